Background: an optimization exercise with open tools, aiming at small area. Do not read the settings as production practice. RTL that was checked went through simulation tests only; none was proved equivalent to the original. The runs stand in the order in which they began. Some may have run side by side, so a run need not build on the results above it, and the first need not be the original design. Not every run is shown, and edits may drop behaviour that the tests do not exercise. The RTL of runs 3 to 5, 7, 9 and 10 was laid out without a check of its function.

$ cat design.v
module ultrasonic_sensor (
    input clk,
    input rst,
    input echo,
    output reg trigger,
    output reg [15:0] distance_cm,
    output reg distance_ready
);
    localparam CLK_FREQ = 50000000;       
    localparam TRIG_PULSE_CYCLES = 500;   
    localparam TIMEOUT_CYCLES = 1250000;   
    reg [31:0] timer;
    reg [31:0] pulse_width;
    reg echo_d, echo_dd;
    reg measuring;
    reg [8:0] state;
    always @(posedge clk or posedge rst) begin
        if (rst) begin
            trigger <= 0;
            distance_cm <= 0;
            distance_ready <= 0;
            timer <= 0;
            pulse_width <= 0;
            measuring <= 0;
            echo_d <= 0;
            echo_dd <= 0;
            state <= 0;
        end else begin
            echo_d <= echo;
            echo_dd <= echo_d;
            distance_ready <= 0;
            case (state)
                0: begin
                    trigger <= 1;
                    timer <= 0;
                    state <= 1;
                end
                1: begin
                    if (timer < TRIG_PULSE_CYCLES)
                        timer <= timer + 1;
                    else begin
                        trigger <= 0;
                        timer <= 0;
                        state <= 2;
                    end
                end
                2: begin
                    if (echo_d && !echo_dd) begin    
                        timer <= 0;
                        measuring <= 1;
                        state <= 3;
                    end else if (timer > TIMEOUT_CYCLES) begin
                        state <= 0;
                    end else
                        timer <= timer + 1;
                end
                3: begin
                    if (!echo_d && echo_dd) begin    
                        pulse_width <= timer;
                        measuring <= 0;
                        state <= 4;
                    end else if (timer > TIMEOUT_CYCLES) begin
                        state <= 0;
                    end else
                        timer <= timer + 1;
                end
                4: begin
                    distance_cm <= timer / 2900;
                    distance_ready <= 1;
                    state <= 0;
                end
            endcase
        end
    end
endmodule
module midi_note_sender (
    input clk,
    input rst,
    input [15:0] distance_cm,
    input distance_ready,
    output reg [7:0] midi_byte,
    output reg midi_send,
    input uart_ready,
    output busy,
    output started
);
    localparam [1:0] IDLE = 2'd0, SEND1 = 2'd1, SEND2 = 2'd2, SEND3 = 2'd3;
    reg [1:0] state;
    assign busy = (state != IDLE);
    assign started = (state == SEND2) || (state == SEND3);
    reg [7:0] note;
    always @(posedge clk or posedge rst) begin
        if (rst) begin
            state <= IDLE;
            midi_byte <= 0;
            midi_send <= 0;
        end else begin
            midi_send <= 0;
            case (state)
                IDLE: begin
                    if (distance_ready) begin
                        note <= (distance_cm < 5) ? 80 :
                                (distance_cm > 60) ? 50 :
                                80 - ((distance_cm - 5) * 30 / 55);
                        state <= SEND1;
                    end
                end
                SEND1: if (uart_ready) begin midi_byte <= 8'h90; midi_send <= 1; state <= SEND2; end
                SEND2: if (uart_ready) begin midi_byte <= note; midi_send <= 1; state <= SEND3; end
                SEND3: if (uart_ready) begin midi_byte <= 8'd100; midi_send <= 1; state <= IDLE; end
            endcase
        end
    end
endmodule
module midi_volume_sender (
    input clk,
    input rst,
    input [15:0] distance_cm,
    input distance_ready,
    output reg [7:0] midi_byte,
    output reg midi_send,
    input uart_ready,
    output busy,
    output started
);
    localparam [1:0] IDLE = 2'd0, SEND1 = 2'd1, SEND2 = 2'd2, SEND3 = 2'd3;
    reg [1:0] state;
    assign busy = (state != IDLE);
    assign started = (state == SEND2) || (state == SEND3);
    reg [7:0] volume;
    always @(posedge clk or posedge rst) begin
        if (rst) begin
            state <= IDLE;
            midi_byte <= 0;
            midi_send <= 0;
        end else begin
            midi_send <= 0;
            case (state)
                IDLE: begin
                    if (distance_ready) begin
                        volume <= (distance_cm < 5) ? 127 :
                                  (distance_cm > 60) ? 0 :
                                  127 - ((distance_cm - 5) * 127 / 55);
                        state <= SEND1;
                    end
                end
                SEND1: if (uart_ready) begin midi_byte <= 8'hB0; midi_send <= 1; state <= SEND2; end
                SEND2: if (uart_ready) begin midi_byte <= 8'h07; midi_send <= 1; state <= SEND3; end
                SEND3: if (uart_ready) begin midi_byte <= volume; midi_send <= 1; state <= IDLE; end
            endcase
        end
    end
endmodule
module uart_tx #(parameter CLK_FREQ = 50000000, BAUD_RATE = 31250) (
    input clk,
    input rst,
    input [7:0] data_in,
    input send,
    output reg tx,
    output reg ready
);
    localparam CLK_PER_BIT = CLK_FREQ / BAUD_RATE;
    reg [15:0] clk_count;
    reg [3:0] bit_index;
    reg [9:0] shift_reg;
    reg sending;
    always @(posedge clk or posedge rst) begin
        if (rst) begin
            tx <= 1;
            ready <= 1;
            clk_count <= 0;
            bit_index <= 0;
            shift_reg <= 0;
            sending <= 0;
        end else begin
            if (send && ready) begin
                shift_reg <= {1'b1, data_in, 1'b0};
                sending <= 1;
                ready <= 0;
                clk_count <= 0;
                bit_index <= 0;
            end else if (sending) begin
                if (clk_count == CLK_PER_BIT - 1) begin
                    clk_count <= 0;
                    tx <= shift_reg[0];
                    shift_reg <= {1'b0, shift_reg[9:1]};
                    if (bit_index == 9) begin
                        sending <= 0;
                        ready <= 1;
                    end else begin
                        bit_index <= bit_index + 1;
                    end
                end else begin
                    clk_count <= clk_count + 1;
                end
            end
        end
    end
endmodule
module top_module (
    input clk,
    input rst,
    input echo1, echo2,
    output trigger1, trigger2,
    output tx
);
    wire [15:0] distancia_tono, distancia_volumen;
    wire listo_tono, listo_volumen;
    wire [7:0] midi_byte_note, midi_byte_vol;
    wire midi_send_note, midi_send_vol;
    wire uart_ready;
    reg [7:0] midi_byte_mux;
    reg midi_send_mux;
    wire note_busy, note_started, vol_busy, vol_started;
    wire bus_free = uart_ready && !midi_send_note && !midi_send_vol;
    wire note_go = bus_free && !vol_started;
    wire vol_go = bus_free && (vol_started || !note_busy);
    ultrasonic_sensor sensor_tono (
        .clk(clk), .rst(rst),
        .echo(echo1), .trigger(trigger1),
        .distance_cm(distancia_tono),
        .distance_ready(listo_tono)
    );
    ultrasonic_sensor sensor_volumen (
        .clk(clk), .rst(rst),
        .echo(echo2), .trigger(trigger2),
        .distance_cm(distancia_volumen),
        .distance_ready(listo_volumen)
    );
    midi_note_sender note_midi (
        .clk(clk), .rst(rst),
        .distance_cm(distancia_tono),
        .distance_ready(listo_tono),
        .midi_byte(midi_byte_note),
        .midi_send(midi_send_note),
        .uart_ready(note_go),
        .busy(note_busy),
        .started(note_started)
    );
    midi_volume_sender volume_midi (
        .clk(clk), .rst(rst),
        .distance_cm(distancia_volumen),
        .distance_ready(listo_volumen),
        .midi_byte(midi_byte_vol),
        .midi_send(midi_send_vol),
        .uart_ready(vol_go),
        .busy(vol_busy),
        .started(vol_started)
    );
    uart_tx uart (
        .clk(clk), .rst(rst),
        .data_in(midi_byte_mux),
        .send(midi_send_mux),
        .tx(tx),
        .ready(uart_ready)
    );
    always @(*) begin
        if (midi_send_note) begin
            midi_byte_mux = midi_byte_note;
            midi_send_mux = 1;
        end else if (midi_send_vol) begin
            midi_byte_mux = midi_byte_vol;
            midi_send_mux = 1;
        end else begin
            midi_byte_mux = 8'd0;
            midi_send_mux = 0;
        end
    end
endmodule
$ cat run.sh
#!/bin/bash
# synth_recipe.tcl (not shown) runs the flow's synth.tcl, then flattens the netlist and writes it again
# the make line also repeats each setting of config.mk as NAME=value (left out here)
make -C /OpenROAD-flow-scripts/flow DESIGN_CONFIG=/design/flow/config.mk WORK_HOME=/design/flow/orfs CLKGATE_MAP_FILE= SYNTH_SCRIPT=/design/flow/synth_recipe.tcl finish
$ cat config.mk
export PLATFORM = sky130hd
export DESIGN_NAME = top_module
export DESIGN_NICKNAME = top_module
export VERILOG_FILES = /design/flow/design.v
export SDC_FILE = /design/flow/constraint.sdc
export NUM_CORES = 4
export LEC_CHECK = 0
export CAP_MARGIN = 20
export CORE_MARGIN = 2
export CORE_UTILIZATION = 40
export SLEW_MARGIN = 20
$ cat constraint.sdc
create_clock -name core_clock -period 30.0 [get_ports {clk}]
set_input_delay 6.0000 -clock core_clock [delete_from_list [all_inputs] [get_ports {clk}]]
set_output_delay 6.0000 -clock core_clock [all_outputs]
set_load 0.01 [all_outputs]
==> results of run 1 <==
[synthesized netlist by cell type (56+ instances only)]
library cell | count | area, µm²
a21o_1 | 100 | 751
nand3_1 | 257 | 1290
a211oi_1 | 89 | 668
o21ai_1 | 97 | 485
or2_2 | 56 | 350
nand2_1 | 672 | 2520
or3_1 | 73 | 457
o31ai_1 | 67 | 503
xnor2_1 | 335 | 2930
nand2b_1 | 64 | 400
a21oi_1 | 459 | 2300
ha_1 | 79 | 988
o21a_1 | 91 | 683
buf_2 | 80 | 400
mux2i_1 | 120 | 1200
o21ai_0 | 417 | 2090
a31oi_1 | 113 | 707
o211ai_1 | 123 | 923
and3_1 | 107 | 669
nor4_1 | 60 | 375
nor2_1 | 595 | 2230
dfrtp_1 | 175 | 4380
fa_1 | 86 | 1720
clkbuf_1 | 188 | 706
inv_1 | 240 | 901
nor3_1 | 242 | 1210
nand4_1 | 86 | 538
and2_1 | 131 | 820
xor2_1 | 130 | 1140
[path summary, 6_finish.rpt]
path	startpoint	to	slack, ns	cells past startpoint
max	sensor_tono.distance_cm[0]$_DFFE_PP0P_	note_midi.note[6]$_SDFFCE_PP1P_	3.67	80
min	sensor_volumen.state[6]$_DFFE_PP0P_	sensor_volumen.state[6]$_DFFE_PP0P_	0.38	0
max reg2reg	sensor_tono.distance_cm[0]$_DFFE_PP0P_	note_midi.note[6]$_SDFFCE_PP1P_	3.67	80
min reg2reg	sensor_volumen.state[6]$_DFFE_PP0P_	sensor_volumen.state[6]$_DFFE_PP0P_	0.38	0
max in group asynchronous	rst	sensor_volumen.state[3]$_DFFE_PP0P_	22.22	3
min in group asynchronous	rst	sensor_volumen.distance_cm[3]$_DFFE_PP0P_	6.35	2
[kinds of logic after synthesis]
family,after synthesis,share of synthesized area
buf+inv,592,0.0528
flops,193,0.101
xor+xnor,484,0.0910
fa+ha+maj,202,0.0636
mux,188,0.0416
compound gates,2476,0.375
simple gates,2642,0.275
[area by class of cell]
type                    instances  area share
clock buffers                  19     0.00868
clock inverters                13     0.00206
inverters                     252      0.0191
multi-input cells            5992       0.823
flip-flops and latches        193      0.0985
well taps                    1612      0.0404
repair buffers                 50     0.00783
[per-stage QoR]
step	setup WS, ns	instances	util	cell area [µm²]
after global routing	1.53	8131	0.415	49900
final	3.67	8131	0.415	49900
after CTS	4.18	8130	0.415	49900
after floorplan	8.67	6777	-	48500
after detailed placement	4.30	8098	0.411	49300
after global placement	5.09	8098	0.411	49300
[critical path, delay by kind of cell, from the launching register on]
kind            cells  cell delay (ns)
compound gates     38            12.10
xor+xnor            5             2.03
fa+ha+maj           5             2.00
buf+inv             3             0.48
flops               1             0.58
mux                 2             1.04
simple gates       27             7.79
[routing by layer]
metal	routed length, µm	vias to the layer above
met5	0	-
met4	1930	0
met3	5450	134
met2	64100	1317
met1	67900	24300
li1	-	25200
==> out/metrics.yaml, run 1 <==
sta:
  fin_crit_sh: 0.878
  finalSetupViolCount: 0
  period_minus_slack_ns: 26.33
  hold_viol_final: 0
  fin_tns_setup_ns: 0
  fmax_mhz: 38.0
  rsz0062_at_grt: "false"
  whs_ns: 0.377
  report.final.slew_viol_count: 0
  relSlewSlack: 0.227
  fin_worst_skew_ns: 0.0155
  worst_pin_slew_ns: 1.16
yosys:
  syn_nets: 6946
  yosys_warnings: 5
  ys_types: 181
  ys_ff_latch: 193
  avgSynthCellArea_um2: 7.16
  yosys_most_used_dff: "dfrtp_1"
  ys_seq_area_frac: 0.101
  synth_area_um2: 48500
  async_reset_ff_frac: 0.917
  syn_inst: 6777
  synth_edf_count: 16
drt:
  vias: 51000
  vias_per_cell: 6.27
  wl_per_cell_um: 17.1
  first_pass_iters: 7
  first_iter_violations: 4492
  routed_wl_um: 139000
  ant_nets: 0
  remaining_drc_errors: 0
floorplan:
  fp.dieW_um: 352
  io_pins: 7
  die_height_um: 352
  rows: 127
  core_area_um2: 120000
  start_util: 0.404
  dieArea_um2: 124000
finish:
  multi_input_area_um2: 41100
  layout-drive-gt1-share: 0.0816
  seq_area_um2: 4910
  diodes: 0
  layout_common_cells: "nand2_1 (672), nor2_1 (595), a21oi_1 (458)"
  nFillCells: 12400
  syn_to_final_growth_pct: 2.77
  final_common_cell: "nand2_1"
  nets: 6675
  top_regs: "sensor_tono.timer x32, sensor_volumen.timer x32"
grt:
  grt_usage: 0.212
  grt_use_met1: 0.304
  met3_usage: 0.0115
  grt_first_pass_wirelength_um: 233000
  overflow: 0
  grt_use_met2: 0.350
  grt_max_degree: 111
  grt_pass1_vias: 46200
  top_usage_layer: "met2"
  antenna_found_initial: 0
worst_setup_path:
  critPathMaxStageDelay_ns: 0.86
  arrival_ns: 26.52
  worst_ep_required_time_ns: 30.19
  path_max_fanout: 18
  slowest_stage: "a31oi_1"
  cp-start-kind: "flip-flop"
  crit_top_cell: "a21oi_1"
  path_class: "reg2reg"
  crit_path_end_kind: "flip-flop"
job:
  drv_cap: 0
clocking:
  h-tree-depth: 4
  cts_inserted_buffers: 17
  clk_path_buf_depth: 2
  cts_tree: "done"
  postCtsHoldBufs: 0
  clkSlewWorstSetupHoldPaths_ns: 0.07
  post_cts_buffers: 0
  cts_resized: 0
  clk_latency_ns: 0.46
  cts.sinks: 193
  root_buffer: "clkbuf_16"
outcome:
  status: "complete, no violations"
worst_hold_path:
  hold_path.class: "reg2reg"
placed_design:
  hpwl_um: 108000
  place_congestion: 0.923
  io_buffers: 6
Power of run 1 is not shown: the default activity estimate is doubtful for this run.
==> run 2: changes to the inputs <==
==> design.v (replaced) <==
module ultrasonic_sensor (
    input clk,
    input rst,
    input echo,
    output trigger,
    output [8:0] distance_cm,
    output distance_ready
);
    localparam [11:0] R500  = 12'd3630;
    localparam [11:0] R2899 = 12'd3674;
    localparam [11:0] R101  = 12'd29;
    localparam [8:0]  Q_TMO = 9'd431;    
    localparam [2:0] S0 = 3'd0, S1 = 3'd6, S2 = 3'd1, S3 = 3'd3, S4 = 3'd2, S0R = 3'd4;
    reg [2:0] state;
    reg echo_d, echo_dd;
    reg [11:0] r;
    reg [8:0] q;
    assign trigger = (state == S1);
    assign distance_ready = (state == S0R);
    assign distance_cm = q;
    wire rise = echo_d & ~echo_dd;
    wire fall = ~echo_d & echo_dd;
    wire wrap = (r == R2899);
    wire tmo = (q == Q_TMO) && (r == R101);
    wire p500 = (r == R500);
    wire [11:0] rstep = {r[10:0], ~(r[11] ^ r[10])};
    reg clr;
    always @(*) begin
        case (state)
            S1: clr = p500;
            S2: clr = rise;
            S3: clr = 1'b0;
            S4: clr = 1'b0;
            default: clr = 1'b1;
        endcase
    end
    wire qen = wrap & ((state == S2) | ((state == S3) & ~fall));
    always @(posedge clk) begin
        echo_d <= echo;
        echo_dd <= echo_d;
        r <= (clr | wrap) ? 12'd0 : rstep;
        q <= clr ? 9'd0 : q + qen;
    end
    always @(posedge clk or posedge rst) begin
        if (rst)
            state <= S0;
        else
            case (state)
                S0, S0R: state <= S1;
                S1: if (p500) state <= S2;
                S2: if (rise) state <= S3; else if (tmo) state <= S0;
                S3: if (fall) state <= S4; else if (tmo) state <= S0;
                S4: state <= S0R;
                default: state <= S0;
            endcase
    end
endmodule
module top_module (
    input clk,
    input rst,
    input echo1, echo2,
    output trigger1, trigger2,
    output tx
);
    wire [8:0] d1, d2;
    wire rdy1, rdy2;
    ultrasonic_sensor sensor_tono (
        .clk(clk), .rst(rst), .echo(echo1), .trigger(trigger1),
        .distance_cm(d1), .distance_ready(rdy1)
    );
    ultrasonic_sensor sensor_volumen (
        .clk(clk), .rst(rst), .echo(echo2), .trigger(trigger2),
        .distance_cm(d2), .distance_ready(rdy2)
    );
    function [5:0] kmap(input [8:0] d);
        kmap = (d < 5) ? 6'd0 : (d > 60) ? 6'd55 : d - 5;
    endfunction
    localparam [1:0] IDLE = 2'd0, SEND1 = 2'd1, SEND2 = 2'd2, SEND3 = 2'd3;
    reg [1:0] ns, vs;           
    reg [4:0] note_off;         
    reg [5:0] vol_k;            
    reg [5:0] vol_fly;          
    reg owner;                  
    reg [3:0] bi;
    reg [10:0] cnt;             
    localparam [10:0] C_T = 11'd1353;
    wire free = (bi == 4'd10);
    wire note_busy = (ns != IDLE);
    wire vol_busy = (vs != IDLE);
    wire vol_started = vs[1];
    wire note_go = free & ~vol_started;
    wire vol_go = free & (vol_started | ~note_busy);
    wire go = free & (note_busy | vol_busy);
    wire tick = (cnt == C_T);
    wire [10:0] cstep = {cnt[9:0], ~(cnt[10] ^ cnt[8])};
    always @(posedge clk) begin
        if (ns == IDLE && rdy1)
            note_off <= ({4'd0, kmap(d1)} * 10'd6) / 10'd11;
        if (vs == IDLE && rdy2)
            vol_k <= kmap(d2);
        if (free) begin
            vol_fly <= vol_k;
            owner <= note_busy & ~vol_started;
        end
        cnt <= go ? C_T : tick ? 11'd0 : cstep;
    end
    always @(posedge clk or posedge rst) begin
        if (rst) begin
            ns <= IDLE;
            vs <= IDLE;
            bi <= 4'd10;
        end else begin
            if (ns == IDLE) begin
                if (rdy1) ns <= SEND1;
            end else if (note_go)
                ns <= ns + 2'd1;
            if (vs == IDLE) begin
                if (rdy2) vs <= SEND1;
            end else if (vol_go)
                vs <= vs + 2'd1;
            if (free) begin
                if (go) bi <= 4'd15;
            end else if (tick)
                bi <= bi + 4'd1;
        end
    end
    wire [7:0] note_byte = 8'd80 - {3'd0, note_off};
    wire [12:0] vol_div = ({7'd0, vol_fly} * 13'd127) / 13'd55;
    wire [7:0] vol_byte = 8'd127 - vol_div[7:0];
    reg [7:0] cur;
    always @(*) begin
        if (owner)
            cur = (ns == SEND2) ? 8'h90 : (ns == SEND3) ? note_byte : 8'd100;
        else
            cur = (vs == SEND2) ? 8'hB0 : (vs == SEND3) ? 8'h07 : vol_byte;
    end
    reg txr;
    always @(*) begin
        case (bi)
            4'd1: txr = 1'b0;
            4'd2: txr = cur[0];
            4'd3: txr = cur[1];
            4'd4: txr = cur[2];
            4'd5: txr = cur[3];
            4'd6: txr = cur[4];
            4'd7: txr = cur[5];
            4'd8: txr = cur[6];
            4'd9: txr = cur[7];
            default: txr = 1'b1;
        endcase
    end
    assign tx = txr;
endmodule
==> run 2 against run 1 <==
Against the previous run: count of clock-buffer cells in the layout is 9 lower; wire length is 87% lower; critical path depth is 50 lower.
==> out/metrics.yaml, run 2 <==
drt:
  first_iter_violations: 451  # -90%
  remaining_drc_errors: 0  # unchanged
  vias_per_cell: 5.58  # -11%
  routed_wl_um: 17400  # -87%
  ant_nets: 0  # unchanged
  first_pass_iters: 7  # unchanged
  vias: 6869  # -87%
  wl_per_cell_um: 14.2  # -17%
grt:
  overflow: 0  # unchanged
  grt_first_pass_wirelength_um: 30100  # -87%
  grt_max_degree: 19  # -83%
  grt_pass1_vias: 6380  # -86%
  antenna_found_initial: 1  # +1
  grt_usage: 0.164  # -0.0479
sta:
  relSlewSlack: 0.269  # +0.0416
  finalSetupViolCount: 0  # unchanged
  fmax_mhz: 61.6  # +62%
  hold_viol_final: 0  # unchanged
  worst_pin_slew_ns: 1.09  # -0.0661 ns
  fin_crit_sh: 0.541  # -0.336
  report.final.slew_viol_count: 0  # unchanged
  rsz0062_at_grt: "false"
  fin_worst_skew_ns: 0.0112  # -0.00429 ns
  fin_tns_setup_ns: 0  # unchanged
  period_minus_slack_ns: 16.24  # -10.09 ns
outcome:
  status: "complete, no violations"
worst_hold_path:
  min_to: "sensor_tono.echo_dd$_DFF_P_"
  hold_path_depth: 0  # unchanged
  hp-start: "sensor_tono.echo_d$_DFF_P_"
  hold_path.class: "reg2reg"
clocking:
  cts.sinks: 89  # -54%
  clkSlewWorstSetupHoldPaths_ns: 0.07  # about the same
  clk_path_buf_depth: 2  # unchanged
  cts_resized: 0  # unchanged
  postCtsHoldBufs: 0  # unchanged
  root_buffer: "clkbuf_16"
  clk_latency_ns: 0.34  # -0.12 ns
  post_cts_buffers: 0  # unchanged
  h-tree-depth: 3  # -1
  cts_inserted_buffers: 9  # -8
  cts_tree: "done"
worst_setup_path:
  critPathMaxStageDelay_ns: 0.67  # -0.19 ns
  r2r-start: "sensor_tono.q[1]$_SDFF_PP0_"
  cp-start-kind: "flip-flop"
  crit_buf_inv: 4  # +1
  r2r_setup_slack_ns: 23.12  # +19.45 ns
  crit_path_end_kind: "output port"
  slowest_stage: "fa_1"
  cp_top_family: "compound AO/OA/AOI/OAI gates"
  reg2reg_depth: 26  # -68%
  path_max_fanout: 12  # -6
  reg2reg_to: "note_off[0]$_DFFE_PP_"
  path_class: "reg2out"
  cp_num_cells: 30  # -63%
  arrival_ns: 10.24  # -16.28 ns
  worst_ep_required_time_ns: 24.00  # -6.19 ns
floorplan:
  io_pins: 7  # unchanged
  die_height_um: 146  # -59%
  fp.dieW_um: 146  # -59%
  dieArea_um2: 21200  # -83%
  start_util: 0.410  # +0.00637
  core_area_um2: 19600  # -84%
  rows: 51  # -60%
yosys:
  syn_nets: 1047  # -85%
  synth_largest_area_cell: "dfxtp_1"
  synth_compound_area_frac: 0.249  # -0.126
  yosys_most_used_dff: "dfxtp_1"
  synth-adder-area-share: 0.130  # +0.0669
  ys_top_cells_by_count: "nor2_1 (76), inv_1 (70), a21oi_1 (69)"
  synth_edf_count: 18  # +2
  async_reset_ff_frac: 0.157  # -0.760
  yosys.area_share.simple: 0.241  # -0.0338
  synth_mux_area_frac: 0.0177  # -0.0238
  ys_ff_latch: 89  # -54%
  yosys_warnings: 2  # -3
  synth_top_family_by_area: "compound AO/OA/AOI/OAI gates"
  synth_area_um2: 8040  # -83%
  syn_inst: 969  # -86%
  ys_seq_area_frac: 0.253  # +0.152
  synth_top_area_share: 0.142  # +0.0517
  synth_xor_area_frac: 0.0609  # -0.0302
  avgSynthCellArea_um2: 8.29  # +16%
  ys_types: 108  # -40%
  synth_area_leaders: "dfxtp_1 (14%), ha_1 (9.2%), edfxtp_1 (6.7%), a21oi_1 (4.3%), dfrtp_1 (3.7%)"
  synthMostInstantiatedCell: "nor2_1"
placed_design:
  hpwl_um: 13400  # -88%
  io_buffers: 6  # unchanged
  place_congestion: 0.859  # -7.0%
finish:
  nets: 1038  # -84%
  syn_to_final_growth_pct: 7.55
  layout-drive-gt1-share: 0.0767  # -0.00492
  nFillCells: 1990  # -84%
  final_common_cell: "nor2_1"
  diodes: 0  # unchanged
  layout_common_cells: "nor2_1 (76), inv_1 (70), a21oi_1 (69)"
  top_regs: "sensor_tono.r x12, sensor_volumen.r x12, cnt x11"
job:
  drv_cap: 0  # unchanged
## run 2: cell types whose count changed after synthesis, sizes merged, moves of 170 or more
cell | before | now
nand2 | 678 | 67
nor2 | 608 | 78
o21ai | 544 | 52
a21oi | 490 | 75
xnor2 | 348 | 29
nand3 | 263 | 32
nor3 | 253 | 35
inv | 245 | 70
clkbuf | 189 | 19
## run 2: how the worst max path moves through the flow
stage,start,endpoint,slack [ns]
floorplan,vol_fly[3]$_DFFE_PP_,tx,15.60
global placement,vol_fly[3]$_DFFE_PP_,tx,14.33
detailed placement,vol_fly[4]$_DFFE_PP_,tx,14.18
CTS,vol_fly[4]$_DFFE_PP_,tx,13.77
global route,vol_fly[4]$_DFFE_PP_,tx,13.23
finish,vol_fly[4]$_DFFE_PP_,tx,13.76
## run 2: cell families (layout without fill, tap and decap cells)
kind of cell,Yosys count,count (layout)
flops,89,89
mux,12,12
buf+inv,98,94
xor+xnor,55,55
simple gates,361,361
compound gates,279,279
fa+ha+maj,75,75
## run 2: cell type report
cell class / count / area [µm²] / area share
timing repair buffer: 8 / 72.6 / 0.00839
clock inverter: 6 / 67.6 / 0.00782
multi-input combinational: 782 / 5630 / 0.651
tap: 265 / 332 / 0.0384
sequential: 89 / 2030 / 0.235
clock buffer: 10 / 250 / 0.0289
inverter: 70 / 263 / 0.0304
## run 2: metal layers
metal,track usage,wire (µm),up-vias
li1,-,-,3536
met1,0.234,8800,3215
met2,0.262,7810,97
met3,0.0210,584,21
met4,0.0431,229,0
met5,0,0,-
## run 2: through the flow
step	cells	setup WS, ns	hold WS [ns]	area, µm²	util
global placement	1213	14.33	0.366	8320	0.424
detailed placement	1214	14.18	0.372	8320	0.425
floorplan	969	15.60	0.351	8040	-
finish	1230	13.76	0.379	8640	0.441
global route	1230	13.23	0.399	8640	0.441
CTS	1230	13.77	0.382	8640	0.441
## run 2: worst register-to-register path, stage by stage (launching register included)
cell and delay [ns]:
dfxtp_1 0.46, inv_1 0.07, ha_1 0.20, inv_1 0.08
nand3_1 0.08, and2_1 0.20, a21oi_1 0.48, ha_1 0.26
inv_1 0.05, fa_1 0.42, inv_1 0.08, a21oi_1 0.06
o21bai_1 0.24, xor2_1 0.89, a21oi_1 0.08, o31ai_1 0.42
xnor2_1 0.27, inv_1 0.12, o21ai_0 0.17, a21oi_1 0.08
or2_2 0.43, mux2i_1 0.23, xnor2_1 0.23, or4_1 0.56
a31o_2 0.25, o22ai_1 0.14, nand2_1 0.09
Power of run 2 is not shown: the default activity estimate is doubtful for this run.
==> run 3: changes to the inputs <==
--- a/design.v
+++ b/design.v
@@ -75,6 +75,128 @@
     function [5:0] kmap(input [8:0] d);
         kmap = (d < 5) ? 6'd0 : (d > 60) ? 6'd55 : d - 5;
     endfunction
+    function [4:0] noff(input [5:0] k);
+        case (k)
+            6'd0: noff = 5'd0;
+            6'd1: noff = 5'd0;
+            6'd2: noff = 5'd1;
+            6'd3: noff = 5'd1;
+            6'd4: noff = 5'd2;
+            6'd5: noff = 5'd2;
+            6'd6: noff = 5'd3;
+            6'd7: noff = 5'd3;
+            6'd8: noff = 5'd4;
+            6'd9: noff = 5'd4;
+            6'd10: noff = 5'd5;
+            6'd11: noff = 5'd6;
+            6'd12: noff = 5'd6;
+            6'd13: noff = 5'd7;
+            6'd14: noff = 5'd7;
+            6'd15: noff = 5'd8;
+            6'd16: noff = 5'd8;
+            6'd17: noff = 5'd9;
+            6'd18: noff = 5'd9;
+            6'd19: noff = 5'd10;
+            6'd20: noff = 5'd10;
+            6'd21: noff = 5'd11;
+            6'd22: noff = 5'd12;
+            6'd23: noff = 5'd12;
+            6'd24: noff = 5'd13;
+            6'd25: noff = 5'd13;
+            6'd26: noff = 5'd14;
+            6'd27: noff = 5'd14;
+            6'd28: noff = 5'd15;
+            6'd29: noff = 5'd15;
+            6'd30: noff = 5'd16;
+            6'd31: noff = 5'd16;
+            6'd32: noff = 5'd17;
+            6'd33: noff = 5'd18;
+            6'd34: noff = 5'd18;
+            6'd35: noff = 5'd19;
+            6'd36: noff = 5'd19;
+            6'd37: noff = 5'd20;
+            6'd38: noff = 5'd20;
+            6'd39: noff = 5'd21;
+            6'd40: noff = 5'd21;
+            6'd41: noff = 5'd22;
+            6'd42: noff = 5'd22;
+            6'd43: noff = 5'd23;
+            6'd44: noff = 5'd24;
+            6'd45: noff = 5'd24;
+            6'd46: noff = 5'd25;
+            6'd47: noff = 5'd25;
+            6'd48: noff = 5'd26;
+            6'd49: noff = 5'd26;
+            6'd50: noff = 5'd27;
+            6'd51: noff = 5'd27;
+            6'd52: noff = 5'd28;
+            6'd53: noff = 5'd28;
+            6'd54: noff = 5'd29;
+            6'd55: noff = 5'd30;
+            default: noff = 5'bx;
+        endcase
+    endfunction
+    function [6:0] vtab(input [5:0] k);
+        case (k)
+            6'd0: vtab = 7'd127;
+            6'd1: vtab = 7'd125;
+            6'd2: vtab = 7'd123;
+            6'd3: vtab = 7'd121;
+            6'd4: vtab = 7'd118;
+            6'd5: vtab = 7'd116;
+            6'd6: vtab = 7'd114;
+            6'd7: vtab = 7'd111;
+            6'd8: vtab = 7'd109;
+            6'd9: vtab = 7'd107;
+            6'd10: vtab = 7'd104;
+            6'd11: vtab = 7'd102;
+            6'd12: vtab = 7'd100;
+            6'd13: vtab = 7'd97;
+            6'd14: vtab = 7'd95;
+            6'd15: vtab = 7'd93;
+            6'd16: vtab = 7'd91;
+            6'd17: vtab = 7'd88;
+            6'd18: vtab = 7'd86;
+            6'd19: vtab = 7'd84;
+            6'd20: vtab = 7'd81;
+            6'd21: vtab = 7'd79;
+            6'd22: vtab = 7'd77;
+            6'd23: vtab = 7'd74;
+            6'd24: vtab = 7'd72;
+            6'd25: vtab = 7'd70;
+            6'd26: vtab = 7'd67;
+            6'd27: vtab = 7'd65;
+            6'd28: vtab = 7'd63;
+            6'd29: vtab = 7'd61;
+            6'd30: vtab = 7'd58;
+            6'd31: vtab = 7'd56;
+            6'd32: vtab = 7'd54;
+            6'd33: vtab = 7'd51;
+            6'd34: vtab = 7'd49;
+            6'd35: vtab = 7'd47;
+            6'd36: vtab = 7'd44;
+            6'd37: vtab = 7'd42;
+            6'd38: vtab = 7'd40;
+            6'd39: vtab = 7'd37;
+            6'd40: vtab = 7'd35;
+            6'd41: vtab = 7'd33;
+            6'd42: vtab = 7'd31;
+            6'd43: vtab = 7'd28;
+            6'd44: vtab = 7'd26;
+            6'd45: vtab = 7'd24;
+            6'd46: vtab = 7'd21;
+            6'd47: vtab = 7'd19;
+            6'd48: vtab = 7'd17;
+            6'd49: vtab = 7'd14;
+            6'd50: vtab = 7'd12;
+            6'd51: vtab = 7'd10;
+            6'd52: vtab = 7'd7;
+            6'd53: vtab = 7'd5;
+            6'd54: vtab = 7'd3;
+            6'd55: vtab = 7'd0;
+            default: vtab = 7'bx;
+        endcase
+    endfunction
     localparam [1:0] IDLE = 2'd0, SEND1 = 2'd1, SEND2 = 2'd2, SEND3 = 2'd3;
     reg [1:0] ns, vs;           
     reg [4:0] note_off;         
@@ -95,7 +217,7 @@
     wire [10:0] cstep = {cnt[9:0], ~(cnt[10] ^ cnt[8])};
     always @(posedge clk) begin
         if (ns == IDLE && rdy1)
-            note_off <= ({4'd0, kmap(d1)} * 10'd6) / 10'd11;
+            note_off <= noff(kmap(d1));
         if (vs == IDLE && rdy2)
             vol_k <= kmap(d2);
         if (free) begin
@@ -125,8 +247,7 @@
         end
     end
     wire [7:0] note_byte = 8'd80 - {3'd0, note_off};
-    wire [12:0] vol_div = ({7'd0, vol_fly} * 13'd127) / 13'd55;
-    wire [7:0] vol_byte = 8'd127 - vol_div[7:0];
+    wire [7:0] vol_byte = {1'b0, vtab(vol_fly)};
     reg [7:0] cur;
     always @(*) begin
         if (owner)
--- a/config.mk
+++ b/config.mk
@@ -5,6 +5,7 @@
 export SDC_FILE = /design/flow/constraint.sdc
 export NUM_CORES = 4
 export LEC_CHECK = 0
+export ABC_AREA = 1
 export CAP_MARGIN = 20
 export CORE_MARGIN = 2
 export CORE_UTILIZATION = 40
==> run 3 against run 2 <==
Against the previous run: worst hold slack lost 0.0078 ns; first-iteration DRC count shrank 43%; still clean; synthesized cell count shrank 17%; global-route usage shrank 2.1 points; clock skew shrank 0.0058 ns; count of clock-buffer cells in the layout grew 2; core utilization shrank 0.083 points; flip-flop and latch count grew 7; register-to-register slack gained 4.3 ns.
==> out/metrics.yaml, run 3 <==
outcome:
  status: "complete, no violations"
yosys:
  synth_area_leaders: "dfxtp_1 (22%), nand2_1 (12%), ha_1 (9.4%), edfxtp_1 (9.3%), inv_1 (8.2%)"
  synth_top_area_share: 0.220  # +0.0776
  synth_area_um2: 5830  # -27%
  yosys.area_share.simple: 0.321  # +0.0798
  ys_top_cells_by_count: "nand2_1 (192), inv_1 (128), nor2_1 (90)"
  syn_nets: 855  # -18%
  synth-adder-area-share: 0.0944  # -0.0361
  synthMostInstantiatedCell: "nand2_1"
  synth_compound_area_frac: 0.0907  # -0.158
  synth_edf_count: 18  # unchanged
  synth_largest_area_cell: "dfxtp_1"
  synth_xor_area_frac: 0.0165  # -0.0444
  synth_mux_area_frac: 0  # -0.0177
  ys_types: 43  # -60%
  synth_top_family_by_area: "simple AND/OR/NAND/NOR gates"
  avgSynthCellArea_um2: 7.23  # -13%
  async_reset_ff_frac: 0.146  # -0.0115
  ys_seq_area_frac: 0.373  # +0.120
  yosys_warnings: 2  # unchanged
  syn_inst: 807  # -17%
  yosys_most_used_dff: "dfxtp_1"
  ys_ff_latch: 96  # +7.9%
clocking:
  postCtsHoldBufs: 0  # unchanged
  cts_inserted_buffers: 9  # unchanged
  cts.sinks: 96  # +7.9%
  clk_path_buf_depth: 2  # unchanged
  cts_tree: "done"
  root_buffer: "clkbuf_16"
  cts_resized: 0  # unchanged
  clk_latency_ns: 0.34  # about the same
  h-tree-depth: 3  # unchanged
  clkSlewWorstSetupHoldPaths_ns: 0.07  # about the same
  post_cts_buffers: 0  # unchanged
worst_setup_path:
  path_class: "reg2out"
  r2r-start: "sensor_tono.q[1]$_SDFF_PP0_"
  crit_path_end_kind: "output port"
  worst_ep_required_time_ns: 24.00  # about the same
  startpoint: "bi[0]$_DFFE_PP0P_"
  path_max_fanout: 6  # -6
  cp-start-kind: "flip-flop"
  arrival_ns: 2.35  # -7.89 ns
floorplan:
  start_util: 0.406  # -0.00425
  die_height_um: 125  # -14%
  core_area_um2: 14400  # -27%
  fp.dieW_um: 125  # -14%
  rows: 44  # -14%
  dieArea_um2: 15600  # -27%
  io_pins: 7  # unchanged
sta:
  finalSetupViolCount: 0  # unchanged
  fin_worst_skew_ns: 0.00540  # -0.00580 ns
  hold_viol_final: 0  # unchanged
  worst_pin_slew_ns: 0.602  # -0.491 ns
  relSlewSlack: 0.599  # +0.330
  fin_tns_setup_ns: 0  # unchanged
  period_minus_slack_ns: 8.35  # -7.90 ns
  fmax_mhz: 120  # +95%
  rsz0062_at_grt: "false"
  setup_ws_ns: 21.65  # +7.90 ns
  report.final.slew_viol_count: 0  # unchanged
  fin_crit_sh: 0.278  # -0.263
grt:
  antenna_found_initial: 0  # -1
  grt_usage: 0.143  # -0.0212
  overflow: 0  # unchanged
  grt_pass1_vias: 4331  # -32%
  grt_max_degree: 21  # +2
  grt_first_pass_wirelength_um: 18900  # -37%
drt:
  remaining_drc_errors: 0  # unchanged
  first_pass_iters: 5  # -2
  vias_per_cell: 4.72  # -15%
  first_iter_violations: 256  # -43%
  vias: 4722  # -31%
  wl_per_cell_um: 10.7  # -24%
  ant_nets: 0  # unchanged
  routed_wl_um: 10700  # -39%
finish:
  final_cells: 1000  # -19%
  diodes: 0  # unchanged
  top_regs: "sensor_tono.r x12, sensor_volumen.r x12, cnt x11"
  nets: 859  # -17%
  layout-drive-gt1-share: 0.0735  # -0.00315
  syn_to_final_growth_pct: 8.47
  stdcell_area_um2: 6330  # -27%
  nFillCells: 1483  # -25%
  final_common_cell: "nand2_1"
  layout_common_cells: "nand2_1 (192), inv_1 (128), nor2_1 (90)"
placed_design:
  placed_cell_area_um2: 6030  # -28%
  place_congestion: 0.902  # +5.0%
  placedCellCount: 984  # -19%
  place_ws_ns: 22.03  # +7.85 ns
  io_buffers: 6  # unchanged
  hpwl_um: 8160  # -39%
worst_hold_path:
  hold_path.class: "reg2reg"
  hp-start: "sensor_tono.echo_d$_DFF_P_"
job:
  drv_cap: 0  # unchanged
==> run 3: cell count changes after synthesis, sizes merged, moves of 17 or more <==
cell,previous run,this run
inv,70,137
nor3,35,13
nand3,32,73
and2,34,0
xor2,26,8
nor2,78,95
nand2,67,204
a21oi,75,21
and3,24,0
xnor2,29,3
==> run 3: logic make-up after synthesis <==
logic type / after synthesis
AND/OR/NAND/NOR: 421
buffers and inverters: 150
flip-flops: 96
AO/OA/AOI/OAI: 85
adder cells (fa/ha/maj): 44
XOR/XNOR: 11
==> run 3: final cells by class <==
cell class              instances  area, µm²  share of cell area
well taps                     184        230              0.0364
flip-flops and latches         96       2170               0.344
clock buffers                  12        268              0.0423
inverters                     137        514              0.0813
clock inverters                 4       32.5             0.00514
multi-input cells             561       3050               0.482
repair buffers                  6       60.1             0.00949
==> run 3: final timing paths <==
path	endpoint	slack, ns	depth (start not counted)
setup reg to reg	note_off[0]$_DFFE_PP_	27.45	16
hold / removal	sensor_tono.echo_dd$_DFF_P_	0.37	0
max in group asynchronous	sensor_volumen.state[0]$_DFFE_PP0P_	23.58	2
setup / recovery	tx	21.65	8
hold reg to reg	sensor_tono.echo_dd$_DFF_P_	0.37	0
min in group asynchronous	sensor_tono.state[2]$_DFFE_PP0P_	6.04	2
==> run 3: worst max-delay path, cell delays in order, from the launching register on <==
cell             delay (ns)
dfrtp_1                0.43
inv_1                  0.09
ha_1                   0.28
inv_2                  0.13
nor2_1                 0.08
nor4_1                 0.27
nand3_1                0.11
nand3_1                0.09
clkdlybuf4s50_1        0.53
==> run 3: routing by layer <==
metal  track usage  share of wire  vias to the layer above
li1              -              -                     2588
met1         0.198           0.53                     2068
met2         0.224           0.43                       51
met3        0.0198          0.024                       15
met4        0.0582          0.019                        0
met5             0              0                        -
==> run 3: stage by stage <==
stage,utilization,hold slack (ns)
6_report,0.440,0.372
3_5_place_dp,0.420,0.363
5_1_grt,0.440,0.385
3_3_place_gp,0.420,0.362
2_1_floorplan,-,0.331
4_1_cts,0.440,0.373
Power of run 3 is not shown: the default activity estimate is doubtful for this run.
==> run 4: changes to the inputs <==
==> design.v (replaced) <==
module ultrasonic_sensor (
    input clk,
    input rst,
    input echo,
    output trigger,
    output [8:0] distance_cm,
    output distance_ready
);
    localparam [11:0] R500  = 12'd3630;
    localparam [11:0] R2899 = 12'd3674;
    localparam [11:0] R101  = 12'd29;
    localparam [8:0]  Q_TMO = 9'd431;    
    localparam [2:0] S0 = 3'd0, S1 = 3'd6, S2 = 3'd1, S3 = 3'd3, S4 = 3'd2, S0R = 3'd4;
    reg [2:0] state;
    reg echo_d, echo_dd;
    reg [11:0] r;
    reg [8:0] q;
    assign trigger = (state == S1);
    assign distance_ready = (state == S0R);
    assign distance_cm = q;
    wire rise = echo_d & ~echo_dd;
    wire fall = ~echo_d & echo_dd;
    wire wrap = (r == R2899);
    wire tmo = (q == Q_TMO) && (r == R101);
    wire p500 = (r == R500);
    wire [11:0] rstep = {r[10:0], ~(r[11] ^ r[10])};
    reg clr;
    always @(*) begin
        case (state)
            S1: clr = p500;
            S2: clr = rise;
            S3: clr = 1'b0;
            S4: clr = 1'b0;
            default: clr = 1'b1;
        endcase
    end
    wire qen = wrap & ((state == S2) | ((state == S3) & ~fall));
    always @(posedge clk) begin
        echo_d <= echo;
        echo_dd <= echo_d;
        r <= (clr | wrap) ? 12'd0 : rstep;
        q <= clr ? 9'd0 : q + qen;
    end
    always @(posedge clk or posedge rst) begin
        if (rst)
            state <= S0;
        else
            case (state)
                S0, S0R: state <= S1;
                S1: if (p500) state <= S2;
                S2: if (rise) state <= S3; else if (tmo) state <= S0;
                S3: if (fall) state <= S4; else if (tmo) state <= S0;
                S4: state <= S0R;
                default: state <= S0;
            endcase
    end
endmodule
module top_module (
    input clk,
    input rst,
    input echo1, echo2,
    output trigger1, trigger2,
    output tx
);
    wire [8:0] d1, d2;
    wire rdy1, rdy2;
    ultrasonic_sensor sensor_tono (
        .clk(clk), .rst(rst), .echo(echo1), .trigger(trigger1),
        .distance_cm(d1), .distance_ready(rdy1)
    );
    ultrasonic_sensor sensor_volumen (
        .clk(clk), .rst(rst), .echo(echo2), .trigger(trigger2),
        .distance_cm(d2), .distance_ready(rdy2)
    );
    function [5:0] kmap(input [8:0] d);
        kmap = (d < 5) ? 6'd0 : (d > 60) ? 6'd55 : d - 5;
    endfunction
    function [4:0] noff(input [5:0] k);
        begin
            noff[0] = (k == 6'd2) |
                (k == 6'd3) |
                (k == 6'd6) |
                (k == 6'd7) |
                (k == 6'd10) |
                (k == 6'd13) |
                (k == 6'd14) |
                (k == 6'd17) |
                (k == 6'd18) |
                (k == 6'd21) |
                (k == 6'd24) |
                (k == 6'd25) |
                (k == 6'd28) |
                (k == 6'd29) |
                (k == 6'd32) |
                (k == 6'd35) |
                (k == 6'd36) |
                (k == 6'd39) |
                (k == 6'd40) |
                (k == 6'd43) |
                (k == 6'd46) |
                (k == 6'd47) |
                (k == 6'd50) |
                (k == 6'd51) |
                (k == 6'd54);
            noff[1] = (k == 6'd4) |
                (k == 6'd5) |
                (k == 6'd6) |
                (k == 6'd7) |
                (k == 6'd11) |
                (k == 6'd12) |
                (k == 6'd13) |
                (k == 6'd14) |
                (k == 6'd19) |
                (k == 6'd20) |
                (k == 6'd21) |
                (k == 6'd26) |
                (k == 6'd27) |
                (k == 6'd28) |
                (k == 6'd29) |
                (k == 6'd33) |
                (k == 6'd34) |
                (k == 6'd35) |
                (k == 6'd36) |
                (k == 6'd41) |
                (k == 6'd42) |
                (k == 6'd43) |
                (k == 6'd48) |
                (k == 6'd49) |
                (k == 6'd50) |
                (k == 6'd51) |
                (k == 6'd55);
            noff[2] = (k == 6'd8) |
                (k == 6'd9) |
                (k == 6'd10) |
                (k == 6'd11) |
                (k == 6'd12) |
                (k == 6'd13) |
                (k == 6'd14) |
                (k == 6'd22) |
                (k == 6'd23) |
                (k == 6'd24) |
                (k == 6'd25) |
                (k == 6'd26) |
                (k == 6'd27) |
                (k == 6'd28) |
                (k == 6'd29) |
                (k == 6'd37) |
                (k == 6'd38) |
                (k == 6'd39) |
                (k == 6'd40) |
                (k == 6'd41) |
                (k == 6'd42) |
                (k == 6'd43) |
                (k == 6'd52) |
                (k == 6'd53) |
                (k == 6'd54) |
                (k == 6'd55);
            noff[3] = (k == 6'd15) |
                (k == 6'd16) |
                (k == 6'd17) |
                (k == 6'd18) |
                (k == 6'd19) |
                (k == 6'd20) |
                (k == 6'd21) |
                (k == 6'd22) |
                (k == 6'd23) |
                (k == 6'd24) |
                (k == 6'd25) |
                (k == 6'd26) |
                (k == 6'd27) |
                (k == 6'd28) |
                (k == 6'd29) |
                (k == 6'd44) |
                (k == 6'd45) |
                (k == 6'd46) |
                (k == 6'd47) |
                (k == 6'd48) |
                (k == 6'd49) |
                (k == 6'd50) |
                (k == 6'd51) |
                (k == 6'd52) |
                (k == 6'd53) |
                (k == 6'd54) |
                (k == 6'd55);
            noff[4] = (k == 6'd30) |
                (k == 6'd31) |
                (k == 6'd32) |
                (k == 6'd33) |
                (k == 6'd34) |
                (k == 6'd35) |
                (k == 6'd36) |
                (k == 6'd37) |
                (k == 6'd38) |
                (k == 6'd39) |
                (k == 6'd40) |
                (k == 6'd41) |
                (k == 6'd42) |
                (k == 6'd43) |
                (k == 6'd44) |
                (k == 6'd45) |
                (k == 6'd46) |
                (k == 6'd47) |
                (k == 6'd48) |
                (k == 6'd49) |
                (k == 6'd50) |
                (k == 6'd51) |
                (k == 6'd52) |
                (k == 6'd53) |
                (k == 6'd54) |
                (k == 6'd55);
        end
    endfunction
    function [6:0] vtab(input [5:0] k);
        begin
            vtab[0] = (k == 6'd0) |
                (k == 6'd1) |
                (k == 6'd2) |
                (k == 6'd3) |
                (k == 6'd7) |
                (k == 6'd8) |
                (k == 6'd9) |
                (k == 6'd13) |
                (k == 6'd14) |
                (k == 6'd15) |
                (k == 6'd16) |
                (k == 6'd20) |
                (k == 6'd21) |
                (k == 6'd22) |
                (k == 6'd26) |
                (k == 6'd27) |
                (k == 6'd28) |
                (k == 6'd29) |
                (k == 6'd33) |
                (k == 6'd34) |
                (k == 6'd35) |
                (k == 6'd39) |
                (k == 6'd40) |
                (k == 6'd41) |
                (k == 6'd42) |
                (k == 6'd46) |
                (k == 6'd47) |
                (k == 6'd48) |
                (k == 6'd52) |
                (k == 6'd53) |
                (k == 6'd54);
            vtab[1] = (k == 6'd0) |
                (k == 6'd2) |
                (k == 6'd4) |
                (k == 6'd6) |
                (k == 6'd7) |
                (k == 6'd9) |
                (k == 6'd11) |
                (k == 6'd14) |
                (k == 6'd16) |
                (k == 6'd18) |
                (k == 6'd21) |
                (k == 6'd23) |
                (k == 6'd25) |
                (k == 6'd26) |
                (k == 6'd28) |
                (k == 6'd30) |
                (k == 6'd32) |
                (k == 6'd33) |
                (k == 6'd35) |
                (k == 6'd37) |
                (k == 6'd40) |
                (k == 6'd42) |
                (k == 6'd44) |
                (k == 6'd47) |
                (k == 6'd49) |
                (k == 6'd51) |
                (k == 6'd52) |
                (k == 6'd54);
            vtab[2] = (k == 6'd0) |
                (k == 6'd1) |
                (k == 6'd4) |
                (k == 6'd5) |
                (k == 6'd7) |
                (k == 6'd8) |
                (k == 6'd11) |
                (k == 6'd12) |
                (k == 6'd14) |
                (k == 6'd15) |
                (k == 6'd18) |
                (k == 6'd19) |
                (k == 6'd21) |
                (k == 6'd22) |
                (k == 6'd25) |
                (k == 6'd28) |
                (k == 6'd29) |
                (k == 6'd32) |
                (k == 6'd35) |
                (k == 6'd36) |
                (k == 6'd39) |
                (k == 6'd42) |
                (k == 6'd43) |
                (k == 6'd46) |
                (k == 6'd49) |
                (k == 6'd50) |
                (k == 6'd52) |
                (k == 6'd53);
            vtab[3] = (k == 6'd0) |
                (k == 6'd1) |
                (k == 6'd2) |
                (k == 6'd3) |
                (k == 6'd7) |
                (k == 6'd8) |
                (k == 6'd9) |
                (k == 6'd10) |
                (k == 6'd14) |
                (k == 6'd15) |
                (k == 6'd16) |
                (k == 6'd17) |
                (k == 6'd21) |
                (k == 6'd22) |
                (k == 6'd23) |
                (k == 6'd24) |
                (k == 6'd28) |
                (k == 6'd29) |
                (k == 6'd30) |
                (k == 6'd31) |
                (k == 6'd35) |
                (k == 6'd36) |
                (k == 6'd37) |
                (k == 6'd38) |
                (k == 6'd42) |
                (k == 6'd43) |
                (k == 6'd44) |
                (k == 6'd45) |
                (k == 6'd49) |
                (k == 6'd50) |
                (k == 6'd51);
            vtab[4] = (k == 6'd0) |
                (k == 6'd1) |
                (k == 6'd2) |
                (k == 6'd3) |
                (k == 6'd4) |
                (k == 6'd5) |
                (k == 6'd6) |
                (k == 6'd14) |
                (k == 6'd15) |
                (k == 6'd16) |
                (k == 6'd17) |
                (k == 6'd18) |
                (k == 6'd19) |
                (k == 6'd20) |
                (k == 6'd28) |
                (k == 6'd29) |
                (k == 6'd30) |
                (k == 6'd31) |
                (k == 6'd32) |
                (k == 6'd33) |
                (k == 6'd34) |
                (k == 6'd42) |
                (k == 6'd43) |
                (k == 6'd44) |
                (k == 6'd45) |
                (k == 6'd46) |
                (k == 6'd47) |
                (k == 6'd48);
            vtab[5] = (k == 6'd0) |
                (k == 6'd1) |
                (k == 6'd2) |
                (k == 6'd3) |
                (k == 6'd4) |
                (k == 6'd5) |
                (k == 6'd6) |
                (k == 6'd7) |
                (k == 6'd8) |
                (k == 6'd9) |
                (k == 6'd10) |
                (k == 6'd11) |
                (k == 6'd12) |
                (k == 6'd13) |
                (k == 6'd28) |
                (k == 6'd29) |
                (k == 6'd30) |
                (k == 6'd31) |
                (k == 6'd32) |
                (k == 6'd33) |
                (k == 6'd34) |
                (k == 6'd35) |
                (k == 6'd36) |
                (k == 6'd37) |
                (k == 6'd38) |
                (k == 6'd39) |
                (k == 6'd40) |
                (k == 6'd41);
            vtab[6] = (k == 6'd0) |
                (k == 6'd1) |
                (k == 6'd2) |
                (k == 6'd3) |
                (k == 6'd4) |
                (k == 6'd5) |
                (k == 6'd6) |
                (k == 6'd7) |
                (k == 6'd8) |
                (k == 6'd9) |
                (k == 6'd10) |
                (k == 6'd11) |
                (k == 6'd12) |
                (k == 6'd13) |
                (k == 6'd14) |
                (k == 6'd15) |
                (k == 6'd16) |
                (k == 6'd17) |
                (k == 6'd18) |
                (k == 6'd19) |
                (k == 6'd20) |
                (k == 6'd21) |
                (k == 6'd22) |
                (k == 6'd23) |
                (k == 6'd24) |
                (k == 6'd25) |
                (k == 6'd26) |
                (k == 6'd27);
        end
    endfunction
    localparam [1:0] IDLE = 2'd0, SEND1 = 2'd1, SEND2 = 2'd2, SEND3 = 2'd3;
    reg [1:0] ns, vs;           
    reg [4:0] note_off;         
    reg [5:0] vol_k;            
    reg [5:0] vol_fly;          
    reg owner;                  
    reg [3:0] bi;
    reg [10:0] cnt;             
    localparam [10:0] C_T = 11'd1353;
    wire free = (bi == 4'd0);
    wire note_busy = (ns != IDLE);
    wire vol_busy = (vs != IDLE);
    wire vol_started = vs[1];
    wire note_go = free & ~vol_started;
    wire vol_go = free & (vol_started | ~note_busy);
    wire go = free & (note_busy | vol_busy);
    wire tick = (cnt == C_T);
    wire [10:0] cstep = {cnt[9:0], ~(cnt[10] ^ cnt[8])};
    always @(posedge clk) begin
        if (ns == IDLE && rdy1)
            note_off <= noff(kmap(d1));
        if (vs == IDLE && rdy2)
            vol_k <= kmap(d2);
        if (free) begin
            vol_fly <= vol_k;
            owner <= note_busy & ~vol_started;
        end
        cnt <= go ? C_T : tick ? 11'd0 : cstep;
    end
    always @(posedge clk or posedge rst) begin
        if (rst) begin
            ns <= IDLE;
            vs <= IDLE;
            bi <= 4'd0;
        end else begin
            if (ns == IDLE) begin
                if (rdy1) ns <= SEND1;
            end else if (note_go)
                ns <= ns + 2'd1;
            if (vs == IDLE) begin
                if (rdy2) vs <= SEND1;
            end else if (vol_go)
                vs <= vs + 2'd1;
            if (free) begin
                if (go) bi <= 4'd5;
            end else if (tick)
                bi <= bi + 4'd1;
        end
    end
    wire [7:0] note_byte = 8'd80 - {3'd0, note_off};
    wire [7:0] vol_byte = {1'b0, vtab(vol_fly)};
    reg [7:0] cur;
    always @(*) begin
        if (owner)
            cur = (ns == SEND2) ? 8'h90 : (ns == SEND3) ? note_byte : 8'd100;
        else
            cur = (vs == SEND2) ? 8'hB0 : (vs == SEND3) ? 8'h07 : vol_byte;
    end
    assign tx = bi[3] ? cur[bi[2:0]] : ~(bi[2] & bi[1] & bi[0]);
endmodule
--- a/config.mk
+++ b/config.mk
@@ -9,4 +9,7 @@
 export CAP_MARGIN = 20
 export CORE_MARGIN = 2
 export CORE_UTILIZATION = 40
+export CTS_BUF_LIST = sky130_fd_sc_hd__clkbuf_8
+export CTS_CLUSTER_DIAMETER = 100
+export CTS_CLUSTER_SIZE = 50
 export SLEW_MARGIN = 20
==> run 4 against run 3 <==
Against the previous run: final cell count increased by 5.2%; flip-flop and latch count shrank 7; critical endpoint unchanged; maximum frequency fell by 9.1%; wire length is 13% higher; design area shrank 3.1%; clock skew is 0.0045 ns higher; global-route usage is 2.5 points higher; critical path depth is 8 higher.
==> out/metrics.yaml, run 4 <==
outcome:
  status: "complete, no violations"
finish:
  top_regs: "sensor_tono.r x12, sensor_volumen.r x12, cnt x11"
  stdcell_area_um2: 6130  # -3.1%
  nets: 893  # +4.0%
  final_common_cell: "nand2_1"
  seq_area_um2: 2030  # -6.6%
  layout-drive-gt1-share: 0.0711  # -0.00243
  multi_input_area_um2: 3090  # +1.4%
  layout_common_cells: "nand2_1 (232), nor2_1 (145), inv_1 (118)"
  diodes: 0  # unchanged
  syn_to_final_growth_pct: 8.10
  nFillCells: 1468  # -1.0%
clocking:
  h-tree-depth: 3  # unchanged
  cts_resized: 0  # unchanged
  post_cts_buffers: 0  # unchanged
  cts_tree: "done"
  cts_inserted_buffers: 9  # unchanged
  root_buffer: "clkbuf_8"
  postCtsHoldBufs: 0  # unchanged
  clkSlewWorstSetupHoldPaths_ns: 0.09  # +0.02 ns
  clk_latency_ns: 0.35  # about the same
  cts.sinks: 89  # -7.3%
  clk_path_buf_depth: 2  # unchanged
yosys:
  yosys_most_used_dff: "dfxtp_1"
  ys_top_cells_by_count: "nand2_1 (232), nor2_1 (145), inv_1 (118)"
  synth_area_leaders: "dfxtp_1 (20%), nand2_1 (15%), nor2_1 (9.6%), edfxtp_1 (9.5%), inv_1 (7.8%)"
  async_reset_ff_frac: 0.157  # +0.0115
  yosys_warnings: 2  # unchanged
  synth_largest_area_cell: "dfxtp_1"
  syn_nets: 885  # +3.5%
  synthMostInstantiatedCell: "nand2_1"
  syn_inst: 859  # +6.4%
  synth_top_area_share: 0.201  # -0.0184
  ys_ff_latch: 89  # -7.3%
  synth_edf_count: 18  # unchanged
  avgSynthCellArea_um2: 6.60  # -8.7%
  synth_area_um2: 5670  # -2.8%
  ys_seq_area_frac: 0.358  # -0.0145
  ys_types: 48  # +12%
drt:
  vias: 5230  # +11%
  routed_wl_um: 12100  # +13%
  wl_per_cell_um: 11.5  # +7.5%
  remaining_drc_errors: 0  # unchanged
  first_iter_violations: 455  # +78%
  first_pass_iters: 6  # +1
  ant_nets: 0  # unchanged
  vias_per_cell: 4.97  # +5.3%
worst_setup_path:
  reg2reg_depth: 8  # -8
  worst_ep_required_time_ns: 24.00  # about the same
  crit_path_end_kind: "output port"
  reg2reg_to: "bi[2]$_DFFE_PP0P_"
  r2r_setup_slack_ns: 27.45  # about the same
  path_class: "reg2out"
  cp-start-kind: "flip-flop"
  r2r-start: "bi[0]$_DFFE_PP0P_"
  arrival_ns: 3.18  # +0.83 ns
  path_max_fanout: 14  # +8
sta:
  relSlewSlack: 0.412  # -0.186
  setup_ws_ns: 20.82  # -0.832 ns
  worst_pin_slew_ns: 0.878  # +0.276 ns
  report.final.slew_viol_count: 0  # unchanged
  finalSetupViolCount: 0  # unchanged
  fmax_mhz: 109  # -9.1%
  fin_crit_sh: 0.306  # +0.0277
  fin_worst_skew_ns: 0.00985  # +0.00445 ns
  fin_tns_setup_ns: 0  # unchanged
  period_minus_slack_ns: 9.18  # +0.832 ns
  rsz0062_at_grt: "false"
  hold_viol_final: 0  # unchanged
placed_design:
  hpwl_um: 9380  # +15%
  io_buffers: 6  # unchanged
  place_ws_ns: 21.25  # -0.776 ns
  place_congestion: 0.952  # +5.5%
  placed_cell_area_um2: 5900  # -2.1%
floorplan:
  io_pins: 7  # unchanged
  die_height_um: 123  # -1.4%
  core_area_um2: 13900  # -3.4%
  start_util: 0.409  # +0.00256
  dieArea_um2: 15100  # -2.7%
  fp.dieW_um: 123  # -1.4%
  rows: 43  # -2.3%
worst_hold_path:
  hold_path.class: "reg2reg"
  hp-start: "sensor_volumen.echo_d$_DFF_P_"
  min_to: "sensor_volumen.echo_dd$_DFF_P_"
  hold_path_depth: 0  # unchanged
grt:
  overflow: 0  # unchanged
  grt_usage: 0.168  # +0.0250
  grt_pass1_vias: 4669  # +7.8%
  grt_max_degree: 18  # -14%
  grt_first_pass_wirelength_um: 20700  # +9.3%
  antenna_found_initial: 0  # unchanged
job:
  drv_cap: 0  # unchanged
run 4: changes by cell type after synthesis, sizes merged, moves of 4 or more:
cell	change
buf	-4
dfxtp	-7
ha	-22
inv	-8
nand2	+37
nand3	-4
nor2	+62
o21ai	-15
run 4: critical path: stages (launching register included):
cell and delay, ns:
edfxtp_1 0.45, nor2_1 0.71, nand3_1 0.27, nand2_1 0.17, nor2_1 0.07, nand2_1 0.06, nor2_1 0.04, nand2_1 0.05
nand2_1 0.04, nand2_1 0.06, nand2_1 0.05, nand3_1 0.07, nand2_1 0.05, nand2_1 0.06, nand3_1 0.07, nand2_1 0.08
clkdlybuf4s50_1 0.53
run 4: per-stage QoR:
stage	hold slack [ns]	std cells	utilization
after CTS	0.374	1052	0.442
after detailed placement	0.363	1036	0.425
after global placement	0.360	1036	0.425
final	0.371	1052	0.442
after floorplan	0.351	859	-
after global routing	0.380	1052	0.442
run 4: worst max path at each step:
stage	from	endpoint	slack, ns
2_1_floorplan	vol_fly[0]$_DFFE_PP_	tx	22.32
3_3_place_gp	vol_fly[4]$_DFFE_PP_	tx	21.21
3_5_place_dp	vol_fly[4]$_DFFE_PP_	tx	21.25
4_1_cts	vol_fly[4]$_DFFE_PP_	tx	20.84
5_1_grt	vol_fly[4]$_DFFE_PP_	tx	20.39
6_report	vol_fly[4]$_DFFE_PP_	tx	20.82
run 4: layout make-up:
class / instances / area share
Clock inverter: 6 / 0.0145
Timing Repair Buffer: 6 / 0.00980
Clock buffer: 10 / 0.0224
Tap cell: 180 / 0.0367
Inverter: 132 / 0.0808
Sequential cell: 89 / 0.331
Multi-Input combinational cell: 629 / 0.504
run 4: logic make-up after synthesis:
| group | Yosys count | share of synthesized area |
|---|---|---|
| buf+inv | 141 | 0.0966 |
| fa+ha+maj | 22 | 0.0485 |
| xor+xnor | 8 | 0.0124 |
| compound gates | 74 | 0.0790 |
| simple gates | 525 | 0.405 |
| flops | 89 | 0.358 |
run 4: per-layer routing:
metal  routed length [µm]  up-vias  global-route usage
li1                     -     2755                   -
met1                 5980     2287               0.238
met2                 5150      161               0.258
met3                  696       27              0.0268
met4                  276        0              0.0611
met5                    0        -                   0
Power of run 4 is not shown: the default activity estimate is doubtful for this run.
==> run 5: changes to the inputs <==
--- a/config.mk
+++ b/config.mk
@@ -9,7 +9,7 @@
 export CAP_MARGIN = 20
 export CORE_MARGIN = 2
 export CORE_UTILIZATION = 40
-export CTS_BUF_LIST = sky130_fd_sc_hd__clkbuf_8
-export CTS_CLUSTER_DIAMETER = 100
-export CTS_CLUSTER_SIZE = 50
+export CTS_BUF_LIST = sky130_fd_sc_hd__clkbuf_16
+export CTS_CLUSTER_DIAMETER = 500
+export CTS_CLUSTER_SIZE = 100
 export SLEW_MARGIN = 20
==> run 5 against run 4 <==
Against the previous run: flip-flop and latch count unchanged; area after synthesis unchanged; sequential share of layout area decreased by 0.46 points; die area unchanged; non-clock buffer count unchanged; global-route usage about the same; worst hold slack got worse by 0.0023 ns; maximum frequency about the same; largest cell class unchanged.
==> out/metrics.yaml, run 5 <==
outcome:
  status: "complete, no violations"
worst_setup_path:
  crit_buf_inv: 1  # unchanged
  r2r_setup_slack_ns: 27.47  # +0.02 ns
  crit_top_cell: "nand2_1"
  crit_path_end_kind: "output port"
  worst_ep_required_time_ns: 24.00  # about the same
  arrival_ns: 3.17  # about the same
  cp-start-kind: "flip-flop"
  cp_cell_sequence: "nor2_1 > nand3_1 > nand2_1 > a21oi_1 > nand2_1 > nor2_1 > nand2_1 > a21oi_1 > nor2_1 > nor2_1 > nand2_1 > nand3_1 > nand2_1 > clkdlybuf4s50_1"
  path_class: "reg2out"
  critPathMaxStageDelay_ns: 0.72  # about the same
  slowest_stage: "nor2_1"
  cp_top_family: "simple AND/OR/NAND/NOR gates"
  path_max_fanout: 14  # unchanged
placed_design:
  placedCellCount: 1036  # unchanged
  hpwl_um: 9380  # unchanged
  place_congestion: 0.952  # unchanged
  io_buffers: 6  # unchanged
  place_ws_ns: 21.25  # unchanged
yosys:
  ys_top_cells_by_count: "nand2_1 (232), nor2_1 (145), inv_1 (118)"
  ys_ff_latch: 89  # unchanged
  synth_area_um2: 5670  # unchanged
  syn_nets: 885  # unchanged
  ys_types: 48  # unchanged
  syn_inst: 859  # unchanged
  synth_top_area_share: 0.201  # unchanged
  yosys_warnings: 2  # unchanged
  synth_largest_area_cell: "dfxtp_1"
  synth_area_leaders: "dfxtp_1 (20%), nand2_1 (15%), nor2_1 (9.6%), edfxtp_1 (9.5%), inv_1 (7.8%)"
  avgSynthCellArea_um2: 6.60  # unchanged
  synthMostInstantiatedCell: "nand2_1"
  ys_seq_area_frac: 0.358  # unchanged
  async_reset_ff_frac: 0.157  # unchanged
  synth_edf_count: 18  # unchanged
  yosys_most_used_dff: "dfxtp_1"
floorplan:
  core_area_um2: 13900  # unchanged
  start_util: 0.409  # unchanged
  fp.dieW_um: 123  # unchanged
  dieArea_um2: 15100  # unchanged
  rows: 43  # unchanged
  die_height_um: 123  # unchanged
  io_pins: 7  # unchanged
drt:
  vias_per_cell: 4.97  # -0.11%
  ant_nets: 0  # unchanged
  remaining_drc_errors: 0  # unchanged
  vias: 5224  # -0.11%
  routed_wl_um: 12000  # -0.60%
  first_iter_violations: 388  # -15%
  wl_per_cell_um: 11.4  # -0.60%
  first_pass_iters: 5  # -1
finish:
  diodes: 0  # unchanged
  syn_to_final_growth_pct: 9.62
  layout-drive-gt1-share: 0.0700  # -0.00115
  final_cells: 1052  # unchanged
  layout_common_cells: "nand2_1 (232), nor2_1 (145), inv_1 (118)"
  nets: 893  # unchanged
  top_regs: "sensor_tono.r x12, sensor_volumen.r x12, cnt x11"
  final_common_cell: "nand2_1"
  nFillCells: 1449  # -1.3%
clocking:
  post_cts_buffers: 0  # unchanged
  cts_inserted_buffers: 9  # unchanged
  cts.sinks: 89  # unchanged
  cts_tree: "done"
  postCtsHoldBufs: 0  # unchanged
  clk_path_buf_depth: 2  # unchanged
  clkSlewWorstSetupHoldPaths_ns: 0.06  # -0.03 ns
  cts_resized: 0  # unchanged
  h-tree-depth: 3  # unchanged
  root_buffer: "clkbuf_16"
  clk_latency_ns: 0.33  # -0.02 ns
sta:
  fin_worst_skew_ns: 0.00606  # -0.00379 ns
  fmax_mhz: 109  # about the same
  setup_ws_ns: 20.83  # +0.00880 ns
  relSlewSlack: 0.407  # -0.00567
  finalSetupViolCount: 0  # unchanged
  report.final.slew_viol_count: 0  # unchanged
  period_minus_slack_ns: 9.17  # -0.00880 ns
  fin_tns_setup_ns: 0  # unchanged
  fin_crit_sh: 0.306  # about the same
  hold_viol_final: 0  # unchanged
  rsz0062_at_grt: "false"
  worst_pin_slew_ns: 0.887  # +0.00847 ns
grt:
  grt_usage: 0.167  # -0.000408
  grt_max_degree: 18  # unchanged
  overflow: 0  # unchanged
  grt_pass1_vias: 4641  # -0.60%
  antenna_found_initial: 0  # unchanged
  grt_first_pass_wirelength_um: 20600  # -0.46%
job:
  drv_cap: 0  # unchanged
worst_hold_path:
  hold_path.class: "reg2reg"
-- run 5: cell counts after synthesis --
No cell type changed its count.
-- run 5: kinds of logic after synthesis --
kind of cell	count (synthesis)	share of synthesized area
adders and majority gates	22	0.0485
buffers and inverters	141	0.0966
DFF	89	0.358
AOI/OAI and AO/OA	74	0.0790
and+or+nand+nor	525	0.405
xor gates and xnor gates	8	0.0124
-- run 5: cell type report --
class | instances | area, µm² | share of cell area
Inverter | 132 | 495 | 0.0797
Sequential cell | 89 | 2030 | 0.327
Clock buffer | 10 | 250 | 0.0402
Timing Repair Buffer | 6 | 60.1 | 0.00966
Multi-Input combinational cell | 629 | 3090 | 0.497
Clock inverter | 6 | 62.6 | 0.0101
Tap cell | 180 | 225 | 0.0362
-- run 5: final timing paths --
path                                               start                               end  cells past startpoint
max                                 vol_fly[4]$_DFFE_PP_                                tx                     14
min                        sensor_volumen.echo_d$_DFF_P_    sensor_volumen.echo_dd$_DFF_P_                      0
max reg2reg                            bi[0]$_DFFE_PP0P_                 bi[2]$_DFFE_PP0P_                      8
min reg2reg                sensor_volumen.echo_d$_DFF_P_    sensor_volumen.echo_dd$_DFF_P_                      0
max in group asynchronous                            rst                 ns[1]$_DFFE_PP0P_                      2
min in group asynchronous                            rst  sensor_tono.state[0]$_DFFE_PP0P_                      2
-- run 5: layer usage --
layer	up-vias	global-route usage	share of wire
met4	0	0.0632	0.023
li1	2753	-	-
met3	27	0.0268	0.062
met5	-	0	0
met2	173	0.256	0.42
met1	2271	0.238	0.49
-- run 5: metrics by stage --
step	utilization	cell area (µm²)	hold slack (ns)
floorplan	-	5670	0.351
global placement	0.425	5900	0.360
detailed placement	0.425	5900	0.363
CTS	0.448	6220	0.371
global route	0.448	6220	0.376
finish	0.448	6220	0.368
Power of run 5 is not shown: the default activity estimate is doubtful for this run.
==> run 6: changes to the inputs <==
==> design.v (replaced) <==
module top_module(clk, rst, echo1, echo2, trigger1, trigger2, tx);
  input clk;
  wire clk;
  input rst;
  wire rst;
  input echo1;
  wire echo1;
  input echo2;
  wire echo2;
  output trigger1;
  wire trigger1;
  output trigger2;
  wire trigger2;
  output tx;
  wire tx;
  reg [3:0] bi;
  reg [10:0] cnt;
  reg [8:0] d1;
  reg [8:0] d2;
  wire go;
  wire n0;
  wire n1;
  wire n10;
  wire n100;
  wire n1000;
  wire n1001;
  wire n1002;
  wire n1003;
  wire n1004;
  wire n1005;
  wire n1006;
  wire n1007;
  wire n1008;
  wire n1009;
  wire n101;
  wire n1010;
  wire n1011;
  wire n1012;
  wire n1013;
  wire n1014;
  wire n1015;
  wire n1016;
  wire n1017;
  wire n1018;
  wire n1019;
  wire n102;
  wire [3:0] n1020;
  wire [1:0] n1021;
  wire [1:0] n1022;
  wire n1023;
  wire n1024;
  wire n1025;
  wire n1026;
  wire n1027;
  wire n1028;
  wire n1029;
  wire n103;
  wire n1030;
  wire n1031;
  wire n1032;
  wire n1033;
  wire n1034;
  wire n1035;
  wire n1036;
  wire n1037;
  wire n1038;
  wire n1039;
  wire n104;
  wire n1040;
  wire n1041;
  wire n1042;
  wire n1043;
  wire n1044;
  wire n1045;
  wire n1046;
  wire n1047;
  wire n1048;
  wire n1049;
  wire n105;
  wire n1050;
  wire n1051;
  wire n1052;
  wire n1053;
  wire n1054;
  wire n1055;
  wire n1056;
  wire n1057;
  wire n1058;
  wire n1059;
  wire n106;
  wire n1060;
  wire n1061;
  wire n1062;
  wire n1063;
  wire n1064;
  wire n1065;
  wire n1066;
  wire n1067;
  wire n1068;
  wire n1069;
  wire n107;
  wire n1070;
  wire n1071;
  wire n1072;
  wire n1073;
  wire n1074;
  wire n1075;
  wire n1076;
  wire n1077;
  wire n1078;
  wire n1079;
  wire n108;
  wire n1080;
  wire n1081;
  wire n1082;
  wire n1083;
  wire n1084;
  wire n1085;
  wire n1086;
  wire n1087;
  wire n1088;
  wire n1089;
  wire n109;
  wire n1090;
  wire n1091;
  wire n1092;
  wire n1093;
  wire n1094;
  wire n1095;
  wire n1096;
  wire n1097;
  wire n1098;
  wire n1099;
  wire n11;
  wire n110;
  wire n1100;
  wire n1101;
  wire n1102;
  wire n1103;
  wire n1104;
  wire n1105;
  wire n1106;
  wire n1107;
  wire n1108;
  wire n1109;
  wire n111;
  wire n1110;
  wire n1111;
  wire n1112;
  wire n1113;
  wire n1114;
  wire n1115;
  wire n1116;
  wire n1117;
  wire n1118;
  wire n1119;
  wire n112;
  wire n1120;
  wire n1121;
  wire n1122;
  wire n1123;
  wire n1124;
  wire n1125;
  wire n1126;
  wire n1127;
  wire n1128;
  wire n1129;
  wire n113;
  wire n1130;
  wire n1131;
  wire n1132;
  wire n1133;
  wire n1134;
  wire n1135;
  wire n1136;
  wire n1137;
  wire n1138;
  wire n1139;
  wire n114;
  wire n1140;
  wire n1141;
  wire n1142;
  wire n1143;
  wire n1144;
  wire n1145;
  wire n1146;
  wire n1147;
  wire n1148;
  wire n1149;
  wire n115;
  wire n1150;
  wire n1151;
  wire n1152;
  wire n1153;
  wire n1154;
  wire n1155;
  wire n1156;
  wire n1157;
  wire n1158;
  wire n1159;
  wire n116;
  wire [8:0] n1160;
  wire [8:0] n1161;
  wire [8:0] n1162;
  wire [8:0] n1163;
  wire [2:0] n1164;
  wire [8:0] n1165;
  wire [2:0] n1166;
  wire n1167;
  wire n1168;
  wire n1169;
  wire n117;
  wire n1170;
  wire n1171;
  wire n1172;
  wire n1173;
  wire n1174;
  wire n1175;
  wire n1176;
  wire n1177;
  wire n1178;
  wire n1179;
  wire n118;
  wire n1180;
  wire n1181;
  wire n1182;
  wire n1183;
  wire n1184;
  wire n1185;
  wire n1186;
  wire n1187;
  wire n1188;
  wire n1189;
  wire n119;
  wire n1190;
  wire n1191;
  wire n1192;
  wire n1193;
  wire n1194;
  wire n1195;
  wire n1196;
  wire n1197;
  wire n1198;
  wire n1199;
  wire n12;
  wire n120;
  wire n1200;
  wire n1201;
  wire n1202;
  wire n1203;
  wire n1204;
  wire n1205;
  wire n1206;
  wire n1207;
  wire n1208;
  wire n1209;
  wire n121;
  wire n1210;
  wire n1211;
  wire n1212;
  wire n1213;
  wire n1214;
  wire n1215;
  wire n1216;
  wire n1217;
  wire n1218;
  wire n1219;
  wire n122;
  wire n1220;
  wire n1221;
  wire n1222;
  wire n1223;
  wire n1224;
  wire n1225;
  wire n1226;
  wire n1227;
  wire n1228;
  wire n1229;
  wire n123;
  wire n1230;
  wire n1231;
  wire n1232;
  wire n1233;
  wire n1234;
  wire n1235;
  wire n1236;
  wire n1237;
  wire n1238;
  wire n1239;
  wire n124;
  wire n1240;
  wire n1241;
  wire n1242;
  wire n1243;
  wire n1244;
  wire n1245;
  wire n1246;
  wire n1247;
  wire n1248;
  wire n1249;
  wire n125;
  wire n1250;
  wire n1251;
  wire n1252;
  wire n1253;
  wire n1254;
  wire n1255;
  wire n1256;
  wire n1257;
  wire n1258;
  wire n1259;
  wire n126;
  wire n1260;
  wire n1261;
  wire n1262;
  wire n1263;
  wire n1264;
  wire n1265;
  wire n1266;
  wire n1267;
  wire n1268;
  wire n1269;
  wire n127;
  wire n1270;
  wire n1271;
  wire n1272;
  wire n1273;
  wire n1274;
  wire n1275;
  wire n1276;
  wire n1277;
  wire n1278;
  wire n1279;
  wire n128;
  wire n1280;
  wire n1281;
  wire n1282;
  wire n1283;
  wire n1284;
  wire n1285;
  wire n1286;
  wire n1287;
  wire n1288;
  wire n1289;
  wire n129;
  wire n1290;
  wire n1291;
  wire n1292;
  wire n1293;
  wire n1294;
  wire n1295;
  wire n1296;
  wire n1297;
  wire n1298;
  wire n1299;
  wire n13;
  wire n130;
  wire n1300;
  wire n1301;
  wire n1302;
  wire n1303;
  wire n1304;
  wire n1305;
  wire n1306;
  wire n1307;
  wire n1308;
  wire n1309;
  wire n131;
  wire n1310;
  wire n1311;
  wire n1312;
  wire n1313;
  wire n1314;
  wire n1315;
  wire n1316;
  wire n1317;
  wire n1318;
  wire n1319;
  wire n132;
  wire n1320;
  wire n1321;
  wire n1322;
  wire n1323;
  wire n1324;
  wire n1325;
  wire n1326;
  wire n1327;
  wire n1328;
  wire n1329;
  wire n133;
  wire n1330;
  wire n1331;
  wire n1332;
  wire n1333;
  wire n1334;
  wire n1335;
  wire n1336;
  wire n1337;
  wire n1338;
  wire n1339;
  wire n134;
  wire n135;
  wire n136;
  wire n137;
  wire n138;
  wire n139;
  wire n14;
  wire n140;
  wire n141;
  wire n142;
  wire n143;
  wire n144;
  wire n145;
  wire n146;
  wire n147;
  wire n148;
  wire n149;
  wire n15;
  wire n150;
  wire n151;
  wire n152;
  wire n153;
  wire n154;
  wire n155;
  wire n156;
  wire n157;
  wire n158;
  wire n159;
  wire n16;
  wire n160;
  wire n161;
  wire n162;
  wire n163;
  wire n164;
  wire n165;
  wire n166;
  wire n167;
  wire n168;
  wire n169;
  wire n17;
  wire n170;
  wire n171;
  wire n172;
  wire n173;
  wire n174;
  wire n175;
  wire n176;
  wire n177;
  wire n178;
  wire n179;
  wire n18;
  wire n180;
  wire n181;
  wire n182;
  wire n183;
  wire n184;
  wire n185;
  wire n186;
  wire n187;
  wire n188;
  wire n189;
  wire n19;
  wire n190;
  wire n191;
  wire n192;
  wire n193;
  wire n194;
  wire n195;
  wire n196;
  wire n197;
  wire n198;
  wire n199;
  wire n2;
  wire n20;
  wire n200;
  wire n201;
  wire n202;
  wire n203;
  wire n204;
  wire n205;
  wire n206;
  wire n207;
  wire n208;
  wire n209;
  wire n21;
  wire n210;
  wire n211;
  wire n212;
  wire n213;
  wire n214;
  wire n215;
  wire n216;
  wire n217;
  wire n218;
  wire n219;
  wire n22;
  wire n220;
  wire n221;
  wire n222;
  wire n223;
  wire n224;
  wire n225;
  wire n226;
  wire n227;
  wire n228;
  wire n229;
  wire n23;
  wire n230;
  wire n231;
  wire n232;
  wire n233;
  wire n234;
  wire n235;
  wire n236;
  wire n237;
  wire n238;
  wire n239;
  wire n24;
  wire n240;
  wire n241;
  wire n242;
  wire n243;
  wire n244;
  wire n245;
  wire n246;
  wire n247;
  wire n248;
  wire n249;
  wire n25;
  wire n250;
  wire n251;
  wire n252;
  wire n253;
  wire n254;
  wire n255;
  wire n256;
  wire n257;
  wire n258;
  wire n259;
  wire n26;
  wire n260;
  wire n261;
  wire n262;
  wire n263;
  wire n264;
  wire n265;
  wire n266;
  wire n267;
  wire n268;
  wire n269;
  wire n27;
  wire n270;
  wire n271;
  wire n272;
  wire n273;
  wire n274;
  wire n275;
  wire n276;
  wire n277;
  wire n278;
  wire n279;
  wire n28;
  wire n280;
  wire n281;
  wire n282;
  wire n283;
  wire n284;
  wire n285;
  wire n286;
  wire n287;
  wire n288;
  wire n289;
  wire n29;
  wire n290;
  wire n291;
  wire n292;
  wire n293;
  wire n294;
  wire n295;
  wire n296;
  wire n297;
  wire n298;
  wire n299;
  wire n3;
  wire n30;
  wire n300;
  wire n301;
  wire n302;
  wire n303;
  wire n304;
  wire n305;
  wire n306;
  wire n307;
  wire n308;
  wire n309;
  wire n31;
  wire n310;
  wire n311;
  wire n312;
  wire n313;
  wire n314;
  wire n315;
  wire n316;
  wire n317;
  wire n318;
  wire n319;
  wire n32;
  wire n320;
  wire n321;
  wire n322;
  wire n323;
  wire n324;
  wire n325;
  wire n326;
  wire n327;
  wire n328;
  wire n329;
  wire n33;
  wire n330;
  wire n331;
  wire n332;
  wire n333;
  wire n334;
  wire n335;
  wire n336;
  wire n337;
  wire n338;
  wire n339;
  wire n34;
  wire n340;
  wire n341;
  wire n342;
  wire n343;
  wire n344;
  wire n345;
  wire n346;
  wire n347;
  wire n348;
  wire n349;
  wire n35;
  wire n350;
  wire n351;
  wire n352;
  wire n353;
  wire n354;
  wire n355;
  wire n356;
  wire n357;
  wire n358;
  wire n359;
  wire n36;
  wire n360;
  wire n361;
  wire n362;
  wire n363;
  wire n364;
  wire n365;
  wire n366;
  wire n367;
  wire n368;
  wire n369;
  wire n37;
  wire n370;
  wire n371;
  wire n372;
  wire n373;
  wire n374;
  wire n375;
  wire n376;
  wire n377;
  wire n378;
  wire n379;
  wire n38;
  wire n380;
  wire n381;
  wire n382;
  wire n383;
  wire n384;
  wire n385;
  wire n386;
  wire n387;
  wire n388;
  wire n389;
  wire n39;
  wire n390;
  wire n391;
  wire n392;
  wire n393;
  wire n394;
  wire n395;
  wire n396;
  wire n397;
  wire n398;
  wire n399;
  wire n4;
  wire n40;
  wire n400;
  wire n401;
  wire n402;
  wire n403;
  wire n404;
  wire n405;
  wire n406;
  wire n407;
  wire n408;
  wire n409;
  wire n41;
  wire n410;
  wire n411;
  wire n412;
  wire n413;
  wire n414;
  wire n415;
  wire n416;
  wire n417;
  wire n418;
  wire n419;
  wire n42;
  wire n420;
  wire n421;
  wire n422;
  wire n423;
  wire n424;
  wire n425;
  wire n426;
  wire n427;
  wire n428;
  wire n429;
  wire n43;
  wire n430;
  wire n431;
  wire n432;
  wire n433;
  wire n434;
  wire n435;
  wire n436;
  wire n437;
  wire n438;
  wire n439;
  wire n44;
  wire n440;
  wire n441;
  wire n442;
  wire n443;
  wire n444;
  wire n445;
  wire n446;
  wire n447;
  wire n448;
  wire n449;
  wire n45;
  wire n450;
  wire n451;
  wire n452;
  wire n453;
  wire n454;
  wire n455;
  wire n456;
  wire n457;
  wire n458;
  wire n459;
  wire n46;
  wire n460;
  wire n461;
  wire n462;
  wire n463;
  wire n464;
  wire n465;
  wire n466;
  wire n467;
  wire n468;
  wire n469;
  wire n47;
  wire n470;
  wire n471;
  wire n472;
  wire n473;
  wire n474;
  wire n475;
  wire n476;
  wire n477;
  wire n478;
  wire n479;
  wire n48;
  wire n480;
  wire n481;
  wire n482;
  wire n483;
  wire n484;
  wire n485;
  wire n486;
  wire n487;
  wire n488;
  wire n489;
  wire n49;
  wire n490;
  wire n491;
  wire n492;
  wire n493;
  wire n494;
  wire n495;
  wire n496;
  wire n497;
  wire n498;
  wire n499;
  wire n5;
  wire n50;
  wire n500;
  wire n501;
  wire n502;
  wire n503;
  wire n504;
  wire n505;
  wire n506;
  wire n507;
  wire n508;
  wire n509;
  wire n51;
  wire n510;
  wire n511;
  wire n512;
  wire n513;
  wire n514;
  wire n515;
  wire n516;
  wire n517;
  wire n518;
  wire n519;
  wire n52;
  wire n520;
  wire n521;
  wire n522;
  wire n523;
  wire n524;
  wire n525;
  wire n526;
  wire n527;
  wire n528;
  wire n529;
  wire n53;
  wire n530;
  wire n531;
  wire n532;
  wire n533;
  wire n534;
  wire n535;
  wire n536;
  wire n537;
  wire n538;
  wire n539;
  wire n54;
  wire n540;
  wire n541;
  wire n542;
  wire n543;
  wire n544;
  wire n545;
  wire n546;
  wire n547;
  wire n548;
  wire n549;
  wire n55;
  wire n550;
  wire n551;
  wire n552;
  wire n553;
  wire n554;
  wire n555;
  wire n556;
  wire n557;
  wire n558;
  wire n559;
  wire n56;
  wire n560;
  wire n561;
  wire n562;
  wire n563;
  wire n564;
  wire n565;
  wire n566;
  wire n567;
  wire n568;
  wire n569;
  wire n57;
  wire n570;
  wire n571;
  wire n572;
  wire n573;
  wire n574;
  wire n575;
  wire n576;
  wire n577;
  wire n578;
  wire n579;
  wire n58;
  wire n580;
  wire n581;
  wire n582;
  wire n583;
  wire n584;
  wire n585;
  wire n586;
  wire n587;
  wire n588;
  wire n589;
  wire n59;
  wire n590;
  wire n591;
  wire n592;
  wire n593;
  wire n594;
  wire n595;
  wire n596;
  wire n597;
  wire n598;
  wire n599;
  wire n6;
  wire n60;
  wire n600;
  wire n601;
  wire n602;
  wire n603;
  wire n604;
  wire n605;
  wire n606;
  wire n607;
  wire n608;
  wire n609;
  wire n61;
  wire n610;
  wire n611;
  wire n612;
  wire n613;
  wire n614;
  wire n615;
  wire n616;
  wire n617;
  wire n618;
  wire n619;
  wire n62;
  wire n620;
  wire n621;
  wire n622;
  wire n623;
  wire n624;
  wire n625;
  wire n626;
  wire n627;
  wire n628;
  wire n629;
  wire n63;
  wire n630;
  wire n631;
  wire n632;
  wire n633;
  wire n634;
  wire n635;
  wire n636;
  wire n637;
  wire n638;
  wire n639;
  wire n64;
  wire n640;
  wire n641;
  wire n642;
  wire n643;
  wire n644;
  wire n645;
  wire n646;
  wire n647;
  wire n648;
  wire n649;
  wire n65;
  wire n650;
  wire n651;
  wire n652;
  wire n653;
  wire n654;
  wire n655;
  wire n656;
  wire n657;
  wire n658;
  wire n659;
  wire n66;
  wire n660;
  wire n661;
  wire n662;
  wire n663;
  wire n664;
  wire n665;
  wire n666;
  wire n667;
  wire n668;
  wire n669;
  wire n67;
  wire n670;
  wire n671;
  wire n672;
  wire n673;
  wire n674;
  wire n675;
  wire n676;
  wire n677;
  wire n678;
  wire n679;
  wire n68;
  wire n680;
  wire n681;
  wire n682;
  wire n683;
  wire n684;
  wire n685;
  wire n686;
  wire n687;
  wire n688;
  wire n689;
  wire n69;
  wire n690;
  wire n691;
  wire n692;
  wire n693;
  wire n694;
  wire n695;
  wire n696;
  wire n697;
  wire n698;
  wire n699;
  wire n7;
  wire n70;
  wire n700;
  wire n701;
  wire n702;
  wire n703;
  wire n704;
  wire n705;
  wire n706;
  wire n707;
  wire n708;
  wire n709;
  wire n71;
  wire n710;
  wire n711;
  wire n712;
  wire n713;
  wire n714;
  wire n715;
  wire n716;
  wire n717;
  wire n718;
  wire n719;
  wire n72;
  wire n720;
  wire n721;
  wire n722;
  wire n723;
  wire n724;
  wire n725;
  wire n726;
  wire n727;
  wire n728;
  wire n729;
  wire n73;
  wire n730;
  wire n731;
  wire n732;
  wire n733;
  wire n734;
  wire n735;
  wire n736;
  wire n737;
  wire n738;
  wire n739;
  wire n74;
  wire n740;
  wire n741;
  wire n742;
  wire n743;
  wire n744;
  wire n745;
  wire n746;
  wire n747;
  wire n748;
  wire n749;
  wire n75;
  wire n750;
  wire n751;
  wire n752;
  wire n753;
  wire n754;
  wire n755;
  wire n756;
  wire n757;
  wire n758;
  wire n759;
  wire n76;
  wire n760;
  wire n761;
  wire n762;
  wire n763;
  wire n764;
  wire n765;
  wire n766;
  wire n767;
  wire n768;
  wire n769;
  wire n77;
  wire n770;
  wire n771;
  wire n772;
  wire n773;
  wire n774;
  wire n775;
  wire n776;
  wire n777;
  wire n778;
  wire n779;
  wire n78;
  wire n780;
  wire n781;
  wire n782;
  wire n783;
  wire n784;
  wire n785;
  wire n786;
  wire n787;
  wire n788;
  wire n789;
  wire n79;
  wire n790;
  wire n791;
  wire n792;
  wire n793;
  wire n794;
  wire n795;
  wire n796;
  wire n797;
  wire n798;
  wire n799;
  wire n8;
  wire n80;
  wire n800;
  wire n801;
  wire n802;
  wire n803;
  wire n804;
  wire n805;
  wire n806;
  wire n807;
  wire n808;
  wire n809;
  wire n81;
  wire n810;
  wire n811;
  wire n812;
  wire n813;
  wire n814;
  wire n815;
  wire n816;
  wire n817;
  wire n818;
  wire n819;
  wire n82;
  wire n820;
  wire n821;
  wire n822;
  wire n823;
  wire n824;
  wire n825;
  wire n826;
  wire n827;
  wire n828;
  wire n829;
  wire n83;
  wire n830;
  wire n831;
  wire n832;
  wire n833;
  wire n834;
  wire n835;
  wire n836;
  wire n837;
  wire n838;
  wire n839;
  wire n84;
  wire n840;
  wire n841;
  wire n842;
  wire n843;
  wire n844;
  wire n845;
  wire n846;
  wire n847;
  wire n848;
  wire n849;
  wire n85;
  wire n850;
  wire n851;
  wire n852;
  wire n853;
  wire n854;
  wire n855;
  wire n856;
  wire n857;
  wire n858;
  wire n859;
  wire n86;
  wire n860;
  wire n861;
  wire n862;
  wire n863;
  wire n864;
  wire n865;
  wire n866;
  wire n867;
  wire n868;
  wire n869;
  wire n87;
  wire n870;
  wire n871;
  wire n872;
  wire n873;
  wire n874;
  wire n875;
  wire n876;
  wire n877;
  wire n878;
  wire n879;
  wire n88;
  wire n880;
  wire n881;
  wire n882;
  wire n883;
  wire n884;
  wire n885;
  wire n886;
  wire n887;
  wire n888;
  wire n889;
  wire n89;
  wire n890;
  wire n891;
  wire n892;
  wire n893;
  wire n894;
  wire n895;
  wire n896;
  wire n897;
  wire n898;
  wire n899;
  wire n9;
  wire n90;
  wire n900;
  wire n901;
  wire n902;
  wire n903;
  wire n904;
  wire n905;
  wire n906;
  wire n907;
  wire n908;
  wire n909;
  wire n91;
  wire n910;
  wire n911;
  wire n912;
  wire n913;
  wire n914;
  wire n915;
  wire n916;
  wire n917;
  wire n918;
  wire n919;
  wire n92;
  wire n920;
  wire n921;
  wire n922;
  wire n923;
  wire n924;
  wire n925;
  wire n926;
  wire n927;
  wire n928;
  wire n929;
  wire n93;
  wire n930;
  wire n931;
  wire n932;
  wire n933;
  wire n934;
  wire n935;
  wire n936;
  wire n937;
  wire n938;
  wire n939;
  wire n94;
  wire n940;
  wire n941;
  wire n942;
  wire n943;
  wire n944;
  wire n945;
  wire n946;
  wire n947;
  wire n948;
  wire n949;
  wire n95;
  wire n950;
  wire n951;
  wire n952;
  wire n953;
  wire n954;
  wire n955;
  wire n956;
  wire n957;
  wire n958;
  wire n959;
  wire n96;
  wire n960;
  wire n961;
  wire n962;
  wire n963;
  wire n964;
  wire n965;
  wire n966;
  wire n967;
  wire n968;
  wire n969;
  wire n97;
  wire n970;
  wire n971;
  wire n972;
  wire n973;
  wire n974;
  wire n975;
  wire n976;
  wire n977;
  wire n978;
  wire n979;
  wire n98;
  wire n980;
  wire n981;
  wire n982;
  wire n983;
  wire n984;
  wire n985;
  wire n986;
  wire n987;
  wire n988;
  wire n989;
  wire n99;
  wire n990;
  wire n991;
  wire n992;
  wire n993;
  wire n994;
  wire n995;
  wire n996;
  wire n997;
  wire n998;
  wire n999;
  wire [7:0] note_byte;
  wire [4:0] note_off;
  reg [1:0] ns;
  reg owner;
  wire \sensor_tono.clr ;
  reg \sensor_tono.echo_d ;
  reg \sensor_tono.echo_dd ;
  reg [11:0] \sensor_tono.r ;
  wire [11:0] \sensor_tono.rstep ;
  reg [2:0] \sensor_tono.state ;
  wire \sensor_volumen.clr ;
  reg \sensor_volumen.echo_d ;
  reg \sensor_volumen.echo_dd ;
  reg [11:0] \sensor_volumen.r ;
  wire [11:0] \sensor_volumen.rstep ;
  reg [2:0] \sensor_volumen.state ;
  reg [5:0] vol_fly;
  reg [5:0] vol_k;
  reg vol_started;
  wire [1:0] vs;
  assign n1329 = ~\sensor_tono.state [2];
  assign n1326 = n1330 | n1329;
  assign n1323 = ~n1326;
  assign trigger1 = n1324 & n1323;
  assign n1317 = ~trigger1;
  assign n1166[2] = n1318 & n1317;
  assign n1308 = ~d2[1];
  assign n1305 = n1309 & n1308;
  assign n1302 = ~n1305;
  assign n1299 = n1303 & n1302;
  assign n1296 = ~n1299;
  assign n1294 = n1297 & n1296;
  assign n1287 = ~d2[3];
  assign n1284 = n1288 | n1287;
  assign n1281 = ~n1284;
  assign n1163[3] = n1282 | n1281;
  assign n1275 = ~cnt[8];
  assign n1244 = n1276 | n1275;
  assign n1264 = ~cnt[9];
  assign n1263 = n1265 & n1264;
  assign n1230 = n1263 & cnt[6];
  assign n1257 = ~cnt[3];
  assign n1253 = n1258 | n1257;
  assign n1250 = ~cnt[7];
  assign n1249 = n1251 & n1250;
  assign n1248 = ~n1253;
  assign n1232 = n1249 & n1248;
  assign n1236 = ~cnt[2];
  assign n1235 = n1237 & n1236;
  assign n1234 = ~n1244;
  assign n1231 = n1235 & n1234;
  assign n1227 = ~n1231;
  assign n1226 = n1228 | n1227;
  assign n1225 = ~n1230;
  assign n1221 = n1226 | n1225;
  assign n1218 = n1219 & n1221;
  assign n1217 = ~n1222;
  assign n1216 = n1217 & n1221;
  assign n1242 = n1218 | n1216;
  assign n1207 = ~n1284;
  assign n1205 = n1208 & n1207;
  assign n1198 = ~d2[7];
  assign n1196 = n1199 & n1198;
  assign n1195 = ~d2[6];
  assign n1194 = n1196 & n1195;
  assign n1188 = ~d2[8];
  assign n1187 = n1194 & n1188;
  assign n1186 = ~d2[4];
  assign n1185 = ~d2[7];
  assign n1184 = n1186 & n1185;
  assign n1183 = ~d2[6];
  assign n1182 = n1184 & n1183;
  assign n1173 = ~d2[8];
  assign n1172 = n1182 & n1173;
  assign n1150 = n1187 | n1172;
  assign n1159 = ~n1285;
  assign n1151 = n1167 & n1159;
  assign n1153 = ~d2[4];
  assign n1149 = n1154 | n1153;
  assign n1146 = n1151 | n1147;
  assign n1145 = ~n1149;
  assign n1241 = n1146 | n1145;
  assign n1136 = ~n1139;
  assign n1133 = n1137 & n1136;
  assign n1129 = ~n1133;
  assign n1128 = n1130 & n1129;
  assign n1127 = ~n1150;
  assign n1240 = n1128 | n1127;
  assign n1115 = ~n1118;
  assign n1113 = n1116 & n1115;
  assign n1105 = ~n1139;
  assign n1104 = n1106 | n1105;
  assign n1103 = ~n1108;
  assign n1239 = n1104 | n1103;
  assign n1097 = ~d2[0];
  assign n1238 = n1098 | n1097;
  assign n1091 = ~n1211;
  assign n1085 = n1092 | n1091;
  assign n1082 = ~d2[6];
  assign n1081 = n1083 & n1082;
  assign n1080 = ~d2[8];
  assign n1079 = n1081 & n1080;
  assign n1078 = ~n1085;
  assign n1086 = n1079 & n1078;
  assign n1063 = ~n1066;
  assign n1058 = n1064 & n1063;
  assign n1055 = ~n1060;
  assign n1054 = n1056 & n1055;
  assign n1053 = ~n1059;
  assign n1052 = n1054 & n1053;
  assign n1051 = ~n1058;
  assign n962 = n1052 | n1051;
  assign n1042 = ~\sensor_volumen.r [8];
  assign n1040 = n1043 & n1042;
  assign n1031 = ~\sensor_volumen.r [9];
  assign n1030 = n1032 | n1031;
  assign n1029 = ~\sensor_volumen.r [11];
  assign n1028 = n1030 | n1029;
  assign n1027 = ~\sensor_volumen.r [10];
  assign n1023 = n1028 | n1027;
  assign n1016 = ~n1024;
  assign n1015 = n1017 & n1016;
  assign n1014 = ~n1023;
  assign n1013 = n1015 & n1014;
  assign n1012 = ~n1019;
  assign n979 = n1013 & n1012;
  assign n997 = ~\sensor_volumen.r [4];
  assign n991 = n998 | n997;
  assign n985 = ~n992;
  assign n982 = n986 & n985;
  assign n981 = ~n991;
  assign n972 = n982 & n981;
  assign n968 = ~n972;
  assign n960 = n969 | n968;
  assign n951 = ~n960;
  assign n949 = n952 & n951;
  assign n927 = ~n1108;
  assign n926 = n928 & n927;
  assign n925 = ~n936;
  assign n920 = n926 & n925;
  assign n915 = ~n920;
  assign n892 = n916 & n915;
  assign n899 = ~d2[3];
  assign n895 = n901 | n899;
  assign n879 = ~n889;
  assign n1161[3] = n886 & n879;
  assign n869 = ~d2[4];
  assign n860 = n874 | n869;
  assign n855 = ~n860;
  assign n853 = n856 & n855;
  assign n844 = n853 & d2[6];
  assign n838 = ~d2[7];
  assign n831 = n839 | n838;
  assign n827 = ~n831;
  assign n820 = n828 & n827;
  assign n819 = d2[8] & n831;
  assign n1161[8] = n820 | n819;
  assign n805 = ~n936;
  assign n802 = n806 & n805;
  assign n799 = ~n802;
  assign n793 = n800 & n799;
  assign n789 = ~n793;
  assign n1161[2] = n790 & n789;
  assign n738 = ~d1[4];
  assign n732 = n739 | n738;
  assign n721 = ~n731;
  assign n720 = n728 & n721;
  assign n719 = ~n730;
  assign n421 = n720 & n719;
  assign n694 = ~n1333;
  assign n687 = n697 & n694;
  assign n681 = ~n1327;
  assign n680 = n682 & n681;
  assign n679 = ~n688;
  assign n676 = n680 & n679;
  assign n675 = ~n687;
  assign n673 = n676 | n675;
  assign n615 = ~\sensor_tono.r [1];
  assign n614 = n616 | n615;
  assign n613 = ~\sensor_tono.r [9];
  assign n604 = n614 | n613;
  assign n597 = ~\sensor_tono.r [8];
  assign n596 = n602 & n597;
  assign n595 = ~n604;
  assign n593 = n596 & n595;
  assign n568 = ~\sensor_tono.r [4];
  assign n497 = n571 | n568;
  assign n525 = ~n553;
  assign n521 = n532 & n525;
  assign n505 = ~n520;
  assign n504 = n506 | n505;
  assign n499 = ~\sensor_tono.r [6];
  assign n496 = n504 | n499;
  assign n492 = ~n496;
  assign n487 = n493 & n492;
  assign n485 = ~n495;
  assign n483 = n487 & n485;
  assign n472 = ~n476;
  assign n432 = n474 | n472;
  assign n448 = ~n451;
  assign n446 = n449 & n448;
  assign n429 = ~n432;
  assign n426 = n430 & n429;
  assign n414 = ~n421;
  assign n406 = n417 | n414;
  assign n403 = ~n407;
  assign n402 = n404 & n403;
  assign n399 = ~n406;
  assign n395 = n402 & n399;
  assign n384 = d1[8] & n393;
  assign n378 = ~d1[8];
  assign n375 = n378 & n395;
  assign n1160[8] = n384 | n375;
  assign n364 = ~n406;
  assign n357 = n365 & n364;
  assign n351 = ~n357;
  assign n343 = n354 & n351;
  assign n340 = ~n343;
  assign n1160[7] = n341 & n340;
  assign n309 = ~\sensor_tono.r [2];
  assign n308 = n310 | n309;
  assign n307 = ~n318;
  assign n301 = n308 | n307;
  assign n292 = ~\sensor_tono.r [4];
  assign n283 = n293 & n292;
  assign n279 = ~n301;
  assign n278 = n283 & n279;
  assign n277 = ~n495;
  assign n274 = n278 & n277;
  assign n271 = ~trigger1;
  assign n219 = n274 | n271;
  assign n254 = ~\sensor_tono.echo_dd ;
  assign n253 = n255 & n254;
  assign n244 = n253 & \sensor_tono.echo_d ;
  assign n236 = ~n244;
  assign n235 = n237 & n236;
  assign n234 = ~n1327;
  assign n226 = n235 | n234;
  assign n202 = n220 & n219;
  assign \sensor_tono.clr  = n203 | n202;
  assign n178 = ~n183;
  assign n175 = n179 & n178;
  assign n172 = ~n175;
  assign n1160[6] = n173 & n172;
  assign n137 = ~bi[1];
  assign n133 = n138 & n137;
  assign n123 = ~n131;
  assign n118 = n124 | n123;
  assign n109 = ~n118;
  assign n706 = n116 & n109;
  assign n87 = ~n94;
  assign n78 = n92 & n87;
  assign n71 = ~bi[2];
  assign n52 = n74 | n71;
  assign n60 = ~n78;
  assign n56 = n65 & n60;
  assign n48 = n49 & n52;
  assign n47 = ~n118;
  assign n46 = n47 & n52;
  assign n1020[2] = n48 | n46;
  assign n23 = ~n731;
  assign n19 = n26 & n23;
  assign n7 = ~n432;
  assign n2 = n9 & n7;
  assign n1319 = ~d1[1];
  assign n1311 = n1321 | n1319;
  assign n1304 = ~n1312;
  assign n1298 = n1307 & n1304;
  assign n1295 = ~n1311;
  assign n1277 = n1298 & n1295;
  assign n1270 = ~n1277;
  assign n1233 = n1271 & n1270;
  assign n1220 = ~n1233;
  assign n1160[5] = n1223 & n1220;
  assign n1200 = ~n78;
  assign n1020[1] = n1202 & n1200;
  assign n1143 = ~\sensor_volumen.state [0];
  assign n1142 = n1144 & n1143;
  assign n1141 = ~\sensor_volumen.state [1];
  assign n1140 = ~\sensor_volumen.state [0];
  assign n1131 = n1141 & n1140;
  assign n1041 = n1142 | n1131;
  assign n1114 = ~n1311;
  assign n1101 = n1117 & n1114;
  assign n1094 = ~n1101;
  assign n1084 = n1099 & n1094;
  assign n1073 = ~n1084;
  assign n1160[4] = n1074 & n1073;
  assign n1044 = ~d1[2];
  assign n1039 = n1045 & n1044;
  assign n1037 = ~d1[4];
  assign n1034 = n1039 & n1037;
  assign n1033 = ~n446;
  assign n797 = n1034 & n1033;
  assign n988 = ~d1[5];
  assign n980 = n993 & n988;
  assign n970 = ~n1313;
  assign n963 = ~d1[5];
  assign n948 = n970 & n963;
  assign n801 = n980 | n948;
  assign n905 = ~n1313;
  assign n894 = n908 & n905;
  assign n878 = ~n894;
  assign n866 = n887 & n878;
  assign n843 = ~n866;
  assign n842 = n846 & n843;
  assign n817 = ~n451;
  assign n815 = ~n866;
  assign n804 = n817 & n815;
  assign n772 = n842 | n804;
  assign n745 = ~n894;
  assign n743 = n747 & n745;
  assign n740 = ~n797;
  assign n718 = n743 & n740;
  assign n717 = ~n772;
  assign n538 = n718 | n717;
  assign n685 = ~d1[4];
  assign n590 = n691 & n685;
  assign n566 = n575 | n801;
  assign n561 = n566 | n587;
  assign n498 = ~n538;
  assign n57 = n509 | n498;
  assign n447 = ~n433;
  assign n367 = n460 & n447;
  assign n396 = ~\sensor_tono.r [10];
  assign n349 = n397 & n396;
  assign n322 = ~n19;
  assign n320 = n339 | n322;
  assign n319 = ~n349;
  assign n68 = n320 | n319;
  assign n241 = ~\sensor_tono.r [8];
  assign n240 = n251 & n241;
  assign n144 = n240 & \sensor_tono.r [0];
  assign n165 = ~n177;
  assign n145 = n174 & n165;
  assign n107 = ~n144;
  assign n105 = n122 | n107;
  assign n104 = ~n408;
  assign n96 = n105 | n104;
  assign n93 = ~d1[7];
  assign n67 = n96 | n93;
  assign n39 = ~n68;
  assign n33 = n40 & n39;
  assign n27 = ~n67;
  assign n20 = n33 & n27;
  assign n16 = ~n57;
  assign n5 = n20 & n16;
  assign n1206 = ~n673;
  assign n1158 = n1210 & n1206;
  assign n1157 = ~n226;
  assign n1152 = ~n673;
  assign n1126 = n1157 & n1152;
  assign n1110 = n1158 | n1126;
  assign n803 = ~n889;
  assign n758 = n875 & n803;
  assign n701 = ~n716;
  assign n1161[4] = n710 & n701;
  assign n229 = ~n373;
  assign n221 = n311 & n229;
  assign n204 = ~n1060;
  assign trigger2 = n221 & n204;
  assign n76 = ~\sensor_volumen.r [2];
  assign n1102 = n83 | n76;
  assign n939 = ~\sensor_volumen.r [4];
  assign n466 = n994 & n939;
  assign n405 = ~n1102;
  assign n15 = n466 & n405;
  assign n181 = n363 & trigger2;
  assign n1018 = ~n15;
  assign n1224 = n1018 & trigger2;
  assign n1125 = n181 | n1224;
  assign n126 = ~n1059;
  assign n134 = n44 | n126;
  assign n139 = ~\sensor_volumen.echo_d ;
  assign n342 = n134 | n139;
  assign n468 = ~\sensor_volumen.state [1];
  assign n576 = n467 & n468;
  assign n715 = ~\sensor_volumen.state [0];
  assign n798 = ~\sensor_volumen.state [1];
  assign n876 = n715 & n798;
  assign n1010 = n576 | n876;
  assign n1062 = ~n1010;
  assign n1124 = n1061 & n1062;
  assign n1272 = ~n1125;
  assign \sensor_volumen.clr  = n1243 & n1272;
  assign n176 = ~\sensor_volumen.r [9];
  assign n200 = n149 & n176;
  assign n266 = ~\sensor_volumen.r [0];
  assign n294 = n265 | n266;
  assign n295 = ~\sensor_volumen.r [3];
  assign n523 = n294 | n295;
  assign n431 = ~d2[7];
  assign n445 = n411 | n431;
  assign n461 = ~d2[8];
  assign n565 = n445 | n461;
  assign n611 = ~d2[4];
  assign n628 = n589 & n611;
  assign n631 = ~n523;
  assign n656 = n628 & n631;
  assign n662 = ~n565;
  assign n941 = n656 & n662;
  assign n893 = ~n1102;
  assign n898 = n877 & n893;
  assign n904 = ~n857;
  assign n913 = n898 & n904;
  assign n937 = ~n1019;
  assign n1009 = n913 & n937;
  assign n1046 = n1011 & n1009;
  assign n1072 = ~n962;
  assign n1075 = n1067 & n1072;
  assign n1089 = ~n1057;
  assign n1090 = ~n962;
  assign n1100 = n1089 & n1090;
  assign n1121 = n1075 | n1100;
  assign n1169 = ~n520;
  assign n1203 = n1168 | n1169;
  assign n1204 = ~n521;
  assign n1269 = n1203 | n1204;
  assign n1293 = ~n673;
  assign n1310 = n1292 & n1293;
  assign n1314 = ~n497;
  assign n1339 = n1310 & n1314;
  assign n1 = ~n1269;
  assign n14 = n1339 & n1;
  assign n18 = ~n446;
  assign n29 = n17 | n18;
  assign n38 = ~n29;
  assign n41 = n35 & n38;
  assign n53 = ~n41;
  assign n66 = n50 & n53;
  assign n75 = ~n1101;
  assign n1160[3] = n70 & n75;
  assign n99 = ~n426;
  assign n106 = n97 & n99;
  assign n119 = ~n106;
  assign n1160[2] = n117 & n119;
  assign n143 = ~n2;
  assign n146 = n140 & n143;
  assign n161 = ~n146;
  assign n1160[1] = n154 & n161;
  assign n191 = ~d2[1];
  assign n192 = n190 & n191;
  assign n193 = ~d2[0];
  assign n194 = ~d2[1];
  assign n199 = n193 & n194;
  assign n201 = n192 | n199;
  assign n225 = ~n802;
  assign n1161[1] = n222 & n225;
  assign n262 = d2[7] & n252;
  assign n263 = ~d2[7];
  assign n264 = n263 & n844;
  assign n1161[7] = n262 | n264;
  assign n302 = d2[0] & n296;
  assign n303 = ~d2[0];
  assign n304 = n303 & n949;
  assign n1165[0] = n302 | n304;
  assign n332 = ~n860;
  assign n348 = n327 & n332;
  assign n358 = ~n348;
  assign n372 = n355 & n358;
  assign n394 = ~n372;
  assign n1161[6] = n374 & n394;
  assign n428 = ~n14;
  assign n434 = n418 & n428;
  assign n457 = ~n2;
  assign n1162[0] = n450 & n457;
  assign n475 = ~\sensor_volumen.echo_d ;
  assign n484 = n469 & n475;
  assign n494 = ~n1046;
  assign n507 = n484 | n494;
  assign n555 = ~\sensor_volumen.state [1];
  assign n556 = n554 | n555;
  assign n559 = ~n1058;
  assign n562 = n556 | n559;
  assign n573 = ~n1057;
  assign n1164[1] = n572 | n573;
  assign n603 = ~\sensor_tono.echo_d ;
  assign n605 = n594 & n603;
  assign n606 = ~n5;
  assign n627 = n605 | n606;
  assign n658 = ~\sensor_tono.state [1];
  assign n659 = n657 | n658;
  assign n660 = ~n687;
  assign n674 = n659 | n660;
  assign n693 = ~n226;
  assign n1166[1] = n692 | n693;
  assign n737 = ~ns[0];
  assign n759 = n729 & n737;
  assign n755 = ~vol_started;
  assign n760 = n754 & n755;
  assign n779 = ~n769;
  assign n786 = n775 & n779;
  assign n787 = ~n760;
  assign n788 = ~n769;
  assign n791 = n787 & n788;
  assign go = n786 | n791;
  assign n829 = ~n1221;
  assign n836 = n818 & n829;
  assign n837 = ~n816;
  assign n1197 = n836 | n837;
  assign n865 = ~n1085;
  assign n792 = n858 | n865;
  assign n921 = ~n1125;
  assign n922 = n919 & n921;
  assign n929 = ~n960;
  assign n1192 = n922 | n929;
  assign n959 = ~n1221;
  assign n1191 = n950 | n959;
  assign n1003 = ~ns[1];
  assign n1005 = n1000 & n1003;
  assign n1006 = ~ns[0];
  assign n1007 = n1005 & n1006;
  assign n1008 = ~n1326;
  assign n1036 = n1007 & n1008;
  assign n1026 = ~n759;
  assign n1035 = n1025 & n1026;
  assign n1190 = n1038 | n1036;
  assign n1048 = ~\sensor_volumen.state [2];
  assign n1049 = n1047 | n1048;
  assign n1050 = ~n760;
  assign n1065 = n1049 | n1050;
  assign n1069 = ~n816;
  assign n1070 = n1068 & n1069;
  assign n1071 = ~n1065;
  assign n1189 = n1070 | n1071;
  assign n1088 = ~n1077;
  assign n1093 = n1087 & n1088;
  assign n1096 = ~n1093;
  assign n1022[1] = n1095 & n1096;
  assign n1112 = ~n1109;
  assign n1120 = n1111 & n1112;
  assign n1123 = ~n1120;
  assign n1021[1] = n1122 & n1123;
  assign n1134 = n131 & n1132;
  assign n1135 = ~n131;
  assign n1138 = n1135 & n52;
  assign n1020[3] = n1134 | n1138;
  assign n1156 = ~n1148;
  assign n1209 = n1155 & n1156;
  assign n1171 = ~vol_fly[3];
  assign n1201 = n1170 & n1171;
  assign n1213 = ~vol_fly[4];
  assign n1214 = n1212 & n1213;
  assign n1215 = ~n1209;
  assign n1273 = n1214 | n1215;
  assign n1246 = ~n1229;
  assign n1247 = n1245 & n1246;
  assign n1252 = ~n1148;
  assign n1254 = ~vol_fly[4];
  assign n1255 = n1252 & n1254;
  assign n1256 = n1247 | n1255;
  assign n1259 = ~vol_fly[2];
  assign n1260 = ~n1229;
  assign n1261 = n1259 & n1260;
  assign n1262 = n1256 | n1261;
  assign n1266 = ~vol_fly[2];
  assign n1267 = ~vol_fly[4];
  assign n1268 = n1266 & n1267;
  assign n1274 = n1262 | n1268;
  assign n1279 = ~n1209;
  assign n1280 = n1278 & n1279;
  assign n1283 = ~n1229;
  assign n1286 = n1280 & n1283;
  assign n1289 = ~n1273;
  assign n1290 = n1286 | n1289;
  assign n1291 = ~n1274;
  assign n6 = n1290 | n1291;
  assign n1301 = ~vol_fly[5];
  assign n1315 = n1300 & n1301;
  assign n1325 = ~n1148;
  assign n1328 = n1322 & n1325;
  assign n1331 = ~n1320;
  assign n1332 = n1328 & n1331;
  assign n1334 = ~n1316;
  assign n1335 = ~n1148;
  assign n1336 = n1334 & n1335;
  assign n1337 = ~n1320;
  assign n1338 = n1336 & n1337;
  assign n0 = n1332 | n1338;
  assign n4 = ~n1315;
  assign n8 = n3 | n4;
  assign n11 = ~n133;
  assign n12 = n10 | n11;
  assign n13 = ~n8;
  assign n163 = n12 | n13;
  assign n25 = ~n22;
  assign n28 = n24 & n25;
  assign n31 = ~n28;
  assign n34 = n30 & n31;
  assign n37 = ~n34;
  assign n85 = n36 & n37;
  assign n43 = ~vol_fly[4];
  assign n45 = n42 & n43;
  assign n55 = ~n1316;
  assign n59 = n54 & n55;
  assign n62 = ~n58;
  assign n63 = n61 & n62;
  assign n64 = ~n59;
  assign n84 = n63 & n64;
  assign n73 = ~n59;
  assign n77 = n72 & n73;
  assign n80 = ~n45;
  assign n81 = n79 & n80;
  assign n82 = ~n77;
  assign n86 = n81 & n82;
  assign n89 = ~n85;
  assign n90 = n88 & n89;
  assign n91 = ~n86;
  assign n162 = n90 & n91;
  assign n101 = ~n1201;
  assign n102 = n100 & n101;
  assign n103 = ~n98;
  assign n108 = n102 | n103;
  assign n111 = ~n108;
  assign n112 = n110 & n111;
  assign n113 = ~bi[0];
  assign n114 = ~n0;
  assign n115 = n113 & n114;
  assign n153 = n112 | n115;
  assign n121 = ~vol_fly[2];
  assign n125 = n120 | n121;
  assign n128 = ~n58;
  assign n129 = n127 & n128;
  assign n130 = ~n125;
  assign n132 = n129 | n130;
  assign n136 = ~vol_fly[5];
  assign n152 = n135 | n136;
  assign n142 = ~vol_fly[5];
  assign n150 = n141 | n142;
  assign n148 = ~n1148;
  assign n151 = n147 & n148;
  assign n156 = ~n151;
  assign n157 = n155 & n156;
  assign n158 = ~n152;
  assign n159 = n157 | n158;
  assign n160 = ~n153;
  assign n164 = n159 | n160;
  assign n167 = ~n164;
  assign n168 = n166 & n167;
  assign n169 = ~n163;
  assign n170 = ~n164;
  assign n171 = n169 & n170;
  assign n379 = n168 | n171;
  assign n185 = ~n182;
  assign n186 = n184 & n185;
  assign n187 = ~bi[1];
  assign n188 = ~n180;
  assign n189 = n187 & n188;
  assign n380 = n186 | n189;
  assign n196 = ~n1320;
  assign n197 = n195 & n196;
  assign n198 = ~n77;
  assign n280 = n197 | n198;
  assign n206 = ~vol_fly[2];
  assign n207 = n205 & n206;
  assign n208 = ~n51;
  assign n209 = ~n22;
  assign n210 = n208 & n209;
  assign n211 = n207 | n210;
  assign n212 = ~vol_fly[4];
  assign n213 = ~vol_fly[2];
  assign n214 = n212 & n213;
  assign n215 = n211 | n214;
  assign n216 = ~vol_fly[4];
  assign n217 = ~n22;
  assign n218 = n216 & n217;
  assign n228 = n215 | n218;
  assign n224 = ~n1320;
  assign n227 = n223 & n224;
  assign n231 = ~n227;
  assign n232 = n230 & n231;
  assign n233 = ~n228;
  assign n243 = n232 & n233;
  assign n239 = ~n45;
  assign n242 = n238 | n239;
  assign n246 = ~n243;
  assign n247 = n245 & n246;
  assign n248 = ~n242;
  assign n249 = ~n243;
  assign n250 = n248 & n249;
  assign n282 = n247 | n250;
  assign n257 = ~n150;
  assign n258 = n256 & n257;
  assign n259 = ~n1320;
  assign n260 = ~n150;
  assign n261 = n259 & n260;
  assign n272 = n258 | n261;
  assign n268 = ~n45;
  assign n269 = n267 & n268;
  assign n270 = ~n125;
  assign n273 = n269 | n270;
  assign n276 = ~n273;
  assign n281 = n275 & n276;
  assign n285 = ~n8;
  assign n286 = n284 & n285;
  assign n287 = ~n280;
  assign n288 = n286 | n287;
  assign n289 = ~n281;
  assign n290 = n288 | n289;
  assign n291 = ~n282;
  assign n328 = n290 | n291;
  assign n298 = ~vol_fly[5];
  assign n299 = n297 | n298;
  assign n300 = ~n151;
  assign n329 = n299 | n300;
  assign n306 = ~n95;
  assign n330 = n305 & n306;
  assign n313 = ~n1229;
  assign n314 = n312 & n313;
  assign n315 = ~n22;
  assign n316 = ~n1229;
  assign n317 = n315 & n316;
  assign n321 = n314 | n317;
  assign n324 = ~n227;
  assign n325 = n323 & n324;
  assign n326 = ~n321;
  assign n331 = n325 | n326;
  assign n334 = ~n329;
  assign n335 = n333 | n334;
  assign n336 = ~n330;
  assign n337 = n335 | n336;
  assign n338 = ~n331;
  assign n381 = n337 | n338;
  assign n345 = ~n1316;
  assign n346 = n344 | n345;
  assign n347 = ~n1320;
  assign n350 = n346 | n347;
  assign n353 = ~n350;
  assign n356 = n352 | n353;
  assign n360 = ~n356;
  assign n361 = n359 & n360;
  assign n362 = ~n163;
  assign n366 = n361 & n362;
  assign n369 = ~n150;
  assign n370 = n368 & n369;
  assign n371 = ~n366;
  assign n382 = n370 | n371;
  assign n377 = ~owner;
  assign n383 = n376 & n377;
  assign n386 = ~n380;
  assign n387 = n385 & n386;
  assign n388 = ~n381;
  assign n389 = n387 | n388;
  assign n390 = ~n382;
  assign n391 = n389 | n390;
  assign n392 = ~n383;
  assign n776 = n391 | n392;
  assign n401 = ~n398;
  assign n420 = n400 & n401;
  assign n410 = ~note_off[1];
  assign n412 = n409 & n410;
  assign n416 = ~n413;
  assign n419 = n415 | n416;
  assign n423 = ~n419;
  assign n424 = n422 & n423;
  assign n425 = ~n420;
  assign n427 = n424 | n425;
  assign n436 = ~n1076;
  assign n437 = n435 & n436;
  assign n438 = ~n419;
  assign n439 = ~n1076;
  assign n440 = n438 & n439;
  assign n441 = n437 | n440;
  assign n442 = ~note_off[3];
  assign n443 = ~n1076;
  assign n444 = n442 & n443;
  assign n534 = n441 | n444;
  assign n454 = ~n413;
  assign n455 = n453 & n454;
  assign n456 = ~n412;
  assign n458 = n455 & n456;
  assign n463 = ~n459;
  assign n464 = n462 & n463;
  assign n465 = ~n95;
  assign n535 = n464 | n465;
  assign n471 = ~note_off[1];
  assign n473 = n470 | n471;
  assign n478 = ~bi[1];
  assign n479 = n477 & n478;
  assign n480 = ~note_byte[0];
  assign n481 = ~bi[1];
  assign n482 = n480 & n481;
  assign n486 = n479 | n482;
  assign n489 = ~n473;
  assign n490 = n488 & n489;
  assign n491 = ~n486;
  assign n536 = n490 | n491;
  assign n501 = ~n1107;
  assign n502 = n500 & n501;
  assign n503 = ~n1109;
  assign n508 = n502 & n503;
  assign n511 = ~n508;
  assign n512 = n510 & n511;
  assign n513 = ~bi[1];
  assign n514 = ~n508;
  assign n515 = n513 & n514;
  assign n516 = n512 | n515;
  assign n517 = ~owner;
  assign n518 = ~n508;
  assign n519 = n517 & n518;
  assign n522 = n516 | n519;
  assign n527 = ~n522;
  assign n528 = n526 & n527;
  assign n529 = ~bi[3];
  assign n530 = n528 | n529;
  assign n531 = ~n524;
  assign n537 = n530 | n531;
  assign n540 = ~n537;
  assign n541 = n539 & n540;
  assign n542 = ~n534;
  assign n543 = ~n537;
  assign n544 = n542 & n543;
  assign n545 = n541 | n544;
  assign n546 = ~n535;
  assign n547 = ~n537;
  assign n548 = n546 & n547;
  assign n549 = n545 | n548;
  assign n550 = ~n536;
  assign n551 = ~n537;
  assign n552 = n550 & n551;
  assign n777 = n549 | n552;
  assign n558 = ~n524;
  assign n560 = n557 & n558;
  assign n564 = ~n133;
  assign n567 = n563 | n564;
  assign n570 = ~n567;
  assign n709 = n569 | n570;
  assign n578 = ~vol_started;
  assign n579 = n577 & n578;
  assign n580 = ~vol_fly[3];
  assign n581 = ~vol_started;
  assign n582 = n580 & n581;
  assign n583 = n579 | n582;
  assign n584 = ~n22;
  assign n585 = ~vol_started;
  assign n586 = n584 & n585;
  assign n588 = n583 | n586;
  assign n592 = ~n398;
  assign n632 = n591 | n592;
  assign n599 = ~n1315;
  assign n600 = n598 & n599;
  assign n601 = ~n34;
  assign n630 = n600 & n601;
  assign n608 = ~n1320;
  assign n609 = n607 & n608;
  assign n610 = ~n51;
  assign n612 = n609 | n610;
  assign n618 = ~n28;
  assign n619 = n617 & n618;
  assign n620 = ~n69;
  assign n621 = ~n28;
  assign n622 = n620 & n621;
  assign n623 = n619 | n622;
  assign n624 = ~n58;
  assign n625 = ~n28;
  assign n626 = n624 & n625;
  assign n629 = n623 | n626;
  assign n635 = ~n630;
  assign n636 = n634 & n635;
  assign n637 = ~n632;
  assign n638 = n636 & n637;
  assign n639 = ~n1316;
  assign n640 = ~n1320;
  assign n641 = n639 & n640;
  assign n642 = ~n632;
  assign n643 = n641 & n642;
  assign n644 = n638 | n643;
  assign n645 = ~n629;
  assign n646 = ~n630;
  assign n647 = n645 & n646;
  assign n648 = ~n632;
  assign n649 = n647 & n648;
  assign n650 = n644 | n649;
  assign n651 = ~n629;
  assign n652 = ~n1320;
  assign n653 = n651 & n652;
  assign n654 = ~n632;
  assign n655 = n653 & n654;
  assign n661 = n650 | n655;
  assign n664 = n131 & n661;
  assign n665 = n663 | n664;
  assign n666 = n383 & bi[0];
  assign n667 = n665 | n666;
  assign n668 = n420 & bi[0];
  assign n669 = n667 | n668;
  assign n670 = n383 & n661;
  assign n671 = n669 | n670;
  assign n672 = n420 & n661;
  assign n708 = n671 | n672;
  assign n678 = ~owner;
  assign n700 = n677 | n678;
  assign n684 = ~note_off[4];
  assign n686 = n683 | n684;
  assign n690 = ~n420;
  assign n699 = n689 | n690;
  assign n696 = ~n533;
  assign n698 = n695 & n696;
  assign n703 = ~n699;
  assign n704 = n702 & n703;
  assign n705 = ~n700;
  assign n707 = n704 | n705;
  assign n712 = ~n708;
  assign n713 = n711 & n712;
  assign n714 = ~n709;
  assign n771 = n713 | n714;
  assign n723 = n722 & bi[1];
  assign n724 = n723 & n699;
  assign n725 = n632 & n95;
  assign n726 = n725 & bi[1];
  assign n727 = n726 & n699;
  assign n757 = n724 | n727;
  assign n734 = ~n630;
  assign n735 = n733 & n734;
  assign n736 = ~n588;
  assign n744 = n735 | n736;
  assign n742 = ~n330;
  assign n746 = n741 | n742;
  assign n749 = ~n746;
  assign n750 = n748 & n749;
  assign n751 = ~n398;
  assign n752 = ~n746;
  assign n753 = n751 & n752;
  assign n756 = n750 | n753;
  assign n762 = ~n756;
  assign n763 = n761 & n762;
  assign n764 = ~n757;
  assign n765 = n763 & n764;
  assign n766 = ~n700;
  assign n767 = n765 | n766;
  assign n768 = ~n560;
  assign n770 = n767 | n768;
  assign n774 = ~n771;
  assign n778 = n773 | n774;
  assign n781 = ~n778;
  assign n782 = n780 & n781;
  assign n783 = ~n777;
  assign n784 = ~n778;
  assign n785 = n783 & n784;
  assign tx = n782 | n785;
  assign n795 = ~n1151;
  assign n796 = n794 & n795;
  assign n1180 = n796 | n792;
  assign n808 = ~n797;
  assign n809 = n807 & n808;
  assign n810 = ~n408;
  assign n811 = n809 | n810;
  assign n812 = ~n407;
  assign n813 = n811 | n812;
  assign n814 = ~n177;
  assign n1178 = n813 | n814;
  assign n822 = ~d1[7];
  assign n823 = n821 & n822;
  assign n824 = ~d1[8];
  assign n825 = n823 & n824;
  assign n826 = ~n421;
  assign n830 = n825 & n826;
  assign n833 = n832 & n830;
  assign n834 = ~n797;
  assign n835 = n834 & n830;
  assign n868 = n833 | n835;
  assign n841 = ~n433;
  assign n845 = n840 & n841;
  assign n848 = ~n845;
  assign n849 = n847 & n848;
  assign n850 = ~d1[5];
  assign n851 = ~n845;
  assign n852 = n850 & n851;
  assign n854 = n849 | n852;
  assign n862 = ~d1[2];
  assign n863 = n861 & n862;
  assign n864 = ~n859;
  assign n867 = n863 & n864;
  assign n871 = ~n867;
  assign n872 = n870 & n871;
  assign n873 = ~n868;
  assign n1177 = n872 | n873;
  assign n881 = ~d1[1];
  assign n882 = n880 & n881;
  assign n883 = ~d1[4];
  assign n884 = n882 & n883;
  assign n885 = ~d1[5];
  assign n888 = n884 & n885;
  assign n891 = ~n888;
  assign n907 = n890 & n891;
  assign n897 = ~n859;
  assign n900 = n896 & n897;
  assign n903 = ~n900;
  assign n906 = n902 & n903;
  assign n910 = ~n906;
  assign n911 = n909 & n910;
  assign n912 = ~n907;
  assign n914 = n911 | n912;
  assign n918 = ~n868;
  assign n1176 = n917 | n918;
  assign n924 = ~n907;
  assign n940 = n923 | n924;
  assign n931 = ~n859;
  assign n932 = n930 & n931;
  assign n933 = ~d1[3];
  assign n934 = ~n859;
  assign n935 = n933 & n934;
  assign n938 = n932 | n935;
  assign n943 = ~n938;
  assign n944 = n942 & n943;
  assign n945 = ~n868;
  assign n946 = n944 | n945;
  assign n947 = ~n940;
  assign n1175 = n946 | n947;
  assign n954 = ~n845;
  assign n955 = n953 & n954;
  assign n956 = ~n590;
  assign n957 = ~n845;
  assign n958 = n956 & n957;
  assign n961 = n955 | n958;
  assign n965 = ~n961;
  assign n966 = n964 & n965;
  assign n967 = ~n830;
  assign n971 = n966 | n967;
  assign n974 = ~n971;
  assign n975 = n973 & n974;
  assign n976 = ~n561;
  assign n977 = ~n971;
  assign n978 = n976 & n977;
  assign n1174 = n975 | n978;
  assign n984 = ~\sensor_volumen.r [10];
  assign n987 = n983 | n984;
  assign n990 = ~n987;
  assign \sensor_volumen.rstep [0] = n989 | n990;
  assign n996 = ~n716;
  assign n999 = n995 & n996;
  assign n1002 = ~n999;
  assign n1161[5] = n1001 & n1002;
  assign n1318 = ~\sensor_tono.state [0];
  assign n1306 = ~d2[2];
  assign n1309 = ~d2[0];
  assign n1303 = ~n1306;
  assign n1297 = ~d2[3];
  assign n1285 = ~n1294;
  assign n1288 = ~n1299;
  assign n1282 = ~n1285;
  assign n1276 = ~cnt[10];
  assign n1222 = cnt[10] | cnt[8];
  assign n1265 = ~cnt[4];
  assign n1258 = ~cnt[0];
  assign n1251 = ~cnt[1];
  assign n1237 = ~cnt[5];
  assign n1228 = ~n1232;
  assign n1219 = ~n1244;
  assign n1211 = ~d2[5];
  assign n1208 = ~n1211;
  assign n1199 = ~n1205;
  assign n1167 = ~d2[4];
  assign n1154 = ~n1285;
  assign n1147 = ~n1150;
  assign n1139 = ~n1305;
  assign n1137 = ~d2[2];
  assign n1130 = ~n1299;
  assign n1119 = ~d2[0];
  assign n1118 = ~d2[1];
  assign n1116 = ~n1119;
  assign n1108 = ~n1113;
  assign n1106 = ~n1150;
  assign n1098 = ~n1150;
  assign n1092 = ~n1151;
  assign n1083 = ~d2[7];
  assign n1060 = ~\sensor_volumen.state [1];
  assign n1059 = ~\sensor_volumen.echo_dd ;
  assign n1066 = ~\sensor_volumen.state [0];
  assign n1064 = ~\sensor_volumen.state [2];
  assign n1056 = ~\sensor_volumen.echo_d ;
  assign n1024 = ~\sensor_volumen.r [3];
  assign n1043 = ~\sensor_volumen.r [7];
  assign n1019 = ~n1040;
  assign n1032 = ~\sensor_volumen.r [1];
  assign n1017 = ~\sensor_volumen.r [0];
  assign n992 = ~\sensor_volumen.r [6];
  assign n1004 = ~\sensor_volumen.r [5];
  assign n998 = ~n1004;
  assign n986 = ~\sensor_volumen.r [2];
  assign n969 = ~n979;
  assign n952 = ~n962;
  assign n936 = ~n949;
  assign n928 = ~n1306;
  assign n916 = ~d2[3];
  assign n901 = ~n920;
  assign n889 = ~n895;
  assign n886 = ~n892;
  assign n874 = ~n889;
  assign n856 = ~n1211;
  assign n839 = ~n844;
  assign n828 = ~d2[8];
  assign n806 = ~n1108;
  assign n800 = ~d2[2];
  assign n790 = ~n920;
  assign n408 = ~d1[6];
  assign n407 = ~d1[7];
  assign n731 = ~d1[2];
  assign n730 = ~d1[5];
  assign n739 = ~d1[3];
  assign n728 = ~n732;
  assign n688 = ~\sensor_tono.echo_dd ;
  assign n697 = ~\sensor_tono.state [2];
  assign n682 = ~\sensor_tono.echo_d ;
  assign n476 = ~n673;
  assign n633 = \sensor_tono.r [11] & \sensor_tono.r [10];
  assign n616 = ~n633;
  assign n602 = ~\sensor_tono.r [0];
  assign n495 = ~n593;
  assign n574 = ~\sensor_tono.r [5];
  assign n571 = ~n574;
  assign n520 = ~\sensor_tono.r [2];
  assign n553 = ~\sensor_tono.r [3];
  assign n532 = ~\sensor_tono.r [7];
  assign n506 = ~n521;
  assign n493 = ~n497;
  assign n474 = ~n483;
  assign n452 = ~d1[0];
  assign n451 = ~d1[1];
  assign n449 = ~n452;
  assign n433 = ~n446;
  assign n430 = ~n433;
  assign n417 = ~n426;
  assign n404 = ~n408;
  assign n393 = ~n395;
  assign n365 = ~n408;
  assign n354 = ~d1[7];
  assign n341 = ~n395;
  assign n318 = ~\sensor_tono.r [6];
  assign n310 = ~n521;
  assign n293 = ~n574;
  assign n255 = ~\sensor_tono.state [2];
  assign n237 = ~n1333;
  assign n220 = ~n226;
  assign n203 = \sensor_tono.state [2] & n219;
  assign n1077 = ~ns[0];
  assign n183 = ~n406;
  assign n179 = ~d1[6];
  assign n173 = ~n357;
  assign n1107 = ~vs[0];
  assign n131 = ~bi[3];
  assign n138 = ~bi[0];
  assign n124 = ~n133;
  assign n116 = ~bi[2];
  assign n95 = ~bi[0];
  assign n94 = ~bi[1];
  assign n92 = ~n95;
  assign n74 = ~n78;
  assign n65 = ~bi[2];
  assign n49 = ~n56;
  assign n1313 = ~d1[4];
  assign n32 = ~d1[3];
  assign n26 = ~n32;
  assign n1312 = ~n19;
  assign n9 = ~n452;
  assign n1321 = ~n2;
  assign n1307 = ~n1313;
  assign n1271 = ~d1[5];
  assign n1223 = ~n183;
  assign n1202 = ~n133;
  assign n1144 = ~\sensor_volumen.state [2];
  assign n1117 = ~n1312;
  assign n1099 = ~d1[4];
  assign n1074 = ~n1277;
  assign n1045 = ~d1[3];
  assign n993 = ~n452;
  assign n908 = ~n452;
  assign n887 = ~d1[1];
  assign n846 = ~n1312;
  assign n747 = ~n801;
  assign n691 = ~d1[3];
  assign n587 = ~n866;
  assign n575 = n452 & n590;
  assign n509 = ~n561;
  assign n460 = ~n497;
  assign n397 = ~\sensor_tono.r [11];
  assign n339 = ~n367;
  assign n251 = ~\sensor_tono.r [9];
  assign n177 = ~d1[8];
  assign n174 = ~\sensor_tono.r [1];
  assign n122 = ~n145;
  assign n40 = ~n301;
  assign n1210 = ~n5;
  assign n1166[0] = trigger1 | n1110;
  assign n716 = ~n860;
  assign n875 = ~d2[4];
  assign n710 = ~n758;
  assign n373 = ~\sensor_volumen.state [2];
  assign n311 = ~\sensor_volumen.state [0];
  assign n83 = ~n992;
  assign n994 = ~n1004;
  assign n363 = ~n979;
  assign n44 = ~n373;
  assign n467 = ~n342;
  assign n1061 = ~\sensor_volumen.state [2];
  assign n1243 = ~n1124;
  assign n1057 = ~n1010;
  assign n149 = ~\sensor_volumen.r [1];
  assign n265 = ~n200;
  assign n411 = ~n1113;
  assign n589 = ~d2[6];
  assign n857 = \sensor_volumen.r [11] | \sensor_volumen.r [10];
  assign n877 = ~n991;
  assign n1011 = n941 & n1205;
  assign n1067 = ~n1046;
  assign n1164[0] = trigger2 | n1121;
  assign n1168 = ~n593;
  assign n1292 = ~n318;
  assign n17 = ~n14;
  assign n35 = ~n731;
  assign n50 = ~d1[3];
  assign n70 = ~n66;
  assign n97 = ~d1[2];
  assign n117 = ~n41;
  assign n140 = ~d1[1];
  assign n154 = ~n426;
  assign n190 = ~n949;
  assign n222 = ~n201;
  assign n252 = ~n844;
  assign n296 = ~n949;
  assign n327 = ~n1211;
  assign n355 = ~d2[6];
  assign n374 = ~n844;
  assign n418 = ~d1[0];
  assign n450 = ~n434;
  assign n469 = ~n1059;
  assign n554 = ~n507;
  assign n572 = ~n562;
  assign n594 = ~n688;
  assign n657 = ~n627;
  assign n692 = ~n674;
  assign n769 = ~n706;
  assign n729 = ~ns[1];
  assign n754 = ~vs[0];
  assign n775 = ~n759;
  assign n816 = ~go;
  assign n818 = ~n706;
  assign n858 = ~n1150;
  assign \sensor_tono.rstep [0] = n349 | n633;
  assign n1193 = n483 | \sensor_tono.clr ;
  assign n919 = ~n1124;
  assign n950 = ~n816;
  assign n1000 = ~\sensor_tono.state [1];
  assign n1025 = ~vol_started;
  assign n1038 = n706 & n1035;
  assign n1047 = ~n1041;
  assign n1068 = ~n1035;
  assign n1076 = ~ns[1];
  assign n1087 = ~n1076;
  assign n1095 = ~n759;
  assign n1109 = ~vol_started;
  assign n1111 = ~n1107;
  assign n1122 = ~n760;
  assign n1132 = ~n52;
  assign n1148 = ~vol_fly[1];
  assign n1155 = ~vol_fly[2];
  assign n1170 = ~vol_fly[0];
  assign n1229 = ~n1201;
  assign n1212 = ~vol_fly[3];
  assign n1245 = ~n1148;
  assign n1278 = ~vol_fly[4];
  assign n1300 = ~vol_fly[2];
  assign n1316 = ~vol_fly[3];
  assign n1320 = ~vol_fly[4];
  assign n1322 = ~n1315;
  assign n3 = ~n0;
  assign n10 = ~n6;
  assign n21 = ~vol_fly[2];
  assign n22 = ~vol_fly[5];
  assign n24 = ~n21;
  assign n30 = ~vol_fly[1];
  assign n36 = ~n1320;
  assign n42 = ~vol_fly[1];
  assign n58 = ~n45;
  assign n51 = ~vol_fly[0];
  assign n54 = ~n51;
  assign n61 = ~bi[0];
  assign n69 = ~n1315;
  assign n72 = ~n69;
  assign n79 = ~n1201;
  assign n88 = ~n84;
  assign n98 = ~n28;
  assign n100 = ~bi[0];
  assign n110 = ~n1315;
  assign n120 = ~n59;
  assign n127 = ~n51;
  assign n135 = ~n132;
  assign n141 = ~vol_fly[3];
  assign n147 = ~vol_fly[4];
  assign n155 = ~n150;
  assign n166 = ~n162;
  assign n180 = ~n163;
  assign n182 = ~n162;
  assign n184 = ~n153;
  assign n195 = ~n1316;
  assign n205 = ~n51;
  assign n223 = ~n21;
  assign n230 = ~vol_fly[1];
  assign n238 = ~n1229;
  assign n245 = ~n28;
  assign n256 = ~n51;
  assign n267 = ~n1229;
  assign n275 = ~n272;
  assign n284 = ~n51;
  assign n297 = ~n132;
  assign n305 = ~bi[1];
  assign n312 = ~n227;
  assign n323 = ~n22;
  assign n333 = ~n328;
  assign n344 = ~n1315;
  assign n352 = ~n125;
  assign n359 = ~n227;
  assign n368 = ~vol_fly[0];
  assign n376 = ~vol_started;
  assign n385 = ~n379;
  assign n398 = ~owner;
  assign n400 = ~n1077;
  assign n413 = ~note_off[2];
  assign n409 = ~note_byte[0];
  assign n415 = ~n412;
  assign n422 = ~note_off[3];
  assign n533 = ~n427;
  assign n435 = ~n78;
  assign n459 = ~n419;
  assign n453 = ~n94;
  assign n462 = ~n458;
  assign n470 = ~bi[0];
  assign n477 = ~n473;
  assign n488 = ~note_byte[0];
  assign n524 = ~bi[2];
  assign n500 = ~owner;
  assign n510 = ~n1076;
  assign n526 = ~n78;
  assign n539 = ~n533;
  assign n557 = ~n131;
  assign n563 = ~n560;
  assign n569 = ~n52;
  assign n577 = ~n227;
  assign n591 = ~n588;
  assign n598 = ~n1316;
  assign n607 = ~n1148;
  assign n617 = ~n612;
  assign n634 = ~n1316;
  assign n663 = n131 & bi[0];
  assign n677 = ~n1076;
  assign n683 = ~n533;
  assign n689 = ~n686;
  assign n695 = ~note_off[4];
  assign n702 = ~n698;
  assign n711 = ~n707;
  assign n722 = vol_fly[5] & n95;
  assign n733 = ~vol_fly[4];
  assign n741 = ~n686;
  assign n748 = ~n744;
  assign n761 = ~n508;
  assign n773 = ~n770;
  assign n780 = ~n776;
  assign n1181 = ~n1125;
  assign n794 = ~n1211;
  assign n1179 = ~n1065;
  assign n807 = ~n730;
  assign n821 = ~d1[6];
  assign n832 = ~d1[5];
  assign n840 = ~n732;
  assign n847 = ~n587;
  assign n859 = ~n854;
  assign n861 = ~d1[3];
  assign n870 = ~n1313;
  assign n880 = ~d1[0];
  assign n890 = ~n590;
  assign n896 = ~d1[2];
  assign n902 = ~n32;
  assign n909 = ~n867;
  assign n917 = ~n914;
  assign n923 = ~n900;
  assign n930 = ~n888;
  assign n942 = ~n731;
  assign n953 = ~n731;
  assign n964 = ~d1[5];
  assign n973 = ~n538;
  assign n983 = ~\sensor_volumen.r [11];
  assign n989 = ~n857;
  assign n995 = ~d2[5];
  assign n1001 = ~n348;
  assign n1324 = ~n1327;
  assign n1330 = ~n1333;
  assign n1333 = ~\sensor_tono.state [0];
  assign n1327 = ~\sensor_tono.state [1];
  always @(posedge clk)
    if (\sensor_tono.clr ) d1[2] <= 1'h0;
    else d1[2] <= n1160[2];
  always @(posedge clk)
    if (\sensor_tono.clr ) d1[1] <= 1'h0;
    else d1[1] <= n1160[1];
  always @(posedge clk)
    if (\sensor_tono.clr ) d1[0] <= 1'h0;
    else d1[0] <= n1162[0];
  always @(posedge clk, posedge rst)
    if (rst) \sensor_volumen.state [1] <= 1'h0;
    else if (n1181) \sensor_volumen.state [1] <= n1164[1];
  always @(posedge clk, posedge rst)
    if (rst) \sensor_volumen.state [0] <= 1'h0;
    else if (n1181) \sensor_volumen.state [0] <= n1164[0];
  always @(posedge clk)
    if (n1179)
      if (n1086) vol_k[4] <= 1'h0;
      else vol_k[4] <= n1241;
  always @(posedge clk)
    if (n1179)
      if (n1086) vol_k[2] <= 1'h0;
      else vol_k[2] <= n1240;
  always @(posedge clk)
    if (n1179)
      if (n1086) vol_k[1] <= 1'h0;
      else vol_k[1] <= n1239;
  always @(posedge clk)
    if (\sensor_tono.clr ) d1[4] <= 1'h0;
    else d1[4] <= n1160[4];
  always @(posedge clk)
    if (n1179)
      if (n1086) vol_k[0] <= 1'h0;
      else vol_k[0] <= n1238;
  reg n2717;
  always @(posedge clk)
    if (n1036) n2717 <= n1177;
  assign note_off[3] = n2717;
  reg n2718;
  always @(posedge clk)
    if (n1036) n2718 <= n1176;
  assign note_off[2] = n2718;
  reg n2719;
  always @(posedge clk)
    if (n1036) n2719 <= n1175;
  assign note_off[1] = n2719;
  reg n2720;
  always @(posedge clk)
    if (n1036) n2720 <= n1174;
  assign note_byte[0] = n2720;
  always @(posedge clk, posedge rst)
    if (rst) bi[2] <= 1'h0;
    else if (n1197) bi[2] <= n1020[2];
  always @(posedge clk, posedge rst)
    if (rst) bi[1] <= 1'h0;
    else if (n1197) bi[1] <= n1020[1];
  always @(posedge clk, posedge rst)
    if (rst) bi[0] <= 1'h0;
    else if (n1197) bi[0] <= n95;
  always @(posedge clk)
    if (\sensor_volumen.clr ) d2[7] <= 1'h0;
    else d2[7] <= n1161[7];
  always @(posedge clk)
    if (\sensor_volumen.clr ) d2[6] <= 1'h0;
    else d2[6] <= n1161[6];
  always @(posedge clk)
    \sensor_volumen.echo_dd  <= \sensor_volumen.echo_d ;
  always @(posedge clk)
    if (go) cnt[8] <= 1'h1;
    else cnt[8] <= cnt[7];
  always @(posedge clk)
    if (go) cnt[6] <= 1'h1;
    else cnt[6] <= cnt[5];
  always @(posedge clk)
    if (go) cnt[3] <= 1'h1;
    else cnt[3] <= cnt[2];
  always @(posedge clk)
    if (go) cnt[0] <= 1'h1;
    else cnt[0] <= n1242;
  always @(posedge clk)
    if (n1191) cnt[7] <= 1'h0;
    else cnt[7] <= cnt[6];
  always @(posedge clk)
    if (go) cnt[10] <= 1'h1;
    else cnt[10] <= cnt[9];
  always @(posedge clk, posedge rst)
    if (rst) \sensor_volumen.state [2] <= 1'h0;
    else if (n1181) \sensor_volumen.state [2] <= n1041;
  always @(posedge clk)
    if (n1191) cnt[5] <= 1'h0;
    else cnt[5] <= cnt[4];
  always @(posedge clk)
    if (n1191) cnt[4] <= 1'h0;
    else cnt[4] <= cnt[3];
  always @(posedge clk)
    if (n1191) cnt[2] <= 1'h0;
    else cnt[2] <= cnt[1];
  always @(posedge clk)
    if (n1191) cnt[1] <= 1'h0;
    else cnt[1] <= cnt[0];
  always @(posedge clk)
    if (n1192) \sensor_volumen.r [11] <= 1'h0;
    else \sensor_volumen.r [11] <= \sensor_volumen.r [10];
  always @(posedge clk)
    if (n1192) \sensor_volumen.r [10] <= 1'h0;
    else \sensor_volumen.r [10] <= \sensor_volumen.r [9];
  always @(posedge clk)
    \sensor_volumen.echo_d  <= echo2;
  always @(posedge clk)
    if (n1192) \sensor_volumen.r [9] <= 1'h0;
    else \sensor_volumen.r [9] <= \sensor_volumen.r [8];
  always @(posedge clk)
    if (n1192) \sensor_volumen.r [8] <= 1'h0;
    else \sensor_volumen.r [8] <= \sensor_volumen.r [7];
  always @(posedge clk)
    if (\sensor_tono.clr ) d1[8] <= 1'h0;
    else d1[8] <= n1160[8];
  always @(posedge clk)
    if (n1192) \sensor_volumen.r [7] <= 1'h0;
    else \sensor_volumen.r [7] <= \sensor_volumen.r [6];
  always @(posedge clk, posedge rst)
    if (rst) \sensor_tono.state [2] <= 1'h0;
    else if (n219) \sensor_tono.state [2] <= n1166[2];
  always @(posedge clk)
    if (n1192) \sensor_volumen.r [6] <= 1'h0;
    else \sensor_volumen.r [6] <= \sensor_volumen.r [5];
  always @(posedge clk)
    \sensor_tono.echo_d  <= echo1;
  always @(posedge clk)
    if (n1179)
      if (n1086) vol_k[5] <= 1'h0;
      else vol_k[5] <= n1180;
  always @(posedge clk)
    \sensor_tono.echo_dd  <= \sensor_tono.echo_d ;
  always @(posedge clk)
    if (n1192) \sensor_volumen.r [5] <= 1'h0;
    else \sensor_volumen.r [5] <= \sensor_volumen.r [4];
  always @(posedge clk)
    if (n1193) \sensor_tono.r [11] <= 1'h0;
    else \sensor_tono.r [11] <= \sensor_tono.r [10];
  always @(posedge clk)
    if (n1192) \sensor_volumen.r [4] <= 1'h0;
    else \sensor_volumen.r [4] <= \sensor_volumen.r [3];
  always @(posedge clk, posedge rst)
    if (rst) vol_started <= 1'h0;
    else if (n1189) vol_started <= n1021[1];
  always @(posedge clk)
    if (n1192) \sensor_volumen.r [3] <= 1'h0;
    else \sensor_volumen.r [3] <= \sensor_volumen.r [2];
  always @(posedge clk)
    if (n706) owner <= n1035;
  always @(posedge clk)
    if (n1192) \sensor_volumen.r [2] <= 1'h0;
    else \sensor_volumen.r [2] <= \sensor_volumen.r [1];
  always @(posedge clk, posedge rst)
    if (rst) ns[1] <= 1'h0;
    else if (n1190) ns[1] <= n1022[1];
  always @(posedge clk)
    if (n1192) \sensor_volumen.r [1] <= 1'h0;
    else \sensor_volumen.r [1] <= \sensor_volumen.r [0];
  always @(posedge clk)
    if (n706) vol_fly[5] <= vol_k[5];
  always @(posedge clk)
    if (n1192) \sensor_volumen.r [0] <= 1'h0;
    else \sensor_volumen.r [0] <= \sensor_volumen.rstep [0];
  always @(posedge clk)
    if (n706) vol_fly[4] <= vol_k[4];
  always @(posedge clk)
    if (n706) vol_fly[3] <= vol_k[3];
  always @(posedge clk)
    if (n706) vol_fly[2] <= vol_k[2];
  always @(posedge clk)
    if (n706) vol_fly[1] <= vol_k[1];
  always @(posedge clk)
    if (n706) vol_fly[0] <= vol_k[0];
  always @(posedge clk, posedge rst)
    if (rst) ns[0] <= 1'h0;
    else if (n1190) ns[0] <= n1077;
  always @(posedge clk)
    if (n1191) cnt[9] <= 1'h0;
    else cnt[9] <= cnt[8];
  always @(posedge clk)
    if (\sensor_volumen.clr ) d2[5] <= 1'h0;
    else d2[5] <= n1161[5];
  always @(posedge clk, posedge rst)
    if (rst) bi[3] <= 1'h0;
    else if (n1197) bi[3] <= n1020[3];
  always @(posedge clk)
    if (\sensor_volumen.clr ) d2[4] <= 1'h0;
    else d2[4] <= n1161[4];
  reg n2771;
  always @(posedge clk, posedge rst)
    if (rst) n2771 <= 1'h0;
    else if (n1189) n2771 <= n1107;
  assign vs[0] = n2771;
  always @(posedge clk)
    if (\sensor_volumen.clr ) d2[3] <= 1'h0;
    else d2[3] <= n1161[3];
  reg n2773;
  always @(posedge clk)
    if (n1036) n2773 <= n1178;
  assign note_off[4] = n2773;
  always @(posedge clk)
    if (\sensor_volumen.clr ) d2[2] <= 1'h0;
    else d2[2] <= n1161[2];
  always @(posedge clk)
    if (n1179)
      if (n792) vol_k[3] <= 1'h0;
      else vol_k[3] <= n1163[3];
  always @(posedge clk)
    if (n1193) \sensor_tono.r [10] <= 1'h0;
    else \sensor_tono.r [10] <= \sensor_tono.r [9];
  always @(posedge clk)
    if (n1193) \sensor_tono.r [9] <= 1'h0;
    else \sensor_tono.r [9] <= \sensor_tono.r [8];
  always @(posedge clk)
    if (n1193) \sensor_tono.r [8] <= 1'h0;
    else \sensor_tono.r [8] <= \sensor_tono.r [7];
  always @(posedge clk)
    if (n1193) \sensor_tono.r [7] <= 1'h0;
    else \sensor_tono.r [7] <= \sensor_tono.r [6];
  always @(posedge clk)
    if (n1193) \sensor_tono.r [6] <= 1'h0;
    else \sensor_tono.r [6] <= \sensor_tono.r [5];
  always @(posedge clk)
    if (n1193) \sensor_tono.r [5] <= 1'h0;
    else \sensor_tono.r [5] <= \sensor_tono.r [4];
  always @(posedge clk)
    if (n1193) \sensor_tono.r [4] <= 1'h0;
    else \sensor_tono.r [4] <= \sensor_tono.r [3];
  always @(posedge clk)
    if (n1193) \sensor_tono.r [3] <= 1'h0;
    else \sensor_tono.r [3] <= \sensor_tono.r [2];
  always @(posedge clk)
    if (n1193) \sensor_tono.r [2] <= 1'h0;
    else \sensor_tono.r [2] <= \sensor_tono.r [1];
  always @(posedge clk)
    if (n1193) \sensor_tono.r [1] <= 1'h0;
    else \sensor_tono.r [1] <= \sensor_tono.r [0];
  always @(posedge clk)
    if (n1193) \sensor_tono.r [0] <= 1'h0;
    else \sensor_tono.r [0] <= \sensor_tono.rstep [0];
  always @(posedge clk, posedge rst)
    if (rst) \sensor_tono.state [1] <= 1'h0;
    else if (n219) \sensor_tono.state [1] <= n1166[1];
  always @(posedge clk, posedge rst)
    if (rst) \sensor_tono.state [0] <= 1'h0;
    else if (n219) \sensor_tono.state [0] <= n1166[0];
  always @(posedge clk)
    if (\sensor_volumen.clr ) d2[1] <= 1'h0;
    else d2[1] <= n1161[1];
  always @(posedge clk)
    if (\sensor_volumen.clr ) d2[0] <= 1'h0;
    else d2[0] <= n1165[0];
  always @(posedge clk)
    if (\sensor_tono.clr ) d1[3] <= 1'h0;
    else d1[3] <= n1160[3];
  always @(posedge clk)
    if (\sensor_tono.clr ) d1[7] <= 1'h0;
    else d1[7] <= n1160[7];
  always @(posedge clk)
    if (\sensor_tono.clr ) d1[6] <= 1'h0;
    else d1[6] <= n1160[6];
  always @(posedge clk)
    if (\sensor_volumen.clr ) d2[8] <= 1'h0;
    else d2[8] <= n1161[8];
  always @(posedge clk)
    if (\sensor_tono.clr ) d1[5] <= 1'h0;
    else d1[5] <= n1160[5];
  assign n1020[0] = n95;
  assign n1021[0] = n1107;
  assign n1022[0] = n1077;
  assign n1160[0] = n1162[0];
  assign n1161[0] = n1165[0];
  assign n1162[8:1] = d1[8:1];
  assign n1164[2] = n1041;
  assign n1165[8:1] = d2[8:1];
  assign \sensor_tono.rstep [11:1] = \sensor_tono.r [10:0];
  assign \sensor_volumen.rstep [11:1] = \sensor_volumen.r [10:0];
  assign note_byte[7] = 1'h0;
  assign note_off[0] = note_byte[0];
  assign vs[1] = vol_started;
endmodule
--- a/config.mk
+++ b/config.mk
@@ -9,7 +9,7 @@
 export CAP_MARGIN = 20
 export CORE_MARGIN = 2
 export CORE_UTILIZATION = 40
-export CTS_BUF_LIST = sky130_fd_sc_hd__clkbuf_16
-export CTS_CLUSTER_DIAMETER = 500
-export CTS_CLUSTER_SIZE = 100
+export CTS_BUF_LIST = sky130_fd_sc_hd__clkbuf_8
+export CTS_CLUSTER_DIAMETER = 100
+export CTS_CLUSTER_SIZE = 50
 export SLEW_MARGIN = 20
==> run 6 against run 5 <==
Against the previous run: global-route usage fell by 1.2 points; critical path depth fell by 4; highest routed layer unchanged; wire length fell by 31%; die area fell by 21%; non-clock buffer count did not move; area after synthesis fell by 21%; critical endpoint unchanged; count of clock-buffer cells in the layout did not move; still clean on timing, DRC and antenna; clock skew rose by 0.0044 ns; synthesized cell count fell by 30%.
==> out/metrics.yaml, run 6 <==
yosys:
  synthMostInstantiatedCell: "nand2_1"
  ys_ff_latch: 89  # unchanged
  ys_types: 36  # -25%
  async_reset_ff_frac: 0.157  # unchanged
  syn_inst: 605  # -30%
  synth_area_leaders: "dfxtp_1 (26%), edfxtp_1 (12%), nand2_1 (11%), inv_1 (9.8%), nor2_1 (7.9%)"
  synth_edf_count: 18  # unchanged
  yosys_warnings: 1  # -1
  synth_top_area_share: 0.256  # +0.0546
  ys_seq_area_frac: 0.456  # +0.0973
  synth_area_um2: 4460  # -21%
  ys_top_cells_by_count: "nand2_1 (132), inv_1 (117), nor2_1 (94)"
  syn_nets: 627  # -29%
  yosys_most_used_dff: "dfxtp_1"
  avgSynthCellArea_um2: 7.37  # +12%
  synth_largest_area_cell: "dfxtp_1"
clocking:
  clkSlewWorstSetupHoldPaths_ns: 0.08  # +0.02 ns
  clk_latency_ns: 0.36  # +0.03 ns
  cts.sinks: 89  # unchanged
  postCtsHoldBufs: 0  # unchanged
  post_cts_buffers: 0  # unchanged
  cts_inserted_buffers: 9  # unchanged
  clk_path_buf_depth: 2  # unchanged
  cts_tree: "done"
  cts_resized: 0  # unchanged
  root_buffer: "clkbuf_8"
  h-tree-depth: 3  # unchanged
drt:
  wl_per_cell_um: 10.8  # -5.3%
  highest_layer: "met4"
  met1_length_um: 4130  # -30%
  remaining_drc_errors: 0  # unchanged
  wl_met2_um: 3750  # -26%
  routed_wl_um: 8250  # -31%
  first_pass_iters: 5  # unchanged
  ant_nets: 0  # unchanged
  vias_per_cell: 4.70  # -5.3%
  met3_length_um: 221  # -70%
  vias: 3582  # -31%
  first_iter_violations: 226  # -42%
sta:
  fin_worst_skew_ns: 0.0105  # +0.00443 ns
  finalSetupViolCount: 0  # unchanged
  fmax_mhz: 118  # +8.4%
  fin_crit_sh: 0.282  # -0.0238
  rsz0062_at_grt: "false"
  relSlewSlack: 0.629  # +0.223
  worst_pin_slew_ns: 0.555  # -0.331 ns
  report.final.slew_viol_count: 0  # unchanged
  period_minus_slack_ns: 8.46  # -0.713 ns
  fin_tns_setup_ns: 0  # unchanged
  hold_viol_final: 0  # unchanged
grt:
  antenna_found_initial: 0  # unchanged
  overflow: 0  # unchanged
  grt_max_degree: 15  # -3
  grt_first_pass_wirelength_um: 15000  # -27%
  grt_pass1_vias: 3494  # -25%
  grt_usage: 0.155  # -0.0122
floorplan:
  fp.dieW_um: 110  # -11%
  dieArea_um2: 12000  # -21%
  rows: 38  # -12%
  die_height_um: 110  # -11%
  start_util: 0.411  # +0.00287
  io_pins: 7  # unchanged
  core_area_um2: 10800  # -22%
finish:
  nFillCells: 1110  # -23%
  diodes: 0  # unchanged
  top_regs: "sensor_tono.r x12, sensor_volumen.r x12, cnt x11"
  layout-drive-gt1-share: 0.0547  # -0.0153
  syn_to_final_growth_pct: 8.36
  final_util: 0.446  # -0.00203
  seq_area_um2: 2030  # unchanged
  layout_common_cells: "nand2_1 (132), inv_1 (117), nor2_1 (94)"
  nets: 639  # -28%
  final_common_cell: "nand2_1"
  multi_input_area_um2: 1950  # -37%
worst_setup_path:
  worst_ep_required_time_ns: 24.00  # about the same
  arrival_ns: 2.46  # -0.71 ns
  crit_path_end_kind: "output port"
  path_max_fanout: 10  # -4
  cp-start-kind: "flip-flop"
  path_class: "reg2out"
placed_design:
  io_buffers: 6  # unchanged
  hpwl_um: 6350  # -32%
  place_congestion: 0.912  # -4.1%
outcome:
  status: "complete, no violations"
worst_hold_path:
  hold_path.class: "reg2reg"
job:
  drv_cap: 0  # unchanged
## run 6: logic make-up after synthesis
group                      share of synthesized area
AOI/OAI and AO/OA                             0.0698
buffers and inverters                          0.108
adders and majority gates                     0.0505
xor gates and xnor gates                      0.0118
DFF                                            0.456
and+or+nand+nor                                0.305
## run 6: critical path: stages, from the launching register on
cell,delay [ns]
edfxtp_1,0.52
inv_1,0.20
nand2_1,0.13
o21ai_0,0.22
nand3_1,0.10
nand2_1,0.08
nor2_1,0.05
nor2_1,0.08
nand2_1,0.06
a21oi_1,0.11
clkdlybuf4s50_1,0.55
## run 6: layout make-up
type	count	share of cell area
clock inverters	6	0.00699
clock buffers	10	0.0285
repair buffers	6	0.0124
flip-flops and latches	89	0.420
inverters	119	0.0924
well taps	140	0.0362
multi-input cells	392	0.403
## run 6: path summary, 6_finish.rpt
| path | cells past startpoint | slack, ns | startpoint | end |
|---|---|---|---|---|
| setup / recovery | 10 | 21.54 | vol_fly[4]$_DFFE_PP_ | tx |
| hold / removal | 0 | 0.38 | sensor_volumen.echo_d$_DFF_P_ | sensor_volumen.echo_dd$_DFF_P_ |
| setup reg to reg | 14 | 27.61 | sensor_volumen.r[3]$_SDFF_PP0_ | d2[8]$_SDFF_PP0_ |
| hold reg to reg | 0 | 0.38 | sensor_volumen.echo_d$_DFF_P_ | sensor_volumen.echo_dd$_DFF_P_ |
| max in group asynchronous | 2 | 23.64 | rst | bi[0]$_DFFE_PP0P_ |
| min in group asynchronous | 2 | 5.98 | rst | ns[1]$_DFFE_PP0P_ |
## run 6: stage by stage
step | hold slack, ns | cells | instance area (µm²) | setup slack (ns)
after global routing | 0.396 | 762 | 4830 | 21.30
after floorplan | 0.351 | 605 | 4460 | 22.57
after detailed placement | 0.372 | 746 | 4660 | 21.94
after CTS | 0.383 | 762 | 4830 | 21.52
final | 0.381 | 762 | 4830 | 21.54
after global placement | 0.367 | 746 | 4660 | 21.95
## run 6: metal layers
layer  track usage  up-vias
li1              -     1921
met1         0.201     1604
met2         0.250       47
met3        0.0391       10
met4        0.0579        0
met5             0        -
Power of run 6 is not shown: the default activity estimate is doubtful for this run.
==> run 7: changes to the inputs <==
==> design.v: back to that of run 4 <==
==> flow/run.sh (new file) <==
#!/bin/bash
# Own layout flow: the standard synthesis, then its combinational logic re-mapped
# for area (registers untouched), then the standard ORFS steps with a smaller
# clock tree (no dummy loads).
set -euo pipefail
HERE=$(pwd)
LIB=$FLOW_HOME/platforms/sky130hd/lib/sky130_fd_sc_hd__tt_025C_1v80.lib
R=$HERE/orfs/results/sky130hd/top_module/base

bash standard.sh synth > 1_standard_synth.log 2>&1
cp $R/1_2_yosys.v $HERE/1_2_yosys.standard.v

python3 flow/comblib.py $LIB $HERE/comb.lib > comblib.log 2>&1
bash flow/resynth.sh $HERE/1_2_yosys.standard.v $HERE/1_2_yosys.resynth.v $LIB $HERE/comb.lib flow/dontuse.txt flow/deepsyn.abc > resynth.log 2>&1
rm -f $HERE/comb.lib

cp $HERE/1_2_yosys.resynth.v $R/1_2_yosys.v
rm -f $R/1_synth.odb $R/1_synth.sdc
bash standard.sh synth > 1_synth_odb.log 2>&1

CTS="-sink_clustering_enable -repair_clock_nets -dont_use_dummy_load"
if [[ -f flow/cts_args ]]; then CTS=$(cat flow/cts_args); fi
bash standard.sh "CTS_ARGS=$CTS" finish > finish.log 2>&1
==> flow/comblib.py (new file) <==
# writes a liberty holding only the combinational cells of the input liberty
import re, sys
src = open(sys.argv[1]).read()
out = []
i = 0
pat = re.compile(r'\n\s*cell\s*\(\s*"?([\w]+)"?\s*\)\s*\{')
pos = 0
m = pat.search(src, pos)
head = src[:m.start()] if m else src
out.append(head)
while m:
    start = m.start()
    j = m.end(); depth = 1
    while depth:
        c = src[j]
        if c == '{': depth += 1
        elif c == '}': depth -= 1
        j += 1
    body = src[start:j]
    if not re.search(r'\b(ff|latch|statetable|ff_bank|latch_bank)\s*\(', body):
        out.append(body)
    pos = j
    m = pat.search(src, pos)
    if not m:
        out.append(src[pos:])
open(sys.argv[2], 'w').write(''.join(out))
==> flow/cts_args (new file) <==
-sink_clustering_enable -repair_clock_nets -dont_use_dummy_load -buf_list sky130_fd_sc_hd__clkbuf_8 -sink_clustering_size 50 -sink_clustering_max_diameter 100
==> flow/deepsyn.abc (new file) <==
strash
&get -n
&deepsyn -T 60
&put
dch -f
map -a
==> flow/dontuse.txt (new file) <==
sky130_fd_sc_hd__fill_1
sky130_fd_sc_hd__fill_2
sky130_fd_sc_hd__fill_4
sky130_fd_sc_hd__fill_8
sky130_fd_sc_hd__lpflow_bleeder_1
sky130_fd_sc_hd__lpflow_clkbufkapwr_1
sky130_fd_sc_hd__lpflow_clkbufkapwr_16
sky130_fd_sc_hd__lpflow_clkbufkapwr_2
sky130_fd_sc_hd__lpflow_clkbufkapwr_4
sky130_fd_sc_hd__lpflow_clkbufkapwr_8
sky130_fd_sc_hd__lpflow_clkinvkapwr_1
sky130_fd_sc_hd__lpflow_clkinvkapwr_16
sky130_fd_sc_hd__lpflow_clkinvkapwr_2
sky130_fd_sc_hd__lpflow_clkinvkapwr_4
sky130_fd_sc_hd__lpflow_clkinvkapwr_8
sky130_fd_sc_hd__lpflow_decapkapwr_12
sky130_fd_sc_hd__lpflow_decapkapwr_3
sky130_fd_sc_hd__lpflow_decapkapwr_4
sky130_fd_sc_hd__lpflow_decapkapwr_6
sky130_fd_sc_hd__lpflow_decapkapwr_8
sky130_fd_sc_hd__lpflow_inputiso0n_1
sky130_fd_sc_hd__lpflow_inputiso0p_1
sky130_fd_sc_hd__lpflow_inputiso1n_1
sky130_fd_sc_hd__lpflow_inputiso1p_1
sky130_fd_sc_hd__lpflow_inputisolatch_1
sky130_fd_sc_hd__lpflow_isobufsrc_1
sky130_fd_sc_hd__lpflow_isobufsrc_16
sky130_fd_sc_hd__lpflow_isobufsrc_2
sky130_fd_sc_hd__lpflow_isobufsrc_4
sky130_fd_sc_hd__lpflow_isobufsrc_8
sky130_fd_sc_hd__lpflow_isobufsrckapwr_16
sky130_fd_sc_hd__lpflow_lsbuf_lh_hl_isowell_tap_1
sky130_fd_sc_hd__lpflow_lsbuf_lh_hl_isowell_tap_2
sky130_fd_sc_hd__lpflow_lsbuf_lh_hl_isowell_tap_4
sky130_fd_sc_hd__lpflow_lsbuf_lh_isowell_4
sky130_fd_sc_hd__lpflow_lsbuf_lh_isowell_tap_1
sky130_fd_sc_hd__lpflow_lsbuf_lh_isowell_tap_2
sky130_fd_sc_hd__lpflow_lsbuf_lh_isowell_tap_4
sky130_fd_sc_hd__probe_p_8
sky130_fd_sc_hd__probec_p_8
==> flow/resynth.sh (new file) <==
#!/bin/bash
# resynth.sh IN.v OUT.v LIB COMBLIB DONTUSE ABCSCRIPT
# Re-maps the combinational logic of a mapped netlist; register cells are kept
# as they are (same instances, names and cell types).
set -euo pipefail
IN=$1; OUT=$2; LIB=$3; CLIB=$4; ABC=$6
DU=$(sed 's/^/-dont_use /' $5 | tr '\n' ' ')
yosys -p "
read_liberty -lib $LIB
read_liberty -overwrite -ignore_miss_func $CLIB
read_verilog $IN
hierarchy -check -top top_module
flatten
opt_clean -purge
stat -liberty $LIB
abc -liberty $LIB $DU -script $ABC
opt_clean -purge
hilomap -singleton -hicell sky130_fd_sc_hd__conb_1 HI -locell sky130_fd_sc_hd__conb_1 LO
splitnets
opt_clean -purge
insbuf -buf sky130_fd_sc_hd__buf_4 A X
rename -enumerate
stat -liberty $LIB
write_verilog -noattr -nohex -nodec $OUT
"
# the written netlist must consist of library cells only
yosys -p "read_liberty -lib $LIB; read_verilog $OUT; hierarchy -check -top top_module; check -assert -mapped"
==> standard.sh (new file) <==
#!/bin/bash
# synth_recipe.tcl (not shown) runs the flow's synth.tcl, then flattens the netlist and writes it again
# the make line also repeats each setting of config.mk as NAME=value (left out here)
make -C /OpenROAD-flow-scripts/flow DESIGN_CONFIG=/design/flow/config.mk WORK_HOME=/design/flow/orfs CLKGATE_MAP_FILE= SYNTH_SCRIPT=/design/flow/synth_recipe.tcl "${@:-finish}"
--- a/config.mk
+++ b/config.mk
@@ -9,7 +9,4 @@
 export CAP_MARGIN = 20
 export CORE_MARGIN = 2
 export CORE_UTILIZATION = 40
-export CTS_BUF_LIST = sky130_fd_sc_hd__clkbuf_8
-export CTS_CLUSTER_DIAMETER = 100
-export CTS_CLUSTER_SIZE = 50
 export SLEW_MARGIN = 20
removed: run.sh
==> run 7 against run 6 <==
Against the previous run: flip-flop and latch count unchanged; area after synthesis fell by 11%; clock skew shrank 0.0012 ns; die area fell by 11%; final cell count fell by 13%; global-route usage fell by 0.59 points; sequential share of layout area rose by 4.7 points; critical endpoint unchanged.
==> out/metrics.yaml, run 7 <==
yosys:
  syn_inst: 513  # -15%
  synth_area_um2: 3970  # -11%
  yosys_warnings: 2  # +1
  syn_nets: 517  # -18%
  avgSynthCellArea_um2: 7.75  # +5.1%
worst_setup_path:
  cp_top_family: "simple AND/OR/NAND/NOR gates"
  path_class: "reg2out"
  arrival_ns: 3.29  # +0.83 ns
  path_max_fanout: 7  # -3
  critPathMaxStageDelay_ns: 0.56  # about the same
  crit_top_cell: "nor2_1"
  worst_ep_required_time_ns: 24.00  # about the same
  crit_buf_inv: 2  # unchanged
  cp-start-kind: "flip-flop"
  cp_cell_sequence: "clkinv_1 > nor2_1 > nand2_1 > nand2_1 > nor2_1 > nand2_1 > a21oi_1 > nor2_1 > nor2_1 > nor3_1 > o311ai_0 > o221ai_1 > a22oi_1 > clkdlybuf4s50_1"
  slowest_stage: "clkdlybuf4s50_1"
  crit_path_end_kind: "output port"
drt:
  vias_per_cell: 4.99  # +6.2%
  routed_wl_um: 7590  # -8.0%
  first_pass_iters: 4  # -1
  ant_nets: 0  # unchanged
  remaining_drc_errors: 0  # unchanged
  first_iter_violations: 125  # -45%
  vias: 3310  # -7.6%
  wl_per_cell_um: 11.4  # +5.7%
grt:
  grt_max_degree: 15  # unchanged
  grt_first_pass_wirelength_um: 13500  # -11%
  antenna_found_initial: 0  # unchanged
  grt_usage: 0.149  # -0.00591
  grt_pass1_vias: 3095  # -11%
  overflow: 0  # unchanged
clocking:
  root_buffer: "clkbuf_8"
  clk_latency_ns: 0.34  # -0.02 ns
  cts_tree: "done"
  cts.sinks: 89  # unchanged
  cts_resized: 0  # unchanged
  post_cts_buffers: 0  # unchanged
  postCtsHoldBufs: 0  # unchanged
  cts_inserted_buffers: 9  # unchanged
  clkSlewWorstSetupHoldPaths_ns: 0.08  # about the same
  clk_path_buf_depth: 2  # unchanged
  h-tree-depth: 3  # unchanged
finish:
  syn_to_final_growth_pct: 9.29
  final_common_cell: "nor2_1"
  nets: 536  # -16%
  layout_common_cells: "nor2_1 (111), clkinv_1 (96), dfxtp_1 (57)"
  layout-drive-gt1-share: 0.0396  # -0.0150
  top_regs: "sensor_tono.r x12, sensor_volumen.r x12, cnt x11"
  diodes: 0  # unchanged
sta:
  fin_worst_skew_ns: 0.00928  # -0.00121 ns
  fin_tns_setup_ns: 0  # unchanged
  whs_ns: 0.374  # -0.00649 ns
  fin_crit_sh: 0.310  # +0.0279
  fmax_mhz: 108  # -9.0%
  rsz0062_at_grt: "false"
  report.final.slew_viol_count: 0  # unchanged
  period_minus_slack_ns: 9.29  # +0.837 ns
  worst_pin_slew_ns: 0.654  # +0.0980 ns
  relSlewSlack: 0.553  # -0.0762
  finalSetupViolCount: 0  # unchanged
  hold_viol_final: 0  # unchanged
floorplan:
  fp.dieW_um: 104  # -5.4%
  io_pins: 7  # unchanged
  rows: 36  # -5.3%
  dieArea_um2: 10700  # -11%
  start_util: 0.408  # -0.00304
  die_height_um: 104  # -5.4%
  core_area_um2: 9730  # -10%
outcome:
  status: "complete, no violations"
placed_design:
  hpwl_um: 5890  # -7.3%
  place_congestion: 0.894  # -2.0%
  io_buffers: 6  # unchanged
worst_hold_path:
  hold_path.class: "reg2reg"
job:
  drv_cap: 0  # unchanged
==> run 7: final timing paths <==
kind / slack [ns] / end / cells past startpoint / from
worst max register to register: 27.40 / sensor_volumen.q[8]$_SDFF_PP0_ / 16 / sensor_volumen.r[10]$_SDFF_PP0_
worst max-delay path: 20.71 / tx / 14 / vol_fly[4]$_DFFE_PP_
min in group asynchronous: 5.97 / bi[2]$_DFFE_PP0P_ / 2 / rst
max in group asynchronous: 23.75 / sensor_tono.state[0]$_DFFE_PP0P_ / 2 / rst
worst min register to register: 0.37 / sensor_volumen.echo_dd$_DFF_P_ / 0 / sensor_volumen.echo_d$_DFF_P_
worst min-delay path: 0.37 / sensor_volumen.echo_dd$_DFF_P_ / 0 / sensor_volumen.echo_d$_DFF_P_
==> run 7: routing by layer <==
metal	track usage	vias to the layer above	part of all wire
met5	0	-	0
met4	0.0676	0	0.021
met3	0.0302	13	0.032
met2	0.246	55	0.45
met1	0.189	1492	0.50
li1	-	1750	-
==> run 7: final cells by class <==
type | count | area [µm²]
fill | 1042 | 5390
sequential | 89 | 2030
multi-input combinational | 328 | 1590
inverter | 96 | 360
tap | 133 | 166
clock buffer | 9 | 124
timing repair buffer | 8 | 72.6
==> run 7: metrics by stage <==
| stage | instance area, µm² | cells | setup slack [ns] | util |
|---|---|---|---|---|
| after global placement | 4210 | 653 | 21.20 | 0.432 |
| after detailed placement | 4210 | 654 | 21.09 | 0.433 |
| after CTS | 4340 | 663 | 20.69 | 0.446 |
| final | 4340 | 663 | 20.71 | 0.446 |
| after global routing | 4340 | 663 | 20.39 | 0.446 |
| after floorplan | 3970 | 513 | 21.92 | - |
==> run 7: worst register-to-register path, stage by stage, from the launching register on <==
cell and delay (ns):
dfxtp_1 0.31, clkinv_1 0.09, nor2_1 0.16, nand3_1 0.08, nor3_1 0.24, nand3_1 0.14, nor3_1 0.20, nand2_1 0.13
nor2_1 0.15, clkinv_1 0.09, nor2_1 0.17, nand2_1 0.09, nor2_1 0.18, nand2_1 0.10, nor2_1 0.17, o21ai_0 0.10
a21oi_1 0.13
Power of run 7 is not shown: the default activity estimate is doubtful for this run.
==> run 8: changes to the inputs <==
--- a/design.v
+++ b/design.v
@@ -6,53 +6,51 @@
     output [8:0] distance_cm,
     output distance_ready
 );
-    localparam [11:0] R500  = 12'd3630;
-    localparam [11:0] R2899 = 12'd3674;
-    localparam [11:0] R101  = 12'd29;
-    localparam [8:0]  Q_TMO = 9'd431;    
-    localparam [2:0] S0 = 3'd0, S1 = 3'd6, S2 = 3'd1, S3 = 3'd3, S4 = 3'd2, S0R = 3'd4;
-    reg [2:0] state;
-    reg echo_d, echo_dd;
-    reg [11:0] r;
-    reg [8:0] q;
-    assign trigger = (state == S1);
-    assign distance_ready = (state == S0R);
+    localparam [2:0] PM_ST = 3'd0;
+    localparam [11:0] PM_R = 12'd2730;
+    localparam [8:0] PM_Q = 9'd0;
+    localparam [1:0] PM_E = 2'd0;
+    localparam [11:0] R0 = 12'd3118;
+    reg [2:0] state_s;
+    reg [1:0] e_s;
+    reg [11:0] r_s;
+    reg [8:0] q_s;
+    wire [2:0] st = state_s ^ PM_ST;
+    wire [1:0] e = e_s ^ PM_E;          
+    wire [11:0] r = r_s ^ PM_R;
+    wire [8:0] q = q_s ^ PM_Q;
+    wire s_1 = st[2] & st[1];
+    wire s_0r = st[2] & ~st[1];
+    wire s_0 = ~st[2] & ~st[1] & ~st[0];
+    wire s_2 = ~st[2] & ~st[1] & st[0];
+    wire s_3 = ~st[2] & st[1] & st[0];
+    wire s_4 = ~st[2] & st[1] & ~st[0];
+    assign trigger = s_1;
+    assign distance_ready = s_0r;
     assign distance_cm = q;
-    wire rise = echo_d & ~echo_dd;
-    wire fall = ~echo_d & echo_dd;
-    wire wrap = (r == R2899);
-    wire tmo = (q == Q_TMO) && (r == R101);
-    wire p500 = (r == R500);
-    wire [11:0] rstep = {r[10:0], ~(r[11] ^ r[10])};
-    reg clr;
-    always @(*) begin
-        case (state)
-            S1: clr = p500;
-            S2: clr = rise;
-            S3: clr = 1'b0;
-            S4: clr = 1'b0;
-            default: clr = 1'b1;
-        endcase
-    end
-    wire qen = wrap & ((state == S2) | ((state == S3) & ~fall));
+    wire rise = e[0] & ~e[1];
+    wire fall = ~e[0] & e[1];
+    wire wrap = (r[0] & r[1] & r[2] & ~r[3] & ~r[5] & ~r[6] & ~r[7] & ~r[8] & r[9] & r[10]);    
+    wire p500 = (r[0] & r[1] & r[2] & r[3] & r[5] & ~r[7] & ~r[8]);    
+    wire tmo = q[0] & q[1] & q[2] & q[3] & q[5] & q[7] & q[8] & (r[4] & ~r[6] & r[8] & r[11]);    
+    wire clr = s_0 | s_0r | (s_1 & p500) | (s_2 & rise);
+    wire qen = wrap & (s_2 | (s_3 & ~fall));
+    wire [11:0] r_n = clr ? R0 : {r[10:0], ~(r[11] ^ r[10]) ^ wrap};
+    wire [8:0] q_n = clr ? 9'd0 : q + {8'd0, qen};
+    wire [2:0] st_n;
+    assign st_n[2] = s_0 | s_0r | (s_1 & ~p500) | s_4;
+    assign st_n[1] = s_0 | s_0r | (s_1 & ~p500) | (s_2 & rise) | (s_3 & (fall | ~tmo));
+    assign st_n[0] = (s_1 & p500) | (s_2 & (rise | ~tmo)) | (s_3 & ~fall & ~tmo);
     always @(posedge clk) begin
-        echo_d <= echo;
-        echo_dd <= echo_d;
-        r <= (clr | wrap) ? 12'd0 : rstep;
-        q <= clr ? 9'd0 : q + qen;
+        e_s <= {e[0], echo} ^ PM_E;
+        r_s <= r_n ^ PM_R;
+        q_s <= q_n ^ PM_Q;
     end
     always @(posedge clk or posedge rst) begin
         if (rst)
-            state <= S0;
+            state_s <= PM_ST;
         else
-            case (state)
-                S0, S0R: state <= S1;
-                S1: if (p500) state <= S2;
-                S2: if (rise) state <= S3; else if (tmo) state <= S0;
-                S3: if (fall) state <= S4; else if (tmo) state <= S0;
-                S4: state <= S0R;
-                default: state <= S0;
-            endcase
+            state_s <= st_n ^ PM_ST;
     end
 endmodule
 module top_module (
@@ -416,53 +414,57 @@
                 (k == 6'd27);
         end
     endfunction
-    localparam [1:0] IDLE = 2'd0, SEND1 = 2'd1, SEND2 = 2'd2, SEND3 = 2'd3;
-    reg [1:0] ns, vs;           
-    reg [4:0] note_off;         
-    reg [5:0] vol_k;            
-    reg [5:0] vol_fly;          
-    reg owner;                  
-    reg [3:0] bi;
-    reg [10:0] cnt;             
-    localparam [10:0] C_T = 11'd1353;
-    wire free = (bi == 4'd0);
-    wire note_busy = (ns != IDLE);
-    wire vol_busy = (vs != IDLE);
+    localparam [1:0] PM_NS = 2'd0, PM_VS = 2'd0;
+    localparam [4:0] PM_NO = 5'd0;
+    localparam [5:0] PM_VK = 6'd0, PM_VF = 6'd0;
+    localparam PM_OW = 1'd0;
+    localparam [3:0] PM_BI = 4'd0;
+    localparam [10:0] PM_C = 11'd1365;
+    reg [1:0] ns_s, vs_s;
+    reg [4:0] note_off_s;       
+    reg [5:0] vol_k_s;          
+    reg [5:0] vol_fly_s;        
+    reg owner_s;                
+    reg [3:0] bi_s;
+    reg [10:0] cnt_s;
+    wire [1:0] ns = ns_s ^ PM_NS, vs = vs_s ^ PM_VS;
+    wire [4:0] note_off = note_off_s ^ PM_NO;
+    wire [5:0] vol_k = vol_k_s ^ PM_VK, vol_fly = vol_fly_s ^ PM_VF;
+    wire owner = owner_s ^ PM_OW;
+    wire [3:0] bi = bi_s ^ PM_BI;
+    wire [10:0] cnt = cnt_s ^ PM_C;
+    wire free = ~bi[3] & ~bi[2];
+    wire note_busy = ns[1] | ns[0];
+    wire vol_busy = vs[1] | vs[0];
     wire vol_started = vs[1];
     wire note_go = free & ~vol_started;
     wire vol_go = free & (vol_started | ~note_busy);
     wire go = free & (note_busy | vol_busy);
-    wire tick = (cnt == C_T);
-    wire [10:0] cstep = {cnt[9:0], ~(cnt[10] ^ cnt[8])};
+    wire tick = (cnt[0] & cnt[3] & cnt[4] & ~cnt[5] & cnt[6] & cnt[7] & ~cnt[8] & ~cnt[9] & cnt[10]);
+    wire [1:0] ns_n = ~note_busy ? {1'b0, rdy1} : note_go ? ns + 2'd1 : ns;
+    wire [1:0] vs_n = ~vol_busy ? {1'b0, rdy2} : vol_go ? vs + 2'd1 : vs;
+    wire [3:0] bi_n = free ? (go ? 4'd5 : 4'd0) : tick ? bi + 4'd1 : bi;
+    wire [10:0] cnt_n = go ? 11'd1241 : {cnt[9:0], ~(cnt[10] ^ cnt[8]) ^ tick};
     always @(posedge clk) begin
-        if (ns == IDLE && rdy1)
-            note_off <= noff(kmap(d1));
-        if (vs == IDLE && rdy2)
-            vol_k <= kmap(d2);
+        if (~note_busy & rdy1)
+            note_off_s <= noff(kmap(d1)) ^ PM_NO;
+        if (~vol_busy & rdy2)
+            vol_k_s <= kmap(d2) ^ PM_VK;
         if (free) begin
-            vol_fly <= vol_k;
-            owner <= note_busy & ~vol_started;
+            vol_fly_s <= vol_k ^ PM_VF;
+            owner_s <= (note_busy & ~vol_started) ^ PM_OW;
         end
-        cnt <= go ? C_T : tick ? 11'd0 : cstep;
+        cnt_s <= cnt_n ^ PM_C;
     end
     always @(posedge clk or posedge rst) begin
         if (rst) begin
-            ns <= IDLE;
-            vs <= IDLE;
-            bi <= 4'd0;
+            ns_s <= PM_NS;
+            vs_s <= PM_VS;
+            bi_s <= PM_BI;
         end else begin
-            if (ns == IDLE) begin
-                if (rdy1) ns <= SEND1;
-            end else if (note_go)
-                ns <= ns + 2'd1;
-            if (vs == IDLE) begin
-                if (rdy2) vs <= SEND1;
-            end else if (vol_go)
-                vs <= vs + 2'd1;
-            if (free) begin
-                if (go) bi <= 4'd5;
-            end else if (tick)
-                bi <= bi + 4'd1;
+            ns_s <= ns_n ^ PM_NS;
+            vs_s <= vs_n ^ PM_VS;
+            bi_s <= bi_n ^ PM_BI;
         end
     end
     wire [7:0] note_byte = 8'd80 - {3'd0, note_off};
@@ -470,9 +472,9 @@
     reg [7:0] cur;
     always @(*) begin
         if (owner)
-            cur = (ns == SEND2) ? 8'h90 : (ns == SEND3) ? note_byte : 8'd100;
+            cur = (ns == 2'd2) ? 8'h90 : (ns == 2'd3) ? note_byte : 8'd100;
         else
-            cur = (vs == SEND2) ? 8'hB0 : (vs == SEND3) ? 8'h07 : vol_byte;
+            cur = (vs == 2'd2) ? 8'hB0 : (vs == 2'd3) ? 8'h07 : vol_byte;
     end
     assign tx = bi[3] ? cur[bi[2:0]] : ~(bi[2] & bi[1] & bi[0]);
 endmodule
==> run 8 against run 7 <==
Against the previous run: die area decreased by 4.0%; critical path type unchanged; highest routed layer unchanged; flip-flop and latch count stayed put; clock skew rose by 0.0089 ns; register-to-register slack got worse by 0.08 ns; maximum frequency decreased by 1.1%; via count shrank 6.4%; count of clock-buffer cells in the layout unchanged; non-clock buffer count down 2; sequential share of layout area up 2.0 points; worst hold slack got worse by 0.0082 ns; core utilization up 0.47 points.
==> out/metrics.yaml, run 8 <==
outcome:
  status: "complete, no violations"
drt:
  remaining_drc_errors: 0  # unchanged
  vias_per_cell: 5.00  # +0.12%
  routed_wl_um: 7370  # -2.9%
  first_iter_violations: 205  # +64%
  ant_nets: 0  # unchanged
  vias: 3099  # -6.4%
  wl_per_cell_um: 11.9  # +3.8%
  first_pass_iters: 4  # unchanged
sta:
  fin_tns_setup_ns: 0  # unchanged
  rsz0062_at_grt: "false"
  period_minus_slack_ns: 9.40  # +0.106 ns
  fin_crit_sh: 0.313  # +0.00353
  fmax_mhz: 106  # -1.1%
  fin_worst_skew_ns: 0.0181  # +0.00886 ns
  worst_pin_slew_ns: 0.858  # +0.204 ns
  finalSetupViolCount: 0  # unchanged
  relSlewSlack: 0.426  # -0.127
  report.final.slew_viol_count: 0  # unchanged
  hold_viol_final: 0  # unchanged
  whs_ns: 0.366  # -0.00816 ns
finish:
  top_regs: "sensor_tono.r_s x12, sensor_volumen.r_s x12, cnt_s x11"
  nets: 497  # -7.3%
  stdcell_area_um2: 4170  # -4.0%
  syn_to_final_growth_pct: 9.39  # about the same
  final_common_cell: "nor2_1"
  diodes: 0  # unchanged
  layout_common_cells: "nor2_1 (100), clkinv_1 (73), nand2_1 (59)"
  layout-drive-gt1-share: 0.0244  # -0.0152
  final_util: 0.451  # +0.00468
yosys:
  avgSynthCellArea_um2: 8.00  # +3.3%
  synth_area_um2: 3810  # -4.1%
  syn_nets: 480  # -7.2%
  yosys_warnings: 2  # unchanged
  syn_inst: 476  # -7.2%
worst_setup_path:
  crit_buf_inv: 3  # +1
  crit_path_end_kind: "output port"
  cp-start-kind: "flip-flop"
  arrival_ns: 3.40  # +0.11 ns
  cp_cell_sequence: "nor2_1 > clkinv_1 > a211oi_1 > clkinv_1 > a21oi_1 > nor2_1 > nand2_1 > a21oi_1 > a211oi_1 > o2111a_1 > o211ai_1 > o31ai_1 > clkdlybuf4s50_1"
  critPathMaxStageDelay_ns: 0.57  # about the same
  path_class: "reg2out"
  cp_top_family: "compound AO/OA/AOI/OAI gates"
  slowest_stage: "clkdlybuf4s50_1"
  path_max_fanout: 6  # -1
  worst_ep_required_time_ns: 24.00  # about the same
clocking:
  cts_inserted_buffers: 9  # unchanged
  clk_latency_ns: 0.34  # about the same
  cts_resized: 0  # unchanged
  cts.sinks: 89  # unchanged
  cts_tree: "done"
  clk_path_buf_depth: 2  # unchanged
  root_buffer: "clkbuf_8"
  clkSlewWorstSetupHoldPaths_ns: 0.07  # about the same
  h-tree-depth: 3  # unchanged
  postCtsHoldBufs: 0  # unchanged
  post_cts_buffers: 0  # unchanged
floorplan:
  start_util: 0.412  # +0.00389
  die_height_um: 102  # -2.0%
  fp.dieW_um: 102  # -2.0%
  dieArea_um2: 10300  # -4.0%
  rows: 35  # -2.8%
  core_area_um2: 9240  # -5.0%
  io_pins: 7  # unchanged
placed_design:
  hpwl_um: 5550  # -5.8%
  placed_cell_area_um2: 4030  # -4.3%
  place_congestion: 0.874  # -2.3%
  io_buffers: 6  # unchanged
job:
  drv_cap: 0  # unchanged
worst_hold_path:
  hold_path.class: "reg2reg"
grt:
  grt_usage: 0.155  # +0.00611
  overflow: 0  # unchanged
  grt_pass1_vias: 2892  # -6.6%
  grt_max_degree: 17  # +2
  grt_first_pass_wirelength_um: 12700  # -5.4%
  antenna_found_initial: 0  # unchanged
-- run 8: final cells by class --
class	instances	area [µm²]
clock buffer	9	124
sequential	89	2030
tap	129	161
inverter	73	274
fill	942	5070
timing repair buffer	6	60.1
multi-input combinational	314	1520
-- run 8: worst register-to-register path, stage by stage, from the launching register on --
cell and delay (ns):
dfrtp_1 0.42, nor2_1 0.66, clkinv_1 0.26, a31oi_1 0.62, clkinv_1 0.42, o211ai_1 0.21
-- run 8: metrics by stage --
step / instances / worst slack, ns
after floorplan: 476 / 21.76
after global routing: 620 / 20.33
after global placement: 611 / 21.06
after CTS: 620 / 20.64
final: 620 / 20.60
after detailed placement: 611 / 21.01
-- run 8: path summary, 6_finish.rpt --
path / start / end / slack (ns) / cells after the start
max: vol_fly_s[4]$_DFFE_PP_ / tx / 20.60 / 13
min: sensor_tono.e_s[0]$_DFF_P_ / sensor_tono.e_s[1]$_DFF_P_ / 0.37 / 0
max reg2reg: bi_s[2]$_DFFE_PP0P_ / bi_s[2]$_DFFE_PP0P_ / 27.32 / 5
min reg2reg: sensor_tono.e_s[0]$_DFF_P_ / sensor_tono.e_s[1]$_DFF_P_ / 0.37 / 0
max in group asynchronous: rst / sensor_volumen.state_s[2]$_DFF_PP0_ / 23.76 / 2
min in group asynchronous: rst / sensor_tono.state_s[0]$_DFF_PP0_ / 5.95 / 2
-- run 8: metal layers --
layer | part of all wire | track usage | vias to the layer above
li1 | - | - | 1637
met1 | 0.50 | 0.212 | 1386
met2 | 0.44 | 0.239 | 60
met3 | 0.034 | 0.0255 | 16
met4 | 0.025 | 0.0780 | 0
met5 | 0 | 0 | -
Power of run 8 is not shown: the default activity estimate is doubtful for this run.
==> run 9: changes to the inputs <==
--- a/design.v
+++ b/design.v
@@ -73,9 +73,9 @@
     function [5:0] kmap(input [8:0] d);
         kmap = (d < 5) ? 6'd0 : (d > 60) ? 6'd55 : d - 5;
     endfunction
-    function [4:0] noff(input [5:0] k);
+    function [4:0] ncap(input [5:0] k);
         begin
-            noff[0] = (k == 6'd2) |
+            ncap[0] = (k == 6'd2) |
                 (k == 6'd3) |
                 (k == 6'd6) |
                 (k == 6'd7) |
@@ -100,61 +100,42 @@
                 (k == 6'd50) |
                 (k == 6'd51) |
                 (k == 6'd54);
-            noff[1] = (k == 6'd4) |
+            ncap[1] = (k == 6'd2) |
+                (k == 6'd3) |
+                (k == 6'd4) |
                 (k == 6'd5) |
-                (k == 6'd6) |
-                (k == 6'd7) |
+                (k == 6'd10) |
                 (k == 6'd11) |
                 (k == 6'd12) |
-                (k == 6'd13) |
-                (k == 6'd14) |
+                (k == 6'd17) |
+                (k == 6'd18) |
                 (k == 6'd19) |
                 (k == 6'd20) |
-                (k == 6'd21) |
-                (k == 6'd26) |
-                (k == 6'd27) |
-                (k == 6'd28) |
-                (k == 6'd29) |
-                (k == 6'd33) |
-                (k == 6'd34) |
-                (k == 6'd35) |
-                (k == 6'd36) |
-                (k == 6'd41) |
-                (k == 6'd42) |
-                (k == 6'd43) |
-                (k == 6'd48) |
-                (k == 6'd49) |
-                (k == 6'd50) |
-                (k == 6'd51) |
-                (k == 6'd55);
-            noff[2] = (k == 6'd8) |
-                (k == 6'd9) |
-                (k == 6'd10) |
-                (k == 6'd11) |
-                (k == 6'd12) |
-                (k == 6'd13) |
-                (k == 6'd14) |
-                (k == 6'd22) |
-                (k == 6'd23) |
                 (k == 6'd24) |
                 (k == 6'd25) |
                 (k == 6'd26) |
                 (k == 6'd27) |
-                (k == 6'd28) |
-                (k == 6'd29) |
-                (k == 6'd37) |
-                (k == 6'd38) |
+                (k == 6'd32) |
+                (k == 6'd33) |
+                (k == 6'd34) |
                 (k == 6'd39) |
                 (k == 6'd40) |
                 (k == 6'd41) |
                 (k == 6'd42) |
-                (k == 6'd43) |
-                (k == 6'd52) |
-                (k == 6'd53) |
+                (k == 6'd46) |
+                (k == 6'd47) |
+                (k == 6'd48) |
+                (k == 6'd49) |
                 (k == 6'd54) |
                 (k == 6'd55);
-            noff[3] = (k == 6'd15) |
-                (k == 6'd16) |
+            ncap[2] = (k == 6'd2) |
+                (k == 6'd3) |
+                (k == 6'd4) |
+                (k == 6'd5) |
+                (k == 6'd6) |
+                (k == 6'd7) |
+                (k == 6'd8) |
+                (k == 6'd9) |
                 (k == 6'd17) |
                 (k == 6'd18) |
                 (k == 6'd19) |
@@ -162,26 +143,6 @@
                 (k == 6'd21) |
                 (k == 6'd22) |
                 (k == 6'd23) |
-                (k == 6'd24) |
-                (k == 6'd25) |
-                (k == 6'd26) |
-                (k == 6'd27) |
-                (k == 6'd28) |
-                (k == 6'd29) |
-                (k == 6'd44) |
-                (k == 6'd45) |
-                (k == 6'd46) |
-                (k == 6'd47) |
-                (k == 6'd48) |
-                (k == 6'd49) |
-                (k == 6'd50) |
-                (k == 6'd51) |
-                (k == 6'd52) |
-                (k == 6'd53) |
-                (k == 6'd54) |
-                (k == 6'd55);
-            noff[4] = (k == 6'd30) |
-                (k == 6'd31) |
                 (k == 6'd32) |
                 (k == 6'd33) |
                 (k == 6'd34) |
@@ -189,13 +150,6 @@
                 (k == 6'd36) |
                 (k == 6'd37) |
                 (k == 6'd38) |
-                (k == 6'd39) |
-                (k == 6'd40) |
-                (k == 6'd41) |
-                (k == 6'd42) |
-                (k == 6'd43) |
-                (k == 6'd44) |
-                (k == 6'd45) |
                 (k == 6'd46) |
                 (k == 6'd47) |
                 (k == 6'd48) |
@@ -203,45 +157,67 @@
                 (k == 6'd50) |
                 (k == 6'd51) |
                 (k == 6'd52) |
-                (k == 6'd53) |
-                (k == 6'd54) |
-                (k == 6'd55);
-        end
-    endfunction
-    function [6:0] vtab(input [5:0] k);
-        begin
-            vtab[0] = (k == 6'd0) |
-                (k == 6'd1) |
-                (k == 6'd2) |
+                (k == 6'd53);
+            ncap[3] = (k == 6'd2) |
                 (k == 6'd3) |
+                (k == 6'd4) |
+                (k == 6'd5) |
+                (k == 6'd6) |
                 (k == 6'd7) |
                 (k == 6'd8) |
                 (k == 6'd9) |
+                (k == 6'd10) |
+                (k == 6'd11) |
+                (k == 6'd12) |
                 (k == 6'd13) |
                 (k == 6'd14) |
                 (k == 6'd15) |
                 (k == 6'd16) |
-                (k == 6'd20) |
-                (k == 6'd21) |
-                (k == 6'd22) |
-                (k == 6'd26) |
-                (k == 6'd27) |
-                (k == 6'd28) |
-                (k == 6'd29) |
+                (k == 6'd32) |
                 (k == 6'd33) |
                 (k == 6'd34) |
                 (k == 6'd35) |
+                (k == 6'd36) |
+                (k == 6'd37) |
+                (k == 6'd38) |
                 (k == 6'd39) |
                 (k == 6'd40) |
                 (k == 6'd41) |
                 (k == 6'd42) |
+                (k == 6'd43) |
+                (k == 6'd44) |
+                (k == 6'd45);
+            ncap[4] = (k == 6'd0) |
+                (k == 6'd1) |
+                (k == 6'd32) |
+                (k == 6'd33) |
+                (k == 6'd34) |
+                (k == 6'd35) |
+                (k == 6'd36) |
+                (k == 6'd37) |
+                (k == 6'd38) |
+                (k == 6'd39) |
+                (k == 6'd40) |
+                (k == 6'd41) |
+                (k == 6'd42) |
+                (k == 6'd43) |
+                (k == 6'd44) |
+                (k == 6'd45) |
                 (k == 6'd46) |
                 (k == 6'd47) |
                 (k == 6'd48) |
+                (k == 6'd49) |
+                (k == 6'd50) |
+                (k == 6'd51) |
                 (k == 6'd52) |
                 (k == 6'd53) |
-                (k == 6'd54);
-            vtab[1] = (k == 6'd0) |
+                (k == 6'd54) |
+                (k == 6'd55);
+        end
+    endfunction
+    function [5:0] vcap(input [5:0] k);
+        begin
+            vcap[0] = (k == 6'd0) |
                 (k == 6'd2) |
                 (k == 6'd4) |
                 (k == 6'd6) |
@@ -269,7 +245,7 @@
                 (k == 6'd51) |
                 (k == 6'd52) |
                 (k == 6'd54);
-            vtab[2] = (k == 6'd0) |
+            vcap[1] = (k == 6'd0) |
                 (k == 6'd1) |
                 (k == 6'd4) |
                 (k == 6'd5) |
@@ -297,7 +273,7 @@
                 (k == 6'd50) |
                 (k == 6'd52) |
                 (k == 6'd53);
-            vtab[3] = (k == 6'd0) |
+            vcap[2] = (k == 6'd0) |
                 (k == 6'd1) |
                 (k == 6'd2) |
                 (k == 6'd3) |
@@ -328,7 +304,7 @@
                 (k == 6'd49) |
                 (k == 6'd50) |
                 (k == 6'd51);
-            vtab[4] = (k == 6'd0) |
+            vcap[3] = (k == 6'd0) |
                 (k == 6'd1) |
                 (k == 6'd2) |
                 (k == 6'd3) |
@@ -356,7 +332,7 @@
                 (k == 6'd46) |
                 (k == 6'd47) |
                 (k == 6'd48);
-            vtab[5] = (k == 6'd0) |
+            vcap[4] = (k == 6'd0) |
                 (k == 6'd1) |
                 (k == 6'd2) |
                 (k == 6'd3) |
@@ -384,7 +360,7 @@
                 (k == 6'd39) |
                 (k == 6'd40) |
                 (k == 6'd41);
-            vtab[6] = (k == 6'd0) |
+            vcap[5] = (k == 6'd0) |
                 (k == 6'd1) |
                 (k == 6'd2) |
                 (k == 6'd3) |
@@ -414,6 +390,39 @@
                 (k == 6'd27);
         end
     endfunction
+    function vlsb(input [5:0] e);
+        vlsb = (e == 6'd1) |
+            (e == 6'd2) |
+            (e == 6'd3) |
+            (e == 6'd8) |
+            (e == 6'd9) |
+            (e == 6'd10) |
+            (e == 6'd15) |
+            (e == 6'd16) |
+            (e == 6'd17) |
+            (e == 6'd18) |
+            (e == 6'd23) |
+            (e == 6'd24) |
+            (e == 6'd25) |
+            (e == 6'd30) |
+            (e == 6'd31) |
+            (e == 6'd32) |
+            (e == 6'd33) |
+            (e == 6'd38) |
+            (e == 6'd39) |
+            (e == 6'd40) |
+            (e == 6'd45) |
+            (e == 6'd46) |
+            (e == 6'd47) |
+            (e == 6'd48) |
+            (e == 6'd53) |
+            (e == 6'd54) |
+            (e == 6'd55) |
+            (e == 6'd60) |
+            (e == 6'd61) |
+            (e == 6'd62) |
+            (e == 6'd63);
+    endfunction
     localparam [1:0] PM_NS = 2'd0, PM_VS = 2'd0;
     localparam [4:0] PM_NO = 5'd0;
     localparam [5:0] PM_VK = 6'd0, PM_VF = 6'd0;
@@ -447,9 +456,9 @@
     wire [10:0] cnt_n = go ? 11'd1241 : {cnt[9:0], ~(cnt[10] ^ cnt[8]) ^ tick};
     always @(posedge clk) begin
         if (~note_busy & rdy1)
-            note_off_s <= noff(kmap(d1)) ^ PM_NO;
+            note_off_s <= ncap(kmap(d1)) ^ PM_NO;
         if (~vol_busy & rdy2)
-            vol_k_s <= kmap(d2) ^ PM_VK;
+            vol_k_s <= vcap(kmap(d2)) ^ PM_VK;
         if (free) begin
             vol_fly_s <= vol_k ^ PM_VF;
             owner_s <= (note_busy & ~vol_started) ^ PM_OW;
@@ -467,8 +476,9 @@
             bi_s <= bi_n ^ PM_BI;
         end
     end
-    wire [7:0] note_byte = 8'd80 - {3'd0, note_off};
-    wire [7:0] vol_byte = {1'b0, vtab(vol_fly)};
+    wire note_hi = note_off[4] & (note_off[3] | note_off[2] | note_off[1]);
+    wire [7:0] note_byte = {1'b0, ~note_hi, note_hi, note_off};
+    wire [7:0] vol_byte = {1'b0, vol_fly, vlsb(vol_fly)};
     reg [7:0] cur;
     always @(*) begin
         if (owner)
--- a/flow/run.sh
+++ b/flow/run.sh
@@ -20,4 +20,6 @@
 
 CTS="-sink_clustering_enable -repair_clock_nets -dont_use_dummy_load"
 if [[ -f flow/cts_args ]]; then CTS=$(cat flow/cts_args); fi
-bash standard.sh "CTS_ARGS=$CTS" finish > finish.log 2>&1
+EXTRA=()
+if [[ -f flow/make_args ]]; then mapfile -t EXTRA < flow/make_args; fi
+bash standard.sh "CTS_ARGS=$CTS" "${EXTRA[@]}" finish > finish.log 2>&1
==> flow/cts_args (replaced) <==
-sink_clustering_enable -repair_clock_nets -dont_use_dummy_load -buf_list sky130_fd_sc_hd__clkbuf_4 -sink_clustering_size 50 -sink_clustering_max_diameter 100
==> flow/make_args (new file) <==
BUFFER_PORTS_ARGS=-buffer_cell sky130_fd_sc_hd__buf_1
--- a/config.mk
+++ b/config.mk
@@ -8,5 +8,6 @@
 export ABC_AREA = 1
 export CAP_MARGIN = 20
 export CORE_MARGIN = 2
-export CORE_UTILIZATION = 40
+export CORE_UTILIZATION = 65
+export PLACE_DENSITY = 0.8
 export SLEW_MARGIN = 20
==> run 9 against run 8 <==
Against the previous run: non-clock buffer count rose by 2; synthesized cell count down 0.42%; highest routed layer unchanged; worst hold slack improved by 0.0011 ns; core utilization is 26 points higher; critical path depth fell by 7; count of clock-buffer cells in the layout did not move; register-to-register slack hardly changed; still clean on timing, DRC and antenna; global-route usage is 8.9 points higher; first-iteration DRC count up 7.8%; sequential share of layout area increased by 2.7 points.
==> out/metrics.yaml, run 9 <==
worst_setup_path:
  critPathMaxStageDelay_ns: 0.57  # about the same
  r2r-start: "sensor_volumen.q_s[4]$_SDFF_PP0_"
  slowest_stage: "nor2_1"
  path_class: "reg2out"
  reg2reg_depth: 15  # +10
  cp_cell_sequence: "nor2_1 > nor2_1 > a32oi_1 > o21ai_0 > o32ai_1 > buf_1"
  r2r_setup_slack_ns: 27.32  # about the same
  worst_ep_required_time_ns: 24.00  # about the same
  path_max_fanout: 10  # +4
  crit_buf_inv: 1  # -2
  crit_path_end_kind: "output port"
  cp_top_family: "simple AND/OR/NAND/NOR gates"
  arrival_ns: 2.12  # -1.28 ns
  cp_num_cells: 6  # -7
  cp-start-kind: "flip-flop"
  crit_top_cell: "nor2_1"
  reg2reg_to: "vol_k_s[1]$_DFFE_PP_"
yosys:
  syn_inst: 474  # -0.42%
  syn_nets: 478  # -0.42%
  yosys_warnings: 2  # unchanged
  synth_area_um2: 3750  # -1.6%
  avgSynthCellArea_um2: 7.91  # -1.2%
grt:
  grt_pass1_vias: 2918  # +0.90%
  grt_max_degree: 16  # -1
  grt_usage: 0.244  # +0.0890
  antenna_found_initial: 0  # unchanged
  overflow: 0  # unchanged
  grt_first_pass_wirelength_um: 12400  # -2.9%
clocking:
  clk_path_buf_depth: 2  # unchanged
  cts_tree: "done"
  postCtsHoldBufs: 0  # unchanged
  root_buffer: "clkbuf_4"
  h-tree-depth: 3  # unchanged
  post_cts_buffers: 0  # unchanged
  clkSlewWorstSetupHoldPaths_ns: 0.12  # +0.05 ns
  cts.sinks: 89  # unchanged
  cts_resized: 0  # unchanged
  clk_latency_ns: 0.40  # +0.06 ns
  cts_inserted_buffers: 9  # unchanged
drt:
  wl_per_cell_um: 12.4  # +4.6%
  first_pass_iters: 5  # +1
  routed_wl_um: 7000  # -5.0%
  vias_per_cell: 5.61  # +12%
  remaining_drc_errors: 0  # unchanged
  ant_nets: 0  # unchanged
  first_iter_violations: 221  # +7.8%
  vias: 3159  # +1.9%
job:
  drv_cap: 0  # unchanged
sta:
  report.final.slew_viol_count: 0  # unchanged
  fin_tns_setup_ns: 0  # unchanged
  rsz0062_at_grt: "false"
  relSlewSlack: 0.519  # +0.0930
  whs_ns: 0.367  # +0.00111 ns
  worst_pin_slew_ns: 0.719  # -0.139 ns
  fin_crit_sh: 0.271  # -0.0427
  period_minus_slack_ns: 8.12  # -1.28 ns
  fmax_mhz: 123  # +16%
  hold_viol_final: 0  # unchanged
  fin_worst_skew_ns: 0.0247  # +0.00658 ns
  finalSetupViolCount: 0  # unchanged
worst_hold_path:
  min_to: "sensor_volumen.e_s[1]$_DFF_P_"
  hold_path.class: "reg2reg"
  hp-start: "sensor_volumen.e_s[0]$_DFF_P_"
  hold_path_depth: 0  # unchanged
floorplan:
  start_util: 0.677  # +0.265
  die_height_um: 80.0  # -21%
  dieArea_um2: 6390  # -38%
  core_area_um2: 5540  # -40%
  io_pins: 7  # unchanged
  rows: 27  # -23%
  fp.dieW_um: 80.0  # -21%
finish:
  top_regs: "sensor_tono.r_s x12, sensor_volumen.r_s x12, cnt_s x11"
  diodes: 0  # unchanged
  syn_to_final_growth_pct: 5.37
  multi_input_area_um2: 1470  # -3.1%
  seq_area_um2: 2030  # unchanged
  nets: 497  # unchanged
  final_common_cell: "nor2_1"
  layout-drive-gt1-share: 0.0285  # +0.00407
  layout_common_cells: "nor2_1 (108), clkinv_1 (68), nand2_1 (59)"
  nFillCells: 467  # -50%
placed_design:
  place_congestion: 0.892  # +2.1%
  hpwl_um: 5360  # -3.5%
  io_buffers: 6  # unchanged
outcome:
  status: "complete, no violations"
run 9: metal layers:
metal,routed length (µm),global-route usage,share of wire
met5,0,0,0
met4,92,0.0864,0.013
met3,308,0.0486,0.044
met2,3320,0.403,0.47
met1,3280,0.321,0.47
run 9: cell type report:
| cell class | count | area share |
|---|---|---|
| Inverter | 68 | 0.0646 |
| Sequential cell | 89 | 0.514 |
| Clock buffer | 9 | 0.0171 |
| Timing Repair Buffer | 8 | 0.00950 |
| Multi-Input combinational cell | 317 | 0.372 |
| Tap cell | 72 | 0.0228 |
run 9: worst max path at each step:
| stage | startpoint | end |
|---|---|---|
| 2_1_floorplan | bi_s[2]$_DFFE_PP0P_ | tx |
| 3_3_place_gp | bi_s[2]$_DFFE_PP0P_ | tx |
| 3_5_place_dp | bi_s[2]$_DFFE_PP0P_ | tx |
| 4_1_cts | bi_s[2]$_DFFE_PP0P_ | tx |
| 5_1_grt | bi_s[2]$_DFFE_PP0P_ | tx |
| 6_report | bi_s[2]$_DFFE_PP0P_ | tx |
run 9: metrics by stage:
step                setup slack (ns)  instance area, µm²  std cells  utilization
floorplan                      22.59                3750        474            -
global placement               22.35                3880        554        0.700
detailed placement             22.32                3880        554        0.700
CTS                            21.88                3950        563        0.712
global route                   21.72                3950        563        0.713
finish                         21.88                3950        563        0.713
Power of run 9 is not shown: the default activity estimate is doubtful for this run.
==> run 10: changes to the inputs <==
==> flow/cts_args (replaced) <==
-sink_clustering_enable -repair_clock_nets -dont_use_dummy_load -buf_list sky130_fd_sc_hd__clkbuf_8 -sink_clustering_size 50 -sink_clustering_max_diameter 100
--- a/config.mk
+++ b/config.mk
@@ -8,6 +8,5 @@
 export ABC_AREA = 1
 export CAP_MARGIN = 20
 export CORE_MARGIN = 2
-export CORE_UTILIZATION = 65
-export PLACE_DENSITY = 0.8
+export CORE_UTILIZATION = 40
 export SLEW_MARGIN = 20
==> run 10 against run 9 <==
Against the previous run: register-to-register slack got worse by 0.07 ns; largest cell class unchanged; non-clock buffer count decreased by 1; sequential share of layout area decreased by 1.2 points; design area increased by 2.5%; maximum frequency increased by 0.64%; area after synthesis unchanged; synthesized cell count unchanged; count of clock-buffer cells in the layout unchanged; wire length increased by 3.5%; critical path depth unchanged; core utilization decreased by 27 points.
==> out/metrics.yaml, run 10 <==
clocking:
  h-tree-depth: 3  # unchanged
  cts_resized: 0  # unchanged
  post_cts_buffers: 0  # unchanged
  cts_inserted_buffers: 9  # unchanged
  clkSlewWorstSetupHoldPaths_ns: 0.09  # -0.03 ns
  postCtsHoldBufs: 0  # unchanged
  clk_path_buf_depth: 2  # unchanged
  clk_latency_ns: 0.34  # -0.06 ns
  root_buffer: "clkbuf_8"
  cts.sinks: 89  # unchanged
  cts_tree: "done"
worst_setup_path:
  path_class: "reg2out"
  crit_path_end_kind: "output port"
  crit_path_end: "tx"
  path_max_fanout: 10  # unchanged
  r2r-start: "sensor_volumen.q_s[3]$_SDFF_PP0_"
  cp-start-kind: "flip-flop"
  r2r_setup_slack_ns: 27.25  # -0.07 ns
  reg2reg_depth: 11  # -4
  worst_ep_required_time_ns: 24.00  # about the same
  startpoint: "bi_s[2]$_DFFE_PP0P_"
  arrival_ns: 2.07  # -0.05 ns
  reg2reg_to: "vol_k_s[2]$_DFFE_PP_"
drt:
  first_iter_violations: 137  # -38%
  vias: 3057  # -3.2%
  wl_per_cell_um: 12.0  # -3.1%
  first_pass_iters: 4  # -1
  vias_per_cell: 5.09  # -9.3%
  ant_nets: 0  # unchanged
  remaining_drc_errors: 0  # unchanged
  routed_wl_um: 7240  # +3.5%
outcome:
  status: "complete, no violations"
sta:
  worst_pin_slew_ns: 0.907  # +0.188 ns
  period_minus_slack_ns: 8.07  # -0.0517 ns
  relSlewSlack: 0.395  # -0.123
  fmax_mhz: 124  # +0.64%
  fin_crit_sh: 0.269  # -0.00172
  finalSetupViolCount: 0  # unchanged
  fin_worst_skew_ns: 0.0208  # -0.00388 ns
  hold_viol_final: 0  # unchanged
  setup_ws_ns: 21.93  # +0.0517 ns
  rsz0062_at_grt: "false"
  fin_tns_setup_ns: 0  # unchanged
  report.final.slew_viol_count: 0  # unchanged
finish:
  nFillCells: 912  # +95%
  nets: 496  # -0.20%
  diodes: 0  # unchanged
  layout-drive-gt1-share: 0.0265  # -0.00198
  layout_common_cells: "nor2_1 (108), clkinv_1 (68), nand2_1 (59)"
  top_regs: "sensor_tono.r_s x12, sensor_volumen.r_s x12, cnt_s x11"
  syn_to_final_growth_pct: 7.97
  final_common_cell: "nor2_1"
floorplan:
  rows: 35  # +30%
  core_area_um2: 9150  # +65%
  die_height_um: 101  # +26%
  fp.dieW_um: 101  # +26%
  start_util: 0.410  # -0.267
  dieArea_um2: 10200  # +59%
  io_pins: 7  # unchanged
yosys:
  yosys_warnings: 2  # unchanged
  avgSynthCellArea_um2: 7.91  # unchanged
  syn_inst: 474  # unchanged
  syn_nets: 478  # unchanged
  synth_area_um2: 3750  # unchanged
grt:
  grt_max_degree: 16  # unchanged
  grt_pass1_vias: 2821  # -3.3%
  antenna_found_initial: 0  # unchanged
  grt_first_pass_wirelength_um: 12500  # +1.1%
  overflow: 0  # unchanged
  grt_usage: 0.156  # -0.0888
placed_design:
  place_ws_ns: 22.27  # -0.0427 ns
  place_congestion: 0.862  # -3.4%
  hpwl_um: 5580  # +4.1%
  io_buffers: 6  # unchanged
worst_hold_path:
  hold_path.class: "reg2reg"
  hp-start: "cnt_s[2]$_DFF_P_"
job:
  drv_cap: 0  # unchanged
-- run 10: critical path, stage by stage (launching register included) --
cell and delay, ns:
dfrtp_1 0.40, nor2_1 0.57, nor2_1 0.15, a32oi_1 0.20
o21ai_0 0.10, o32ai_1 0.13, buf_1 0.18
-- run 10: worst min path at each step --
| stage | to | slack [ns] | cells past startpoint |
|---|---|---|---|
| 6_report | cnt_s[3]$_SDFF_PP1_ | 0.35 | 1 |
| 5_1_grt | sensor_volumen.e_s[1]$_DFF_P_ | 0.36 | 0 |
| 3_3_place_gp | cnt_s[3]$_SDFF_PP1_ | 0.35 | 1 |
| 3_5_place_dp | sensor_volumen.e_s[1]$_DFF_P_ | 0.36 | 0 |
| 2_1_floorplan | sensor_volumen.e_s[1]$_DFF_P_ | 0.34 | 0 |
| 4_1_cts | sensor_volumen.e_s[1]$_DFF_P_ | 0.35 | 0 |
-- run 10: metrics by stage --
step | area [µm²] | instances | hold slack [ns] | utilization
2_1_floorplan | 3750 | 474 | 0.338 | -
3_3_place_gp | 3920 | 592 | 0.354 | 0.428
3_5_place_dp | 3920 | 592 | 0.360 | 0.428
4_1_cts | 4040 | 601 | 0.352 | 0.442
5_1_grt | 4050 | 601 | 0.360 | 0.442
6_report | 4050 | 601 | 0.353 | 0.442
-- run 10: layout make-up --
class                           count  area (µm²)  share of cell area
Multi-Input combinational cell    317        1470               0.363
Inverter                           68         255              0.0630
Clock buffer                        9         124              0.0306
Timing Repair Buffer                7        30.0             0.00742
Tap cell                          111         139              0.0343
Sequential cell                    89        2030               0.502
-- run 10: per-layer routing --
layer  up-vias  track usage  wire [µm]
met3         4       0.0368        240
met1      1389        0.217       3760
met4         0       0.0643         57
li1       1618            -          -
met2        46        0.232       3190
met5         -            0          0
Power of run 10 is not shown: the default activity estimate is doubtful for this run.
==> run 11: changes to the inputs <==
--- a/design.v
+++ b/design.v
@@ -423,56 +423,73 @@
             (e == 6'd62) |
             (e == 6'd63);
     endfunction
-    localparam [1:0] PM_NS = 2'd0, PM_VS = 2'd0;
+    localparam [2:0] PM_SS = 3'd0;
     localparam [4:0] PM_NO = 5'd0;
     localparam [5:0] PM_VK = 6'd0, PM_VF = 6'd0;
     localparam PM_OW = 1'd0;
     localparam [3:0] PM_BI = 4'd0;
     localparam [10:0] PM_C = 11'd1365;
-    reg [1:0] ns_s, vs_s;
+    reg [2:0] ss_s;
+    reg owner_s;
     reg [4:0] note_off_s;       
     reg [5:0] vol_k_s;          
     reg [5:0] vol_fly_s;        
-    reg owner_s;                
     reg [3:0] bi_s;
     reg [10:0] cnt_s;
-    wire [1:0] ns = ns_s ^ PM_NS, vs = vs_s ^ PM_VS;
+    wire [2:0] ss = ss_s ^ PM_SS;
+    wire st = ss[2], pn = ss[1], pv = ss[0];
     wire [4:0] note_off = note_off_s ^ PM_NO;
     wire [5:0] vol_k = vol_k_s ^ PM_VK, vol_fly = vol_fly_s ^ PM_VF;
     wire owner = owner_s ^ PM_OW;
     wire [3:0] bi = bi_s ^ PM_BI;
     wire [10:0] cnt = cnt_s ^ PM_C;
     wire free = ~bi[3] & ~bi[2];
-    wire note_busy = ns[1] | ns[0];
-    wire vol_busy = vs[1] | vs[0];
-    wire vol_started = vs[1];
-    wire note_go = free & ~vol_started;
-    wire vol_go = free & (vol_started | ~note_busy);
-    wire go = free & (note_busy | vol_busy);
+    wire note_idle = ~pn & ~(st & owner);
+    wire vol_idle = ~pv & ~(st & ~owner);
+    wire cap1 = note_idle & rdy1;
+    wire cap2 = vol_idle & rdy2;
+    wire go = free & (st | pn | pv);
+    wire go_note = st ? owner : pn;
     wire tick = (cnt[0] & cnt[3] & cnt[4] & ~cnt[5] & cnt[6] & cnt[7] & ~cnt[8] & ~cnt[9] & cnt[10]);
-    wire [1:0] ns_n = ~note_busy ? {1'b0, rdy1} : note_go ? ns + 2'd1 : ns;
-    wire [1:0] vs_n = ~vol_busy ? {1'b0, rdy2} : vol_go ? vs + 2'd1 : vs;
+    reg [2:0] ss_n;
+    always @(*) begin
+        ss_n = ss;
+        if (go) begin
+            if (st) begin
+                if (owner) begin
+                    if (pn) ss_n = {1'b0, 1'b0, pv};      
+                    else ss_n = {1'b1, 1'b1, pv};         
+                end else begin
+                    if (pv) ss_n = {1'b0, pn, 1'b0};      
+                    else ss_n = {1'b1, pn, 1'b1};         
+                end
+            end else if (pn)
+                ss_n = {1'b1, 1'b0, pv};                  
+            else
+                ss_n = {1'b1, 1'b0, 1'b0};                
+        end
+        if (cap1) ss_n[1] = 1'b1;
+        if (cap2) ss_n[0] = 1'b1;
+    end
     wire [3:0] bi_n = free ? (go ? 4'd5 : 4'd0) : tick ? bi + 4'd1 : bi;
     wire [10:0] cnt_n = go ? 11'd1241 : {cnt[9:0], ~(cnt[10] ^ cnt[8]) ^ tick};
     always @(posedge clk) begin
-        if (~note_busy & rdy1)
+        if (cap1)
             note_off_s <= ncap(kmap(d1)) ^ PM_NO;
-        if (~vol_busy & rdy2)
+        if (cap2)
             vol_k_s <= vcap(kmap(d2)) ^ PM_VK;
-        if (free) begin
+        if (free)
             vol_fly_s <= vol_k ^ PM_VF;
-            owner_s <= (note_busy & ~vol_started) ^ PM_OW;
-        end
+        if (go)
+            owner_s <= go_note ^ PM_OW;
         cnt_s <= cnt_n ^ PM_C;
     end
     always @(posedge clk or posedge rst) begin
         if (rst) begin
-            ns_s <= PM_NS;
-            vs_s <= PM_VS;
+            ss_s <= PM_SS;
             bi_s <= PM_BI;
         end else begin
-            ns_s <= ns_n ^ PM_NS;
-            vs_s <= vs_n ^ PM_VS;
+            ss_s <= ss_n ^ PM_SS;
             bi_s <= bi_n ^ PM_BI;
         end
     end
@@ -482,9 +499,9 @@
     reg [7:0] cur;
     always @(*) begin
         if (owner)
-            cur = (ns == 2'd2) ? 8'h90 : (ns == 2'd3) ? note_byte : 8'd100;
+            cur = ~st ? 8'd100 : pn ? note_byte : 8'h90;
         else
-            cur = (vs == 2'd2) ? 8'hB0 : (vs == 2'd3) ? 8'h07 : vol_byte;
+            cur = ~st ? vol_byte : pv ? 8'h07 : 8'hB0;
     end
     assign tx = bi[3] ? cur[bi[2:0]] : ~(bi[2] & bi[1] & bi[0]);
 endmodule
==> run 11 against run 10 <==
Against the previous run: design area shrank 1.2%; worst setup slack lost 0.047 ns; core utilization shrank 0.32 points; wire length shrank 2.8%; final cell count shrank 2.3%; flip-flop and latch count shrank 1; maximum frequency shrank 0.58%; count of clock-buffer cells in the layout is the same.
==> out/metrics.yaml, run 11 <==
outcome:
  status: "complete, no violations"
floorplan:
  rows: 35  # unchanged
  fp.dieW_um: 100  # -0.53%
  core_area_um2: 9110  # -0.48%
  die_height_um: 100  # -0.53%
  dieArea_um2: 10100  # -1.0%
  io_pins: 7  # unchanged
  start_util: 0.407  # -0.00256
finish:
  final_util: 0.439  # -0.00323
  final_common_cell: "nor2_1"
  top_regs: "sensor_tono.r_s x12, sensor_volumen.r_s x12, cnt_s x11"
  stdcell_area_um2: 4000  # -1.2%
  diodes: 0  # unchanged
  nets: 482  # -2.8%
  layout_common_cells: "nor2_1 (100), clkinv_1 (76), dfxtp_1 (57)"
  syn_to_final_growth_pct: 7.86
  layout-drive-gt1-share: 0.0378  # +0.0113
grt:
  grt_pass1_vias: 2842  # +0.74%
  overflow: 0  # unchanged
  grt_first_pass_wirelength_um: 12400  # -0.50%
  antenna_found_initial: 0  # unchanged
  grt_usage: 0.153  # -0.00278
  grt_max_degree: 15  # -1
worst_setup_path:
  path_class: "reg2out"
  startpoint: "ss_s[2]$_DFFE_PP0P_"
  r2r_setup_slack_ns: 27.31  # +0.06 ns
  crit_path_end_kind: "output port"
  path_max_fanout: 8  # -2
  reg2reg_depth: 12  # +1
  worst_ep_required_time_ns: 24.00  # about the same
  reg2reg_to: "vol_k_s[2]$_DFFE_PP_"
  arrival_ns: 2.11  # +0.04 ns
  crit_path_end: "tx"
  r2r-start: "sensor_volumen.q_s[4]$_SDFF_PP0_"
  cp-start-kind: "flip-flop"
placed_design:
  placed_cell_area_um2: 3870  # -1.2%
  io_buffers: 6  # unchanged
  place_congestion: 0.873  # +1.2%
  hpwl_um: 5240  # -6.1%
yosys:
  yosys_warnings: 2  # unchanged
  syn_inst: 461  # -2.7%
  avgSynthCellArea_um2: 8.04  # +1.7%
  syn_nets: 465  # -2.7%
  synth_area_um2: 3710  # -1.1%
sta:
  worst_pin_slew_ns: 0.911  # +0.00419 ns
  finalSetupViolCount: 0  # unchanged
  relSlewSlack: 0.390  # -0.00504
  period_minus_slack_ns: 8.11  # +0.0469 ns
  fin_crit_sh: 0.270  # +0.00156
  hold_viol_final: 0  # unchanged
  report.final.slew_viol_count: 0  # unchanged
  whs_ns: 0.359  # +0.00580 ns
  fmax_mhz: 123  # -0.58%
  fin_tns_setup_ns: 0  # unchanged
  fin_worst_skew_ns: 0.0244  # +0.00358 ns
  rsz0062_at_grt: "false"
worst_hold_path:
  hold_path.class: "reg2reg"
clocking:
  postCtsHoldBufs: 0  # unchanged
  clk_latency_ns: 0.34  # about the same
  clk_path_buf_depth: 2  # unchanged
  cts_tree: "done"
  clkSlewWorstSetupHoldPaths_ns: 0.07  # -0.02 ns
  post_cts_buffers: 0  # unchanged
  h-tree-depth: 3  # unchanged
  cts.sinks: 88  # -1.1%
  cts_resized: 0  # unchanged
  root_buffer: "clkbuf_8"
  cts_inserted_buffers: 9  # unchanged
drt:
  first_pass_iters: 4  # unchanged
  vias: 2993  # -2.1%
  wl_per_cell_um: 12.0  # -0.51%
  ant_nets: 0  # unchanged
  first_iter_violations: 180  # +31%
  remaining_drc_errors: 0  # unchanged
  routed_wl_um: 7040  # -2.8%
  vias_per_cell: 5.10  # +0.24%
job:
  drv_cap: 0  # unchanged
run 11: worst min path at each step:
stage | cells past startpoint | to | start
6_report | 0 | sensor_tono.e_s[1]$_DFF_P_ | sensor_tono.e_s[0]$_DFF_P_
5_1_grt | 0 | sensor_tono.e_s[1]$_DFF_P_ | sensor_tono.e_s[0]$_DFF_P_
4_1_cts | 0 | sensor_tono.e_s[1]$_DFF_P_ | sensor_tono.e_s[0]$_DFF_P_
3_5_place_dp | 0 | sensor_tono.e_s[1]$_DFF_P_ | sensor_tono.e_s[0]$_DFF_P_
3_3_place_gp | 0 | sensor_volumen.e_s[1]$_DFF_P_ | sensor_volumen.e_s[0]$_DFF_P_
2_1_floorplan | 0 | sensor_tono.e_s[1]$_DFF_P_ | sensor_tono.e_s[0]$_DFF_P_
run 11: area by class of cell:
type                            instances  area (µm²)
Fill cell                             912        5110
Sequential cell                        88        2010
Multi-Input combinational cell        297        1420
Inverter                               76         285
Tap cell                              111         139
Clock buffer                            9         124
Timing Repair Buffer                    6        22.5
run 11: metal layers:
| metal | vias to the layer above | global-route usage | routed length (µm) |
|---|---|---|---|
| met1 | 1362 | 0.201 | 3520 |
| li1 | 1582 | - | - |
| met4 | 0 | 0.0537 | 53 |
| met3 | 6 | 0.0411 | 255 |
| met5 | - | 0 | 0 |
| met2 | 43 | 0.243 | 3200 |
run 11: stage by stage:
stage	cells	worst slack (ns)
floorplan	461	22.57
global placement	578	22.30
detailed placement	578	22.28
CTS	587	21.91
global route	587	21.58
finish	587	21.89
run 11: critical path, cell delays in order, from the launching register on:
cell      delay, ns
dfrtp_1        0.49
clkinv_1       0.24
nor2_1         0.28
nand2_1        0.13
nand2_1        0.08
a21oi_1        0.04
a21oi_1        0.11
or2_2          0.11
a32o_1         0.15
buf_1          0.15
Power of run 11 is not shown: the default activity estimate is doubtful for this run.
==> run 12: changes to the inputs <==
--- a/design.v
+++ b/design.v
@@ -3,7 +3,7 @@
     input rst,
     input echo,
     output trigger,
-    output [8:0] distance_cm,
+    output [8:0] distance_cm,      
     output distance_ready
 );
     localparam [2:0] PM_ST = 3'd0;
@@ -19,12 +19,12 @@
     wire [1:0] e = e_s ^ PM_E;          
     wire [11:0] r = r_s ^ PM_R;
     wire [8:0] q = q_s ^ PM_Q;
-    wire s_1 = st[2] & st[1];
-    wire s_0r = st[2] & ~st[1];
-    wire s_0 = ~st[2] & ~st[1] & ~st[0];
-    wire s_2 = ~st[2] & ~st[1] & st[0];
-    wire s_3 = ~st[2] & st[1] & st[0];
-    wire s_4 = ~st[2] & st[1] & ~st[0];
+    wire s_0 = (~st[0] & ~st[1] & ~st[2]);
+    wire s_1 = (st[1] & st[2]);
+    wire s_2 = (st[0] & ~st[1]);
+    wire s_3 = (st[0] & st[1]);
+    wire s_4 = (~st[0] & st[1] & ~st[2]);
+    wire s_0r = (~st[1] & st[2]);
     assign trigger = s_1;
     assign distance_ready = s_0r;
     assign distance_cm = q;
@@ -32,15 +32,15 @@
     wire fall = ~e[0] & e[1];
     wire wrap = (r[0] & r[1] & r[2] & ~r[3] & ~r[5] & ~r[6] & ~r[7] & ~r[8] & r[9] & r[10]);    
     wire p500 = (r[0] & r[1] & r[2] & r[3] & r[5] & ~r[7] & ~r[8]);    
-    wire tmo = q[0] & q[1] & q[2] & q[3] & q[5] & q[7] & q[8] & (r[4] & ~r[6] & r[8] & r[11]);    
+    wire tmo = (q[1] & q[3] & ~q[4] & q[5] & q[7] & q[8]) & (r[4] & ~r[6] & r[8] & r[11]);    
     wire clr = s_0 | s_0r | (s_1 & p500) | (s_2 & rise);
     wire qen = wrap & (s_2 | (s_3 & ~fall));
     wire [11:0] r_n = clr ? R0 : {r[10:0], ~(r[11] ^ r[10]) ^ wrap};
-    wire [8:0] q_n = clr ? 9'd0 : q + {8'd0, qen};
+    wire [8:0] q_n = clr ? 9'd507 : q + {8'd0, qen};
     wire [2:0] st_n;
-    assign st_n[2] = s_0 | s_0r | (s_1 & ~p500) | s_4;
-    assign st_n[1] = s_0 | s_0r | (s_1 & ~p500) | (s_2 & rise) | (s_3 & (fall | ~tmo));
-    assign st_n[0] = (s_1 & p500) | (s_2 & (rise | ~tmo)) | (s_3 & ~fall & ~tmo);
+    assign st_n[0] = (s_1 & p500) | (s_2 & rise) | (s_2 & ~rise & ~tmo) | (s_3 & ~fall & ~tmo);
+    assign st_n[1] = (s_0) | (s_0r) | (s_1 & ~p500) | (s_2 & rise) | (s_3 & fall) | (s_3 & ~fall & ~tmo);
+    assign st_n[2] = (s_0) | (s_0r) | (s_1 & ~p500) | (s_4);
     always @(posedge clk) begin
         e_s <= {e[0], echo} ^ PM_E;
         r_s <= r_n ^ PM_R;
@@ -48,7 +48,7 @@
     end
     always @(posedge clk or posedge rst) begin
         if (rst)
-            state_s <= PM_ST;
+            state_s <= 3'd0 ^ PM_ST;
         else
             state_s <= st_n ^ PM_ST;
     end
@@ -70,8 +70,8 @@
         .clk(clk), .rst(rst), .echo(echo2), .trigger(trigger2),
         .distance_cm(d2), .distance_ready(rdy2)
     );
-    function [5:0] kmap(input [8:0] d);
-        kmap = (d < 5) ? 6'd0 : (d > 60) ? 6'd55 : d - 5;
+    function [5:0] kmap(input [8:0] q);
+        kmap = (q[8:3] == 6'b111111) ? 6'd0 : (q > 9'd55) ? 6'd55 : q[5:0];
     endfunction
     function [4:0] ncap(input [5:0] k);
         begin
--- a/flow/run.sh
+++ b/flow/run.sh
@@ -11,7 +11,7 @@
 cp $R/1_2_yosys.v $HERE/1_2_yosys.standard.v
 
 python3 flow/comblib.py $LIB $HERE/comb.lib > comblib.log 2>&1
-bash flow/resynth.sh $HERE/1_2_yosys.standard.v $HERE/1_2_yosys.resynth.v $LIB $HERE/comb.lib flow/dontuse.txt flow/deepsyn.abc > resynth.log 2>&1
+bash flow/resynth.sh $HERE/1_2_yosys.standard.v $HERE/1_2_yosys.resynth.v $LIB $HERE/comb.lib flow/dontuse.txt > resynth.log 2>&1
 rm -f $HERE/comb.lib
 
 cp $HERE/1_2_yosys.resynth.v $R/1_2_yosys.v
==> flow/resynth.sh (replaced) <==
#!/bin/bash
# resynth.sh IN.v OUT.v LIB COMBLIB DONTUSE
# Re-maps the combinational logic of a mapped netlist for area; register cells
# are kept as they are (same instances, names and cell types). ABC's &deepsyn
# is run with several seeds in parallel and the smallest result is kept.
set -euo pipefail
IN=$1; OUT=$2; LIB=$3; CLIB=$4
DU=$(sed 's/^/-dont_use /' $5 | tr '\n' ' ')
SEEDS=${RESYNTH_SEEDS:-"0 1 2 3"}
T=${RESYNTH_TIME:-90}
for S in $SEEDS; do
  printf 'strash\n&get -n\n&deepsyn -T %s -S %s\n&put\ndch -f\nmap -a\n' $T $S > resynth_s$S.abc
  yosys -p "
read_liberty -lib $LIB
read_liberty -overwrite -ignore_miss_func $CLIB
read_verilog $IN
hierarchy -check -top top_module
flatten
opt_clean -purge
abc -liberty $LIB $DU -script resynth_s$S.abc
opt_clean -purge
hilomap -singleton -hicell sky130_fd_sc_hd__conb_1 HI -locell sky130_fd_sc_hd__conb_1 LO
splitnets
opt_clean -purge
insbuf -buf sky130_fd_sc_hd__buf_4 A X
rename -enumerate
write_verilog -noattr -nohex -nodec resynth_s$S.v
" > resynth_s$S.log 2>&1 &
done
wait
BEST=""; BA=""
for S in $SEEDS; do
  [[ -s resynth_s$S.v ]] || continue
  A=$(yosys -p "read_liberty -lib $LIB; read_verilog resynth_s$S.v; hierarchy -check -top top_module; check -assert -mapped; stat -liberty $LIB" 2>&1 | tee resynth_s$S.check.log | grep "Chip area" | awk '{print $NF}')
  grep -q "Found and reported 0 problems" resynth_s$S.check.log || continue
  echo "seed $S area $A"
  if [[ -z "$BA" ]] || awk "BEGIN{exit !($A < $BA)}"; then BA=$A; BEST=$S; fi
done
echo "best seed $BEST area $BA"
cp resynth_s$BEST.v $OUT
removed: flow/deepsyn.abc
==> run 12 against run 11 <==
Against the previous run: clock skew is essentially flat; critical path depth is the same; area after synthesis shrank 1.8%; critical path type unchanged; largest cell class unchanged; still clean; non-clock buffer count grew 2; die area shrank 1.7%.
==> out/metrics.yaml, run 12 <==
drt:
  first_iter_violations: 144  # -20%
  vias: 2962  # -1.0%
  vias_per_cell: 5.15  # +1.0%
  wl_per_cell_um: 12.5  # +4.1%
  remaining_drc_errors: 0  # unchanged
  first_pass_iters: 4  # unchanged
  routed_wl_um: 7180  # +2.0%
  ant_nets: 0  # unchanged
worst_setup_path:
  r2r-start: "bi_s[3]$_DFFE_PP0P_"
  crit_path_end_kind: "output port"
  worst_ep_required_time_ns: 24.00  # about the same
  cp-start-kind: "flip-flop"
  r2r_setup_slack_ns: 26.91  # -0.40 ns
  arrival_ns: 2.21  # +0.10 ns
  reg2reg_depth: 5  # -7
  reg2reg_to: "owner_s$_DFFE_PP_"
  path_max_fanout: 8  # unchanged
  path_class: "reg2out"
  startpoint: "ss_s[2]$_DFFE_PP0P_"
placed_design:
  placed_cell_area_um2: 3810  # -1.6%
  place_ws_ns: 22.18  # -0.103 ns
  hpwl_um: 5360  # +2.3%
  place_congestion: 0.935  # +7.2%
  io_buffers: 6  # unchanged
yosys:
  yosys_warnings: 2  # unchanged
  syn_inst: 450  # -2.4%
  synth_area_um2: 3640  # -1.8%
  syn_nets: 454  # -2.4%
  avgSynthCellArea_um2: 8.09  # +0.61%
floorplan:
  dieArea_um2: 9890  # -1.7%
  io_pins: 7  # unchanged
  start_util: 0.416  # +0.00848
  core_area_um2: 8760  # -3.8%
  rows: 34  # -2.9%
  fp.dieW_um: 99.4  # -0.86%
  die_height_um: 99.4  # -0.86%
worst_hold_path:
  hp-start: "cnt_s[2]$_DFF_P_"
  hold_path_depth: 1  # +1
  hold_path.class: "reg2reg"
  min_to: "cnt_s[3]$_SDFF_PP1_"
finish:
  stdcell_area_um2: 3940  # -1.6%
  diodes: 0  # unchanged
  top_regs: "sensor_tono.r_s x12, sensor_volumen.r_s x12, cnt_s x11"
  nets: 473  # -1.9%
  syn_to_final_growth_pct: 8.07
  layout-drive-gt1-share: 0.0278  # -0.00998
  final_common_cell: "nor2_1"
  final_util: 0.449  # +0.0100
  layout_common_cells: "nor2_1 (94), clkinv_1 (72), dfxtp_1 (57)"
sta:
  finalSetupViolCount: 0  # unchanged
  rsz0062_at_grt: "false"
  report.final.slew_viol_count: 0  # unchanged
  worst_pin_slew_ns: 0.839  # -0.0720 ns
  hold_viol_final: 0  # unchanged
  fin_crit_sh: 0.274  # +0.00326
  setup_ws_ns: 21.79  # -0.0978 ns
  fin_worst_skew_ns: 0.0242  # -0.000226 ns
  fin_tns_setup_ns: 0  # unchanged
  fmax_mhz: 122  # -1.2%
  period_minus_slack_ns: 8.21  # +0.0978 ns
  relSlewSlack: 0.439  # +0.0482
grt:
  grt_pass1_vias: 2854  # +0.42%
  grt_max_degree: 16  # +1
  grt_first_pass_wirelength_um: 12400  # -0.16%
  antenna_found_initial: 0  # unchanged
  overflow: 0  # unchanged
  grt_usage: 0.155  # +0.00188
clocking:
  cts.sinks: 88  # unchanged
  h-tree-depth: 3  # unchanged
  cts_inserted_buffers: 9  # unchanged
  post_cts_buffers: 0  # unchanged
  cts_resized: 0  # unchanged
  postCtsHoldBufs: 0  # unchanged
  clkSlewWorstSetupHoldPaths_ns: 0.07  # about the same
  root_buffer: "clkbuf_8"
  clk_path_buf_depth: 2  # unchanged
  cts_tree: "done"
  clk_latency_ns: 0.35  # about the same
job:
  drv_cap: 0  # unchanged
outcome:
  status: "complete, no violations"
## run 12: per-layer routing
layer  vias to the layer above  share of wire  GRT usage
met5                         -              0          0
met1                      1354           0.50      0.202
met2                        53           0.45      0.244
met4                         0          0.012     0.0601
li1                       1547              -          -
met3                         8          0.037     0.0443
## run 12: metrics by stage
stage | std cells | hold slack (ns)
after floorplan | 450 | 0.338
after global placement | 565 | 0.347
after detailed placement | 565 | 0.359
after CTS | 574 | 0.367
after global routing | 575 | 0.368
final | 575 | 0.365
## run 12: layout make-up
cell class                 count  area (µm²)
tap                          108         135
multi-input combinational    290        1370
inverter                      72         270
fill                         871        4830
sequential                    88        2010
clock buffer                   9         124
timing repair buffer           8        35.0
## run 12: worst max-delay path, stage by stage (launching register included)
cell	delay (ns)
dfrtp_1	0.37
clkinv_1	0.18
nor2_1	0.26
clkinv_1	0.12
nor2_1	0.26
nand2_1	0.10
nand3_1	0.10
a21oi_1	0.06
o32ai_1	0.25
buf_1	0.18
## run 12: worst max path at each step
stage	to	depth (start not counted)
detailed placement	tx	9
floorplan	tx	8
global route	tx	9
global placement	tx	9
finish	tx	9
CTS	tx	9
Power of run 12 is not shown: the default activity estimate is doubtful for this run.
==> run 13: changes to the inputs <==
--- a/flow/resynth.sh
+++ b/flow/resynth.sh
@@ -6,10 +6,14 @@
 set -euo pipefail
 IN=$1; OUT=$2; LIB=$3; CLIB=$4
 DU=$(sed 's/^/-dont_use /' $5 | tr '\n' ' ')
-SEEDS=${RESYNTH_SEEDS:-"0 1 2 3"}
+SEEDS=${RESYNTH_SEEDS:-"0 1 2 3 4 5 6 7"}
+JOBS=${RESYNTH_JOBS:-${NUM_CORES:-4}}
 T=${RESYNTH_TIME:-90}
 for S in $SEEDS; do
-  printf 'strash\n&get -n\n&deepsyn -T %s -S %s\n&put\ndch -f\nmap -a\n' $T $S > resynth_s$S.abc
+  # seeds alternate between two mappers, and between plain and two-input-LUT deepsyn
+  if (( S % 2 )); then MAP="amap"; else MAP="map -a"; fi
+  if (( (S / 2) % 2 )); then OPT="-t"; else OPT=""; fi
+  printf 'strash\n&get -n\n&deepsyn -T %s -S %s %s\n&put\ndch -f\n%s\n' $T $S "$OPT" "$MAP" > resynth_s$S.abc
   yosys -p "
 read_liberty -lib $LIB
 read_liberty -overwrite -ignore_miss_func $CLIB
@@ -26,6 +30,7 @@
 rename -enumerate
 write_verilog -noattr -nohex -nodec resynth_s$S.v
 " > resynth_s$S.log 2>&1 &
+  while (( $(jobs -r | wc -l) >= JOBS )); do sleep 1; done
 done
 wait
 BEST=""; BA=""
@@ -36,5 +41,10 @@
   echo "seed $S area $A"
   if [[ -z "$BA" ]] || awk "BEGIN{exit !($A < $BA)}"; then BA=$A; BEST=$S; fi
 done
-echo "best seed $BEST area $BA"
-cp resynth_s$BEST.v $OUT
+if [[ -z "$BEST" ]]; then
+  echo "no re-mapped netlist passed its check; keeping the standard one"
+  cp $IN $OUT
+else
+  echo "best seed $BEST area $BA"
+  cp resynth_s$BEST.v $OUT
+fi
==> run 13 against run 12 <==
Against the previous run: flip-flop and latch count unchanged; register-to-register slack improved by 0.24 ns; global-route usage increased by 0.52 points; still clean; design area decreased by 0.22%; final cell count decreased by 5.4%; wire length decreased by 1.9%; sequential share of layout area increased by 0.11 points; via count decreased by 1.7%.
==> out/metrics.yaml, run 13 <==
sta:
  report.final.slew_viol_count: 0  # unchanged
  rsz0062_at_grt: "false"
  hold_viol_final: 0  # unchanged
  fin_crit_sh: 0.280  # +0.00616
  fin_tns_setup_ns: 0  # unchanged
  relSlewSlack: 0.481  # +0.0420
  worst_pin_slew_ns: 0.776  # -0.0628 ns
  fin_worst_skew_ns: 0.0188  # -0.00543 ns
  period_minus_slack_ns: 8.39  # +0.185 ns
  fmax_mhz: 119  # -2.2%
  finalSetupViolCount: 0  # unchanged
floorplan:
  start_util: 0.413  # -0.00286
  fp.dieW_um: 99.1  # -0.33%
  rows: 34  # unchanged
  io_pins: 7  # unchanged
  die_height_um: 99.1  # -0.33%
  dieArea_um2: 9820  # -0.66%
  core_area_um2: 8760  # unchanged
clocking:
  postCtsHoldBufs: 0  # unchanged
  cts_resized: 0  # unchanged
  cts_tree: "done"
  post_cts_buffers: 0  # unchanged
  clk_path_buf_depth: 2  # unchanged
  clk_latency_ns: 0.35  # about the same
  h-tree-depth: 3  # unchanged
  clkSlewWorstSetupHoldPaths_ns: 0.07  # about the same
  root_buffer: "clkbuf_8"
  cts.sinks: 88  # unchanged
  cts_inserted_buffers: 9  # unchanged
yosys:
  syn_nets: 422  # -7.0%
  synth_area_um2: 3620  # -0.69%
  avgSynthCellArea_um2: 8.65  # +6.9%
  yosys_warnings: 2  # unchanged
  syn_inst: 418  # -7.1%
worst_setup_path:
  cp_cell_sequence: "clkinv_1 > nor2_1 > clkinv_1 > o22ai_1 > clkinv_1 > o21ai_0 > a31oi_1 > a31oi_1 > buf_1"
  r2r_setup_slack_ns: 27.15  # +0.24 ns
  path_max_fanout: 9  # +1
  cp-start-kind: "flip-flop"
  arrival_ns: 2.39  # +0.18 ns
  crit_top_cell: "clkinv_1"
  slowest_stage: "nor2_1"
  crit_path_end_kind: "output port"
  path_class: "reg2out"
  critPathMaxStageDelay_ns: 0.40  # +0.03 ns
  worst_ep_required_time_ns: 24.00  # about the same
finish:
  layout_common_cells: "nor2_1 (88), dfxtp_1 (57), clkinv_1 (56)"
  final_util: 0.448  # -0.00100
  top_regs: "sensor_tono.r_s x12, sensor_volumen.r_s x12, cnt_s x11"
  layout-drive-gt1-share: 0.0298  # +0.00198
  syn_to_final_growth_pct: 8.58
  final_common_cell: "nor2_1"
  diodes: 0  # unchanged
  nets: 442  # -6.6%
outcome:
  status: "complete, no violations"
placed_design:
  hpwl_um: 5290  # -1.4%
  place_congestion: 0.845  # -9.6%
  io_buffers: 6  # unchanged
grt:
  overflow: 0  # unchanged
  grt_max_degree: 15  # -1
  grt_pass1_vias: 2826  # -0.98%
  antenna_found_initial: 0  # unchanged
  top_usage_layer: "met2"
  grt_first_pass_wirelength_um: 12800  # +3.2%
  grt_use_met2: 0.247  # +0.00312
  met3_usage: 0.0457  # +0.00141
  grt_usage: 0.160  # +0.00523
  grt_use_met1: 0.216  # +0.0140
drt:
  remaining_drc_errors: 0  # unchanged
  first_iter_violations: 140  # -2.8%
  routed_wl_um: 7040  # -1.9%
  first_pass_iters: 4  # unchanged
  wl_per_cell_um: 12.9  # +3.7%
  ant_nets: 0  # unchanged
  vias_per_cell: 5.35  # +3.9%
  vias: 2911  # -1.7%
job:
  drv_cap: 0  # unchanged
worst_hold_path:
  hold_path.class: "reg2reg"
-- run 13: critical path, delay by kind of cell (launching register included) --
| family | cells | cell delay [ns] |
|---|---|---|
| and+or+nand+nor | 1 | 0.40 |
| buffers and inverters | 4 | 0.62 |
| DFF | 1 | 0.39 |
| AOI/OAI and AO/OA | 4 | 0.64 |
-- run 13: worst paths after layout --
kind	from	endpoint	cells past startpoint
setup / recovery	ss_s[2]$_DFFE_PP0P_	tx	9
hold / removal	sensor_volumen.e_s[0]$_DFF_P_	sensor_volumen.e_s[1]$_DFF_P_	0
setup reg to reg	sensor_volumen.q_s[4]$_SDFF_PP1_	vol_k_s[4]$_DFFE_PP_	12
hold reg to reg	sensor_volumen.e_s[0]$_DFF_P_	sensor_volumen.e_s[1]$_DFF_P_	0
max in group asynchronous	rst	sensor_volumen.state_s[0]$_DFF_PP0_	2
min in group asynchronous	rst	bi_s[3]$_DFFE_PP0P_	2
-- run 13: cell type report --
cell class	count	area, µm²
fill	850	4840
sequential	88	2010
multi-input combinational	274	1410
inverter	56	210
tap	108	135
clock buffer	9	124
timing repair buffer	9	45.0
-- run 13: metrics by stage --
stage	setup WS (ns)	hold slack, ns	area (µm²)	instances
finish	21.61	0.359	3930	544
global route	21.21	0.371	3930	544
CTS	21.65	0.357	3920	544
detailed placement	22.03	0.345	3800	535
global placement	22.10	0.347	3800	535
floorplan	22.33	0.338	3620	418
-- run 13: metal layers --
layer  part of all wire  up-vias
met2               0.44       52
li1                   -     1502
met5                  0        -
met4              0.019        0
met1               0.50     1344
met3              0.038       13
Power of run 13 is not shown: the default activity estimate is doubtful for this run.
==> run 14: changes to the inputs <==
--- a/design.v
+++ b/design.v
@@ -215,6 +215,347 @@
                 (k == 6'd55);
         end
     endfunction
+    function [4:0] noff(input [5:0] k);
+        begin
+            noff[0] = (k == 6'd2) |
+                (k == 6'd3) |
+                (k == 6'd6) |
+                (k == 6'd7) |
+                (k == 6'd10) |
+                (k == 6'd13) |
+                (k == 6'd14) |
+                (k == 6'd17) |
+                (k == 6'd18) |
+                (k == 6'd21) |
+                (k == 6'd24) |
+                (k == 6'd25) |
+                (k == 6'd28) |
+                (k == 6'd29) |
+                (k == 6'd32) |
+                (k == 6'd35) |
+                (k == 6'd36) |
+                (k == 6'd39) |
+                (k == 6'd40) |
+                (k == 6'd43) |
+                (k == 6'd46) |
+                (k == 6'd47) |
+                (k == 6'd50) |
+                (k == 6'd51) |
+                (k == 6'd54);
+            noff[1] = (k == 6'd4) |
+                (k == 6'd5) |
+                (k == 6'd6) |
+                (k == 6'd7) |
+                (k == 6'd11) |
+                (k == 6'd12) |
+                (k == 6'd13) |
+                (k == 6'd14) |
+                (k == 6'd19) |
+                (k == 6'd20) |
+                (k == 6'd21) |
+                (k == 6'd26) |
+                (k == 6'd27) |
+                (k == 6'd28) |
+                (k == 6'd29) |
+                (k == 6'd33) |
+                (k == 6'd34) |
+                (k == 6'd35) |
+                (k == 6'd36) |
+                (k == 6'd41) |
+                (k == 6'd42) |
+                (k == 6'd43) |
+                (k == 6'd48) |
+                (k == 6'd49) |
+                (k == 6'd50) |
+                (k == 6'd51) |
+                (k == 6'd55);
+            noff[2] = (k == 6'd8) |
+                (k == 6'd9) |
+                (k == 6'd10) |
+                (k == 6'd11) |
+                (k == 6'd12) |
+                (k == 6'd13) |
+                (k == 6'd14) |
+                (k == 6'd22) |
+                (k == 6'd23) |
+                (k == 6'd24) |
+                (k == 6'd25) |
+                (k == 6'd26) |
+                (k == 6'd27) |
+                (k == 6'd28) |
+                (k == 6'd29) |
+                (k == 6'd37) |
+                (k == 6'd38) |
+                (k == 6'd39) |
+                (k == 6'd40) |
+                (k == 6'd41) |
+                (k == 6'd42) |
+                (k == 6'd43) |
+                (k == 6'd52) |
+                (k == 6'd53) |
+                (k == 6'd54) |
+                (k == 6'd55);
+            noff[3] = (k == 6'd15) |
+                (k == 6'd16) |
+                (k == 6'd17) |
+                (k == 6'd18) |
+                (k == 6'd19) |
+                (k == 6'd20) |
+                (k == 6'd21) |
+                (k == 6'd22) |
+                (k == 6'd23) |
+                (k == 6'd24) |
+                (k == 6'd25) |
+                (k == 6'd26) |
+                (k == 6'd27) |
+                (k == 6'd28) |
+                (k == 6'd29) |
+                (k == 6'd44) |
+                (k == 6'd45) |
+                (k == 6'd46) |
+                (k == 6'd47) |
+                (k == 6'd48) |
+                (k == 6'd49) |
+                (k == 6'd50) |
+                (k == 6'd51) |
+                (k == 6'd52) |
+                (k == 6'd53) |
+                (k == 6'd54) |
+                (k == 6'd55);
+            noff[4] = (k == 6'd30) |
+                (k == 6'd31) |
+                (k == 6'd32) |
+                (k == 6'd33) |
+                (k == 6'd34) |
+                (k == 6'd35) |
+                (k == 6'd36) |
+                (k == 6'd37) |
+                (k == 6'd38) |
+                (k == 6'd39) |
+                (k == 6'd40) |
+                (k == 6'd41) |
+                (k == 6'd42) |
+                (k == 6'd43) |
+                (k == 6'd44) |
+                (k == 6'd45) |
+                (k == 6'd46) |
+                (k == 6'd47) |
+                (k == 6'd48) |
+                (k == 6'd49) |
+                (k == 6'd50) |
+                (k == 6'd51) |
+                (k == 6'd52) |
+                (k == 6'd53) |
+                (k == 6'd54) |
+                (k == 6'd55);
+        end
+    endfunction
+    function [6:0] vtab(input [5:0] k);
+        begin
+            vtab[0] = (k == 6'd0) |
+                (k == 6'd1) |
+                (k == 6'd2) |
+                (k == 6'd3) |
+                (k == 6'd7) |
+                (k == 6'd8) |
+                (k == 6'd9) |
+                (k == 6'd13) |
+                (k == 6'd14) |
+                (k == 6'd15) |
+                (k == 6'd16) |
+                (k == 6'd20) |
+                (k == 6'd21) |
+                (k == 6'd22) |
+                (k == 6'd26) |
+                (k == 6'd27) |
+                (k == 6'd28) |
+                (k == 6'd29) |
+                (k == 6'd33) |
+                (k == 6'd34) |
+                (k == 6'd35) |
+                (k == 6'd39) |
+                (k == 6'd40) |
+                (k == 6'd41) |
+                (k == 6'd42) |
+                (k == 6'd46) |
+                (k == 6'd47) |
+                (k == 6'd48) |
+                (k == 6'd52) |
+                (k == 6'd53) |
+                (k == 6'd54);
+            vtab[1] = (k == 6'd0) |
+                (k == 6'd2) |
+                (k == 6'd4) |
+                (k == 6'd6) |
+                (k == 6'd7) |
+                (k == 6'd9) |
+                (k == 6'd11) |
+                (k == 6'd14) |
+                (k == 6'd16) |
+                (k == 6'd18) |
+                (k == 6'd21) |
+                (k == 6'd23) |
+                (k == 6'd25) |
+                (k == 6'd26) |
+                (k == 6'd28) |
+                (k == 6'd30) |
+                (k == 6'd32) |
+                (k == 6'd33) |
+                (k == 6'd35) |
+                (k == 6'd37) |
+                (k == 6'd40) |
+                (k == 6'd42) |
+                (k == 6'd44) |
+                (k == 6'd47) |
+                (k == 6'd49) |
+                (k == 6'd51) |
+                (k == 6'd52) |
+                (k == 6'd54);
+            vtab[2] = (k == 6'd0) |
+                (k == 6'd1) |
+                (k == 6'd4) |
+                (k == 6'd5) |
+                (k == 6'd7) |
+                (k == 6'd8) |
+                (k == 6'd11) |
+                (k == 6'd12) |
+                (k == 6'd14) |
+                (k == 6'd15) |
+                (k == 6'd18) |
+                (k == 6'd19) |
+                (k == 6'd21) |
+                (k == 6'd22) |
+                (k == 6'd25) |
+                (k == 6'd28) |
+                (k == 6'd29) |
+                (k == 6'd32) |
+                (k == 6'd35) |
+                (k == 6'd36) |
+                (k == 6'd39) |
+                (k == 6'd42) |
+                (k == 6'd43) |
+                (k == 6'd46) |
+                (k == 6'd49) |
+                (k == 6'd50) |
+                (k == 6'd52) |
+                (k == 6'd53);
+            vtab[3] = (k == 6'd0) |
+                (k == 6'd1) |
+                (k == 6'd2) |
+                (k == 6'd3) |
+                (k == 6'd7) |
+                (k == 6'd8) |
+                (k == 6'd9) |
+                (k == 6'd10) |
+                (k == 6'd14) |
+                (k == 6'd15) |
+                (k == 6'd16) |
+                (k == 6'd17) |
+                (k == 6'd21) |
+                (k == 6'd22) |
+                (k == 6'd23) |
+                (k == 6'd24) |
+                (k == 6'd28) |
+                (k == 6'd29) |
+                (k == 6'd30) |
+                (k == 6'd31) |
+                (k == 6'd35) |
+                (k == 6'd36) |
+                (k == 6'd37) |
+                (k == 6'd38) |
+                (k == 6'd42) |
+                (k == 6'd43) |
+                (k == 6'd44) |
+                (k == 6'd45) |
+                (k == 6'd49) |
+                (k == 6'd50) |
+                (k == 6'd51);
+            vtab[4] = (k == 6'd0) |
+                (k == 6'd1) |
+                (k == 6'd2) |
+                (k == 6'd3) |
+                (k == 6'd4) |
+                (k == 6'd5) |
+                (k == 6'd6) |
+                (k == 6'd14) |
+                (k == 6'd15) |
+                (k == 6'd16) |
+                (k == 6'd17) |
+                (k == 6'd18) |
+                (k == 6'd19) |
+                (k == 6'd20) |
+                (k == 6'd28) |
+                (k == 6'd29) |
+                (k == 6'd30) |
+                (k == 6'd31) |
+                (k == 6'd32) |
+                (k == 6'd33) |
+                (k == 6'd34) |
+                (k == 6'd42) |
+                (k == 6'd43) |
+                (k == 6'd44) |
+                (k == 6'd45) |
+                (k == 6'd46) |
+                (k == 6'd47) |
+                (k == 6'd48);
+            vtab[5] = (k == 6'd0) |
+                (k == 6'd1) |
+                (k == 6'd2) |
+                (k == 6'd3) |
+                (k == 6'd4) |
+                (k == 6'd5) |
+                (k == 6'd6) |
+                (k == 6'd7) |
+                (k == 6'd8) |
+                (k == 6'd9) |
+                (k == 6'd10) |
+                (k == 6'd11) |
+                (k == 6'd12) |
+                (k == 6'd13) |
+                (k == 6'd28) |
+                (k == 6'd29) |
+                (k == 6'd30) |
+                (k == 6'd31) |
+                (k == 6'd32) |
+                (k == 6'd33) |
+                (k == 6'd34) |
+                (k == 6'd35) |
+                (k == 6'd36) |
+                (k == 6'd37) |
+                (k == 6'd38) |
+                (k == 6'd39) |
+                (k == 6'd40) |
+                (k == 6'd41);
+            vtab[6] = (k == 6'd0) |
+                (k == 6'd1) |
+                (k == 6'd2) |
+                (k == 6'd3) |
+                (k == 6'd4) |
+                (k == 6'd5) |
+                (k == 6'd6) |
+                (k == 6'd7) |
+                (k == 6'd8) |
+                (k == 6'd9) |
+                (k == 6'd10) |
+                (k == 6'd11) |
+                (k == 6'd12) |
+                (k == 6'd13) |
+                (k == 6'd14) |
+                (k == 6'd15) |
+                (k == 6'd16) |
+                (k == 6'd17) |
+                (k == 6'd18) |
+                (k == 6'd19) |
+                (k == 6'd20) |
+                (k == 6'd21) |
+                (k == 6'd22) |
+                (k == 6'd23) |
+                (k == 6'd24) |
+                (k == 6'd25) |
+                (k == 6'd26) |
+                (k == 6'd27);
+        end
+    endfunction
     function [5:0] vcap(input [5:0] k);
         begin
             vcap[0] = (k == 6'd0) |
@@ -423,6 +764,22 @@
             (e == 6'd62) |
             (e == 6'd63);
     endfunction
+    function [4:0] ncap_a(input [5:0] k);
+        reg [11:0] p;
+        reg [6:0] n;
+        begin
+            p = ({6'd0, k} * 12'd30) / 12'd55;
+            n = 7'd80 - p[6:0];
+            ncap_a = n[4:0];
+        end
+    endfunction
+    function [5:0] vcap_a(input [5:0] k);
+        reg [12:0] p;
+        begin
+            p = ({7'd0, k} * 13'd127) / 13'd110;
+            vcap_a = ~p[5:0];
+        end
+    endfunction
     localparam [2:0] PM_SS = 3'd0;
     localparam [4:0] PM_NO = 5'd0;
     localparam [5:0] PM_VK = 6'd0, PM_VF = 6'd0;
@@ -475,9 +832,9 @@
     wire [10:0] cnt_n = go ? 11'd1241 : {cnt[9:0], ~(cnt[10] ^ cnt[8]) ^ tick};
     always @(posedge clk) begin
         if (cap1)
-            note_off_s <= ncap(kmap(d1)) ^ PM_NO;
+            note_off_s <= ncap_a(kmap(d1)) ^ PM_NO;
         if (cap2)
-            vol_k_s <= vcap(kmap(d2)) ^ PM_VK;
+            vol_k_s <= vcap_a(kmap(d2)) ^ PM_VK;
         if (free)
             vol_fly_s <= vol_k ^ PM_VF;
         if (go)
==> run 14 against run 13 <==
Against the previous run: design area down 0.57%; critical path depth unchanged; count of clock-buffer cells in the layout unchanged; worst setup slack worse by 0.0043 ns; register-to-register slack worse by 1.2 ns; global-route usage down 1.1 points; area after synthesis down 0.62%; clock skew down 0.0015 ns; die area down 0.59%; final cell count unchanged; sequential share of layout area up 0.29 points; flip-flop and latch count unchanged; critical endpoint unchanged; largest cell class unchanged.
==> out/metrics.yaml, run 14 <==
sta:
  rsz0062_at_grt: "false"
  period_minus_slack_ns: 8.40  # +0.00430 ns
  whs_ns: 0.367  # +0.00848 ns
  relSlewSlack: 0.436  # -0.0443
  fmax_mhz: 119  # about the same
  hold_viol_final: 0  # unchanged
  fin_crit_sh: 0.280  # about the same
  fin_worst_skew_ns: 0.0173  # -0.00149 ns
  worst_pin_slew_ns: 0.842  # +0.0662 ns
  fin_tns_setup_ns: 0  # unchanged
  report.final.slew_viol_count: 0  # unchanged
  finalSetupViolCount: 0  # unchanged
drt:
  routed_wl_um: 6840  # -2.9%
  vias_per_cell: 5.28  # -1.4%
  remaining_drc_errors: 0  # unchanged
  vias: 2870  # -1.4%
  ant_nets: 0  # unchanged
  first_pass_iters: 4  # unchanged
  first_iter_violations: 142  # +1.4%
  wl_per_cell_um: 12.6  # -2.9%
grt:
  grt_max_degree: 16  # +1
  grt_pass1_vias: 2652  # -6.2%
  grt_usage: 0.149  # -0.0108
  overflow: 0  # unchanged
  antenna_found_initial: 0  # unchanged
  grt_first_pass_wirelength_um: 11900  # -6.8%
yosys:
  avgSynthCellArea_um2: 8.60  # -0.62%
  yosys_warnings: 2  # unchanged
  synth_area_um2: 3590  # -0.62%
  syn_nets: 422  # unchanged
  syn_inst: 418  # unchanged
clocking:
  clk_path_buf_depth: 2  # unchanged
  cts_inserted_buffers: 9  # unchanged
  post_cts_buffers: 0  # unchanged
  clk_latency_ns: 0.34  # about the same
  clkSlewWorstSetupHoldPaths_ns: 0.08  # about the same
  cts.sinks: 88  # unchanged
  cts_tree: "done"
  postCtsHoldBufs: 0  # unchanged
  h-tree-depth: 3  # unchanged
  root_buffer: "clkbuf_8"
  cts_resized: 0  # unchanged
floorplan:
  start_util: 0.412  # -0.000569
  rows: 34  # unchanged
  die_height_um: 98.8  # -0.30%
  dieArea_um2: 9760  # -0.59%
  fp.dieW_um: 98.8  # -0.30%
  io_pins: 7  # unchanged
  core_area_um2: 8720  # -0.49%
finish:
  final_common_cell: "nor2_1"
  layout_common_cells: "nor2_1 (90), dfxtp_1 (57), clkinv_1 (44)"
  nets: 442  # unchanged
  syn_to_final_growth_pct: 8.63  # about the same
  layout-drive-gt1-share: 0.0298  # unchanged
  stdcell_area_um2: 3910  # -0.57%
  top_regs: "sensor_tono.r_s x12, sensor_volumen.r_s x12, cnt_s x11"
  diodes: 0  # unchanged
job:
  drv_cap: 0  # unchanged
worst_setup_path:
  path_class: "reg2out"
  worst_ep_required_time_ns: 24.00  # about the same
  arrival_ns: 2.40  # about the same
  path_max_fanout: 8  # -1
  cp-start-kind: "flip-flop"
  crit_path_end_kind: "output port"
placed_design:
  hpwl_um: 5010  # -5.2%
  place_congestion: 0.919  # +8.7%
  placed_cell_area_um2: 3770  # -0.59%
  io_buffers: 6  # unchanged
outcome:
  status: "complete, no violations"
worst_hold_path:
  hold_path.class: "reg2reg"
==> run 14: cell types whose count changed in the layout (fill, tap and decap cells not counted), sizes merged, moves of 4 or more <==
cell,previous run,this run
a21oi,18,25
clkinv,56,44
and3,1,5
nand2,36,41
o21ai,37,42
==> run 14: path summary, 6_finish.rpt <==
path,start,cells past startpoint,slack (ns),to
min in group asynchronous,rst,2,5.59,sensor_tono.state_s[0]$_DFF_PP0_
worst max register to register,sensor_volumen.q_s[3]$_SDFF_PP1_,22,25.92,vol_k_s[0]$_DFFE_PP_
worst min-delay path,cnt_s[2]$_DFF_P_,1,0.37,cnt_s[3]$_SDFF_PP1_
max in group asynchronous,rst,2,24.11,bi_s[0]$_DFFE_PP0P_
worst min register to register,cnt_s[2]$_DFF_P_,1,0.37,cnt_s[3]$_SDFF_PP1_
worst max-delay path,ss_s[2]$_DFFE_PP0P_,9,21.60,tx
==> run 14: metal layers <==
layer | GRT usage | part of all wire | vias to the layer above
met5 | 0 | 0 | -
met4 | 0.0474 | 0.016 | 0
met3 | 0.0376 | 0.045 | 10
met2 | 0.221 | 0.42 | 54
met1 | 0.214 | 0.51 | 1315
li1 | - | - | 1491
==> run 14: final cells by class <==
class / instances / area, µm²
Fill cell: 836 / 4820
Sequential cell: 88 / 2010
Multi-Input combinational cell: 286 / 1430
Inverter: 44 / 165
Timing Repair Buffer: 9 / 45.0
Tap cell: 108 / 135
Clock buffer: 9 / 124
==> run 14: through the flow <==
stage	setup WS, ns	util	instances
3_5_place_dp	21.99	0.433	535
3_3_place_gp	22.05	0.433	535
6_report	21.60	0.448	544
4_1_cts	21.60	0.447	544
5_1_grt	21.40	0.448	544
2_1_floorplan	22.28	-	418
==> run 14: critical path, stage by stage, from the launching register on <==
cell and delay [ns]:
dfrtp_1 0.47, clkinv_1 0.17, nor2_1 0.30, clkinv_1 0.13, nor2_1 0.16, a311oi_1 0.07, o22a_1 0.19, o221a_1 0.26
a31oi_1 0.15, buf_1 0.17
Power of run 14 is not shown: the default activity estimate is doubtful for this run.
==> run 15: changes to the inputs <==
--- a/flow/resynth.sh
+++ b/flow/resynth.sh
@@ -7,7 +7,8 @@
 IN=$1; OUT=$2; LIB=$3; CLIB=$4
 DU=$(sed 's/^/-dont_use /' $5 | tr '\n' ' ')
 SEEDS=${RESYNTH_SEEDS:-"0 1 2 3 4 5 6 7"}
-JOBS=${RESYNTH_JOBS:-${NUM_CORES:-4}}
+JOBS=${RESYNTH_JOBS:-4}
+RUNNING=0
 T=${RESYNTH_TIME:-90}
 for S in $SEEDS; do
   # seeds alternate between two mappers, and between plain and two-input-LUT deepsyn
@@ -30,7 +31,8 @@
 rename -enumerate
 write_verilog -noattr -nohex -nodec resynth_s$S.v
 " > resynth_s$S.log 2>&1 &
-  while (( $(jobs -r | wc -l) >= JOBS )); do sleep 1; done
+  RUNNING=$((RUNNING + 1))
+  if (( RUNNING >= JOBS )); then wait -n || true; RUNNING=$((RUNNING - 1)); fi
 done
 wait
 BEST=""; BA=""
--- a/config.mk
+++ b/config.mk
@@ -9,4 +9,5 @@
 export CAP_MARGIN = 20
 export CORE_MARGIN = 2
 export CORE_UTILIZATION = 40
+export GPL_TIMING_DRIVEN = 0
 export SLEW_MARGIN = 20
==> run 15 against run 14 <==
Against the previous run: still clean; via count rose by 0.66%; register-to-register slack improved by 0.50 ns; area after synthesis rose by 0.66%; die area rose by 0.63%; count of clock-buffer cells in the layout did not move; worst setup slack improved by 0.013 ns; wire length rose by 0.23%; core utilization fell by 0.13 points.
==> out/metrics.yaml, run 15 <==
outcome:
  status: "complete, no violations"
worst_setup_path:
  r2r-start: "sensor_volumen.q_s[4]$_SDFF_PP1_"
  startpoint: "ss_s[2]$_DFFE_PP0P_"
  worst_ep_required_time_ns: 24.00  # about the same
  critPathMaxStageDelay_ns: 0.43  # -0.04 ns
  crit_path_end_kind: "output port"
  crit_buf_inv: 3  # unchanged
  arrival_ns: 2.39  # about the same
  path_class: "reg2out"
  path_max_fanout: 6  # -2
  slowest_stage: "dfrtp_1"
  cp-start-kind: "flip-flop"
  cp_cell_sequence: "clkinv_1 > nor2_1 > clkinv_1 > nor2_1 > a311o_1 > a21oi_1 > o221a_1 > a31oi_1 > buf_1"
  cp_top_family: "compound AO/OA/AOI/OAI gates"
sta:
  rsz0062_at_grt: "false"
  fin_worst_skew_ns: 0.0283  # +0.0111 ns
  fin_crit_sh: 0.280  # -0.000443
  hold_viol_final: 0  # unchanged
  relSlewSlack: 0.326  # -0.110
  fin_tns_setup_ns: 0  # unchanged
  period_minus_slack_ns: 8.39  # -0.0133 ns
  worst_pin_slew_ns: 1.01  # +0.165 ns
  report.final.slew_viol_count: 0  # unchanged
  fmax_mhz: 119  # +0.16%
  finalSetupViolCount: 0  # unchanged
yosys:
  synth_area_um2: 3620  # +0.66%
  syn_nets: 433  # +2.6%
  yosys_warnings: 2  # unchanged
  syn_inst: 429  # +2.6%
  avgSynthCellArea_um2: 8.43  # -1.9%
finish:
  syn_to_final_growth_pct: 8.13
  diodes: 0  # unchanged
  top_regs: "sensor_tono.r_s x12, sensor_volumen.r_s x12, cnt_s x11"
  layout_common_cells: "nor2_1 (101), dfxtp_1 (57), clkinv_1 (48)"
  final_common_cell: "nor2_1"
  layout-drive-gt1-share: 0.0248  # -0.00504
  nets: 450  # +1.8%
  nFillCells: 883  # +5.6%
  stdcell_area_um2: 3910  # +0.19%
floorplan:
  io_pins: 7  # unchanged
  die_height_um: 99.1  # +0.31%
  core_area_um2: 8760  # +0.49%
  fp.dieW_um: 99.1  # +0.31%
  dieArea_um2: 9820  # +0.63%
  start_util: 0.413  # +0.000712
  rows: 34  # unchanged
clocking:
  clk_latency_ns: 0.36  # +0.02 ns
  h-tree-depth: 3  # unchanged
  post_cts_buffers: 0  # unchanged
  cts_tree: "done"
  root_buffer: "clkbuf_8"
  cts.sinks: 88  # unchanged
  postCtsHoldBufs: 0  # unchanged
  cts_inserted_buffers: 9  # unchanged
  clk_path_buf_depth: 2  # unchanged
  cts_resized: 0  # unchanged
  clkSlewWorstSetupHoldPaths_ns: 0.09  # about the same
drt:
  vias: 2889  # +0.66%
  ant_nets: 0  # unchanged
  remaining_drc_errors: 0  # unchanged
  routed_wl_um: 6850  # +0.23%
  first_pass_iters: 4  # unchanged
  first_iter_violations: 220  # +55%
  wl_per_cell_um: 12.4  # -1.2%
  vias_per_cell: 5.23  # -0.80%
grt:
  grt_usage: 0.149  # about the same
  grt_max_degree: 17  # +1
  overflow: 0  # unchanged
  grt_first_pass_wirelength_um: 11900  # -0.17%
  grt_pass1_vias: 2642  # -0.38%
  antenna_found_initial: 0  # unchanged
placed_design:
  place_congestion: 0.842  # -8.3%
  hpwl_um: 5040  # +0.62%
  placed_cell_area_um2: 3780  # +0.20%
  io_buffers: 6  # unchanged
worst_hold_path:
  hold_path.class: "reg2reg"
  hp-start: "sensor_tono.r_s[9]$_DFF_P_"
job:
  drv_cap: 0  # unchanged
-- run 15: changes by cell type in the layout (fill, tap and decap cells not counted), sizes merged, moves of 3 or more --
cell,change
nand4,+3
nor2,+11
a31oi,-3
clkinv,+4
buf,-3
-- run 15: worst paths after layout --
kind	slack (ns)	cells past startpoint	endpoint
hold reg to reg	0.36	1	sensor_tono.r_s[10]$_SDFF_PP1_
max in group asynchronous	24.15	2	sensor_volumen.state_s[2]$_DFF_PP0_
min in group asynchronous	5.56	2	sensor_tono.state_s[2]$_DFF_PP0_
setup / recovery	21.61	9	tx
setup reg to reg	26.42	15	vol_k_s[0]$_DFFE_PP_
hold / removal	0.36	1	sensor_tono.r_s[10]$_SDFF_PP1_
-- run 15: area by class of cell --
class / count / area (µm²) / share of cell area
inverter: 48 / 180 / 0.0461
sequential: 88 / 2010 / 0.513
timing repair buffer: 6 / 22.5 / 0.00576
multi-input combinational: 293 / 1440 / 0.369
clock buffer: 9 / 124 / 0.0317
tap: 108 / 135 / 0.0345
-- run 15: layer usage --
metal  GRT usage  vias to the layer above  routed length [µm]
met1       0.203                     1316                3510
met5           0                        -                   0
met4      0.0411                        0                  88
met2       0.231                       51                2950
li1            -                     1514                   -
met3      0.0471                        8                 307
-- run 15: worst reg2reg max path, stage by stage, from the launching register on --
cell and delay [ns]:
dfxtp_1 0.48, clkinv_1 0.21, nor2_1 0.19, nand2_1 0.15, nor3b_1 0.31, a21oi_1 0.13
nor2_1 0.21, o31ai_1 0.12, a211oi_1 0.48, clkinv_1 0.13, o32ai_1 0.33, nand2_1 0.08
o21ai_0 0.12, nor2_1 0.08, o21ai_0 0.19, o21ai_0 0.10
-- run 15: metrics by stage --
step           hold slack (ns)  instances  utilization  worst slack, ns
4_1_cts                  0.371        552        0.446            21.64
3_5_place_dp             0.354        543        0.432            22.03
6_report                 0.364        552        0.446            21.61
5_1_grt                  0.374        552        0.446            21.31
3_3_place_gp             0.347        543        0.431            22.02
2_1_floorplan            0.343        429            -            22.34
Power of run 15 is not shown: the default activity estimate is doubtful for this run.
==> run 16: changes to the inputs <==
--- a/flow/run.sh
+++ b/flow/run.sh
@@ -11,7 +11,7 @@
 cp $R/1_2_yosys.v $HERE/1_2_yosys.standard.v
 
 python3 flow/comblib.py $LIB $HERE/comb.lib > comblib.log 2>&1
-bash flow/resynth.sh $HERE/1_2_yosys.standard.v $HERE/1_2_yosys.resynth.v $LIB $HERE/comb.lib flow/dontuse.txt > resynth.log 2>&1
+RESYNTH_SEEDS="0 1 2 3 4 5 6 7 8 9 10 11 12 13 14 15" RESYNTH_TIME=120 bash flow/resynth.sh $HERE/1_2_yosys.standard.v $HERE/1_2_yosys.resynth.v $LIB $HERE/comb.lib flow/dontuse.txt > resynth.log 2>&1
 rm -f $HERE/comb.lib
 
 cp $HERE/1_2_yosys.resynth.v $R/1_2_yosys.v
==> run 16 against run 15 <==
Against the previous run: worst hold slack lost 0.0039 ns; design area decreased by 0.64%; via count fell by 1.8%; wire length shrank 0.76%; maximum frequency shrank 1.4%; synthesized cell count is 2.6% lower; critical path type unchanged; largest cell class unchanged; highest routed layer unchanged.
==> out/metrics.yaml, run 16 <==
outcome:
  status: "complete, no violations"
sta:
  hold_viol_final: 0  # unchanged
  finalSetupViolCount: 0  # unchanged
  period_minus_slack_ns: 8.50  # +0.117 ns
  fin_worst_skew_ns: 0.0355  # +0.00716 ns
  rsz0062_at_grt: "false"
  fin_tns_setup_ns: 0  # unchanged
  worst_pin_slew_ns: 1.01  # +0.00449 ns
  relSlewSlack: 0.319  # -0.00674
  fmax_mhz: 118  # -1.4%
  report.final.slew_viol_count: 0  # unchanged
  fin_crit_sh: 0.283  # +0.00390
drt:
  first_pass_iters: 4  # unchanged
  first_iter_violations: 122  # -45%
  vias_per_cell: 5.25  # +0.23%
  wl_per_cell_um: 12.6  # +1.3%
  remaining_drc_errors: 0  # unchanged
  vias: 2838  # -1.8%
  ant_nets: 0  # unchanged
  routed_wl_um: 6800  # -0.76%
finish:
  layout_common_cells: "nor2_1 (90), dfxtp_1 (57), clkinv_1 (44)"
  syn_to_final_growth_pct: 8.14  # about the same
  layout-drive-gt1-share: 0.0254  # +0.000629
  final_util: 0.446  # -0.000691
  nFillCells: 885  # +0.23%
  diodes: 0  # unchanged
  final_common_cell: "nor2_1"
  nets: 439  # -2.4%
  top_regs: "sensor_tono.r_s x12, sensor_volumen.r_s x12, cnt_s x11"
grt:
  overflow: 0  # unchanged
  grt_pass1_vias: 2687  # +1.7%
  grt_first_pass_wirelength_um: 11900  # unchanged
  grt_max_degree: 17  # unchanged
  antenna_found_initial: 0  # unchanged
  grt_usage: 0.149  # -0.000200
worst_setup_path:
  slowest_stage: "dfrtp_1"
  worst_ep_required_time_ns: 24.00  # about the same
  arrival_ns: 2.50  # +0.11 ns
  path_max_fanout: 8  # +2
  cp-start-kind: "flip-flop"
  critPathMaxStageDelay_ns: 0.48  # +0.05 ns
  path_class: "reg2out"
  crit_path_end_kind: "output port"
  r2r_setup_slack_ns: 25.87  # -0.55 ns
  cp_cell_sequence: "clkinv_1 > nor2_1 > clkinv_1 > nor2_1 > a311oi_1 > o22a_1 > o221a_1 > a31oi_1 > buf_1"
clocking:
  h-tree-depth: 3  # unchanged
  cts_inserted_buffers: 9  # unchanged
  root_buffer: "clkbuf_8"
  post_cts_buffers: 0  # unchanged
  cts.sinks: 88  # unchanged
  cts_tree: "done"
  clk_latency_ns: 0.35  # about the same
  clkSlewWorstSetupHoldPaths_ns: 0.07  # -0.02 ns
  postCtsHoldBufs: 0  # unchanged
  cts_resized: 0  # unchanged
  clk_path_buf_depth: 2  # unchanged
floorplan:
  dieArea_um2: 9760  # -0.62%
  rows: 34  # unchanged
  die_height_um: 98.8  # -0.31%
  io_pins: 7  # unchanged
  start_util: 0.412  # -0.000712
  fp.dieW_um: 98.8  # -0.31%
  core_area_um2: 8720  # -0.49%
worst_hold_path:
  hold_path.class: "reg2reg"
yosys:
  synth_area_um2: 3590  # -0.66%
  yosys_warnings: 2  # unchanged
  syn_nets: 422  # -2.5%
  syn_inst: 418  # -2.6%
  avgSynthCellArea_um2: 8.60  # +2.0%
job:
  drv_cap: 0  # unchanged
placed_design:
  hpwl_um: 4990  # -1.0%
  place_congestion: 0.875  # +3.8%
  io_buffers: 6  # unchanged
[run 16: cell count changes in the layout (fill, tap and decap cells not counted), sizes merged, moves of 3 or more]
cell / previous run / this run
a31oi: 7 / 10
nand4: 5 / 2
nor2: 101 / 90
clkinv: 48 / 44
[run 16: layout make-up]
type	count	area, µm²	share of cell area
clock buffers	9	124	0.0319
inverters	44	165	0.0425
multi-input cells	286	1430	0.369
flip-flops and latches	88	2010	0.516
well taps	108	135	0.0348
repair buffers	6	22.5	0.00579
[run 16: metrics by stage]
| step | cells | instance area (µm²) | hold slack [ns] | setup slack, ns |
|---|---|---|---|---|
| 3_3_place_gp | 532 | 3750 | 0.351 | 21.95 |
| 6_report | 541 | 3890 | 0.360 | 21.50 |
| 2_1_floorplan | 418 | 3590 | 0.343 | 22.28 |
| 4_1_cts | 541 | 3890 | 0.368 | 21.50 |
| 3_5_place_dp | 532 | 3760 | 0.355 | 21.91 |
| 5_1_grt | 541 | 3890 | 0.383 | 21.26 |
[run 16: worst max-delay path, delay by kind of cell, from the launching register on]
family / cells / cell delay [ns]
and+or+nand+nor: 2 / 0.52
buffers and inverters: 3 / 0.51
AOI/OAI and AO/OA: 4 / 0.67
DFF: 1 / 0.48
[run 16: path summary, 6_finish.rpt]
| kind | startpoint | endpoint | cells past startpoint |
|---|---|---|---|
| min in group asynchronous | rst | sensor_tono.state_s[0]$_DFF_PP0_ | 2 |
| setup reg to reg | sensor_volumen.q_s[4]$_SDFF_PP1_ | vol_k_s[0]$_DFFE_PP_ | 24 |
| hold reg to reg | cnt_s[2]$_DFF_P_ | cnt_s[3]$_SDFF_PP1_ | 1 |
| max in group asynchronous | rst | bi_s[1]$_DFFE_PP0P_ | 2 |
| hold / removal | cnt_s[2]$_DFF_P_ | cnt_s[3]$_SDFF_PP1_ | 1 |
| setup / recovery | ss_s[2]$_DFFE_PP0P_ | tx | 9 |
[run 16: metal layers]
layer,vias up,track usage,part of all wire
met5,-,0,0
met4,0,0.0516,0.015
met3,10,0.0348,0.053
met2,56,0.233,0.43
met1,1289,0.203,0.50
li1,1483,-,-
Power of run 16 is not shown: the default activity estimate is doubtful for this run.
==> run 17: changes to the inputs <==
--- a/flow/run.sh
+++ b/flow/run.sh
@@ -11,7 +11,7 @@
 cp $R/1_2_yosys.v $HERE/1_2_yosys.standard.v
 
 python3 flow/comblib.py $LIB $HERE/comb.lib > comblib.log 2>&1
-RESYNTH_SEEDS="0 1 2 3 4 5 6 7 8 9 10 11 12 13 14 15" RESYNTH_TIME=120 bash flow/resynth.sh $HERE/1_2_yosys.standard.v $HERE/1_2_yosys.resynth.v $LIB $HERE/comb.lib flow/dontuse.txt > resynth.log 2>&1
+RESYNTH_SEEDS="$(seq -s " " 0 31)" RESYNTH_TIME=120 bash flow/resynth.sh $HERE/1_2_yosys.standard.v $HERE/1_2_yosys.resynth.v $LIB $HERE/comb.lib flow/dontuse.txt > resynth.log 2>&1
 rm -f $HERE/comb.lib
 
 cp $HERE/1_2_yosys.resynth.v $R/1_2_yosys.v
==> run 17 against run 16 <==
Against the previous run: non-clock buffer count stayed put; global-route usage unchanged; flip-flop and latch count stayed put; core utilization unchanged; final cell count did not move; register-to-register slack about the same; die area is the same; worst setup slack unchanged; critical path depth stayed put; largest cell class unchanged; highest routed layer unchanged.
==> out/metrics.yaml, run 17 <==
finish:
  top_regs: "sensor_tono.r_s x12, sensor_volumen.r_s x12, cnt_s x11"
  nets: 439  # unchanged
  syn_to_final_growth_pct: 8.14  # unchanged
  layout_common_cells: "nor2_1 (90), dfxtp_1 (57), clkinv_1 (44)"
  diodes: 0  # unchanged
  final_common_cell: "nor2_1"
  layout-drive-gt1-share: 0.0254  # unchanged
  final_util: 0.446  # unchanged
clocking:
  root_buffer: "clkbuf_8"
  cts_resized: 0  # unchanged
  cts.sinks: 88  # unchanged
  cts_inserted_buffers: 9  # unchanged
  post_cts_buffers: 0  # unchanged
  postCtsHoldBufs: 0  # unchanged
  clk_path_buf_depth: 2  # unchanged
  h-tree-depth: 3  # unchanged
  clk_latency_ns: 0.35  # about the same
  clkSlewWorstSetupHoldPaths_ns: 0.07  # about the same
  cts_tree: "done"
grt:
  grt_pass1_vias: 2687  # unchanged
  top_usage_layer: "met2"
  grt_first_pass_wirelength_um: 11900  # unchanged
  overflow: 0  # unchanged
  antenna_found_initial: 0  # unchanged
  grt_use_met1: 0.203  # unchanged
  grt_max_degree: 17  # unchanged
  grt_use_met2: 0.233  # unchanged
  met3_usage: 0.0348  # unchanged
  grt_usage: 0.149  # unchanged
sta:
  fmax_mhz: 118  # unchanged
  hold_viol_final: 0  # unchanged
  rsz0062_at_grt: "false"
  fin_tns_setup_ns: 0  # unchanged
  fin_crit_sh: 0.283  # unchanged
  fin_worst_skew_ns: 0.0355  # unchanged
  period_minus_slack_ns: 8.50  # unchanged
  worst_pin_slew_ns: 1.01  # unchanged
  report.final.slew_viol_count: 0  # unchanged
  finalSetupViolCount: 0  # unchanged
  relSlewSlack: 0.319  # unchanged
yosys:
  syn_nets: 422  # unchanged
  avgSynthCellArea_um2: 8.60  # unchanged
  synth_area_um2: 3590  # unchanged
  syn_inst: 418  # unchanged
  yosys_warnings: 2  # unchanged
worst_setup_path:
  arrival_ns: 2.50  # about the same
  startpoint: "ss_s[2]$_DFFE_PP0P_"
  worst_ep_required_time_ns: 24.00  # about the same
  path_class: "reg2out"
  r2r-start: "sensor_volumen.q_s[4]$_SDFF_PP1_"
  cp-start-kind: "flip-flop"
  path_max_fanout: 8  # unchanged
  crit_path_end_kind: "output port"
floorplan:
  io_pins: 7  # unchanged
  fp.dieW_um: 98.8  # unchanged
  rows: 34  # unchanged
  core_area_um2: 8720  # unchanged
  start_util: 0.412  # unchanged
  die_height_um: 98.8  # unchanged
  dieArea_um2: 9760  # unchanged
drt:
  vias: 2838  # unchanged
  first_iter_violations: 122  # unchanged
  wl_per_cell_um: 12.6  # unchanged
  vias_per_cell: 5.25  # unchanged
  ant_nets: 0  # unchanged
  first_pass_iters: 4  # unchanged
  routed_wl_um: 6800  # unchanged
  remaining_drc_errors: 0  # unchanged
job:
  drv_cap: 0  # unchanged
placed_design:
  place_congestion: 0.875  # unchanged
  io_buffers: 6  # unchanged
  hpwl_um: 4990  # unchanged
outcome:
  status: "complete, no violations"
worst_hold_path:
  hold_path.class: "reg2reg"
  hp-start: "cnt_s[2]$_DFF_P_"
run 17: layout make-up:
| cell class | instances | area (µm²) |
|---|---|---|
| inverter | 44 | 165 |
| sequential | 88 | 2010 |
| clock buffer | 9 | 124 |
| fill | 885 | 4830 |
| timing repair buffer | 6 | 22.5 |
| tap | 108 | 135 |
| multi-input combinational | 286 | 1430 |
run 17: worst max-delay path, cell delays in order (launching register included):
cell and delay, ns:
dfrtp_1 0.48, clkinv_1 0.20, nor2_1 0.33, clkinv_1 0.14, nor2_1 0.19, a311oi_1 0.08
o22a_1 0.18, o221a_1 0.26, a31oi_1 0.15, buf_1 0.17
run 17: path summary, 6_finish.rpt:
| kind | to | slack [ns] | cells past startpoint |
|---|---|---|---|
| setup / recovery | tx | 21.50 | 9 |
| hold / removal | cnt_s[3]$_SDFF_PP1_ | 0.36 | 1 |
| setup reg to reg | vol_k_s[0]$_DFFE_PP_ | 25.87 | 24 |
| hold reg to reg | cnt_s[3]$_SDFF_PP1_ | 0.36 | 1 |
| max in group asynchronous | bi_s[1]$_DFFE_PP0P_ | 24.10 | 2 |
| min in group asynchronous | sensor_tono.state_s[0]$_DFF_PP0_ | 5.58 | 2 |
run 17: layer usage:
metal / vias up / wire (µm)
met3: 10 / 360
met5: - / 0
met4: 0 / 99
met1: 1289 / 3400
met2: 56 / 2940
li1: 1483 / -
run 17: metrics by stage:
stage	instances	setup slack [ns]	hold WS [ns]	area, µm²
3_3_place_gp	532	21.95	0.351	3750
4_1_cts	541	21.50	0.368	3890
5_1_grt	541	21.26	0.383	3890
6_report	541	21.50	0.360	3890
2_1_floorplan	418	22.28	0.343	3590
3_5_place_dp	532	21.91	0.355	3760
Power of run 17 is not shown: the default activity estimate is doubtful for this run.

-- afterwards: timing with drivers on the ports --
How much do the figures lean on ideal ports? The routed layouts below were timed once more, with nothing changed but the port constraints. Step 1: set_driving_cell puts a clkbuf_16 on clk and a buf_2 on each other input, an assumption about the parent block. Step 2 also shifts input and output timing later by t, the mid clock arrival at the registers, as if the neighbouring blocks saw the same clock. Slacks: ideal ports / drivers / drivers and shift; pairs: ideal ports / drivers.
run | t, ns | setup slack, ns | clock arrival spread, ns | slew at the worst register clock pin (ns)
run 1 | 0.516 | 3.670 / 3.670 / 3.670 | 0.020 / 0.020 | 0.08 / 0.08
run 2 | 0.377 | 13.756 / 13.715 / 14.092 | 0.012 / 0.011 | 0.07 / 0.07
run 3 | 0.376 | 21.654 / 21.615 / 21.991 | 0.008 / 0.008 | 0.07 / 0.07
run 4 | 0.377 | 20.822 / 20.789 / 21.166 | 0.010 / 0.011 | 0.09 / 0.09
run 5 | 0.367 | 20.831 / 20.794 / 21.161 | 0.007 / 0.006 | 0.06 / 0.06
run 6 | 0.386 | 21.545 / 21.513 / 21.899 | 0.011 / 0.011 | 0.09 / 0.09
run 7 | 0.370 | 20.708 / 20.675 / 21.045 | 0.016 / 0.016 | 0.08 / 0.08
run 8 | 0.365 | 20.602 / 20.572 / 20.937 | 0.018 / 0.019 | 0.08 / 0.08
run 9 | 0.414 | 21.883 / 21.858 / 22.272 | 0.026 / 0.027 | 0.12 / 0.12
run 10 | 0.365 | 21.935 / 21.904 / 22.269 | 0.021 / 0.020 | 0.09 / 0.09
run 11 | 0.360 | 21.888 / 21.858 / 22.218 | 0.027 / 0.027 | 0.08 / 0.08
run 12 | 0.363 | 21.790 / 21.760 / 22.123 | 0.024 / 0.024 | 0.09 / 0.09
run 13 | 0.369 | 21.605 / 21.575 / 21.945 | 0.023 / 0.023 | 0.09 / 0.09
run 14 | 0.363 | 21.601 / 21.570 / 21.934 | 0.023 / 0.023 | 0.09 / 0.09
run 15 | 0.375 | 21.614 / 21.581 / 21.956 | 0.030 / 0.030 | 0.09 / 0.09
run 16 | 0.364 | 21.497 / 21.469 / 21.833 | 0.038 / 0.037 | 0.09 / 0.09
run 17 | 0.364 | 21.497 / 21.469 / 21.833 | 0.038 / 0.037 | 0.09 / 0.09
After both steps every run listed still meets setup and hold.
